Context: an optimization exercise on an open-source flow, tuned for small area and a short achievable clock period. The choices shown serve that exercise and are no tape-out recipe.
Where RTL was checked, it was by simulation tests only, not by an equivalence proof against the original.
Runs are listed by start time; runs that overlapped did not see each other's results, and the first one shown may already differ from the original design.
The series may have gaps, and a smaller design here may also do less where the tests do not look.
The RTL of runs 2 and 17 was laid out without a check of its function.

<file path="flow/run.sh">
#!/bin/bash
# synth_recipe.tcl (not shown) runs the flow's synth.tcl, then flattens the netlist and writes it again
# the make line also repeats each setting of config.mk as NAME=value (left out here)
make -C /OpenROAD-flow-scripts/flow DESIGN_CONFIG=/design/flow/config.mk WORK_HOME=/design/flow/orfs CLKGATE_MAP_FILE= SYNTH_SCRIPT=/design/flow/synth_recipe.tcl finish
</file>
<file path="flow/config.mk">
export PLATFORM = sky130hd
export DESIGN_NAME = sub_module16
export DESIGN_NICKNAME = sub_module16
export VERILOG_FILES = /design/flow/design.v
export SDC_FILE = /design/flow/constraint.sdc
export NUM_CORES = 4
export LEC_CHECK = 0
export CAP_MARGIN = 20
export CORE_AREA = 10 10 290 390
export DIE_AREA = 0 0 300 400
export PLACE_DENSITY = 0.55
export SLEW_MARGIN = 20
</file>
<file path="flow/design.v">
module first_A(
  input clk, rst,
  input [7:0] data,
  output reg signed [10:0] A
);
  always @(posedge clk) begin
    if (rst)
      A <= {data, 3'b000};
  end
endmodule
module regfile_32x3_dual (
  input wire clk,
  input wire rst,
  input wire en,
  input signed  [4:0] addr,
  output reg [2:0] dout1,
  output reg [2:0] dout2
);
  reg [2:0] mem1 [0:31];
  reg [2:0] mem2 [0:31];
  always @(posedge clk) begin
    if (rst) begin
      mem1[0] <= 3'b000; mem1[1] <= 3'b010; mem1[2] <= 3'b001; mem1[3] <= 3'b010;
      mem1[4] <= 3'b000; mem1[5] <= 3'b001; mem1[6] <= 3'b001; mem1[7] <= 3'b000;
      mem1[8] <= 3'b000; mem1[9] <= 3'b010; mem1[10] <= 3'b001; mem1[11] <= 3'b010;
      mem1[12] <= 3'b000; mem1[13] <= 3'b001; mem1[14] <= 3'b001; mem1[15] <= 3'b000;
      mem1[16] <= 3'b101; mem1[17] <= 3'b100; mem1[18] <= 3'b101; mem1[19] <= 3'b101;
      mem1[20] <= 3'b100; mem1[21] <= 3'b110; mem1[22] <= 3'b101; mem1[23] <= 3'b110;
      mem1[24] <= 3'b101; mem1[25] <= 3'b100; mem1[26] <= 3'b101; mem1[27] <= 3'b101;
      mem1[28] <= 3'b100; mem1[29] <= 3'b110; mem1[30] <= 3'b101; mem1[31] <= 3'b110;
      mem2[0] <= 3'b100; mem2[1] <= 3'b111; mem2[2] <= 3'b110; mem2[3] <= 3'b011;
      mem2[4] <= 3'b101; mem2[5] <= 3'b011; mem2[6] <= 3'b010; mem2[7] <= 3'b111;
      mem2[8] <= 3'b100; mem2[9] <= 3'b111; mem2[10] <= 3'b110; mem2[11] <= 3'b011;
      mem2[12] <= 3'b101; mem2[13] <= 3'b011; mem2[14] <= 3'b010; mem2[15] <= 3'b111;
      mem2[16] <= 3'b101; mem2[17] <= 3'b011; mem2[18] <= 3'b110; mem2[19] <= 3'b111;
      mem2[20] <= 3'b001; mem2[21] <= 3'b111; mem2[22] <= 3'b010; mem2[23] <= 3'b011;
      mem2[24] <= 3'b101; mem2[25] <= 3'b011; mem2[26] <= 3'b110; mem2[27] <= 3'b111;
      mem2[28] <= 3'b001; mem2[29] <= 3'b111; mem2[30] <= 3'b010; mem2[31] <= 3'b011;
    end
  end
  always @(*) begin
    if (en) begin
    dout1 = mem1[addr[4:0]];  
    dout2 = mem2[addr[4:0]];
    end else begin
      dout1 = 3'b000;
      dout2 = 3'b000;
    end
  end
endmodule
module mux8_1 (
  input [10:0] A,
  input [2:0] dout1,
  output reg [10:0] out
);
  always @(*) begin
    case (dout1)
      3'd0: out = A;
      3'd1: out = A >> 1;
      3'd2: out = A >> 2;
      3'd3: out = A >> 3;
      3'd4: out = ~A + 1;
      3'd5: out = (~A + 1) >> 1;
      3'd6: out = (~A + 1) >> 2;
      3'd7: out = (~A + 1) >> 3;
      default: out = 11'b0;
    endcase
  end
endmodule
module mux4_1 (
  input [10:0] A,
  input [1:0] sel,  
  output reg [11:0] mux_out
);
  always @(*) begin
    case (sel)
      2'b00: mux_out = 12'b0;
      2'b01: mux_out = {1'b0, A};  
      2'b10: mux_out = {1'b0, (~A + 11'b00000000001)};  
      2'b11: mux_out = 12'b0;
      default: mux_out = 12'b0;
    endcase
  end
endmodule
module top_module(
  input clk, rst, en,
  input signed [7:0] data,
  input signed [4:0] addr,
  output signed [10:0] out1,
  output signed [10:0] out2,
  output signed [11:0] sum_out,
  output signed [12:0] final_sum
);
  wire signed [10:0] A_wire;
  wire [2:0] dout1, dout2;
  wire signed [11:0] temp_output3;
  first_A u1 (
    .clk(clk),
    .rst(rst),
    .data(data),
    .A(A_wire)
  );
  regfile_32x3_dual u2 (
    .clk(clk),
    .rst(rst),
    .en(en),
    .addr(addr),
    .dout1(dout1),
    .dout2(dout2)
  );
  mux8_1 u3 (
    .A(A_wire),
    .dout1(dout1),
    .out(out1)
  );
  mux8_1 u4 (
    .A(A_wire),
    .dout1(dout2), 
    .out(out2)
  );
  mux4_1 u5 (
    .A(A_wire),
    .sel(addr[4:3]),
    .mux_out(temp_output3)
  );
  assign sum_out = out1 + out2;
  assign final_sum = sum_out + temp_output3;
endmodule
module sub_module(
  input clk, rst, en,
  input signed [7:0] data1,data2,
  input signed [4:0] addr1,addr2,
  output signed [10:0] out1,out1_2,
  output signed [10:0] out2,out2_2,
  output signed [11:0] sum_out1,sum_out2,
  output signed [12:0] final_sum1,final_sum2,
  output signed [13:0] partial_sum14
);
  top_module t1 (
    .clk(clk),
    .rst(rst),
    .en(en),
    .data(data1),
    .addr(addr1),
    .out1(out1),
    .out2(out2),
    .sum_out(sum_out1),
    .final_sum(final_sum1)
  );
   top_module t2 (
    .clk(clk),
    .rst(rst),
    .en(en),
     .data(data2),
     .addr(addr2),
     .out1(out1_2),
     .out2(out2_2),
     .sum_out(sum_out2),
     .final_sum(final_sum2)
  );
  assign partial_sum14 = final_sum1 + final_sum2;
endmodule
module sub_module15(
  input clk,rst,en,
  input signed [7:0] data1,data2,data3,data4,
  input signed [4:0] addr1,addr2,addr3,addr4,
  output signed [10:0] out1,out1_2,out1_3,out1_4,
  output signed [10:0] out2,out2_2,out2_3,out2_4,
  output signed [11:0] sum_out1,sum_out2,sum_out3,sum_out4,
  output signed [12:0] final_sum1,final_sum2,final_sum3,final_sum4,
  output signed [13:0] partial_sum14,partial_sum14_1,
  output signed [14:0] partial_sum15
);
  sub_module s1 (
    .clk(clk),
    .rst(rst),
    .en(en),
    .data1(data1),
    .data2(data2),
    .addr1(addr1),
    .addr2(addr2),
    .out1(out1),
    .out1_2(out1_2),
    .out2(out2),
    .out2_2(out2_2),
    .sum_out1(sum_out1),
    .sum_out2(sum_out2),
    .final_sum1(final_sum1),
    .final_sum2(final_sum2),
    .partial_sum14(partial_sum14)
  );
    sub_module s2 (
    .clk(clk),
    .rst(rst),
    .en(en),
    .data1(data3),
    .data2(data4),
    .addr1(addr3),
    .addr2(addr4),
    .out1(out1_3),
    .out1_2(out1_4),
      .out2(out2_3),
      .out2_2(out2_4),
      .sum_out1(sum_out3),
      .sum_out2(sum_out4),
      .final_sum1(final_sum3),
      .final_sum2(final_sum4),
      .partial_sum14(partial_sum14_1)
  );
  assign partial_sum15 = partial_sum14 + partial_sum14_1;
endmodule
module sub_module16(
  input clk,rst,en,
  input signed [7:0] data1,data2,data3,data4,data5,data6,data7,data8,
  input signed [4:0] addr1,addr2,addr3,addr4,addr5,addr6,addr7,addr8,
  output signed [10:0] out1,out1_2,out1_3,out1_4,out1_5,out1_6,out1_7,out1_8,
  output signed [10:0] out2,out2_2,out2_3,out2_4,out2_5,out2_6,out2_7,out2_8,
  output signed [11:0] sum_out1,sum_out2,sum_out3,sum_out4,sum_out5,sum_out6,sum_out7,sum_out8,
  output signed [12:0] final_sum1,final_sum2,final_sum3,final_sum4,final_sum5,final_sum6,final_sum7,final_sum8,
  output signed [13:0] partial_sum14,partial_sum14_1,partial_sum14_2,partial_sum14_3,
  output signed [14:0] partial_sum15,partial_sum15_1,
  output signed [15:0] partial_sum16
);
   sub_module15 sm1 (
    .clk(clk),
    .rst(rst),
    .en(en),
    .data1(data1),
    .data2(data2),
    .data3(data3),
    .data4(data4),
    .addr1(addr1),
    .addr2(addr2),
    .addr3(addr3),
    .addr4(addr4),
    .out1(out1),
    .out1_2(out1_2),
    .out1_3(out1_3),
    .out1_4(out1_4),
    .out2(out2),
    .out2_2(out2_2),
    .out2_3(out2_3),
    .out2_4(out2_4),
    .sum_out1(sum_out1),
    .sum_out2(sum_out2),
    .sum_out3(sum_out3),
    .sum_out4(sum_out4), 
    .final_sum1(final_sum1),
    .final_sum2(final_sum2),
    .final_sum3(final_sum3),
    .final_sum4(final_sum4),
    .partial_sum14(partial_sum14),
    .partial_sum14_1(partial_sum14_1),
    .partial_sum15(partial_sum15)
   );
  sub_module15 sm2 (
    .clk(clk),
    .rst(rst),
    .en(en),
    .data1(data5),
    .data2(data6),
    .data3(data7),
    .data4(data8),
    .addr1(addr5),
    .addr2(addr6),
    .addr3(addr7),
    .addr4(addr8),
    .out1(out1_5),
    .out1_2(out1_6),
    .out1_3(out1_7),
    .out1_4(out1_8),
    .out2(out2_5),
    .out2_2(out2_6),
    .out2_3(out2_7),
    .out2_4(out2_8),
    .sum_out1(sum_out5),
    .sum_out2(sum_out6),
    .sum_out3(sum_out7),
    .sum_out4(sum_out8), 
    .final_sum1(final_sum5),
    .final_sum2(final_sum6),
    .final_sum3(final_sum7),
    .final_sum4(final_sum8),
    .partial_sum14(partial_sum14_2),
    .partial_sum14_1(partial_sum14_3),
    .partial_sum15(partial_sum15_1)
   );
  assign partial_sum16 = partial_sum15 + partial_sum15_1;
endmodule
</file>
<file path="flow/constraint.sdc">
create_clock -name core_clock -period 13.0 [get_ports {clk}]
set_input_delay 2.6000 -clock core_clock [delete_from_list [all_inputs] [get_ports {clk}]]
set_output_delay 2.6000 -clock core_clock [all_outputs]
set_load 0.01 [all_outputs]
</file>
==> results_dict.tcl, run 1 <==
set metrics [dict create \
    syn_avg_cell_area_um2 7.08 \
    synthArstFlopShare_pct 0 \
    vias_per_cell 4.92 \
    netlist_area_um2 21600 \
    core_area_um2 106000 \
    dp_hpwl_mm 107 \
    synth.area.top_cells "ha_1 (15%), xnor2_1 (11%), edfxtp_1 (8.9%)" \
    hold_class "primary input to flop" \
    slew_headroom_pct 32.4 \
    cp.arrival_ps 9990 \
    slew_viol_final 0 \
    grt_max_degree 45 \
    cts_inserted_buffers 9 \
    dr.pass1.iters 6 \
    dieArea_um2 120000 \
    preCtsSetupSlack_ps -648 \
    yosysTopAreaCellShare_pct 14.8 \
    grt_overflow_total 0 \
    fin_util_pct 33.0 \
    cp-start-kind "primary input" \
    drive_gt1_share_pct 22.1 \
    fin_ws_ps 413 \
    syn_inst 3052 \
    tritoncts "yes" \
    synth_area_leader_cell "ha_1" \
    yosys_warnings 6 \
    critPathTopFamily "compound AO/OA/AOI/OAI gates" \
    tightestPinTransition_ps 1010 \
    cpMaxStageDelayCell "clkdlybuf4s50_1" \
    grt_pass1_vias 27600 \
    synth-edff-count 64 \
    drt_iter0_drc 1947 \
    cp_num_buf_inv 4 \
    drtAntennaViolNets 0 \
    status "finished clean" \
    port_buffers 576 \
    die-width_um 300 \
    row_count 139 \
    place_inst 5563 \
    fmax_ghz 0.0794 \
    ctsHoldBuffers 0 \
    drt_wl_total_mm 124 \
    criticalPathCategory "primary input to output port" \
    clock-root-buffer "clkbuf_16" \
    grt_util_all_layers_pct 19.7 \
    nFillCells 11400 \
    path_clk_slew_ps 70 \
    fin_nets 4567 \
    area_growth_pct 61.4 \
    timing.final.crit_share_pct 96.8 \
    grt_first_pass_wirelength_mm 178 \
    yosys_most_used_dff "edfxtp_1" \
    gp_congestion 0.952 \
    ys_seq_area_share_pct 8.89 \
    period_minus_slack_ps 12590 \
    cpPeakStageDelay_ps 540 \
    clock-sinks 64 \
    h-tree-depth 3 \
    start_util_pct 20.4 \
    instances_no_fill 5598 \
    antenna_found_initial 4 \
    vias 27500 \
    seq_area_um2 1920 \
    synth-seq-cells 64 \
    crit_path_frequent_cell "ha_1" \
    cts_max_path_buffers 2 \
    hold_viol 0 \
    critPathRequiredTime_ps 10400 \
    setup_viol_count_final 0 \
    wl_per_cell_um 22.2 \
    io-pin-count 585 \
    remaining_drc_errors 0 \
    critPathCaptureType "output port" \
    crit_fanout 6 \
    maxCapViolCount 0 \
    die_h_um 400 \
    multiInputGateArea_um2 19000 \
    synthDistinctLibCells 90 \
]
[per-stage QoR]
stage	hold WS [ps]	setup TNS [ps]	area, um2
after floorplan	2700	0	21700
after global placement	3140	-2380	33700
after detailed placement	3140	-2580	33700
after CTS	2650	0	34300
after global routing	2680	-30.5	34900
final	2670	0	34900
[cell type report]
| type | instances | share of cell area [%] |
|---|---|---|
| multi-input cells | 2632 | 54.4 |
| repair buffers | 1311 | 32.5 |
| flip-flops and latches | 64 | 5.51 |
| well taps | 1410 | 5.06 |
| inverters | 163 | 1.75 |
| clock buffers | 9 | 0.646 |
| clock inverters | 7 | 0.0825 |
| diodes | 2 | 0.0144 |
[synth_stat cells, types with 34 or more instances]
cell type	number
a21o_1	51
a21oi_1	276
a22o_1	44
clkbuf_1	153
edfxtp_1	64
ha_1	256
inv_1	160
nand2_1	216
nand3_1	50
nor2_1	378
nor2b_1	64
nor3_1	85
o21ai_0	193
o21bai_1	47
o22ai_1	48
or3_1	34
xnor2_1	278
xor2_1	77
[cells in the final DEF (no fill, tap or decap), types with 34 or more instances in the layout]
master	synthesis	layout
or3_1	34	34
a21oi_1	276	247
nor3_1	85	84
edfxtp_1	64	64
o21bai_1	47	46
ha_1	256	252
buf_4	32	732
nor2b_1	64	62
a22o_1	44	44
xor2_1	77	65
nand3_1	50	50
o21ai_0	193	169
nand2_1	216	215
nor2_1	378	367
xnor2_2	2	38
o22ai_1	48	46
xnor2_1	278	242
inv_1	160	160
a21o_1	51	51
clkdlybuf4s50_1	0	559
[timing repair]
| action | CTS | global route |
|---|---|---|
| pin swaps | 10 | 23 |
| setup endpoints to repair | 6 | 8 |
| buffers inserted | 5 | 12 |
| resized for setup | 63 | 122 |
| gates cloned | 0 | 0 |
[metal layers]
layer	global-route usage, %	vias to the layer above	part of all wire [%]
met2	34.1	1012	48
met5	0	-	0.022
li1	-	13300	-
met4	11.0	4	5.9
met1	22.0	13000	40
met3	4.72	250	6.5
[sequential cells by signal, summed over array words and instances (netlist names)]
| register | count |
|---|---|
| sm1.s1.t1.u1.A | 8 |
| sm1.s1.t2.u1.A | 8 |
| sm1.s2.t1.u1.A | 8 |
| sm1.s2.t2.u1.A | 8 |
| sm2.s1.t1.u1.A | 8 |
| sm2.s1.t2.u1.A | 8 |
| sm2.s2.t1.u1.A | 8 |
| sm2.s2.t2.u1.A | 8 |
[cell families after synthesis]
kind of cell | Yosys count | synth area share (%)
simple gates | 962 | 20.8
mux | 23 | 1.08
xor+xnor | 357 | 14.5
fa+ha+maj | 281 | 17.0
flops | 64 | 8.89
other cells | 1 | 0.0173
compound gates | 993 | 30.6
buf+inv | 371 | 7.04
[path summary, 6_finish.rpt]
| check | startpoint | slack [ps] | cells after the start | endpoint |
|---|---|---|---|---|
| worst max-delay path | addr4[4] | 410 | 37 | partial_sum16[15] |
| worst min-delay path | rst | 2670 | 1 | sm1.s1.t1.u1.A[3] |
Power of run 1 is left out: the tool's default activity adds up to more than one toggle a clock period on the data nets, which glitch-free logic cannot reach.
--- run 2: outline of the changes from run 1 ---
flow/design.v: 289 -> 2321 lines; modules unchanged: 0
  sm_lane: new, 59 lines
  sub_module16: edited, 78 -> 2262 lines, shown in part
  removed: first_A, regfile_32x3_dual, mux8_1, mux4_1, top_module, sub_module, sub_module15
==> module sm_lane as of run 2 <==
module sm_lane (
  input         clk,
  input         rst,
  input         en,
  input  [7:0]  data,
  input  [4:0]  addr,
  output [10:0] out1,
  output [10:0] out2,
  output [10:0] t
);
  reg [7:0] d;
  always @(posedge clk)
    if (rst) d <= data;
  wire [7:0] n  = -d;
  wire       nz = |d;
  reg [2:0] s1, s2;
  always @(*) begin
    s1 = 3'd0;
    s2 = 3'd0;
    if (en) begin
      case ({addr[4], addr[2:0]})
        4'd0:  begin s1 = 3'd0; s2 = 3'd4; end
        4'd1:  begin s1 = 3'd2; s2 = 3'd7; end
        4'd2:  begin s1 = 3'd1; s2 = 3'd6; end
        4'd3:  begin s1 = 3'd2; s2 = 3'd3; end
        4'd4:  begin s1 = 3'd0; s2 = 3'd5; end
        4'd5:  begin s1 = 3'd1; s2 = 3'd3; end
        4'd6:  begin s1 = 3'd1; s2 = 3'd2; end
        4'd7:  begin s1 = 3'd0; s2 = 3'd7; end
        4'd8:  begin s1 = 3'd5; s2 = 3'd5; end
        4'd9:  begin s1 = 3'd4; s2 = 3'd3; end
        4'd10: begin s1 = 3'd5; s2 = 3'd6; end
        4'd11: begin s1 = 3'd5; s2 = 3'd7; end
        4'd12: begin s1 = 3'd4; s2 = 3'd1; end
        4'd13: begin s1 = 3'd6; s2 = 3'd7; end
        4'd14: begin s1 = 3'd5; s2 = 3'd2; end
        default: begin s1 = 3'd6; s2 = 3'd3; end
      endcase
    end
  end
  function [10:0] shf(input [2:0] s, input [7:0] dv, input [7:0] nv, input z);
    reg [7:0] v;
    reg       f;
    begin
      v = s[2] ? nv : dv;
      f = s[2] & z;
      case (s[1:0])
        2'd0: shf = {v, 3'b000};
        2'd1: shf = {f, v, 2'b00};
        2'd2: shf = {f, f, v, 1'b0};
        default: shf = {f, f, f, v};
      endcase
    end
  endfunction
  assign out1 = shf(s1, d, n, nz);
  assign out2 = shf(s2, d, n, nz);
  assign t = (addr[4:3] == 2'b01) ? {d, 3'b000} :
             (addr[4:3] == 2'b10) ? {n, 3'b000} : 11'd0;
endmodule
==> module sub_module16, changes in run 2, first 70 of 2317 lines <==
@@ -12,67 +12,2251 @@
 );
-   sub_module15 sm1 (
-    .clk(clk),
-    .rst(rst),
-    .en(en),
-    .data1(data1),
-    .data2(data2),
-    .data3(data3),
-    .data4(data4),
-    .addr1(addr1),
-    .addr2(addr2),
-    .addr3(addr3),
-    .addr4(addr4),
-    .out1(out1),
-    .out1_2(out1_2),
-    .out1_3(out1_3),
-    .out1_4(out1_4),
-    .out2(out2),
-    .out2_2(out2_2),
-    .out2_3(out2_3),
-    .out2_4(out2_4),
-    .sum_out1(sum_out1),
-    .sum_out2(sum_out2),
-    .sum_out3(sum_out3),
-    .sum_out4(sum_out4), 
-    .final_sum1(final_sum1),
-    .final_sum2(final_sum2),
-    .final_sum3(final_sum3),
-    .final_sum4(final_sum4),
-    .partial_sum14(partial_sum14),
-    .partial_sum14_1(partial_sum14_1),
-    .partial_sum15(partial_sum15)
-   );
-  sub_module15 sm2 (
-    .clk(clk),
-    .rst(rst),
-    .en(en),
-    .data1(data5),
-    .data2(data6),
-    .data3(data7),
-    .data4(data8),
-    .addr1(addr5),
-    .addr2(addr6),
-    .addr3(addr7),
-    .addr4(addr8),
-    .out1(out1_5),
-    .out1_2(out1_6),
-    .out1_3(out1_7),
-    .out1_4(out1_8),
-    .out2(out2_5),
-    .out2_2(out2_6),
-    .out2_3(out2_7),
-    .out2_4(out2_8),
-    .sum_out1(sum_out5),
-    .sum_out2(sum_out6),
-    .sum_out3(sum_out7),
-    .sum_out4(sum_out8), 
-    .final_sum1(final_sum5),
-    .final_sum2(final_sum6),
-    .final_sum3(final_sum7),
-    .final_sum4(final_sum8),
-    .partial_sum14(partial_sum14_2),
-    .partial_sum14_1(partial_sum14_3),
-    .partial_sum15(partial_sum15_1)
-   );
-  assign partial_sum16 = partial_sum15 + partial_sum15_1;
+  wire [10:0] t1;
+  sm_lane l1 (.clk(clk), .rst(rst), .en(en), .data(data1), .addr(addr1), .out1(out1), .out2(out2), .t(t1));
+  wire [10:0] t2;
--- a/flow/config.mk
+++ b/flow/config.mk
@@ -8,5 +8,6 @@
 export CAP_MARGIN = 20
-export CORE_AREA = 10 10 290 390
-export DIE_AREA = 0 0 300 400
-export PLACE_DENSITY = 0.55
+export CORE_MARGIN = 2
+export CORE_UTILIZATION = 50
+export GPL_TIMING_DRIVEN = 0
+export PLACE_DENSITY = 0.65
 export SLEW_MARGIN = 20
==> results_dict.tcl, run 2 <==
set metrics [dict create \
    drive_gt1_share_pct 23.7 \
    netlist_area_um2 26000 \
    synth-edff-count 64 \
    start_util_pct 50.6 \
    syn_avg_cell_area_um2 7.94 \
    port_buffers 574 \
    fin_ws_ps -124 \
    clock-sinks 64 \
    tritoncts "yes" \
    critPathCaptureType "output port" \
    syn_inst 3275 \
    dieArea_um2 53800 \
    ys_seq_area_share_pct 7.39 \
    criticalPathCategory "primary input to output port" \
    tightestPinTransition_ps 1140 \
    clock-root-buffer "clkbuf_16" \
    critPathTopFamily "adder cells" \
    synth.area.top_cells "ha_1 (14%), fa_1 (12%), buf_4 (8.7%)" \
    timing.final.crit_share_pct 101 \
    vias_per_cell 6.10 \
    mostFrequentLayoutCell "clkdlybuf4s50_1" \
    slew_headroom_pct 23.5 \
    hold_viol 0 \
    cts_inserted_buffers 9 \
    drt_iter0_drc 2658 \
    slew_viol_final 0 \
    die_h_um 232 \
    synthDistinctLibCells 85 \
    cp-start-kind "primary input" \
    synth_area_leader_cell "ha_1" \
    yosys_warnings 1 \
    instances_no_fill 4683 \
    rsz0062_at_grt "yes" \
    period_minus_slack_ps 13120 \
    status "finished with violations" \
    mostFrequentLayoutCells "clkdlybuf4s50_1 (548), buf_4 (450), inv_1 (263)" \
    synth-seq-cells 64 \
    grt_util_all_layers_pct 40.6 \
    gp_congestion 1.01 \
    fin_nets 4537 \
    ys_top_cells_by_count "buf_4 (302), ha_1 (281), inv_1 (275)" \
    cpPeakStageDelay_ps 580 \
    synthArstFlopShare_pct 0 \
    io-pin-count 585 \
    dp_hpwl_mm 90.0 \
    path_clk_slew_ps 80 \
    hold_class "primary input to flop" \
    drtAntennaViolNets 0 \
    yosys_most_used_dff "edfxtp_1" \
    maxCapViolCount 0 \
    cp_num_buf_inv 13 \
    so_faults "setup timing" \
    h-tree-depth 3 \
    cts_max_path_buffers 2 \
    core_area_um2 51400 \
    crit_path_frequent_cell "buf_4" \
    drt_wl_total_mm 114 \
    dr.pass1.iters 6 \
    cpMaxStageDelayCell "fa_1" \
    nFillCells 3993 \
    setup_viol_count_final 4 \
    antenna_found_initial 6 \
    fmax_ghz 0.0762 \
    yosysMostFrequentCell "buf_4" \
    grt_overflow_total 0 \
    crit_fanout 10 \
    place_inst 4531 \
    cp.arrival_ps 10520 \
    ctsHoldBuffers 0 \
    row_count 83 \
    die-width_um 232 \
    remaining_drc_errors 0 \
    vias 28600 \
    grt_first_pass_wirelength_mm 166 \
    area_growth_pct 40.2 \
    grt_max_degree 41 \
    critPathRequiredTime_ps 10400 \
    yosysTopAreaCellShare_pct 13.5 \
    wl_per_cell_um 24.3 \
    grt_pass1_vias 28100 \
]
## run 2: cell types whose count changed in the layout (fill, tap and decap cells not counted), moves of 59 or more
cell / before / now
fa_1: 23 / 133
inv_1: 160 / 263
xnor2_1: 242 / 138
a21oi_1: 247 / 132
clkbuf_1: 0 / 82
nor2_1: 367 / 221
o21ai_0: 169 / 110
buf_4: 732 / 450
## run 2: area by class of cell
| cell class | instances | area, um2 | share of cell area [%] |
|---|---|---|---|
| inverter | 276 | 1040 | 2.87 |
| antenna | 5 | 12.5 | 0.0343 |
| buffer | 447 | 3080 | 8.44 |
| sequential | 64 | 1920 | 5.27 |
| clock inverter | 7 | 77.6 | 0.213 |
| multi-input combinational | 2482 | 22500 | 61.7 |
| clock buffer | 9 | 225 | 0.618 |
| timing repair buffer | 713 | 6740 | 18.5 |
| tap | 680 | 851 | 2.33 |
## run 2: cell families (layout without fill, tap and decap cells)
family / after synthesis / in the layout / synth area share (%)
buffers and inverters: 729 / 1452 / 15.1
flip-flops: 64 / 64 / 7.39
other: 0 / 5 / 0
AND/OR/NAND/NOR: 841 / 841 / 15.6
AO/OA/AOI/OAI: 779 / 779 / 20.7
adder cells (fa/ha/maj): 437 / 437 / 25.5
XOR/XNOR: 295 / 295 / 9.94
multiplexers: 130 / 130 / 5.78
## run 2: path summary, 6_finish.rpt
kind / startpoint / depth (start not counted) / end / slack, ps
max: en / 35 / partial_sum16[15] / -120
min: rst / 1 / l4.d[5] / 2660
## run 2: layer usage
metal  global-route usage [%]  vias up  routed length (um)
met5                        0        -                  29
li1                         -    12700                   -
met2                     65.4     1776               51600
met4                     28.8        4                9420
met3                     7.58      439               10400
met1                     48.7    13700               42500
## run 2: repair_timing
| action | CTS | global route |
|---|---|---|
| cloned | 1 | 0 |
| hold endpoints to repair | 0 | 0 |
| endpoints found under the setup margin | 70 | 15 |
| resized for setup | 495 | 120 |
| pin swaps | 120 | 44 |
| buffers inserted | 107 | 29 |
## run 2: stage by stage
step / area, um2 / setup slack, ps / util (%) / TNS [ps] / hold slack [ps]
2_1_floorplan: 26000 / 0.000888 / - / 0 / 2700
3_3_place_gp: 32600 / -3930 / 63.4 / -110880 / 3160
3_5_place_dp: 32700 / -3980 / 63.5 / -96660 / 3080
4_1_cts: 35800 / 0.357 / 69.6 / 0 / 2660
5_1_grt: 36400 / -375 / 70.9 / -1890 / 2670
6_report: 36500 / -124 / 70.9 / -316 / 2660
Power of run 2 is left out for the same reason.
==> inputs of run 3 (changes only) <==
==> flow/design.v: back to that of run 1 <==
--- a/flow/config.mk
+++ b/flow/config.mk
@@ -8,6 +8,6 @@
 export CAP_MARGIN = 20
-export CORE_MARGIN = 2
-export CORE_UTILIZATION = 50
+export CORE_AREA = 10 10 290 390
+export DIE_AREA = 0 0 300 400
 export GPL_TIMING_DRIVEN = 0
-export PLACE_DENSITY = 0.65
+export PLACE_DENSITY = 0.55
 export SLEW_MARGIN = 20
==> results_dict.tcl, run 3 <==
set metrics [dict create \
    yosysTopAreaCellShare_pct 14.8 \
    rsz0062_at_grt "yes" \
    die-width_um 300 \
    path_clk_slew_ps 70 \
    cp.arrival_ps 10220 \
    cp_num_buf_inv 6 \
    fin_ws_ps 179 \
    yosysMostFrequentCell "nor2_1" \
    row_count 139 \
    dieArea_um2 120000 \
    gp_congestion 0.959 \
    drt_wl_total_mm 130 \
    slew_viol_final 0 \
    grt_max_degree 41 \
    tritoncts "yes" \
    area_growth_pct 50.1 \
    grt_first_pass_wirelength_mm 183 \
    cp-start-kind "primary input" \
    h-tree-depth 3 \
    crit_fanout 10 \
    netlist_area_um2 21600 \
    clock-root-buffer "clkbuf_16" \
    core_area_um2 106000 \
    grt_util_all_layers_pct 20.6 \
    ys_seq_area_share_pct 8.89 \
    critPathRequiredTime_ps 10400 \
    cts_max_path_buffers 2 \
    vias 26600 \
    synth_area_leader_cell "ha_1" \
    dr.pass1.iters 7 \
    drt_iter0_drc 2074 \
    tightestPinTransition_ps 1050 \
    mostFrequentLayoutCell "clkdlybuf4s50_1" \
    wl_per_cell_um 25.4 \
    remaining_drc_errors 0 \
    yosys_most_used_dff "edfxtp_1" \
    period_minus_slack_ps 12820 \
    cts_inserted_buffers 9 \
    status "finished clean" \
    die_h_um 400 \
    yosys_warnings 6 \
    setup_viol_count_final 0 \
    hold_class "primary input to flop" \
    dp_hpwl_mm 109 \
    grt_overflow_total 0 \
    cpPeakStageDelay_ps 700 \
    setup_tns_ps 0 \
    drive_gt1_share_pct 14.5 \
    syn_inst 3052 \
    synthDistinctLibCells 90 \
    timing.final.crit_share_pct 98.6 \
    synth-edff-count 64 \
    cpMaxStageDelayCell "o21ai_0" \
    antenna_found_initial 15 \
    hold_ws_ps 2580 \
    ctsHoldBuffers 0 \
    preCtsSetupSlack_ps -4560 \
    hold_viol 0 \
    critPathCaptureType "output port" \
    drtAntennaViolNets 0 \
    synthArstFlopShare_pct 0 \
    start_util_pct 20.4 \
    synth.area.top_cells "ha_1 (15%), xnor2_1 (11%), edfxtp_1 (8.9%)" \
    mostFrequentLayoutCells "clkdlybuf4s50_1 (543), nor2_1 (347), ha_1 (237)" \
    fmax_ghz 0.0780 \
    slew_headroom_pct 30.2 \
    maxCapViolCount 0 \
    vias_per_cell 5.18 \
    criticalPathCategory "primary input to output port" \
    io-pin-count 585 \
    clock-sinks 64 \
    port_buffers 562 \
    critPathTopFamily "compound AO/OA/AOI/OAI gates" \
    ys_top_cells_by_count "nor2_1 (378), xnor2_1 (278), a21oi_1 (276)" \
    fin_nets 4094 \
    grt_pass1_vias 26000 \
    synth-seq-cells 64 \
    syn_avg_cell_area_um2 7.08 \
]
[run 3: cell types whose count changed after synthesis, moves of 109 or more]
cell and change:
buf_4 -270, nor2_1 +135, fa_1 -133, a21oi_1 +122, inv_1 -115, xnor2_1 +109
[run 3: timing repair]
action	in CTS	in global routing
setup endpoints to repair	99	12
gates resized for setup	340	250
buffers inserted	49	28
pin swaps	29	39
[run 3: worst paths after layout]
check | from | to | cells past startpoint
setup / recovery | addr1[4] | partial_sum16[15] | 30
hold / removal | rst | sm1.s1.t2.u1.A[4] | 1
[run 3: area by class of cell]
type / instances / area [um2]
fillers: 11600 / 73300
multi-input cells: 2632 / 20300
repair buffers: 643 / 6300
flip-flops and latches: 64 / 1920
well taps: 1410 / 1760
plain buffers: 195 / 1290
inverters: 163 / 616
clock buffers: 9 / 225
clock inverters: 7 / 52.6
diodes: 4 / 10.0
[run 3: cells by family after synthesis]
kind of cell / synth area share (%)
compound gates: 30.6
xor+xnor: 14.5
fa+ha+maj: 17.0
buf+inv: 7.04
flops: 8.89
mux: 1.08
other cells: 0.0173
simple gates: 20.8
[run 3: metal layers]
layer | part of all wire (%) | GRT usage (%) | vias to the layer above
met1 | 39 | 23.2 | 12700
met3 | 7.6 | 5.38 | 283
li1 | - | - | 12400
met4 | 6.5 | 12.3 | 8
met5 | 0.037 | 0 | -
met2 | 47 | 34.7 | 1230
[run 3: stage by stage]
step                      utilization (%)  area (um2)  cells
after floorplan                         -       21700   3067
after global placement               27.5       29100   5039
after detailed placement             27.6       29200   5043
after CTS                            29.7       31400   5101
after global routing                 30.7       32400   5125
final                                30.7       32400   5127
Power of run 3 is left out for the same reason.
## Run 4: large edit since run 3, in outline
flow/design.v: 289 -> 2892 lines; modules unchanged: 0
  sm_lane: new, 60 lines
  sub_module16: edited, 78 -> 2832 lines, shown in part
  removed: first_A, regfile_32x3_dual, mux8_1, mux4_1, top_module, sub_module, sub_module15
==> module sm_lane as of run 4 <==
module sm_lane (
  input         clk,
  input         rst,
  input         en,
  input  [7:0]  data,
  input  [4:0]  addr,
  output [10:0] out1,
  output [10:0] out2,
  output [10:0] t
);
  reg [7:0] d;
  always @(posedge clk)
    if (rst) d <= data;
  wire [7:0] n  = -d;
  wire       nz = |d;
  wire [2:0] a = addr[2:0];
  wire       sn1 = en & addr[4];
  reg        sn2;
  reg  [1:0] k1, k2;
  always @(*) begin
    if (!en) begin
      sn2 = 1'b0; k1 = 2'd0; k2 = 2'd0;
    end else if (!addr[4]) begin
      case (a)
        3'd0: begin k1 = 2'd0; sn2 = 1'b1; k2 = 2'd0; end
        3'd1: begin k1 = 2'd2; sn2 = 1'b1; k2 = 2'd3; end
        3'd2: begin k1 = 2'd1; sn2 = 1'b1; k2 = 2'd2; end
        3'd3: begin k1 = 2'd2; sn2 = 1'b0; k2 = 2'd3; end
        3'd4: begin k1 = 2'd0; sn2 = 1'b1; k2 = 2'd1; end
        3'd5: begin k1 = 2'd1; sn2 = 1'b0; k2 = 2'd3; end
        3'd6: begin k1 = 2'd1; sn2 = 1'b0; k2 = 2'd2; end
        default: begin k1 = 2'd0; sn2 = 1'b1; k2 = 2'd3; end
      endcase
    end else begin
      case (a)
        3'd0: begin k1 = 2'd1; sn2 = 1'b1; k2 = 2'd1; end
        3'd1: begin k1 = 2'd0; sn2 = 1'b0; k2 = 2'd3; end
        3'd2: begin k1 = 2'd1; sn2 = 1'b1; k2 = 2'd2; end
        3'd3: begin k1 = 2'd1; sn2 = 1'b1; k2 = 2'd3; end
        3'd4: begin k1 = 2'd0; sn2 = 1'b0; k2 = 2'd1; end
        3'd5: begin k1 = 2'd2; sn2 = 1'b1; k2 = 2'd3; end
        3'd6: begin k1 = 2'd1; sn2 = 1'b0; k2 = 2'd2; end
        default: begin k1 = 2'd2; sn2 = 1'b0; k2 = 2'd3; end
      endcase
    end
  end
  wire [7:0] v1 = sn1 ? n : d;
  wire [7:0] v2 = sn2 ? n : d;
  wire       f1 = sn1 & nz;
  wire       f2 = sn2 & nz;
  assign out1 = ({11{k1 == 2'd0}} & {v1, 3'b000}) |
                ({11{k1 == 2'd1}} & {f1, v1, 2'b00}) |
                ({11{k1 == 2'd2}} & {f1, f1, v1, 1'b0});
  assign out2 = ({11{k2 == 2'd0}} & {v2, 3'b000}) |
                ({11{k2 == 2'd1}} & {f2, v2, 2'b00}) |
                ({11{k2 == 2'd2}} & {f2, f2, v2, 1'b0}) |
                ({11{k2 == 2'd3}} & {f2, f2, f2, v2});
  assign t = (addr[4:3] == 2'b01) ? {d, 3'b000} :
             (addr[4:3] == 2'b10) ? {n, 3'b000} : 11'd0;
endmodule
==> module sub_module16, changes in run 4, first 70 of 2887 lines <==
@@ -12,67 +12,2821 @@
 );
-   sub_module15 sm1 (
-    .clk(clk),
-    .rst(rst),
-    .en(en),
-    .data1(data1),
-    .data2(data2),
-    .data3(data3),
-    .data4(data4),
-    .addr1(addr1),
-    .addr2(addr2),
-    .addr3(addr3),
-    .addr4(addr4),
-    .out1(out1),
-    .out1_2(out1_2),
-    .out1_3(out1_3),
-    .out1_4(out1_4),
-    .out2(out2),
-    .out2_2(out2_2),
-    .out2_3(out2_3),
-    .out2_4(out2_4),
-    .sum_out1(sum_out1),
-    .sum_out2(sum_out2),
-    .sum_out3(sum_out3),
-    .sum_out4(sum_out4), 
-    .final_sum1(final_sum1),
-    .final_sum2(final_sum2),
-    .final_sum3(final_sum3),
-    .final_sum4(final_sum4),
-    .partial_sum14(partial_sum14),
-    .partial_sum14_1(partial_sum14_1),
-    .partial_sum15(partial_sum15)
-   );
-  sub_module15 sm2 (
-    .clk(clk),
-    .rst(rst),
-    .en(en),
-    .data1(data5),
-    .data2(data6),
-    .data3(data7),
-    .data4(data8),
-    .addr1(addr5),
-    .addr2(addr6),
-    .addr3(addr7),
-    .addr4(addr8),
-    .out1(out1_5),
-    .out1_2(out1_6),
-    .out1_3(out1_7),
-    .out1_4(out1_8),
-    .out2(out2_5),
-    .out2_2(out2_6),
-    .out2_3(out2_7),
-    .out2_4(out2_8),
-    .sum_out1(sum_out5),
-    .sum_out2(sum_out6),
-    .sum_out3(sum_out7),
-    .sum_out4(sum_out8), 
-    .final_sum1(final_sum5),
-    .final_sum2(final_sum6),
-    .final_sum3(final_sum7),
-    .final_sum4(final_sum8),
-    .partial_sum14(partial_sum14_2),
-    .partial_sum14_1(partial_sum14_3),
-    .partial_sum15(partial_sum15_1)
-   );
-  assign partial_sum16 = partial_sum15 + partial_sum15_1;
+  wire [10:0] t1;
+  sm_lane l1 (.clk(clk), .rst(rst), .en(en), .data(data1), .addr(addr1), .out1(out1), .out2(out2), .t(t1));
+  wire [10:0] t2;
--- a/flow/config.mk
+++ b/flow/config.mk
@@ -8,6 +8,7 @@
 export CAP_MARGIN = 20
-export CORE_AREA = 10 10 290 390
-export DIE_AREA = 0 0 300 400
+export CORE_MARGIN = 2
+export CORE_UTILIZATION = 50
 export GPL_TIMING_DRIVEN = 0
-export PLACE_DENSITY = 0.55
+export PLACE_DENSITY = 0.65
+export SETUP_SLACK_MARGIN = 2
 export SLEW_MARGIN = 20
==> results_dict.tcl, run 4 <==
set metrics [dict create \
    yosysMostFrequentCell "buf_4" \
    port_buffers 568 \
    ys_seq_area_share_pct 8.32 \
    remaining_drc_errors 0 \
    wl_per_cell_um 24.6 \
    mostFrequentLayoutCell "buf_4" \
    yosysTopAreaCellShare_pct 12.9 \
    dieArea_um2 47900 \
    tritoncts "yes" \
    die_h_um 219 \
    synth_top_family_by_area "compound AO/OA/AOI/OAI gates" \
    grt_first_pass_wirelength_mm 158 \
    synthAdderAreaFrac_pct 19.8 \
    clock-sinks 64 \
    synthMuxAreaShare_pct 0.829 \
    setup_viol_count_final 0 \
    path_clk_slew_ps 70 \
    synth-seq-cells 64 \
    critPathTopFamily "compound AO/OA/AOI/OAI gates" \
    netlist_area_um2 23100 \
    rsz0062_at_grt "yes" \
    core_area_um2 45500 \
    crit_fanout 7 \
    io-pin-count 585 \
    gp_congestion 1.00 \
    grt_util_all_layers_pct 42.8 \
    drt_iter0_drc 2832 \
    drive_gt1_share_pct 34.1 \
    cp_num_buf_inv 6 \
    critPathRequiredTime_ps 10400 \
    setup_tns_ps 0 \
    start_util_pct 50.8 \
    synthDistinctLibCells 87 \
    seq_area_um2 1920 \
    yosys_warnings 1 \
    cpPeakStageDelay_ps 500 \
    h-tree-depth 3 \
    grt_overflow_total 0 \
    yosys_most_used_dff "edfxtp_1" \
    fmax_ghz 0.0809 \
    nFillCells 2876 \
    tightestPinTransition_ps 1080 \
    synthArstFlopShare_pct 0 \
    area_growth_pct 58.0 \
    drtAntennaViolNets 0 \
    timing.final.crit_share_pct 95.1 \
    status "finished clean" \
    synthSimpleGateAreaFrac_pct 18.2 \
    multiInputGateArea_um2 21700 \
    dp_hpwl_mm 81.7 \
    row_count 78 \
    cts_inserted_buffers 9 \
    synth-xor-area-share_pct 12.6 \
    die-width_um 219 \
    syn_avg_cell_area_um2 7.69 \
    cp.arrival_ps 9760 \
    vias 28200 \
    cp-start-kind "primary input" \
    ys_top_cells_by_count "buf_4 (312), ha_1 (238), nor2_1 (216)" \
    critPathCaptureType "output port" \
    synth.area.top_cells "ha_1 (13%), buf_4 (10%), edfxtp_1 (8.3%)" \
    dr.pass1.iters 6 \
    ctsHoldBuffers 0 \
    slew_headroom_pct 27.1 \
    hold_class "primary input to flop" \
    mostFrequentLayoutCells "buf_4 (588), clkdlybuf4s50_1 (521), nand2_1 (191)" \
    period_minus_slack_ps 12360 \
    finalInstanceArea_um2 36500 \
    cpMaxStageDelayCell "fa_1" \
    synth-edff-count 64 \
    syn_inst 3001 \
    criticalPathCategory "primary input to output port" \
    grt_pass1_vias 27600 \
    clock-root-buffer "clkbuf_16" \
    slew_viol_final 0 \
    hold_viol 0 \
    cts_max_path_buffers 2 \
    synth_compound_gate_area_share_pct 25.2 \
    fin_nets 4301 \
    synth_area_leader_cell "ha_1" \
    grt_max_degree 43 \
    maxCapViolCount 0 \
    postPlaceCellArea_um2 29900 \
    vias_per_cell 6.29 \
    antenna_found_initial 5 \
    drt_wl_total_mm 111 \
]
==> run 4: cell types whose count changed after synthesis, moves of 55 or more <==
| cell | change |
|---|---|
| xnor2_1 | -80 |
| nor2_1 | -162 |
| a21oi_1 | -96 |
| o21ai_0 | -55 |
| clkbuf_1 | -64 |
| buf_4 | +280 |
| fa_1 | +56 |
==> run 4: cell type report <==
| class | instances | area share [%] |
|---|---|---|
| Antenna cell | 6 | 0.0412 |
| Buffer | 438 | 8.89 |
| Clock buffer | 9 | 0.617 |
| Clock inverter | 7 | 0.195 |
| Inverter | 159 | 1.65 |
| Multi-Input combinational cell | 2347 | 59.6 |
| Sequential cell | 64 | 5.27 |
| Tap cell | 600 | 2.06 |
| Timing Repair Buffer | 858 | 21.7 |
==> run 4: cells by family after synthesis <==
kind of cell,Yosys count
AOI/OAI and AO/OA,838
xor gates and xnor gates,329
adders and majority gates,319
buffers and inverters,597
DFF,64
muxes,18
other,1
and+or+nand+nor,835
==> run 4: through the flow <==
| stage | instances | setup WS [ps] | util, % | hold WS, ps |
|---|---|---|---|---|
| after floorplan | 3008 | 1370 | - | 2700 |
| after global placement | 4176 | -2080 | 65.6 | 3160 |
| after detailed placement | 4177 | -2240 | 65.7 | 3070 |
| after CTS | 4418 | 1050 | 76.9 | 2660 |
| after global routing | 4485 | 436 | 80.2 | 2670 |
| final | 4488 | 636 | 80.2 | 2660 |
==> run 4: worst paths after layout <==
path / from / to / depth (start not counted)
setup / recovery: addr8[0] / partial_sum16[14] / 36
hold / removal: rst / l4.d[2] / 1
==> run 4: what timing repair did <==
item                                    in CTS  in global routing
setup buffers                              225                 64
endpoints found under the setup margin     137                 36
resized for setup                          722                252
pin swaps                                  229                139
==> run 4: layer usage <==
layer / vias to the layer above / global-route usage, % / part of all wire [%]
li1: 12200 / - / -
met1: 13500 / 48.1 / 35
met2: 1928 / 71.5 / 46
met3: 634 / 9.22 / 9.9
met4: 2 / 31.7 / 9.0
met5: - / 0 / 0.012
Power of run 4 is left out for the same reason.
==> inputs of run 5 (changes only) <==
==> flow/flow/run.sh (new file) <==
#!/bin/bash
# The standard ORFS layout (standard.sh, unchanged synthesis) with two changes
# before global placement:
#  - the buffers that synthesis left in the netlist are removed, as the
#    standard flow does only when timing-driven placement is on;
#  - every port gets a sky130_fd_sc_hd__buf_1 as its buffer rather than the
#    larger cell buffer_ports picks by default (the resizer may still upsize it).
# make's whole output goes to standard.log; ORFS keeps each step's log under orfs/logs.
set -euo pipefail
work=$(pwd)
export PRE_GLOBAL_PLACE_TCL="$work/flow/pre_global_place.tcl"
export BUFFER_PORTS_ARGS="-buffer_cell sky130_fd_sc_hd__buf_1"
bash standard.sh > "$work/standard.log" 2>&1
==> flow/flow/pre_global_place.tcl (new file) <==
# Sourced by ORFS's global_place.tcl before it buffers the ports.
remove_buffers
==> flow/standard.sh (new file) <==
#!/bin/bash
# synth_recipe.tcl (not shown) runs the flow's synth.tcl, then flattens the netlist and writes it again
# the make line also repeats each setting of config.mk as NAME=value (left out here)
make -C /OpenROAD-flow-scripts/flow DESIGN_CONFIG=/design/flow/config.mk WORK_HOME=/design/flow/orfs CLKGATE_MAP_FILE= SYNTH_SCRIPT=/design/flow/synth_recipe.tcl "${@:-finish}"
--- a/flow/config.mk
+++ b/flow/config.mk
@@ -12,3 +12,3 @@
 export PLACE_DENSITY = 0.65
-export SETUP_SLACK_MARGIN = 2
+export SETUP_SLACK_MARGIN = 3
 export SLEW_MARGIN = 20
removed: flow/run.sh
==> results_dict.tcl, run 5 <==
set metrics [dict create \
    synth-edff-count 64 \
    period_minus_slack_ps 11870 \
    grt_overflow_total 0 \
    tritoncts "yes" \
    diodes 0 \
    yosysMostFrequentCell "buf_4" \
    h-tree-depth 3 \
    syn_inst 3001 \
    cts_inserted_buffers 9 \
    grt_first_pass_wirelength_mm 134 \
    seq_area_um2 1920 \
    setup_viol_count_final 0 \
    instances_no_fill 4089 \
    clock-sinks 64 \
    gp_congestion 0.984 \
    drt_wl_total_mm 94.6 \
    row_count 78 \
    fin_nets 3909 \
    yosysTopAreaCellShare_pct 12.9 \
    drt_iter0_drc 1809 \
    criticalPathCategory "primary input to output port" \
    vias_per_cell 6.19 \
    fmax_ghz 0.0842 \
    cpMaxStageDelayCell "fa_1" \
    slew_viol_final 0 \
    synthDistinctLibCells 87 \
    clock-root-buffer "clkbuf_16" \
    syn_avg_cell_area_um2 7.69 \
    vias 25300 \
    dieArea_um2 47900 \
    cp-start-kind "primary input" \
    critPathCaptureType "output port" \
    crit_fanout 7 \
    grt_util_all_layers_pct 36.0 \
    ys_top_cells_by_count "buf_4 (312), ha_1 (238), nor2_1 (216)" \
    die_h_um 219 \
    area_growth_pct 38.1 \
    hold_ws_ps 2370 \
    port_buffers 576 \
    status "finished clean" \
    netlist_area_um2 23100 \
    remaining_drc_errors 0 \
    drive_gt1_share_pct 31.9 \
    io-pin-count 585 \
    synthArstFlopShare_pct 0 \
    cpPeakStageDelay_ps 590 \
    synth.area.top_cells "ha_1 (13%), buf_4 (10%), edfxtp_1 (8.3%)" \
    slew_headroom_pct 36.6 \
    start_util_pct 50.8 \
    crit_path_frequent_cell "ha_4" \
    ys_seq_area_share_pct 8.32 \
    ctsHoldBuffers 0 \
    finalInstanceArea_um2 31900 \
    cts_max_path_buffers 2 \
    nFillCells 3609 \
    grt_max_degree 44 \
    timing.final.crit_share_pct 91.3 \
    wl_per_cell_um 23.1 \
    mostFrequentLayoutCell "buf_1" \
    critPathRequiredTime_ps 10400 \
    place_inst 3751 \
    mostFrequentLayoutCells "buf_1 (500), buf_4 (290), nand2_1 (187)" \
    postPlaceCellArea_um2 23900 \
    hold_class "primary input to flop" \
    multiInputGateArea_um2 22800 \
    core_area_um2 45500 \
    hold_viol 0 \
    cp.arrival_ps 9270 \
    die-width_um 219 \
    rsz0062_at_grt "yes" \
    synth_area_leader_cell "ha_1" \
    path_clk_slew_ps 60 \
    tightestPinTransition_ps 942 \
    yosys_most_used_dff "edfxtp_1" \
    dr.pass1.iters 6 \
    drtAntennaViolNets 0 \
    synth-seq-cells 64 \
    yosys_warnings 1 \
    maxCapViolCount 0 \
    grt_pass1_vias 23400 \
    antenna_found_initial 0 \
    dp_hpwl_mm 70.2 \
]
run 5: cell counts after synthesis:
Identical to the previous run, type by type.
run 5: layer usage:
metal	global-route usage (%)	part of all wire, %	up-vias
met5	0	0	-
met2	61.1	48	1249
met3	6.61	8.4	264
met4	17.0	5.5	0
li1	-	-	11400
met1	44.0	38	12400
run 5: stage by stage:
stage,TNS [ps],setup slack (ps),util [%]
floorplan,0,1370,-
global placement,-548320,-6200,52.2
detailed placement,-3490,-883,52.4
CTS,0,1320,62.8
global route,0,887,70.1
finish,0,1130,70.1
run 5: logic make-up (layout without fill, tap and decap cells):
| kind of cell | after synthesis | in the layout | synth area share (%) |
|---|---|---|---|
| xor+xnor | 329 | 329 | 12.6 |
| flops | 64 | 64 | 8.32 |
| simple gates | 835 | 835 | 18.2 |
| other cells | 1 | 8 | 0.0162 |
| compound gates | 838 | 838 | 25.2 |
| buf+inv | 597 | 1078 | 15.0 |
| mux | 18 | 18 | 0.829 |
| fa+ha+maj | 319 | 319 | 19.8 |
run 5: worst paths after layout:
kind | startpoint | to | slack [ps] | cells after the start
max | addr6[4] | partial_sum16[14] | 1130 | 34
min | data1[1] | l1.d[1] | 2370 | 1
run 5: final cells by class:
| cell class | instances | area share (%) |
|---|---|---|
| clock inverters | 2 | 0.0236 |
| inverters | 159 | 1.90 |
| clock buffers | 13 | 0.754 |
| flip-flops and latches | 64 | 6.03 |
| multi-input cells | 2347 | 71.4 |
| well taps | 600 | 2.36 |
| repair buffers | 904 | 17.5 |
run 5: worst max-delay path: cells and delay by family:
kind,cells,cell delay [ps]
buf+inv,5,700
compound gates,12,2240
xor+xnor,3,660
simple gates,9,1490
fa+ha+maj,5,1570
run 5: repair_timing:
item | CTS | global route
gates resized for setup | 549 | 473
cloned | 4 | 4
pin swaps | 168 | 215
setup endpoints to repair | 81 | 51
setup buffers | 185 | 130
Power of run 5 is left out for the same reason.
==> inputs of run 6 (changes only) <==
--- a/flow/config.mk
+++ b/flow/config.mk
@@ -12,3 +12,3 @@
 export PLACE_DENSITY = 0.65
-export SETUP_SLACK_MARGIN = 3
+export SETUP_SLACK_MARGIN = 1.5
 export SLEW_MARGIN = 20
==> results_dict.tcl, run 6 <==
set metrics [dict create \
    fin_nets 3754 \
    tritoncts "yes" \
    drtAntennaViolNets 0 \
    start_util_pct 50.8 \
    remaining_drc_errors 0 \
    grt_pass1_vias 23000 \
    ys_top_cells_by_count "buf_4 (312), ha_1 (238), nor2_1 (216)" \
    yosysTopAreaCellShare_pct 12.9 \
    slew_headroom_pct 26.6 \
    row_count 78 \
    synthArstFlopShare_pct 0 \
    die-width_um 219 \
    synth-edff-count 64 \
    netlist_area_um2 23100 \
    synth.area.top_cells "ha_1 (13%), buf_4 (10%), edfxtp_1 (8.3%)" \
    grt_max_degree 46 \
    synth-seq-cells 64 \
    grt_util_all_layers_pct 34.9 \
    yosysMostFrequentCell "buf_4" \
    maxCapViolCount 0 \
    syn_avg_cell_area_um2 7.69 \
    dr.pass1.iters 8 \
    period_minus_slack_ps 12010 \
    criticalPathCategory "primary input to output port" \
    crit_fanout 12 \
    path_clk_slew_ps 70 \
    cts_max_path_buffers 2 \
    drt_iter0_drc 1972 \
    yosys_most_used_dff "edfxtp_1" \
    core_area_um2 45500 \
    antenna_found_initial 0 \
    ctsHoldBuffers 0 \
    fmax_ghz 0.0833 \
    mostFrequentLayoutCells "buf_1 (536), nand2_1 (199), nor2_1 (195)" \
    gp_congestion 0.976 \
    area_growth_pct 21.3 \
    cpMaxStageDelayCell "fa_1" \
    dieArea_um2 47900 \
    preCtsSetupSlack_ps -707 \
    drive_gt1_share_pct 20.9 \
    cts_inserted_buffers 9 \
    fin_ws_ps 991 \
    grt_first_pass_wirelength_mm 130 \
    critPathCaptureType "output port" \
    vias 24100 \
    slew_viol_final 0 \
    synth_area_leader_cell "ha_1" \
    cp-start-kind "primary input" \
    critPathRequiredTime_ps 10400 \
    wl_per_cell_um 22.3 \
    rsz0062_at_grt "yes" \
    clock-sinks 64 \
    port_buffers 576 \
    hold_class "primary input to flop" \
    io-pin-count 585 \
    ys_seq_area_share_pct 8.32 \
    status "finished clean" \
    mostFrequentLayoutCell "buf_1" \
    cp.arrival_ps 9410 \
    timing.final.crit_share_pct 92.4 \
    synthDistinctLibCells 87 \
    yosys_warnings 1 \
    cpPeakStageDelay_ps 520 \
    clock-root-buffer "clkbuf_16" \
    dp_hpwl_mm 69.5 \
    die_h_um 219 \
    hold_viol 0 \
    vias_per_cell 6.11 \
    h-tree-depth 3 \
    setup_viol_count_final 0 \
    syn_inst 3001 \
    grt_overflow_total 0 \
    drt_wl_total_mm 87.8 \
    tightestPinTransition_ps 1090 \
]
run 6: layout make-up:
| class | count | area, um2 |
|---|---|---|
| diodes | 1 | 2.50 |
| clock buffers | 9 | 225 |
| clock inverters | 7 | 81.3 |
| fillers | 4036 | 17500 |
| inverters | 159 | 598 |
| multi-input cells | 2347 | 20600 |
| flip-flops and latches | 64 | 1920 |
| well taps | 600 | 751 |
| repair buffers | 749 | 3790 |
run 6: metrics by stage:
stage,cells,setup TNS (ps),area (um2),utilization (%),hold WS [ps]
after CTS,3921,0,27600,60.7,2350
after global placement,3746,-482560,23400,51.4,2770
after detailed placement,3751,-2120,23500,51.6,2770
after floorplan,3008,0,23300,-,2700
after global routing,3935,0,28000,61.6,2370
final,3936,0,28000,61.6,2370
run 6: critical path, delay by kind of cell:
| family | cells | cell delay, ps |
|---|---|---|
| fa+ha+maj | 5 | 1770 |
| buf+inv | 4 | 550 |
| compound gates | 11 | 2780 |
| simple gates | 6 | 850 |
| xor+xnor | 4 | 860 |
run 6: layer usage:
metal,part of all wire (%),vias up,GRT usage [%]
met5,0,-,0
met1,39,11600,41.7
met2,47,1135,59.3
met3,7.7,261,6.33
li1,-,11100,-
met4,6.4,0,19.0
run 6: cells by family (layout without fill, tap and decap cells):
kind of cell / after synthesis / in the layout / synth area share (%)
compound gates: 838 / 838 / 25.2
xor+xnor: 329 / 329 / 12.6
fa+ha+maj: 319 / 319 / 19.8
buf+inv: 597 / 924 / 15.0
flops: 64 / 64 / 8.32
mux: 18 / 18 / 0.829
other cells: 1 / 9 / 0.0162
simple gates: 835 / 835 / 18.2
run 6: worst paths after layout:
| check | startpoint | end | slack, ps | cells after the start |
|---|---|---|---|---|
| setup / recovery | addr6[0] | partial_sum16[14] | 990 | 30 |
| hold / removal | data2[4] | l2.d[4] | 2370 | 1 |
run 6: timing repair:
item	CTS	global route
endpoints found under the setup margin	33	12
gates resized for setup	526	49
cloned	1	0
setup buffers	153	14
pin swaps	180	44
Power of run 6 is left out for the same reason.
==> inputs of run 7 (changes only) <==
--- a/flow/config.mk
+++ b/flow/config.mk
@@ -12,3 +12,2 @@
 export PLACE_DENSITY = 0.65
-export SETUP_SLACK_MARGIN = 1.5
 export SLEW_MARGIN = 20
==> results_dict.tcl, run 7 <==
set metrics [dict create \
    status "finished clean" \
    grt_util_all_layers_pct 32.7 \
    cts_inserted_buffers 9 \
    synth-seq-cells 64 \
    dr.pass1.iters 8 \
    syn_avg_cell_area_um2 7.69 \
    cp.arrival_ps 10120 \
    cts_max_path_buffers 2 \
    port_buffers 576 \
    h-tree-depth 3 \
    instances_no_fill 3799 \
    yosys_most_used_dff "edfxtp_1" \
    syn_inst 3001 \
    hold_class "primary input to flop" \
    slew_headroom_pct 22.3 \
    drtAntennaViolNets 0 \
    ctsHoldBuffers 0 \
    drive_gt1_share_pct 8.17 \
    area_growth_pct 6.55 \
    cpPeakStageDelay_ps 630 \
    mostFrequentLayoutCells "buf_1 (550), ha_1 (233), nor2_1 (214)" \
    path_clk_slew_ps 70 \
    yosysTopAreaCellShare_pct 12.9 \
    start_util_pct 50.8 \
    io-pin-count 585 \
    netlist_area_um2 23100 \
    grt_max_degree 48 \
    mostFrequentLayoutCell "buf_1" \
    cp-start-kind "primary input" \
    antenna_found_initial 2 \
    setup_viol_count_final 0 \
    critPathCaptureType "output port" \
    tritoncts "yes" \
    grt_pass1_vias 21700 \
    core_area_um2 45500 \
    ys_seq_area_share_pct 8.32 \
    dp_hpwl_mm 68.8 \
    synthArstFlopShare_pct 0 \
    dieArea_um2 47900 \
    fin_util_pct 54.1 \
    fmax_ghz 0.0786 \
    slew_viol_final 0 \
    maxCapViolCount 0 \
    timing.final.crit_share_pct 97.9 \
    yosys_warnings 1 \
    crit_fanout 15 \
    remaining_drc_errors 0 \
    crit_path_frequent_cell "ha_1" \
    period_minus_slack_ps 12720 \
    postPlaceCellArea_um2 23300 \
    place_inst 3753 \
    synth_area_leader_cell "ha_1" \
    tightestPinTransition_ps 1150 \
    drt_iter0_drc 1882 \
    vias 23200 \
    clock-root-buffer "clkbuf_16" \
    die_h_um 219 \
    yosysMostFrequentCell "buf_4" \
    synth.area.top_cells "ha_1 (13%), buf_4 (10%), edfxtp_1 (8.3%)" \
    synthDistinctLibCells 87 \
    hold_viol 0 \
    wl_per_cell_um 21.7 \
    finalInstanceArea_um2 24600 \
    cpMaxStageDelayCell "xor2_1" \
    ys_top_cells_by_count "buf_4 (312), ha_1 (238), nor2_1 (216)" \
    drt_wl_total_mm 82.3 \
    critPathRequiredTime_ps 10400 \
    criticalPathCategory "primary input to output port" \
    fin_nets 3615 \
    clock-sinks 64 \
    die-width_um 219 \
    vias_per_cell 6.12 \
    gp_congestion 0.980 \
    row_count 78 \
    synth-edff-count 64 \
    grt_overflow_total 0 \
    grt_first_pass_wirelength_mm 122 \
]
==> run 7: cell counts after synthesis <==
Identical to the previous run, type by type.
==> run 7: layout make-up <==
type,count,area [um2]
multi-input cells,2347,18400
fillers,4506,20900
inverters,159,601
clock inverters,7,118
flip-flops and latches,64,1920
clock buffers,9,225
diodes,3,7.51
repair buffers,610,2530
well taps,600,751
==> run 7: cell families (layout without fill, tap and decap cells) <==
group | after synthesis | count (layout) | synth area share, %
xor gates and xnor gates | 329 | 329 | 12.6
muxes | 18 | 18 | 0.829
DFF | 64 | 64 | 8.32
AOI/OAI and AO/OA | 838 | 838 | 25.2
other | 1 | 11 | 0.0162
adders and majority gates | 319 | 319 | 19.8
buffers and inverters | 597 | 785 | 15.0
and+or+nand+nor | 835 | 835 | 18.2
==> run 7: metal layers <==
metal,GRT usage [%],share of wire (%),wire length [um]
met5,0,0,0
met2,54.3,46,38200
met3,5.20,7.2,5910
met4,18.6,6.2,5130
met1,40.1,40,33100
==> run 7: critical path: cells and delay by family <==
family,cells,cell delay [ps]
compound gates,11,2480
xor+xnor,5,1570
fa+ha+maj,5,1940
buf+inv,3,730
simple gates,6,760
==> run 7: timing repair <==
action | CTS | global route
buffers inserted | 2 | 25
setup endpoints to repair | 5 | 6
resized for setup | 54 | 114
gates cloned | 0 | 0
pin swaps | 1 | 25
==> run 7: through the flow <==
step	hold slack, ps	TNS, ps	setup WS [ps]
5_1_grt	2360	-68.2	-51.6
3_5_place_dp	2770	-2790	-953
2_1_floorplan	2700	0	840
4_1_cts	2350	0	11.9
6_report	2370	0	275
3_3_place_gp	2770	-508510	-6240
==> run 7: path summary, 6_finish.rpt <==
path / startpoint / endpoint / slack, ps / cells after the start
worst max-delay path: addr4[4] / partial_sum16[13] / 280 / 30
worst min-delay path: data7[1] / l7.d[1] / 2370 / 1
Power of run 7 is left out for the same reason.
==> run 8: too many edits to list; what changed since run 7 <==
flow/design.v: 2892 -> 2456 lines; modules unchanged: 1
  sub_module16: edited, 2832 -> 2396 lines, shown in part
==> module sub_module16 as of run 8, first 29 of 2396 lines <==
module sub_module16(
  input clk,rst,en,
  input signed [7:0] data1,data2,data3,data4,data5,data6,data7,data8,
  input signed [4:0] addr1,addr2,addr3,addr4,addr5,addr6,addr7,addr8,
  output signed [10:0] out1,out1_2,out1_3,out1_4,out1_5,out1_6,out1_7,out1_8,
  output signed [10:0] out2,out2_2,out2_3,out2_4,out2_5,out2_6,out2_7,out2_8,
  output signed [11:0] sum_out1,sum_out2,sum_out3,sum_out4,sum_out5,sum_out6,sum_out7,sum_out8,
  output signed [12:0] final_sum1,final_sum2,final_sum3,final_sum4,final_sum5,final_sum6,final_sum7,final_sum8,
  output signed [13:0] partial_sum14,partial_sum14_1,partial_sum14_2,partial_sum14_3,
  output signed [14:0] partial_sum15,partial_sum15_1,
  output signed [15:0] partial_sum16
);
  wire [10:0] t1;
  sm_lane l1 (.clk(clk), .rst(rst), .en(en), .data(data1), .addr(addr1), .out1(out1), .out2(out2), .t(t1));
  wire [10:0] t2;
  sm_lane l2 (.clk(clk), .rst(rst), .en(en), .data(data2), .addr(addr2), .out1(out1_2), .out2(out2_2), .t(t2));
  wire [10:0] t3;
  sm_lane l3 (.clk(clk), .rst(rst), .en(en), .data(data3), .addr(addr3), .out1(out1_3), .out2(out2_3), .t(t3));
  wire [10:0] t4;
  sm_lane l4 (.clk(clk), .rst(rst), .en(en), .data(data4), .addr(addr4), .out1(out1_4), .out2(out2_4), .t(t4));
  wire [10:0] t5;
  sm_lane l5 (.clk(clk), .rst(rst), .en(en), .data(data5), .addr(addr5), .out1(out1_5), .out2(out2_5), .t(t5));
  wire [10:0] t6;
  sm_lane l6 (.clk(clk), .rst(rst), .en(en), .data(data6), .addr(addr6), .out1(out1_6), .out2(out2_6), .t(t6));
  wire [10:0] t7;
  sm_lane l7 (.clk(clk), .rst(rst), .en(en), .data(data7), .addr(addr7), .out1(out1_7), .out2(out2_7), .t(t7));
  wire [10:0] t8;
  sm_lane l8 (.clk(clk), .rst(rst), .en(en), .data(data8), .addr(addr8), .out1(out1_8), .out2(out2_8), .t(t8));
  wire w1 = out1[1] ^ out2[1];
--- a/flow/config.mk
+++ b/flow/config.mk
@@ -9,5 +9,5 @@
 export CORE_MARGIN = 2
-export CORE_UTILIZATION = 50
+export CORE_UTILIZATION = 70
 export GPL_TIMING_DRIVEN = 0
-export PLACE_DENSITY = 0.65
+export PLACE_DENSITY = 0.82
 export SLEW_MARGIN = 20
==> results_dict.tcl, run 8 <==
set metrics [dict create \
    path_clk_slew_ps 70 \
    drive_gt1_share_pct 5.89 \
    io-pin-count 585 \
    cp.arrival_ps 10130 \
    fin_ws_ps 266 \
    clock-root-buffer "clkbuf_16" \
    status "finished clean" \
    yosys_warnings 1 \
    dieArea_um2 33000 \
    place_inst 3378 \
    dr.pass1.iters 6 \
    synth-edff-count 64 \
    row_count 65 \
    syn_inst 2819 \
    grt_max_degree 43 \
    area_growth_pct 4.03 \
    grt_overflow_total 0 \
    holdPathEnd "l5.d[5]" \
    die_h_um 182 \
    remaining_drc_errors 0 \
    crit_fanout 42 \
    antenna_found_initial 0 \
    tightestPinTransition_ps 828 \
    timing.final.crit_share_pct 98.0 \
    synth-seq-cells 64 \
    ys_top_cells_by_count "buf_4 (310), inv_1 (258), nor2_1 (247)" \
    drtAntennaViolNets 0 \
    hold_viol 0 \
    cts_inserted_buffers 9 \
    mostFrequentLayoutCells "buf_1 (562), inv_1 (258), nor2_1 (247)" \
    synth.area.top_cells "fa_1 (14%), buf_4 (11%), ha_1 (9.9%)" \
    hold_ws_ps 2380 \
    diodes 0 \
    hold_class "primary input to flop" \
    core_area_um2 31300 \
    cpPeakStageDelay_ps 480 \
    slew_viol_final 0 \
    cp-start-kind "primary input" \
    cts_max_path_buffers 2 \
    yosysTopAreaCellShare_pct 13.7 \
    port_buffers 576 \
    yosysMostFrequentCell "buf_4" \
    critPathRequiredTime_ps 10400 \
    hold_start "data5[5]" \
    preCtsSetupSlack_ps -370 \
    synthDistinctLibCells 77 \
    start_util_pct 70.5 \
    hold_depth 1 \
    clock-sinks 64 \
    gp_congestion 1.04 \
    syn_avg_cell_area_um2 7.83 \
    seq_area_um2 1920 \
    tritoncts "yes" \
    fmax_ghz 0.0785 \
    drt_wl_total_mm 76.4 \
    drt_iter0_drc 2186 \
    setup_viol_count_final 0 \
    synth_area_leader_cell "fa_1" \
    nFillCells 2500 \
    ys_seq_area_share_pct 8.71 \
    period_minus_slack_ps 12730 \
    grt_util_all_layers_pct 44.5 \
    h-tree-depth 3 \
    instances_no_fill 3405 \
    mostFrequentLayoutCell "buf_1" \
    grt_pass1_vias 20800 \
    fin_nets 3431 \
    vias_per_cell 6.50 \
    synthArstFlopShare_pct 0 \
    grt_first_pass_wirelength_mm 114 \
    crit_path_frequent_cell "ha_1" \
    multiInputGateArea_um2 16800 \
    maxCapViolCount 0 \
    slew_headroom_pct 44.6 \
    cpMaxStageDelayCell "fa_1" \
    vias 22100 \
    die-width_um 182 \
    wl_per_cell_um 22.4 \
    netlist_area_um2 22100 \
    dp_hpwl_mm 63.8 \
    critPathCaptureType "output port" \
    yosys_most_used_dff "edfxtp_1" \
    criticalPathCategory "primary input to output port" \
]
-- run 8: cell count changes after synthesis, moves of 32 or more --
| cell | previous run | this run |
|---|---|---|
| ha_1 | 238 | 175 |
| fa_1 | 79 | 151 |
| inv_1 | 158 | 258 |
| nand2_1 | 211 | 158 |
| o221ai_1 | 68 | 36 |
| o21ai_0 | 138 | 70 |
| xnor2_1 | 198 | 146 |
| o22ai_1 | 30 | 64 |
-- run 8: layout make-up --
class | instances | area share [%]
Inverter | 265 | 4.33
Multi-Input combinational cell | 2067 | 73.4
Clock buffer | 9 | 0.981
Tap cell | 402 | 2.19
Sequential cell | 64 | 8.37
Timing Repair Buffer | 591 | 10.3
Clock inverter | 7 | 0.480
-- run 8: metrics by stage --
step / util, % / cell area, um2 / setup TNS (ps)
after global routing: 73.3 / 23000 / -79.4
final: 73.3 / 23000 / 0
after global placement: 70.1 / 22000 / -134830
after CTS: 71.7 / 22500 / 0
after detailed placement: 70.4 / 22000 / -1180
after floorplan: - / 22100 / 0
-- run 8: layer usage --
layer  track usage, %  vias to the layer above  part of all wire, %
li1                 -                     9865                    -
met1             51.7                    10400                   35
met2             72.3                     1492                   45
met3             10.1                      390                   11
met4             32.8                        0                  9.0
met5                0                        -                    0
-- run 8: how the worst max path moves through the flow --
stage | start | end | slack [ps] | cells past startpoint
2_1_floorplan | en | partial_sum16[14] | 1120 | 30
3_3_place_gp | en | partial_sum16[14] | -3490 | 30
3_5_place_dp | en | partial_sum16[14] | -370 | 31
4_1_cts | addr8[4] | partial_sum16[15] | 20 | 32
5_1_grt | en | partial_sum16[14] | -70 | 32
6_report | en | partial_sum16[14] | 270 | 32
-- run 8: repair_timing --
action | in CTS | in global routing
gates resized for setup | 15 | 83
pin swaps | 0 | 1
hold buffers | 0 | 0
gates cloned | 0 | 0
endpoints found under the setup margin | 4 | 6
buffers inserted | 0 | 11
-- run 8: kinds of logic (layout without fill, tap and decap cells) --
group | count (synthesis) | count (layout) | share of synthesized area, %
AOI/OAI and AO/OA | 737 | 737 | 23.2
xor gates and xnor gates | 283 | 283 | 11.4
adders and majority gates | 326 | 326 | 23.6
buffers and inverters | 695 | 872 | 17.2
DFF | 64 | 64 | 8.71
muxes | 24 | 24 | 1.09
other | 1 | 8 | 0.0170
and+or+nand+nor | 689 | 689 | 14.8
-- run 8: critical path, delay by kind of cell --
kind	cells	cell delay (ps)
AOI/OAI and AO/OA	11	2500
adders and majority gates	5	1710
and+or+nand+nor	8	1670
buffers and inverters	5	960
xor gates and xnor gates	3	600
Power of run 8 is left out for the same reason.
--- run 9: outline of the changes from run 8 ---
flow/design.v: 2456 -> 2736 lines; modules unchanged: 1
  sub_module16: edited, 2396 -> 2676 lines, shown in part
==> module sub_module16 as of run 9, first 29 of 2676 lines <==
module sub_module16(
  input clk,rst,en,
  input signed [7:0] data1,data2,data3,data4,data5,data6,data7,data8,
  input signed [4:0] addr1,addr2,addr3,addr4,addr5,addr6,addr7,addr8,
  output signed [10:0] out1,out1_2,out1_3,out1_4,out1_5,out1_6,out1_7,out1_8,
  output signed [10:0] out2,out2_2,out2_3,out2_4,out2_5,out2_6,out2_7,out2_8,
  output signed [11:0] sum_out1,sum_out2,sum_out3,sum_out4,sum_out5,sum_out6,sum_out7,sum_out8,
  output signed [12:0] final_sum1,final_sum2,final_sum3,final_sum4,final_sum5,final_sum6,final_sum7,final_sum8,
  output signed [13:0] partial_sum14,partial_sum14_1,partial_sum14_2,partial_sum14_3,
  output signed [14:0] partial_sum15,partial_sum15_1,
  output signed [15:0] partial_sum16
);
  wire [10:0] t1;
  sm_lane l1 (.clk(clk), .rst(rst), .en(en), .data(data1), .addr(addr1), .out1(out1), .out2(out2), .t(t1));
  wire [10:0] t2;
  sm_lane l2 (.clk(clk), .rst(rst), .en(en), .data(data2), .addr(addr2), .out1(out1_2), .out2(out2_2), .t(t2));
  wire [10:0] t3;
  sm_lane l3 (.clk(clk), .rst(rst), .en(en), .data(data3), .addr(addr3), .out1(out1_3), .out2(out2_3), .t(t3));
  wire [10:0] t4;
  sm_lane l4 (.clk(clk), .rst(rst), .en(en), .data(data4), .addr(addr4), .out1(out1_4), .out2(out2_4), .t(t4));
  wire [10:0] t5;
  sm_lane l5 (.clk(clk), .rst(rst), .en(en), .data(data5), .addr(addr5), .out1(out1_5), .out2(out2_5), .t(t5));
  wire [10:0] t6;
  sm_lane l6 (.clk(clk), .rst(rst), .en(en), .data(data6), .addr(addr6), .out1(out1_6), .out2(out2_6), .t(t6));
  wire [10:0] t7;
  sm_lane l7 (.clk(clk), .rst(rst), .en(en), .data(data7), .addr(addr7), .out1(out1_7), .out2(out2_7), .t(t7));
  wire [10:0] t8;
  sm_lane l8 (.clk(clk), .rst(rst), .en(en), .data(data8), .addr(addr8), .out1(out1_8), .out2(out2_8), .t(t8));
  wire w1 = out1[1] ^ out2[1];
--- a/flow/config.mk
+++ b/flow/config.mk
@@ -9,5 +9,5 @@
 export CORE_MARGIN = 2
-export CORE_UTILIZATION = 70
+export CORE_UTILIZATION = 50
 export GPL_TIMING_DRIVEN = 0
-export PLACE_DENSITY = 0.82
+export PLACE_DENSITY = 0.62
 export SLEW_MARGIN = 20
==> results_dict.tcl, run 9 <==
set metrics [dict create \
    h-tree-depth 3 \
    drt_wl_total_mm 75.0 \
    grt_first_pass_wirelength_mm 110 \
    cpPeakStageDelay_ps 510 \
    vias 20900 \
    grt_util_all_layers_pct 32.6 \
    die_h_um 207 \
    clock-root-buffer "clkbuf_16" \
    hold_class "primary input to flop" \
    clock-sinks 64 \
    synth_area_leader_cell "ha_1" \
    postPlaceCellArea_um2 20800 \
    drtAntennaViolNets 0 \
    cp.arrival_ps 10040 \
    criticalPathCategory "primary input to output port" \
    rsz0062_at_grt "yes" \
    synthArstFlopShare_pct 0 \
    setup_viol_count_final 0 \
    timing.final.crit_share_pct 97.2 \
    ys_seq_area_share_pct 9.31 \
    start_util_pct 50.6 \
    cts_max_path_buffers 2 \
    cp-start-kind "primary input" \
    port_buffers 576 \
    io-pin-count 585 \
    status "finished clean" \
    critPathCaptureType "output port" \
    core_area_um2 40800 \
    nFillCells 3954 \
    synthDistinctLibCells 73 \
    syn_inst 2752 \
    syn_avg_cell_area_um2 7.50 \
    wl_per_cell_um 21.5 \
    slew_viol_final 0 \
    cpMaxStageDelayCell "fa_1" \
    period_minus_slack_ps 12640 \
    synth-edff-count 64 \
    mostFrequentLayoutCell "buf_1" \
    slew_headroom_pct 45.1 \
    hold_start "data6[4]" \
    fin_util_pct 55.9 \
    hold_viol 0 \
    tritoncts "yes" \
    path_clk_slew_ps 60 \
    fmax_ghz 0.0791 \
    die-width_um 207 \
    synth.area.top_cells "ha_1 (15%), buf_4 (11%), edfxtp_1 (9.3%)" \
    yosysMostFrequentCell "buf_4" \
    grt_pass1_vias 19300 \
    setup.worst_path.start "addr7[1]" \
    dr.pass1.iters 5 \
    synth-seq-cells 64 \
    cts_inserted_buffers 9 \
    yosysTopAreaCellShare_pct 15.0 \
    grt_max_degree 44 \
    drt_iter0_drc 1261 \
    grt_overflow_total 0 \
    ys_top_cells_by_count "buf_4 (310), ha_1 (247), xnor2_1 (212)" \
    drive_gt1_share_pct 11.8 \
    yosys_most_used_dff "edfxtp_1" \
    dp_hpwl_mm 63.3 \
    antenna_found_initial 2 \
    netlist_area_um2 20700 \
    yosys_warnings 1 \
    fin_nets 3335 \
    multiInputGateArea_um2 16700 \
    critPathRequiredTime_ps 10400 \
    finalInstanceArea_um2 22800 \
    seq_area_um2 1920 \
    mostFrequentLayoutCells "buf_1 (546), ha_1 (225), nor2_1 (191)" \
    remaining_drc_errors 0 \
    crit_path_frequent_cell "ha_1" \
    crit_fanout 10 \
    row_count 74 \
    gp_congestion 1.02 \
    maxCapViolCount 0 \
    vias_per_cell 5.98 \
    area_growth_pct 10.4 \
    dieArea_um2 42900 \
    hold_ws_ps 2380 \
    tightestPinTransition_ps 818 \
]
run 9: changes by cell type after synthesis, moves of 29 or more:
cell	change
fa_1	-128
ha_1	+72
inv_1	-112
nor2_1	-46
o21ai_0	+56
o21bai_1	+32
o221a_2	-29
o221ai_1	+35
xnor2_1	+66
run 9: cells by family after synthesis:
kind of cell	synth area share, %
buf+inv	16.6
simple gates	16.0
mux	1.23
xor+xnor	14.1
flops	9.31
compound gates	25.6
fa+ha+maj	17.2
other cells	0.0182
run 9: timing repair:
| action | CTS | global route |
|---|---|---|
| pin swaps | 13 | 67 |
| buffers inserted | 7 | 45 |
| resized for setup | 82 | 208 |
| endpoints found under the setup margin | 7 | 9 |
| hold buffers | 0 | 0 |
run 9: cell type report:
cell class	instances	area share, %
multi-input combinational	2098	73.0
inverter	153	2.52
clock inverter	4	0.302
clock buffer	12	1.04
timing repair buffer	632	11.7
antenna	1	0.0110
tap	532	2.92
sequential	64	8.43
run 9: metal layers:
layer | vias to the layer above | GRT usage (%) | wire length [um]
met5 | - | 0 | 0
met4 | 0 | 18.4 | 4920
met3 | 208 | 6.57 | 5030
met2 | 844 | 56.3 | 35900
met1 | 9981 | 37.6 | 29200
li1 | 9875 | - | -
run 9: metrics by stage:
| stage | cells | worst slack (ps) | TNS (ps) |
|---|---|---|---|
| after CTS | 3450 | 13.3 | 0 |
| after global placement | 3423 | -4710 | -204520 |
| after global routing | 3496 | -107 | -174 |
| after floorplan | 2759 | 675 | 0 |
| after detailed placement | 3427 | -1100 | -3980 |
| final | 3496 | 362 | 0 |
run 9: critical path, delay by kind of cell:
family | cells | cell delay (ps)
fa+ha+maj | 7 | 2330
compound gates | 13 | 2470
simple gates | 6 | 1110
buf+inv | 6 | 790
xor+xnor | 3 | 720
run 9: final timing paths:
path	cells after the start	slack, ps	endpoint
min	1	2380	l6.d[4]
max	35	360	partial_sum16[15]
Power of run 9 is left out for the same reason.
==> inputs of run 10 (changes only) <==
==> flow/design.v: back to that of run 8 <==
==> results_dict.tcl, run 10 <==
set metrics [dict create \
    fin_util_pct 53.0 \
    critPathCaptureType "output port" \
    synth-xor-area-share_pct 11.4 \
    vias 21000 \
    cpMaxStageDelayCell "fa_1" \
    setup.worst_path.start "addr1[1]" \
    fin_ws_ps 425 \
    cts_max_path_buffers 2 \
    hold_viol 0 \
    status "finished clean" \
    ys_seq_area_share_pct 8.71 \
    crit_path_frequent_cell "ha_1" \
    cp-start-kind "primary input" \
    grt_overflow_total 0 \
    slew_viol_final 0 \
    yosysMostFrequentCell "buf_4" \
    io-pin-count 585 \
    synth-seq-cells 64 \
    clock-sinks 64 \
    synth_area_leader_cell "fa_1" \
    preCtsSetupSlack_ps -254 \
    tritoncts "yes" \
    dr.pass1.iters 5 \
    nFillCells 4338 \
    maxCapViolCount 0 \
    tightestPinTransition_ps 841 \
    dp_hpwl_mm 67.0 \
    crit_fanout 9 \
    syn_avg_cell_area_um2 7.83 \
    grt_util_all_layers_pct 32.9 \
    grt_max_degree 40 \
    start_util_pct 50.9 \
    h-tree-depth 3 \
    synthMuxAreaShare_pct 1.09 \
    period_minus_slack_ps 12580 \
    path_clk_slew_ps 70 \
    antenna_found_initial 1 \
    drive_gt1_share_pct 5.47 \
    grt_pass1_vias 20400 \
    port_buffers 576 \
    cpPeakStageDelay_ps 510 \
    synth_compound_gate_area_share_pct 23.2 \
    timing.final.crit_share_pct 96.7 \
    hold_ws_ps 2380 \
    multiInputGateArea_um2 16700 \
    netlist_area_um2 22100 \
    drt_wl_total_mm 78.2 \
    synthAdderAreaFrac_pct 23.6 \
    core_area_um2 43400 \
    row_count 76 \
    slew_headroom_pct 43.5 \
    cts_inserted_buffers 9 \
    yosys_most_used_dff "edfxtp_1" \
    remaining_drc_errors 0 \
    gp_congestion 0.969 \
    mostFrequentLayoutCells "buf_1 (560), inv_1 (258), nor2_1 (247)" \
    criticalPathCategory "primary input to output port" \
    drt_iter0_drc 1402 \
    synthDistinctLibCells 77 \
    clock-root-buffer "clkbuf_16" \
    area_growth_pct 4.21 \
    diodes 0 \
    seq_area_um2 1920 \
    fmax_ghz 0.0795 \
    syn_inst 2819 \
    cp.arrival_ps 9980 \
    synthSimpleGateAreaFrac_pct 14.8 \
    ctsHoldBuffers 0 \
    synth-edff-count 64 \
    synth.area.top_cells "fa_1 (14%), buf_4 (11%), ha_1 (9.9%)" \
    hold_class "primary input to flop" \
    setup_viol_count_final 0 \
    wl_per_cell_um 21.8 \
    fin_nets 3427 \
    ys_top_cells_by_count "buf_4 (310), inv_1 (258), nor2_1 (247)" \
    mostFrequentLayoutCell "buf_1" \
    synth_top_family_by_area "adder cells" \
    hold_start "data6[4]" \
    vias_per_cell 5.87 \
    yosys_warnings 1 \
    die_h_um 214 \
    dieArea_um2 45800 \
    drtAntennaViolNets 0 \
    grt_first_pass_wirelength_mm 118 \
    yosysTopAreaCellShare_pct 13.7 \
    die-width_um 214 \
    synthArstFlopShare_pct 0 \
    critPathRequiredTime_ps 10400 \
]
[run 10: logic make-up (layout without fill, tap and decap cells)]
| logic type | after synthesis | after routing |
|---|---|---|
| AO/OA/AOI/OAI | 737 | 738 |
| XOR/XNOR | 283 | 283 |
| adder cells (fa/ha/maj) | 326 | 326 |
| buffers and inverters | 695 | 867 |
| flip-flops | 64 | 64 |
| multiplexers | 24 | 24 |
| other | 1 | 8 |
| AND/OR/NAND/NOR | 689 | 689 |
[run 10: what timing repair did]
item / in CTS / in global routing
gates resized for setup: 9 / 73
buffers inserted: 0 / 6
endpoints found under the setup margin: 4 / 5
cloned: 0 / 1
pin swaps: 0 / 3
[run 10: metal layers]
metal	global-route usage [%]	part of all wire [%]
met5	0	0.015
met4	17.7	5.8
met3	7.67	8.0
met2	53.7	46
met1	40.2	40
[run 10: metrics by stage]
step           cell area (um2)  TNS [ps]  cells
3_5_place_dp             22300      -559   3561
4_1_cts                  22600         0   3577
5_1_grt                  23000     -53.2   3584
2_1_floorplan            22100         0   2826
3_3_place_gp             22200   -228890   3557
6_report                 23000         0   3584
[run 10: worst paths after layout]
check                                to  slack [ps]  cells past startpoint
worst max-delay path  partial_sum16[14]         420                     33
worst min-delay path            l6.d[4]        2380                      1
[run 10: worst max-delay path, delay by kind of cell]
family / cells / cell delay [ps]
XOR/XNOR: 6 / 1460
adder cells (fa/ha/maj): 5 / 1800
AND/OR/NAND/NOR: 8 / 1330
AO/OA/AOI/OAI: 11 / 2120
buffers and inverters: 3 / 660
[run 10: cell type report]
type                       instances  share of cell area, %
multi-input combinational       2068                   72.7
tap                              585                   3.18
clock buffer                       9                  0.980
inverter                         265                   4.33
timing repair buffer             586                   10.1
sequential                        64                   8.36
clock inverter                     7                  0.375
Power of run 10 is left out for the same reason.
==> inputs of run 11 (changes only) <==
--- a/flow/config.mk
+++ b/flow/config.mk
@@ -7,2 +7,3 @@
 export LEC_CHECK = 0
+export ABC_AREA = 1
 export CAP_MARGIN = 20
==> results_dict.tcl, run 11 <==
set metrics [dict create \
    synth-seq-cells 64 \
    hold_depth 1 \
    cp_num_buf_inv 5 \
    syn_inst 3471 \
    cpPeakStageDelay_ps 500 \
    yosys_most_used_dff "edfxtp_1" \
    gp_congestion 1.03 \
    cts_max_path_buffers 2 \
    netlist_area_um2 22700 \
    synthArstFlopShare_pct 0 \
    critPathRequiredTime_ps 10400 \
    setup_tns_ps 0 \
    grt_util_all_layers_pct 32.1 \
    remaining_drc_errors 0 \
    instances_no_fill 4354 \
    tritoncts "yes" \
    io-pin-count 585 \
    setup_viol_count_final 0 \
    multiInputGateArea_um2 16000 \
    dieArea_um2 47100 \
    synth_compound_gate_area_share_pct 15.5 \
    synthDistinctLibCells 53 \
    area_growth_pct 4.66 \
    critPathCaptureType "output port" \
    slew_viol_final 0 \
    vias_per_cell 5.27 \
    slew_headroom_pct 53.4 \
    core_area_um2 45100 \
    grt_first_pass_wirelength_mm 117 \
    status "finished clean" \
    vias 22900 \
    hold_class "primary input to flop" \
    drtAntennaViolNets 0 \
    die-width_um 217 \
    crit_path_frequent_cell "nand2_1" \
    cts_inserted_buffers 9 \
    fmax_ghz 0.0801 \
    crit_fanout 19 \
    synth.area.top_cells "fa_1 (13%), nand2_1 (13%), inv_1 (10%)" \
    critPathTopFamily "simple AND/OR/NAND/NOR gates" \
    yosys_warnings 1 \
    clock-sinks 64 \
    port_buffers 576 \
    mostFrequentLayoutCells "nand2_1 (766), inv_1 (628), buf_1 (569)" \
    dr.pass1.iters 7 \
    timing.final.crit_share_pct 96.1 \
    cp.arrival_ps 9890 \
    synthAdderAreaFrac_pct 23.0 \
    grt_max_degree 31 \
    seq_area_um2 1920 \
    wl_per_cell_um 17.8 \
    grt_pass1_vias 20900 \
    die_h_um 217 \
    fin_nets 4181 \
    syn_avg_cell_area_um2 6.53 \
    dp_hpwl_mm 67.9 \
    grt_overflow_total 0 \
    synth-xor-area-share_pct 6.91 \
    cp-start-kind "primary input" \
    synth_top_family_by_area "simple AND/OR/NAND/NOR gates" \
    nFillCells 4784 \
    path_clk_slew_ps 70 \
    drt_wl_total_mm 77.7 \
    synthMuxAreaShare_pct 0 \
    crit_cells 37 \
    clock-root-buffer "clkbuf_16" \
    yosysMostFrequentCell "nand2_1" \
    start_util_pct 50.3 \
    synth-edff-count 64 \
    ys_seq_area_share_pct 8.47 \
    ctsHoldBuffers 0 \
    cpMaxStageDelayCell "fa_1" \
    antenna_found_initial 0 \
    ys_top_cells_by_count "nand2_1 (769), inv_1 (628), buf_4 (311)" \
    period_minus_slack_ps 12490 \
    holdPathEnd "l6.d[3]" \
    maxCapViolCount 0 \
    row_count 78 \
    criticalPathCategory "primary input to output port" \
    hold_start "data6[3]" \
    synth_area_leader_cell "fa_1" \
    synthSimpleGateAreaFrac_pct 24.6 \
    yosysTopAreaCellShare_pct 13.3 \
    h-tree-depth 3 \
    place_inst 4330 \
    mostFrequentLayoutCell "nand2_1" \
    hold_viol 0 \
    drive_gt1_share_pct 4.08 \
    tightestPinTransition_ps 692 \
    drt_iter0_drc 1969 \
]
run 11: how the worst max path moves through the flow:
stage / from / to / slack (ps)
5_1_grt: addr5[0] / partial_sum16[15] / -20
3_3_place_gp: en / partial_sum16[15] / -2050
2_1_floorplan: addr3[0] / partial_sum16[15] / 2040
4_1_cts: en / partial_sum16[15] / 150
3_5_place_dp: en / partial_sum16[15] / -110
6_report: en / partial_sum16[15] / 510
run 11: logic make-up after synthesis:
kind of cell             Yosys count
AND/OR/NAND/NOR                 1322
buffers and inverters            976
AO/OA/AOI/OAI                    603
adder cells (fa/ha/maj)          326
XOR/XNOR                         179
flip-flops                        64
other                              1
run 11: layout make-up:
| type | count | share of cell area [%] |
|---|---|---|
| well taps | 600 | 3.16 |
| clock buffers | 9 | 0.949 |
| clock inverters | 7 | 0.327 |
| multi-input cells | 2438 | 67.4 |
| diodes | 1 | 0.0105 |
| inverters | 649 | 10.3 |
| flip-flops and latches | 64 | 8.10 |
| repair buffers | 586 | 9.71 |
run 11: metrics by stage:
step	util [%]	setup slack, ps	hold WS, ps	area [um2]
2_1_floorplan	-	2040	2700	22700
3_3_place_gp	51.4	-2050	2770	23200
3_5_place_dp	51.6	-111	2770	23300
4_1_cts	52.3	153	2350	23600
5_1_grt	52.6	-17.7	2360	23700
6_report	52.6	511	2360	23700
run 11: what timing repair did:
item                       CTS  global route
setup endpoints to repair    2             6
gates resized for setup      2            41
pin swaps                    0             6
buffers inserted             0             7
run 11: per-layer routing:
layer  GRT usage [%]  up-vias  wire length (um)
li1                -    11400                 -
met1            40.7    10500             32100
met2            52.1      939             35300
met3            7.37      171              6590
met4            14.5        0              3670
met5               0        -                 0
Power of run 11 is left out for the same reason.
==> inputs of run 12 (changes only) <==
==> flow/design.v: back to that of run 9 <==
==> results_dict.tcl, run 12 <==
set metrics [dict create \
    yosysTopAreaCellShare_pct 15.3 \
    cp-start-kind "primary input" \
    grt_util_all_layers_pct 34.7 \
    hold_start "data5[7]" \
    fin_util_pct 55.1 \
    critPathTopFamily "compound AO/OA/AOI/OAI gates" \
    dr.pass1.iters 6 \
    status "finished clean" \
    drive_gt1_share_pct 6.34 \
    syn_inst 3444 \
    slew_headroom_pct 53.8 \
    yosys_warnings 1 \
    grt_max_degree 29 \
    port_buffers 576 \
    path_clk_slew_ps 60 \
    h-tree-depth 3 \
    synth_area_leader_cell "nand2_1" \
    cp.arrival_ps 10090 \
    synth.area.top_cells "nand2_1 (15%), ha_1 (14%), buf_4 (11%)" \
    maxCapViolCount 0 \
    critPathRequiredTime_ps 10400 \
    setup_viol_count_final 0 \
    die_h_um 211 \
    drt_iter0_drc 2049 \
    hold_depth 1 \
    hold_class "primary input to flop" \
    grt_first_pass_wirelength_mm 119 \
    area_growth_pct 8.17 \
    dp_hpwl_mm 70.9 \
    synth-edff-count 64 \
    critPathCaptureType "output port" \
    tightestPinTransition_ps 688 \
    drt_wl_total_mm 82.4 \
    vias_per_cell 5.60 \
    synth-seq-cells 64 \
    synthAdderAreaFrac_pct 16.5 \
    timing.final.crit_share_pct 97.6 \
    ys_top_cells_by_count "nand2_1 (874), inv_1 (438), buf_4 (312)" \
    syn_avg_cell_area_um2 6.24 \
    ys_seq_area_share_pct 8.94 \
    fin_nets 4141 \
    synthMuxAreaShare_pct 0.0466 \
    clock-root-buffer "clkbuf_16" \
    cpMaxStageDelayCell "fa_1" \
    synthArstFlopShare_pct 0 \
    criticalPathCategory "primary input to output port" \
    grt_pass1_vias 21300 \
    cpPeakStageDelay_ps 450 \
    cts_inserted_buffers 9 \
    netlist_area_um2 21500 \
    gp_congestion 1.00 \
    io-pin-count 585 \
    wl_per_cell_um 19.1 \
    clock-sinks 64 \
    synthDistinctLibCells 56 \
    core_area_um2 42200 \
    holdPathEnd "l5.d[7]" \
    grt_overflow_total 0 \
    synth_top_family_by_area "simple AND/OR/NAND/NOR gates" \
    cts_max_path_buffers 2 \
    drtAntennaViolNets 0 \
    antenna_found_initial 2 \
    synth_compound_gate_area_share_pct 17.0 \
    start_util_pct 50.9 \
    synth-xor-area-share_pct 8.96 \
    rsz0062_at_grt "yes" \
    tritoncts "yes" \
    synthSimpleGateAreaFrac_pct 29.1 \
    instances_no_fill 4313 \
    cp_num_buf_inv 7 \
    die-width_um 211 \
    mostFrequentLayoutCell "nand2_1" \
    crit_fanout 10 \
    yosysMostFrequentCell "nand2_1" \
    place_inst 4237 \
    dieArea_um2 44700 \
    yosys_most_used_dff "edfxtp_1" \
    remaining_drc_errors 0 \
    fmax_ghz 0.0788 \
    hold_viol 0 \
    period_minus_slack_ps 12690 \
    vias 24200 \
    row_count 75 \
    crit_path_frequent_cell "nand3_1" \
    slew_viol_final 0 \
    mostFrequentLayoutCells "nand2_1 (865), buf_1 (561), inv_1 (433)" \
]
==> run 12: cell count changes in the layout (fill, tap and decap cells not counted), sizes merged, moves of 25 or more <==
cell / delta
a21oi: +25
fa: -128
nand2: +107
nor2: -78
ha: +72
o21ai: -38
inv: -200
nand3: +112
buf: +39
xor2: +34
==> run 12: cell type report <==
cell class              count  area, um2
fillers                  4437      19000
multi-input cells        2600      15900
repair buffers            633       2670
flip-flops and latches     64       1920
inverters                 456       1730
well taps                 539        674
clock buffers               9        225
clock inverters             7       93.8
diodes                      5       12.5
==> run 12: worst max-delay path by stage <==
| stage | endpoint | cells past startpoint | slack, ps | startpoint |
|---|---|---|---|---|
| after global routing | partial_sum16[14] | 45 | -130 | addr5[0] |
| after floorplan | partial_sum16[14] | 42 | 1390 | en |
| after CTS | partial_sum16[14] | 40 | 2 | en |
| final | partial_sum16[14] | 44 | 310 | addr6[1] |
| after detailed placement | partial_sum16[14] | 39 | -610 | en |
| after global placement | partial_sum16[14] | 38 | -2440 | en |
==> run 12: logic make-up (layout without fill, tap and decap cells) <==
group	count (synthesis)	count (layout)
adders and majority gates	270	270
xor gates and xnor gates	220	220
and+or+nand+nor	1479	1480
DFF	64	64
muxes	1	1
AOI/OAI and AO/OA	621	621
buffers and inverters	788	1105
other	1	13
==> run 12: metrics by stage <==
step	hold slack [ps]	setup WS, ps	setup TNS (ps)	area (um2)
after floorplan	2700	1390	0	21500
after global placement	2770	-2440	-37760	21900
after detailed placement	2770	-613	-1810	22000
after global routing	2370	-129	-172	23200
after CTS	2360	2.46	0	22400
final	2380	306	0	23300
==> run 12: timing repair <==
| action | in CTS | in global routing |
|---|---|---|
| gates cloned | 0 | 1 |
| hold buffers | 0 | 0 |
| buffers inserted | 4 | 50 |
| endpoints found under the setup margin | 5 | 7 |
| pin swaps | 3 | 42 |
| gates resized for setup | 19 | 133 |
==> run 12: per-layer routing <==
| metal | GRT usage (%) | vias up | wire [um] |
|---|---|---|---|
| met5 | 0 | - | 0 |
| met4 | 16.4 | 0 | 4150 |
| met3 | 8.26 | 174 | 8220 |
| met2 | 54.7 | 1070 | 36200 |
| met1 | 44.7 | 11100 | 33800 |
| li1 | - | 11900 | - |
Power of run 12 is left out for the same reason.
==> inputs of run 13 (changes only) <==
--- a/flow/config.mk
+++ b/flow/config.mk
@@ -7,8 +7,8 @@
 export LEC_CHECK = 0
-export ABC_AREA = 1
 export CAP_MARGIN = 20
 export CORE_MARGIN = 2
-export CORE_UTILIZATION = 50
+export CORE_UTILIZATION = 40
+export CTS_BUF_LIST = sky130_fd_sc_hd__clkbuf_4 sky130_fd_sc_hd__clkbuf_8
 export GPL_TIMING_DRIVEN = 0
-export PLACE_DENSITY = 0.62
+export PLACE_DENSITY = 0.52
 export SLEW_MARGIN = 20
==> results_dict.tcl, run 13 <==
set metrics [dict create \
    synth_compound_gate_area_share_pct 25.6 \
    yosysMostFrequentCell "buf_4" \
    synthMuxAreaShare_pct 1.23 \
    fmax_ghz 0.0784 \
    met3WireLength_mm 4.71 \
    hold_class "primary input to flop" \
    tightestPinTransition_ps 816 \
    core_area_um2 51200 \
    port_buffers 576 \
    start_util_pct 40.3 \
    wl_per_cell_um 21.2 \
    grt_first_pass_wirelength_mm 112 \
    mostFrequentLayoutCell "buf_1" \
    clock-root-buffer "clkbuf_8" \
    cpPeakStageDelay_ps 380 \
    synthArstFlopShare_pct 0 \
    critPathCaptureType "output port" \
    antenna_found_initial 0 \
    io-pin-count 585 \
    crit_fanout 12 \
    wl_met1_mm 31.8 \
    drive_gt1_share_pct 12.3 \
    drt_wl_total_mm 77.5 \
    remaining_drc_errors 0 \
    slew_viol_final 0 \
    synth-edff-count 64 \
    yosys_warnings 1 \
    grt_overflow_total 0 \
    syn_inst 2752 \
    hold_depth 1 \
    die_h_um 231 \
    maxCapViolCount 0 \
    finalInstanceArea_um2 23000 \
    grt_max_degree 40 \
    cp-start-kind "primary input" \
    timing.final.crit_share_pct 98.1 \
    grt_util_all_layers_pct 27.1 \
    area_growth_pct 11.5 \
    synth.area.top_cells "ha_1 (15%), buf_4 (11%), edfxtp_1 (9.3%)" \
    dr.pass1.iters 8 \
    postPlaceCellArea_um2 20900 \
    period_minus_slack_ps 12760 \
    hold_viol 0 \
    cts_inserted_buffers 9 \
    met2WireLength_mm 37.7 \
    slew_headroom_pct 45.3 \
    top_layer "met4" \
    cp.arrival_ps 10160 \
    syn_avg_cell_area_um2 7.50 \
    fin_nets 3336 \
    vias_per_cell 5.62 \
    synth_area_leader_cell "ha_1" \
    row_count 83 \
    synth_top_family_by_area "compound AO/OA/AOI/OAI gates" \
    synthAdderAreaFrac_pct 17.2 \
    nFillCells 5339 \
    die-width_um 231 \
    synthDistinctLibCells 73 \
    h-tree-depth 3 \
    dieArea_um2 53500 \
    yosys_most_used_dff "edfxtp_1" \
    netlist_area_um2 20700 \
    hold_start "data1[3]" \
    multiInputGateArea_um2 16700 \
    dp_hpwl_mm 65.2 \
    holdPathEnd "l1.d[3]" \
    yosysTopAreaCellShare_pct 15.0 \
    gp_congestion 0.981 \
    mostFrequentLayoutCells "buf_1 (545), ha_1 (226), nor2_1 (189)" \
    cpMaxStageDelayCell "ha_2" \
    ctsHoldBuffers 0 \
    criticalPathCategory "primary input to output port" \
    clock-sinks 64 \
    tritoncts "yes" \
    fin_util_pct 45.0 \
    drt_iter0_drc 1205 \
    drtAntennaViolNets 0 \
    ys_top_cells_by_count "buf_4 (310), ha_1 (247), xnor2_1 (212)" \
    synth-xor-area-share_pct 14.1 \
    vias 20500 \
    grt_pass1_vias 19200 \
    status "finished clean" \
    seq_area_um2 1920 \
    synthSimpleGateAreaFrac_pct 16.0 \
    ys_seq_area_share_pct 9.31 \
    setup_viol_count_final 0 \
    critPathRequiredTime_ps 10400 \
    cts_max_path_buffers 2 \
    path_clk_slew_ps 100 \
    synth-seq-cells 64 \
]
## run 13: metrics by stage
stage | hold WS [ps] | cells | setup slack, ps | setup TNS (ps)
after floorplan | 2700 | 2759 | 675 | 0
after global placement | 2770 | 3571 | -5120 | -276160
after detailed placement | 2770 | 3575 | -1250 | -6750
after CTS | 2280 | 3601 | -29.8 | -29.8
after global routing | 2300 | 3644 | -102 | -159
final | 2330 | 3645 | 244 | 0
## run 13: final cells by class
type,count,area share [%]
Tap cell,680,3.70
Clock inverter,6,0.364
Sequential cell,64,8.35
Clock buffer,10,0.571
Multi-Input combinational cell,2099,72.5
Inverter,153,2.50
Antenna cell,1,0.0109
Timing Repair Buffer,632,12.0
## run 13: kinds of logic after synthesis
group | count (synthesis)
buf+inv | 597
fa+ha+maj | 270
flops | 64
mux | 25
other cells | 1
xor+xnor | 332
simple gates | 696
compound gates | 767
## run 13: layer usage
metal / global-route usage (%) / up-vias
met5: 0 / -
met4: 10.8 / 0
met3: 5.24 / 133
met2: 47.4 / 735
met1: 32.4 / 9749
li1: - / 9875
## run 13: critical path, delay by kind of cell
kind                       cells  cell delay [ps]
and+or+nand+nor                9             1160
buffers and inverters          3              450
xor gates and xnor gates       4              850
adders and majority gates      5             1700
AOI/OAI and AO/OA             17             3380
## run 13: worst max-delay path by stage
stage | from | to | slack [ps] | cells past startpoint
after floorplan | en | partial_sum16[14] | 670 | 36
after global placement | en | partial_sum16[14] | -5120 | 34
after detailed placement | en | partial_sum16[14] | -1250 | 35
after CTS | addr7[0] | partial_sum16[14] | -30 | 38
after global routing | addr5[1] | partial_sum16[14] | -100 | 39
final | addr5[1] | partial_sum16[14] | 240 | 38
## run 13: timing repair
item / in CTS / in global routing
resized for setup: 76 / 233
pin swaps: 8 / 55
cloned: 2 / 1
endpoints found under the setup margin: 12 / 7
setup buffers: 8 / 42
Power of run 13 is left out for the same reason.
==> inputs of run 14 (changes only) <==
--- a/flow/config.mk
+++ b/flow/config.mk
@@ -9,6 +9,6 @@
 export CORE_MARGIN = 2
-export CORE_UTILIZATION = 40
+export CORE_UTILIZATION = 50
 export CTS_BUF_LIST = sky130_fd_sc_hd__clkbuf_4 sky130_fd_sc_hd__clkbuf_8
 export GPL_TIMING_DRIVEN = 0
-export PLACE_DENSITY = 0.52
+export PLACE_DENSITY = 0.62
 export SLEW_MARGIN = 20
==> results_dict.tcl, run 14 <==
set metrics [dict create \
    cp-start-kind "primary input" \
    grt_max_degree 44 \
    netlist_area_um2 20700 \
    crit_path_frequent_cell "a21oi_2" \
    status "finished clean" \
    antenna_found_initial 2 \
    die-width_um 207 \
    met3WireLength_mm 5.18 \
    wl_per_cell_um 21.5 \
    synth-edff-count 64 \
    setup_viol_count_final 0 \
    dp_hpwl_mm 63.3 \
    tritoncts "yes" \
    synth-seq-cells 64 \
    port_buffers 576 \
    syn_inst 2752 \
    cp.arrival_ps 10030 \
    preCtsSetupSlack_ps -1100 \
    drive_gt1_share_pct 11.9 \
    grt_util_all_layers_pct 32.6 \
    gp_congestion 1.02 \
    drtAntennaViolNets 0 \
    ys_top_cells_by_count "buf_4 (310), ha_1 (247), xnor2_1 (212)" \
    grt_overflow_total 0 \
    synthArstFlopShare_pct 0 \
    syn_avg_cell_area_um2 7.50 \
    tightestPinTransition_ps 814 \
    dr.pass1.iters 5 \
    vias 20900 \
    dieArea_um2 42900 \
    clock-sinks 64 \
    timing.final.crit_share_pct 97.2 \
    synth_area_leader_cell "ha_1" \
    core_area_um2 40800 \
    hold_depth 1 \
    met2WireLength_mm 35.9 \
    fin_ws_ps 370 \
    crit_fanout 9 \
    period_minus_slack_ps 12630 \
    cts_max_path_buffers 2 \
    yosysMostFrequentCell "buf_4" \
    fin_nets 3337 \
    grt_first_pass_wirelength_mm 110 \
    slew_viol_final 0 \
    synthDistinctLibCells 73 \
    row_count 74 \
    cpMaxStageDelayCell "ha_2" \
    cpPeakStageDelay_ps 370 \
    yosys_most_used_dff "edfxtp_1" \
    slew_headroom_pct 45.4 \
    ctsHoldBuffers 0 \
    clock-root-buffer "clkbuf_8" \
    criticalPathCategory "primary input to output port" \
    critPathCaptureType "output port" \
    drt_iter0_drc 1314 \
    critPathRequiredTime_ps 10400 \
    remaining_drc_errors 0 \
    synth.area.top_cells "ha_1 (15%), buf_4 (11%), edfxtp_1 (9.3%)" \
    yosysTopAreaCellShare_pct 15.0 \
    mostFrequentLayoutCells "buf_1 (546), ha_1 (226), nor2_1 (191)" \
    hold_class "primary input to flop" \
    h-tree-depth 3 \
    grt_pass1_vias 19300 \
    die_h_um 207 \
    cts_inserted_buffers 9 \
    top_layer "met4" \
    area_growth_pct 10.0 \
    drt_wl_total_mm 75.2 \
    ys_seq_area_share_pct 9.31 \
    rsz0062_at_grt "yes" \
    path_clk_slew_ps 90 \
    mostFrequentLayoutCell "buf_1" \
    fin_util_pct 55.6 \
    vias_per_cell 5.97 \
    yosys_warnings 1 \
    start_util_pct 50.6 \
    fmax_ghz 0.0792 \
    maxCapViolCount 0 \
    wl_met1_mm 29.3 \
    hold_viol 0 \
    io-pin-count 585 \
]
run 14: cells by family after synthesis:
| family | Yosys count | share of synthesized area (%) |
|---|---|---|
| AND/OR/NAND/NOR | 696 | 16.0 |
| other | 1 | 0.0182 |
| multiplexers | 25 | 1.23 |
| buffers and inverters | 597 | 16.6 |
| XOR/XNOR | 332 | 14.1 |
| flip-flops | 64 | 9.31 |
| AO/OA/AOI/OAI | 767 | 25.6 |
| adder cells (fa/ha/maj) | 270 | 17.2 |
run 14: path summary, 6_finish.rpt:
path,startpoint,to,slack [ps]
hold / removal,data6[2],l6.d[2],2320
setup / recovery,addr1[1],partial_sum16[14],370
run 14: layout make-up:
type / count / area, um2
timing repair buffer: 634 / 2690
multi-input combinational: 2098 / 16600
clock buffer: 12 / 146
tap: 532 / 666
sequential: 64 / 1920
fill: 3958 / 18100
inverter: 153 / 576
clock inverter: 4 / 68.8
antenna: 1 / 2.50
run 14: critical path: cells and delay by family:
family / cells / cell delay [ps]
and+or+nand+nor: 9 / 1390
AOI/OAI and AO/OA: 18 / 2930
adders and majority gates: 5 / 1520
buffers and inverters: 3 / 470
xor gates and xnor gates: 6 / 1100
run 14: routing by layer:
metal	track usage [%]	vias up
li1	-	9878
met1	37.5	9975
met2	56.1	839
met3	6.87	203
met4	18.8	0
met5	0	-
run 14: stage by stage:
step	setup TNS [ps]	instances	cell area, um2	hold slack (ps)
2_1_floorplan	0	2759	20700	2700
3_3_place_gp	-204520	3423	20700	2770
3_5_place_dp	-3980	3427	20800	2770
4_1_cts	0	3450	21400	2280
5_1_grt	-182	3498	22700	2300
6_report	0	3498	22700	2320
run 14: what timing repair did:
action,in CTS,in global routing
gates resized for setup,82,208
pin swaps,13,69
setup endpoints to repair,7,9
setup buffers,7,47
endpoints found under the hold margin,0,0
Power of run 14 is left out for the same reason.
==> inputs of run 15 (changes only) <==
==> flow/design.v: back to that of run 8 <==
==> results_dict.tcl, run 15 <==
set metrics [dict create \
    synth_area_leader_cell "fa_1" \
    wl_per_cell_um 21.8 \
    drt_iter0_drc 1243 \
    cp.arrival_ps 10090 \
    die_h_um 214 \
    critPathRequiredTime_ps 10400 \
    ys_seq_area_share_pct 8.71 \
    drt_wl_total_mm 78.1 \
    synth.area.top_cells "fa_1 (14%), buf_4 (11%), ha_1 (9.9%)" \
    path_clk_slew_ps 100 \
    postPlaceCellArea_um2 22300 \
    ctsHoldBuffers 0 \
    multiInputGateArea_um2 16700 \
    synth_compound_gate_area_share_pct 23.2 \
    syn_avg_cell_area_um2 7.83 \
    synth-xor-area-share_pct 11.4 \
    hold_class "primary input to flop" \
    fin_nets 3427 \
    tritoncts "yes" \
    clock-sinks 64 \
    mostFrequentLayoutCells "buf_1 (560), inv_1 (258), nor2_1 (247)" \
    fmax_ghz 0.0788 \
    h-tree-depth 3 \
    top_usage_layer "met2" \
    synthMuxAreaShare_pct 1.09 \
    slew_headroom_pct 41.2 \
    row_count 76 \
    yosysTopAreaCellShare_pct 13.7 \
    cp-start-kind "primary input" \
    criticalPathCategory "primary input to output port" \
    synth-seq-cells 64 \
    crit_fanout 39 \
    grt_first_pass_wirelength_mm 118 \
    grt_util_all_layers_pct 32.9 \
    ys_top_cells_by_count "buf_4 (310), inv_1 (258), nor2_1 (247)" \
    cpPeakStageDelay_ps 520 \
    critPathCaptureType "output port" \
    slew_viol_final 0 \
    hold_depth 1 \
    diodes 0 \
    tightestPinTransition_ps 874 \
    maxCapViolCount 0 \
    syn_inst 2819 \
    synth-edff-count 64 \
    cts_max_path_buffers 2 \
    drtAntennaViolNets 0 \
    period_minus_slack_ps 12690 \
    remaining_drc_errors 0 \
    antenna_found_initial 1 \
    yosys_most_used_dff "edfxtp_1" \
    hold_viol 0 \
    io-pin-count 585 \
    mostFrequentLayoutCell "buf_1" \
    finalInstanceArea_um2 22900 \
    core_area_um2 43400 \
    synthArstFlopShare_pct 0 \
    synthSimpleGateAreaFrac_pct 14.8 \
    gp_congestion 0.969 \
    vias 21000 \
    gr-usage-met2_pct 53.7 \
    cts_inserted_buffers 9 \
    setup_viol_count_final 0 \
    yosysMostFrequentCell "buf_4" \
    dp_hpwl_mm 67.0 \
    cpMaxStageDelayCell "fa_1" \
    drive_gt1_share_pct 5.47 \
    port_buffers 576 \
    nFillCells 4348 \
    grt_use_met1_pct 40.3 \
    grt_pass1_vias 20400 \
    area_growth_pct 3.75 \
    vias_per_cell 5.86 \
    yosys_warnings 1 \
    synthAdderAreaFrac_pct 23.6 \
    start_util_pct 50.9 \
    netlist_area_um2 22100 \
    crit_path_frequent_cell "ha_1" \
    seq_area_um2 1920 \
    grt_overflow_total 0 \
    use_met3_pct 7.46 \
    clock-root-buffer "clkbuf_8" \
    dr.pass1.iters 8 \
    die-width_um 214 \
    dieArea_um2 45800 \
    grt_max_degree 40 \
    synthDistinctLibCells 77 \
    synth_top_family_by_area "adder cells" \
    timing.final.crit_share_pct 97.6 \
    status "finished clean" \
]
[run 15: cell count changes after synthesis, moves of 29 or more]
| cell | change |
|---|---|
| fa_1 | +128 |
| ha_1 | -72 |
| inv_1 | +112 |
| nor2_1 | +46 |
| o21ai_0 | -56 |
| o21bai_1 | -32 |
| o221a_2 | +29 |
| o221ai_1 | -35 |
| xnor2_1 | -66 |
[run 15: worst max-delay path: cells and delay by family]
kind,cells,cell delay [ps]
buf+inv,4,810
compound gates,13,2600
simple gates,6,1060
xor+xnor,5,1140
fa+ha+maj,5,1840
[run 15: kinds of logic after synthesis]
logic type	count (synthesis)
flops	64
buf+inv	695
fa+ha+maj	326
xor+xnor	283
simple gates	689
mux	24
compound gates	737
other cells	1
[run 15: timing repair]
action / 4_1_cts / 5_1_grt
cloned: 0 / 1
gates resized for setup: 8 / 75
setup endpoints to repair: 4 / 6
pin swaps: 0 / 3
setup buffers: 0 / 6
[run 15: metrics by stage]
step	cells	hold slack (ps)	setup WS [ps]	utilization, %	setup TNS [ps]
CTS	3577	2280	12.9	51.9	0
floorplan	2826	2700	1120	-	0
global placement	3557	2770	-4150	51.2	-228890
global route	3584	2290	-53.2	52.8	-53.2
finish	3584	2320	313	52.8	0
detailed placement	3561	2770	-254	51.4	-559
[run 15: area by class of cell]
cell class | instances | area share [%]
Multi-Input combinational cell | 2068 | 73.0
Timing Repair Buffer | 586 | 10.1
Sequential cell | 64 | 8.40
Inverter | 265 | 4.35
Tap cell | 585 | 3.20
Clock buffer | 9 | 0.541
Clock inverter | 7 | 0.377
[run 15: layer usage]
layer / wire [um] / share of wire, %
met1: 31300 / 40
met2: 36100 / 46
met3: 6180 / 7.9
met4: 4590 / 5.9
met5: 12 / 0.015
[run 15: worst paths after layout]
kind                  startpoint           endpoint
worst max-delay path          en  partial_sum16[14]
worst min-delay path    data6[4]            l6.d[4]
Power of run 15 is left out for the same reason.
==> inputs of run 16 (changes only) <==
==> flow/design.v: back to that of run 9 <==
--- a/flow/flow/run.sh
+++ b/flow/flow/run.sh
@@ -12,2 +12,3 @@
 export BUFFER_PORTS_ARGS="-buffer_cell sky130_fd_sc_hd__buf_1"
+export RECOVER_POWER=100
 bash standard.sh > "$work/standard.log" 2>&1
==> results_dict.tcl, run 16 <==
set metrics [dict create \
    fin_ws_ps 343 \
    grt_pass1_vias 19300 \
    start_util_pct 50.6 \
    cts_inserted_buffers 9 \
    tritoncts "yes" \
    crit_path_frequent_cell "a21oi_2" \
    criticalPathCategory "primary input to output port" \
    syn_avg_cell_area_um2 7.50 \
    so_faults "capacitance limit, slew limit" \
    wl_per_cell_um 21.5 \
    critPathCaptureType "output port" \
    core_area_um2 40800 \
    mostFrequentLayoutCell "buf_1" \
    vias_per_cell 5.98 \
    yosys_warnings 1 \
    cp-start-kind "primary input" \
    ys_seq_area_share_pct 9.31 \
    slew_headroom_pct -33.9 \
    crit_fanout 10 \
    drive_gt1_share_pct 11.8 \
    period_minus_slack_ps 12660 \
    rsz0062_at_grt "yes" \
    preCtsSetupSlack_ps -1100 \
    nFillCells 3969 \
    grt_max_degree 44 \
    area_growth_pct 9.84 \
    cp.arrival_ps 10060 \
    syn_inst 2752 \
    timing.final.crit_share_pct 97.4 \
    yosys_most_used_dff "edfxtp_1" \
    synth_area_leader_cell "ha_1" \
    synthDistinctLibCells 73 \
    dp_hpwl_mm 63.3 \
    gp_congestion 1.02 \
    cpMaxStageDelayCell "ha_1" \
    die-width_um 207 \
    row_count 74 \
    die_h_um 207 \
    critPathRequiredTime_ps 10400 \
    port_buffers 576 \
    ctsHoldBuffers 0 \
    synthArstFlopShare_pct 0 \
    fmax_ghz 0.0790 \
    fin_nets 3337 \
    synth.area.top_cells "ha_1 (15%), buf_4 (11%), edfxtp_1 (9.3%)" \
    dieArea_um2 42900 \
    setup_viol_count_final 0 \
    tightestPinTransition_ps 2010 \
    antenna_found_initial 2 \
    vias 20900 \
    grt_first_pass_wirelength_mm 110 \
    drt_iter0_drc 1332 \
    cpPeakStageDelay_ps 380 \
    cts_max_path_buffers 2 \
    slew_viol_final 56 \
    grt_util_all_layers_pct 32.6 \
    h-tree-depth 3 \
    clock-root-buffer "clkbuf_8" \
    io-pin-count 585 \
    maxCapViolCount 2 \
    hold_viol 0 \
    remaining_drc_errors 0 \
    clock-sinks 64 \
    dr.pass1.iters 6 \
    ys_top_cells_by_count "buf_4 (310), ha_1 (247), xnor2_1 (212)" \
    synth-seq-cells 64 \
    mostFrequentLayoutCells "buf_1 (546), ha_1 (226), nor2_1 (191)" \
    hold_class "primary input to flop" \
    setup_tns_ps 0 \
    grt_overflow_total 0 \
    yosysTopAreaCellShare_pct 15.0 \
    netlist_area_um2 20700 \
    yosysMostFrequentCell "buf_4" \
    drt_wl_total_mm 75.3 \
    drtAntennaViolNets 0 \
    path_clk_slew_ps 90 \
    synth-edff-count 64 \
    status "finished with violations" \
]
## run 16: changes by cell type after synthesis, moves of 29 or more
| cell | previous run | this run |
|---|---|---|
| o21bai_1 | 18 | 50 |
| o221ai_1 | 36 | 71 |
| nor2_1 | 247 | 201 |
| o21ai_0 | 70 | 126 |
| inv_1 | 258 | 146 |
| ha_1 | 175 | 247 |
| xnor2_1 | 146 | 212 |
| fa_1 | 151 | 23 |
| o221a_2 | 29 | 0 |
## run 16: worst paths after layout
check / from / endpoint / slack (ps) / cells past startpoint
worst max-delay path: addr7[1] / partial_sum16[14] / 340 / 39
worst min-delay path: data6[3] / l6.d[3] / 2320 / 1
## run 16: per-stage QoR
| stage | area, um2 | util [%] | cells | hold slack, ps |
|---|---|---|---|---|
| 2_1_floorplan | 20700 | - | 2759 | 2700 |
| 6_report | 22700 | 55.6 | 3499 | 2320 |
| 5_1_grt | 22700 | 55.6 | 3499 | 2300 |
| 3_5_place_dp | 20800 | 50.8 | 3427 | 2770 |
| 4_1_cts | 21400 | 52.4 | 3450 | 2280 |
| 3_3_place_gp | 20700 | 50.6 | 3423 | 2770 |
## run 16: kinds of logic after synthesis
logic type               count (synthesis)  synth area share (%)
AO/OA/AOI/OAI                          767                  25.6
AND/OR/NAND/NOR                        696                  16.0
buffers and inverters                  597                  16.6
XOR/XNOR                               332                  14.1
adder cells (fa/ha/maj)                270                  17.2
flip-flops                              64                  9.31
multiplexers                            25                  1.23
other                                    1                0.0182
## run 16: final cells by class
class / count / area, um2 / share of cell area [%]
multi-input combinational: 2098 / 16600 / 73.4
timing repair buffer: 634 / 2660 / 11.7
sequential: 64 / 1920 / 8.47
tap: 532 / 666 / 2.93
inverter: 153 / 576 / 2.54
clock buffer: 12 / 146 / 0.645
clock inverter: 4 / 68.8 / 0.303
antenna: 2 / 5.00 / 0.0221
## run 16: critical path: cells and delay by family
kind,cells,cell delay (ps)
and+or+nand+nor,5,750
xor gates and xnor gates,6,1390
buffers and inverters,6,790
AOI/OAI and AO/OA,17,2940
adders and majority gates,5,1570
## run 16: what timing repair did
| item | 4_1_cts | 5_1_grt |
|---|---|---|
| resized for setup | 82 | 208 |
| endpoints found under the setup margin | 7 | 9 |
| gates cloned | 0 | 0 |
| setup buffers | 7 | 47 |
| pin swaps | 13 | 69 |
## run 16: metal layers
| metal | global-route usage, % | up-vias | share of wire, % | routed length, um |
|---|---|---|---|---|
| met2 | 56.1 | 832 | 48 | 35800 |
| met5 | 0 | - | 0 | 0 |
| met3 | 6.87 | 209 | 6.7 | 5050 |
| met4 | 18.8 | 0 | 6.6 | 4970 |
| met1 | 37.5 | 9995 | 39 | 29500 |
| li1 | - | 9887 | - | - |
Power of run 16 is left out for the same reason.
==> inputs of run 17 (changes only) <==
--- a/flow/design.v
+++ b/flow/design.v
@@ -50,9 +50,12 @@
   wire       f2 = sn2 & nz;
-  assign out1 = ({11{k1 == 2'd0}} & {v1, 3'b000}) |
-                ({11{k1 == 2'd1}} & {f1, v1, 2'b00}) |
-                ({11{k1 == 2'd2}} & {f1, f1, v1, 1'b0});
-  assign out2 = ({11{k2 == 2'd0}} & {v2, 3'b000}) |
-                ({11{k2 == 2'd1}} & {f2, v2, 2'b00}) |
-                ({11{k2 == 2'd2}} & {f2, f2, v2, 1'b0}) |
-                ({11{k2 == 2'd3}} & {f2, f2, f2, v2});
+  assign out1 = (k1 == 2'd0) ? {v1, 3'b000} : (k1 == 2'd1) ? {f1, v1, 2'b00} : {f1, f1, v1, 1'b0};
+  reg [10:0] o2;
+  always @(*)
+    case (k2)
+      2'd0: o2 = {v2, 3'b000};
+      2'd1: o2 = {f2, v2, 2'b00};
+      2'd2: o2 = {f2, f2, v2, 1'b0};
+      default: o2 = {f2, f2, f2, v2};
+    endcase
+  assign out2 = o2;
   assign t = (addr[4:3] == 2'b01) ? {d, 3'b000} :
--- a/flow/flow/run.sh
+++ b/flow/flow/run.sh
@@ -12,3 +12,2 @@
 export BUFFER_PORTS_ARGS="-buffer_cell sky130_fd_sc_hd__buf_1"
-export RECOVER_POWER=100
 bash standard.sh > "$work/standard.log" 2>&1
==> results_dict.tcl, run 17 <==
set metrics [dict create \
    yosysMostFrequentCell "buf_4" \
    core_area_um2 41900 \
    cpMaxStageDelayCell "xnor2_1" \
    syn_inst 2866 \
    dr.pass1.iters 7 \
    start_util_pct 50.6 \
    yosys_warnings 1 \
    rsz0062_at_grt "yes" \
    mostFrequentLayoutCells "buf_1 (546), nor2_1 (238), ha_1 (238)" \
    slew_viol_final 0 \
    synth_compound_gate_area_share_pct 26.0 \
    synth_area_leader_cell "ha_1" \
    cts_max_path_buffers 2 \
    tightestPinTransition_ps 865 \
    hold_start "data6[2]" \
    finalInstanceArea_um2 22800 \
    path_clk_slew_ps 100 \
    hold_class "primary input to flop" \
    grt_overflow_total 0 \
    antenna_found_initial 7 \
    grt_max_degree 51 \
    clock-sinks 64 \
    hold_depth 1 \
    synth.area.top_cells "ha_1 (15%), buf_4 (11%), edfxtp_1 (9.1%)" \
    period_minus_slack_ps 12700 \
    maxCapViolCount 0 \
    remaining_drc_errors 0 \
    vias 21400 \
    fin_nets 3427 \
    synthDistinctLibCells 87 \
    netlist_area_um2 21200 \
    vias_per_cell 5.94 \
    cts_inserted_buffers 9 \
    timing.final.crit_share_pct 97.7 \
    ys_top_cells_by_count "buf_4 (310), ha_1 (247), nor2_1 (243)" \
    grt_pass1_vias 19200 \
    synth-xor-area-share_pct 13.9 \
    hold_viol 0 \
    synth_top_family_by_area "compound AO/OA/AOI/OAI gates" \
    slew_headroom_pct 41.9 \
    fmax_ghz 0.0787 \
    mostFrequentLayoutCell "buf_1" \
    clock-root-buffer "clkbuf_8" \
    yosysTopAreaCellShare_pct 14.6 \
    tritoncts "yes" \
    postPlaceCellArea_um2 21300 \
    syn_avg_cell_area_um2 7.38 \
    ctsHoldBuffers 0 \
    drtAntennaViolNets 0 \
    row_count 75 \
    cpPeakStageDelay_ps 710 \
    cp-start-kind "primary input" \
    drt_iter0_drc 1513 \
    critPathCaptureType "output port" \
    holdPathEnd "l6.d[2]" \
    yosys_most_used_dff "edfxtp_1" \
    wl_per_cell_um 21.8 \
    critPathRequiredTime_ps 10400 \
    grt_util_all_layers_pct 33.6 \
    setup_viol_count_final 0 \
    criticalPathCategory "primary input to output port" \
    synth-seq-cells 64 \
    area_growth_pct 7.58 \
    synthAdderAreaFrac_pct 16.8 \
    gp_congestion 1.02 \
    die-width_um 210 \
    cp.arrival_ps 10100 \
    drt_wl_total_mm 78.6 \
    synthArstFlopShare_pct 0 \
    port_buffers 576 \
    dieArea_um2 44000 \
    drive_gt1_share_pct 8.51 \
    h-tree-depth 3 \
    dp_hpwl_mm 66.6 \
    synth-edff-count 64 \
    ys_seq_area_share_pct 9.08 \
    synthMuxAreaShare_pct 1.63 \
    grt_first_pass_wirelength_mm 114 \
    crit_fanout 9 \
    synthSimpleGateAreaFrac_pct 16.2 \
    die_h_um 210 \
    io-pin-count 585 \
    status "finished clean" \
]
-- run 17: changes by cell type after synthesis, sizes merged, moves of 9 or more --
cell,delta
nor2,+42
o221ai,-35
a21oi,+33
o22a,-33
a31oi,+17
inv,+13
a21o,+12
nand3,-12
nand2,+11
a211oi,+10
a221oi,+10
o31ai,+10
nor3,+9
-- run 17: cells by family after synthesis --
logic type	after synthesis
XOR/XNOR	336
AO/OA/AOI/OAI	812
adder cells (fa/ha/maj)	270
multiplexers	34
other	1
buffers and inverters	610
flip-flops	64
AND/OR/NAND/NOR	739
-- run 17: worst max-delay path: cells and delay by family --
family,cells,cell delay [ps]
simple gates,4,820
buf+inv,6,730
xor+xnor,5,1520
fa+ha+maj,5,1850
compound gates,13,2460
mux,1,130
-- run 17: per-stage QoR --
| step | setup slack (ps) | setup TNS [ps] | utilization (%) | hold slack [ps] | cells |
|---|---|---|---|---|---|
| floorplan | 475 | 0 | - | 2700 | 2873 |
| global placement | -5240 | -344590 | 50.6 | 2770 | 3538 |
| detailed placement | -756 | -3120 | 50.8 | 2770 | 3543 |
| CTS | 10.1 | 0 | 52.2 | 2320 | 3571 |
| global route | -143 | -223 | 54.4 | 2340 | 3597 |
| finish | 298 | 0 | 54.4 | 2340 | 3599 |
-- run 17: worst max path at each step --
stage,cells past startpoint,startpoint,end,slack (ps)
floorplan,36,en,partial_sum16[13],480
global placement,35,en,partial_sum16[15],-5240
CTS,37,en,partial_sum16[13],10
detailed placement,34,en,partial_sum16[14],-760
finish,34,addr5[0],partial_sum16[13],300
global route,39,addr6[1],partial_sum16[15],-140
-- run 17: metal layers --
layer | up-vias | global-route usage, % | wire [um]
met5 | - | 0 | 27
met4 | 4 | 12.2 | 2910
met3 | 139 | 6.43 | 5890
met2 | 833 | 56.0 | 36600
met1 | 10200 | 43.2 | 33100
li1 | 10200 | - | -
-- run 17: area by class of cell --
cell class	count	area, um2
well taps	539	674
flip-flops and latches	64	1920
inverters	160	601
clock inverters	7	95.1
repair buffers	616	2670
diodes	5	12.5
fillers	4232	19100
multi-input cells	2199	16700
clock buffers	9	124
-- run 17: timing repair --
| action | CTS | global route |
|---|---|---|
| pin swaps | 4 | 27 |
| gates cloned | 1 | 3 |
| endpoints found under the setup margin | 8 | 7 |
| buffers inserted | 11 | 20 |
| hold endpoints to repair | 0 | 0 |
| gates resized for setup | 53 | 148 |
Power of run 17 is left out for the same reason.
==> inputs of run 18 (changes only) <==
--- a/flow/design.v
+++ b/flow/design.v
@@ -50,12 +50,6 @@
   wire       f2 = sn2 & nz;
-  assign out1 = (k1 == 2'd0) ? {v1, 3'b000} : (k1 == 2'd1) ? {f1, v1, 2'b00} : {f1, f1, v1, 1'b0};
-  reg [10:0] o2;
-  always @(*)
-    case (k2)
-      2'd0: o2 = {v2, 3'b000};
-      2'd1: o2 = {f2, v2, 2'b00};
-      2'd2: o2 = {f2, f2, v2, 1'b0};
-      default: o2 = {f2, f2, f2, v2};
-    endcase
-  assign out2 = o2;
+  wire [10:0] x1 = k1[0] ? {f1, v1, 2'b00} : {v1, 3'b000};
+  wire [10:0] x2 = k2[0] ? {f2, v2, 2'b00} : {v2, 3'b000};
+  assign out1 = k1[1] ? {f1, f1, x1[10:2]} : x1;
+  assign out2 = k2[1] ? {f2, f2, x2[10:2]} : x2;
   assign t = (addr[4:3] == 2'b01) ? {d, 3'b000} :
==> results_dict.tcl, run 18 <==
set metrics [dict create \
    instances_no_fill 3479 \
    vias 19900 \
    synth-seq-cells 64 \
    criticalPathCategory "primary input to output port" \
    fin_nets 3321 \
    postPlaceCellArea_um2 21000 \
    ys_top_cells_by_count "buf_4 (310), ha_1 (247), nor2_1 (209)" \
    maxCapViolCount 0 \
    grt_overflow_total 0 \
    vias_per_cell 5.72 \
    yosysMostFrequentCell "buf_4" \
    critPathRequiredTime_ps 10400 \
    syn_inst 2745 \
    clock-sinks 64 \
    slew_viol_final 0 \
    cp.arrival_ps 10000 \
    core_area_um2 41000 \
    row_count 74 \
    ctsHoldBuffers 0 \
    dr.pass1.iters 5 \
    synth.area.top_cells "ha_1 (15%), buf_4 (11%), edfxtp_1 (9.2%)" \
    yosys_most_used_dff "edfxtp_1" \
    cp-start-kind "primary input" \
    dieArea_um2 43300 \
    cts_inserted_buffers 9 \
    yosys_warnings 1 \
    io-pin-count 585 \
    grt_max_degree 45 \
    fmax_ghz 0.0794 \
    tritoncts "yes" \
    drive_gt1_share_pct 9.44 \
    rsz0062_at_grt "yes" \
    critPathCaptureType "output port" \
    cpMaxStageDelayCell "fa_1" \
    h-tree-depth 3 \
    remaining_drc_errors 0 \
    synth-edff-count 64 \
    area_growth_pct 6.67 \
    drt_wl_total_mm 70.9 \
    slew_headroom_pct 48.6 \
    synth_area_leader_cell "ha_1" \
    setup.worst_path.start "addr3[4]" \
    start_util_pct 50.8 \
    mostFrequentLayoutCells "buf_1 (544), ha_1 (237), nor2_1 (205)" \
    clock-root-buffer "clkbuf_8" \
    cts_max_path_buffers 2 \
    dp_hpwl_mm 60.4 \
    grt_first_pass_wirelength_mm 105 \
    port_buffers 576 \
    setup_viol_count_final 0 \
    die-width_um 208 \
    crit_path_frequent_cell "nor2_1" \
    finalInstanceArea_um2 22200 \
    setup_tns_ps 0 \
    hold_ws_ps 2330 \
    hold_start "data5[7]" \
    ys_seq_area_share_pct 9.22 \
    syn_avg_cell_area_um2 7.59 \
    hold_viol 0 \
    antenna_found_initial 1 \
    tightestPinTransition_ps 766 \
    gp_congestion 0.973 \
    grt_util_all_layers_pct 31.1 \
    grt_pass1_vias 18800 \
    crit_fanout 14 \
    synthDistinctLibCells 67 \
    cpPeakStageDelay_ps 460 \
    hold_class "primary input to flop" \
    place_inst 3429 \
    drtAntennaViolNets 0 \
    netlist_area_um2 20800 \
    yosysTopAreaCellShare_pct 14.8 \
    period_minus_slack_ps 12600 \
    nFillCells 4065 \
    wl_per_cell_um 20.4 \
    drt_iter0_drc 1006 \
    die_h_um 208 \
    timing.final.crit_share_pct 96.9 \
    status "finished clean" \
    synthArstFlopShare_pct 0 \
    path_clk_slew_ps 90 \
    mostFrequentLayoutCell "buf_1" \
]
## run 18: final timing paths
path                       endpoint  slack (ps)  cells past startpoint
hold / removal              l5.d[7]        2330                      1
setup / recovery  partial_sum16[15]         400                     38
## run 18: cell families (layout without fill, tap and decap cells)
family	Yosys count	count (layout)	share of synthesized area, %
DFF	64	64	9.22
and+or+nand+nor	690	690	15.5
other	1	9	0.0180
AOI/OAI and AO/OA	629	629	19.3
buffers and inverters	583	777	16.1
muxes	168	168	8.42
xor gates and xnor gates	340	340	14.4
adders and majority gates	270	270	17.0
## run 18: metal layers
metal / vias to the layer above / share of wire, % / wire length, um / GRT usage, %
li1: 9629 / - / - / -
met4: 0 / 5.3 / 3790 / 16.3
met1: 9353 / 40 / 28500 / 36.8
met5: - / 0 / 0 / 0
met3: 167 / 7.1 / 5050 / 5.75
met2: 748 / 47 / 33600 / 53.6
## run 18: repair_timing
item	in CTS	in global routing
endpoints found under the setup margin	7	7
gates cloned	0	1
resized for setup	43	150
setup buffers	3	32
pin swaps	0	34
## run 18: cell type report
cell class              count  area [um2]  area share, %
diodes                      1        2.50         0.0113
well taps                 532         666           2.99
multi-input cells        2105       16300           73.4
repair buffers            617        2620           11.8
clock inverters             3        12.5         0.0563
clock buffers              10         131          0.591
inverters                 147         552           2.48
flip-flops and latches     64        1920           8.64
## run 18: worst max-delay path, delay by kind of cell
family                   cells  cell delay, ps
AO/OA/AOI/OAI               13            2320
buffers and inverters        4             610
XOR/XNOR                     5            1130
AND/OR/NAND/NOR              9             990
adder cells (fa/ha/maj)      7            2360
## run 18: metrics by stage
stage / utilization (%) / setup slack [ps]
after floorplan: - / 968
after global placement: 50.9 / -4590
after detailed placement: 51.1 / -607
after CTS: 51.9 / 13.5
after global routing: 54.2 / -61.0
final: 54.2 / 398
Power of run 18 is left out for the same reason.
==> inputs of run 19 (changes only) <==
--- a/flow/config.mk
+++ b/flow/config.mk
@@ -13,2 +13,3 @@
 export PLACE_DENSITY = 0.62
+export SETUP_SLACK_MARGIN = -0.2
 export SLEW_MARGIN = 20
==> results_dict.tcl, run 19 <==
set metrics [dict create \
    status "finished clean" \
    criticalPathCategory "primary input to output port" \
    cpMaxStageDelayCell "fa_1" \
    synth_top_family_by_area "compound AO/OA/AOI/OAI gates" \
    hold_viol 0 \
    grt_pass1_vias 18700 \
    hold_depth 1 \
    path_clk_slew_ps 90 \
    synthAdderAreaFrac_pct 17.0 \
    port_buffers 576 \
    yosysMostFrequentCell "buf_4" \
    cpPeakStageDelay_ps 460 \
    h-tree-depth 3 \
    synth_area_leader_cell "ha_1" \
    io-pin-count 585 \
    crit_fanout 14 \
    die-width_um 208 \
    drive_gt1_share_pct 6.73 \
    dp_hpwl_mm 60.4 \
    core_area_um2 41000 \
    vias_per_cell 5.73 \
    synth-edff-count 64 \
    grt_util_all_layers_pct 31.1 \
    synth-xor-area-share_pct 14.4 \
    clock-root-buffer "clkbuf_8" \
    yosys_most_used_dff "edfxtp_1" \
    period_minus_slack_ps 12740 \
    yosys_warnings 1 \
    hold_ws_ps 2330 \
    drt_wl_total_mm 70.2 \
    ys_seq_area_share_pct 9.22 \
    synth-seq-cells 64 \
    clock-sinks 64 \
    synthArstFlopShare_pct 0 \
    drtAntennaViolNets 0 \
    tritoncts "yes" \
    finalInstanceArea_um2 21700 \
    grt_max_degree 45 \
    hold_start "data5[7]" \
    die_h_um 208 \
    syn_inst 2745 \
    mostFrequentLayoutCells "buf_1 (548), ha_1 (246), nor2_1 (207)" \
    netlist_area_um2 20800 \
    tightestPinTransition_ps 770 \
    synthSimpleGateAreaFrac_pct 15.5 \
    mostFrequentLayoutCell "buf_1" \
    fin_nets 3304 \
    start_util_pct 50.8 \
    slew_viol_final 0 \
    syn_avg_cell_area_um2 7.59 \
    cts_max_path_buffers 2 \
    cts_inserted_buffers 9 \
    row_count 74 \
    timing.final.crit_share_pct 98.0 \
    drt_iter0_drc 1089 \
    dr.pass1.iters 6 \
    slew_headroom_pct 48.3 \
    grt_first_pass_wirelength_mm 105 \
    vias 19800 \
    remaining_drc_errors 0 \
    crit_path_frequent_cell "nor2_1" \
    synth_compound_gate_area_share_pct 19.3 \
    dieArea_um2 43300 \
    setup_viol_count_final 0 \
    ys_top_cells_by_count "buf_4 (310), ha_1 (247), nor2_1 (209)" \
    cp-start-kind "primary input" \
    grt_overflow_total 0 \
    maxCapViolCount 0 \
    cp.arrival_ps 10140 \
    yosysTopAreaCellShare_pct 14.8 \
    fmax_ghz 0.0785 \
    wl_per_cell_um 20.3 \
    gp_congestion 0.973 \
    antenna_found_initial 1 \
    synthMuxAreaShare_pct 8.42 \
    synthDistinctLibCells 67 \
    critPathRequiredTime_ps 10400 \
    area_growth_pct 4.34 \
    critPathCaptureType "output port" \
    holdPathEnd "l5.d[7]" \
    postPlaceCellArea_um2 21000 \
    setup.worst_path.start "addr3[4]" \
    synth.area.top_cells "ha_1 (15%), buf_4 (11%), edfxtp_1 (9.2%)" \
    hold_class "primary input to flop" \
    nFillCells 4097 \
]
## run 19: layer usage
layer  up-vias  wire length (um)  GRT usage (%)
li1       9585                 -              -
met1      9302             28300           36.8
met2       790             33200           53.4
met3       160              4950           5.72
met4         0              3720           16.4
met5         -                 0              0
## run 19: cell families (layout without fill, tap and decap cells)
group,after synthesis,count (layout)
fa+ha+maj,270,270
flops,64,64
xor+xnor,340,340
other cells,1,9
buf+inv,583,760
simple gates,690,690
mux,168,168
compound gates,629,629
## run 19: through the flow
| stage | utilization [%] | instances | setup TNS, ps | worst slack, ps |
|---|---|---|---|---|
| after floorplan | - | 2752 | 0 | 968 |
| after global placement | 50.9 | 3424 | -252810 | -4590 |
| after detailed placement | 51.1 | 3429 | -2040 | -607 |
| after CTS | 51.6 | 3442 | -376 | -193 |
| after global routing | 53.0 | 3461 | -481 | -249 |
| final | 53.0 | 3462 | 0 | 264 |
## run 19: area by class of cell
class / count / area (um2) / share of cell area, %
repair buffers: 600 / 2450 / 11.3
multi-input cells: 2105 / 16000 / 73.6
inverters: 147 / 552 / 2.54
diodes: 1 / 2.50 / 0.0115
flip-flops and latches: 64 / 1920 / 8.84
clock buffers: 10 / 131 / 0.604
clock inverters: 3 / 12.5 / 0.0575
well taps: 532 / 666 / 3.06
## run 19: how the worst max path moves through the flow
stage and to:
2_1_floorplan partial_sum16[14], 3_5_place_dp partial_sum16[15], 6_report partial_sum16[15], 4_1_cts partial_sum16[14], 5_1_grt partial_sum16[14], 3_3_place_gp partial_sum16[14]
## run 19: timing repair
action	CTS	global route
endpoints found under the setup margin	4	7
gates resized for setup	17	104
cloned	0	0
hold buffers	0	0
pin swaps	0	10
buffers inserted	0	19
## run 19: critical path: cells and delay by family
family | cells | cell delay, ps
AOI/OAI and AO/OA | 13 | 2310
and+or+nand+nor | 9 | 1050
xor gates and xnor gates | 5 | 1140
adders and majority gates | 7 | 2390
buffers and inverters | 4 | 640
Power of run 19 is left out for the same reason.
==> inputs of run 20 (changes only) <==
--- a/flow/config.mk
+++ b/flow/config.mk
@@ -9,6 +9,6 @@
 export CORE_MARGIN = 2
-export CORE_UTILIZATION = 50
+export CORE_UTILIZATION = 45
 export CTS_BUF_LIST = sky130_fd_sc_hd__clkbuf_4 sky130_fd_sc_hd__clkbuf_8
 export GPL_TIMING_DRIVEN = 0
-export PLACE_DENSITY = 0.62
+export PLACE_DENSITY = 0.57
 export SETUP_SLACK_MARGIN = -0.2
==> results_dict.tcl, run 20 <==
set metrics [dict create \
    area_growth_pct 5.60 \
    vias_per_cell 5.59 \
    cp_num_buf_inv 3 \
    core_area_um2 45600 \
    netlist_area_um2 20800 \
    grt_overflow_total 0 \
    ys_seq_area_share_pct 9.22 \
    gp_congestion 0.970 \
    synthArstFlopShare_pct 0 \
    hold_depth 1 \
    die-width_um 219 \
    place_inst 3498 \
    remaining_drc_errors 0 \
    synth.area.top_cells "ha_1 (15%), buf_4 (11%), edfxtp_1 (9.2%)" \
    status "finished clean" \
    wl_met1_mm 29.5 \
    antenna_found_initial 2 \
    synth_area_leader_cell "ha_1" \
    holdPathEnd "l6.d[5]" \
    fin_nets 3306 \
    met3WireLength_mm 4.76 \
    wl_per_cell_um 20.3 \
    drtAntennaViolNets 0 \
    mostFrequentLayoutCells "buf_1 (547), ha_1 (240), nor2_1 (206)" \
    hold_viol 0 \
    hold_start "data6[5]" \
    yosys_warnings 1 \
    maxCapViolCount 0 \
    criticalPathCategory "primary input to output port" \
    rsz0062_at_grt "yes" \
    yosysMostFrequentCell "buf_4" \
    syn_inst 2745 \
    grt_max_degree 42 \
    critPathCaptureType "output port" \
    cp.arrival_ps 10150 \
    io-pin-count 585 \
    tritoncts "yes" \
    cp-start-kind "primary input" \
    synth-seq-cells 64 \
    synth-edff-count 64 \
    cpPeakStageDelay_ps 420 \
    drt_iter0_drc 1236 \
    clock-root-buffer "clkbuf_8" \
    yosysTopAreaCellShare_pct 14.8 \
    setup_viol_count_final 0 \
    start_util_pct 45.7 \
    critPathTopFamily "compound AO/OA/AOI/OAI gates" \
    timing.final.crit_share_pct 98.1 \
    tightestPinTransition_ps 852 \
    ctsHoldBuffers 0 \
    met2WireLength_mm 34.5 \
    mostFrequentLayoutCell "buf_1" \
    cpMaxStageDelayCell "o31a_1" \
    drive_gt1_share_pct 7.37 \
    grt_util_all_layers_pct 28.3 \
    port_buffers 576 \
    syn_avg_cell_area_um2 7.59 \
    dr.pass1.iters 5 \
    crit_fanout 14 \
    grt_first_pass_wirelength_mm 104 \
    ys_top_cells_by_count "buf_4 (310), ha_1 (247), nor2_1 (209)" \
    dp_hpwl_mm 61.5 \
    hold_ws_ps 2340 \
    cts_inserted_buffers 9 \
    fin_ws_ps 246 \
    clock-sinks 64 \
    preCtsSetupSlack_ps -772 \
    grt_pass1_vias 18600 \
    vias 19700 \
    crit_path_frequent_cell "ha_1" \
    die_h_um 219 \
    fmax_ghz 0.0784 \
    row_count 78 \
    critPathRequiredTime_ps 10400 \
    instances_no_fill 3534 \
    synthDistinctLibCells 67 \
    yosys_most_used_dff "edfxtp_1" \
    period_minus_slack_ps 12750 \
    path_clk_slew_ps 90 \
    drt_wl_total_mm 71.9 \
    slew_headroom_pct 42.8 \
    dieArea_um2 48100 \
    cts_max_path_buffers 2 \
    hold_class "primary input to flop" \
    slew_viol_final 0 \
    setup.worst_path.start "addr1[4]" \
    h-tree-depth 3 \
    top_layer "met4" \
]
[run 20: worst max path at each step]
stage	endpoint	slack (ps)	cells after the start
2_1_floorplan	partial_sum16[14]	970	37
3_3_place_gp	partial_sum16[14]	-5000	33
3_5_place_dp	partial_sum16[14]	-770	37
4_1_cts	partial_sum16[14]	-190	39
5_1_grt	partial_sum16[14]	-280	38
6_report	partial_sum16[15]	250	37
[run 20: stage by stage]
stage               util [%]  TNS [ps]  instance area [um2]
floorplan                  -         0                20900
global placement        46.0   -270360                21000
detailed placement      46.2     -3310                21100
CTS                     46.8      -390                21300
global route            48.3      -915                22000
finish                  48.3         0                22000
[run 20: logic make-up after synthesis]
kind of cell             Yosys count  share of synthesized area (%)
adder cells (fa/ha/maj)          270                           17.0
buffers and inverters            583                           16.1
multiplexers                     168                           8.42
other                              1                         0.0180
XOR/XNOR                         340                           14.4
flip-flops                        64                           9.22
AO/OA/AOI/OAI                    629                           19.3
AND/OR/NAND/NOR                  690                           15.5
[run 20: cell type report]
type                       count  area (um2)
clock inverter                 3        12.5
timing repair buffer         602        2500
sequential                    64        1920
antenna                        3        7.51
tap                          600         751
multi-input combinational   2105       16100
clock buffer                  10         131
fill                        4604       23600
inverter                     147         552
[run 20: metal layers]
metal / GRT usage (%) / vias to the layer above
met1: 33.9 / 9348
met2: 48.8 / 686
met3: 5.64 / 125
li1: - / 9583
met5: 0 / -
met4: 12.3 / 0
[run 20: timing repair]
action | in CTS | in global routing
setup endpoints to repair | 6 | 8
gates resized for setup | 29 | 118
cloned | 0 | 1
buffers inserted | 2 | 17
pin swaps | 0 | 15
endpoints found under the hold margin | 0 | 0
Power of run 20 is left out for the same reason.
==> inputs of run 21 (changes only) <==
--- a/flow/config.mk
+++ b/flow/config.mk
@@ -9,7 +9,7 @@
 export CORE_MARGIN = 2
-export CORE_UTILIZATION = 45
+export CORE_UTILIZATION = 50
 export CTS_BUF_LIST = sky130_fd_sc_hd__clkbuf_4 sky130_fd_sc_hd__clkbuf_8
 export GPL_TIMING_DRIVEN = 0
-export PLACE_DENSITY = 0.57
-export SETUP_SLACK_MARGIN = -0.2
+export PLACE_DENSITY = 0.62
+export SETUP_SLACK_MARGIN = -0.27
 export SLEW_MARGIN = 20
==> results_dict.tcl, run 21 <==
set metrics [dict create \
    status "finished clean" \
    critPathRequiredTime_ps 10400 \
    clock-sinks 64 \
    antenna_found_initial 1 \
    fin_nets 3303 \
    syn_inst 2745 \
    criticalPathCategory "primary input to output port" \
    drtAntennaViolNets 0 \
    start_util_pct 50.8 \
    synth-edff-count 64 \
    netlist_area_um2 20800 \
    mostFrequentLayoutCells "buf_1 (549), ha_1 (246), nor2_1 (207)" \
    remaining_drc_errors 0 \
    cp-start-kind "primary input" \
    grt_overflow_total 0 \
    cpPeakStageDelay_ps 430 \
    synth_area_leader_cell "ha_1" \
    vias_per_cell 5.71 \
    setup.worst_path.start "addr3[4]" \
    critPathCaptureType "output port" \
    tritoncts "yes" \
    yosysTopAreaCellShare_pct 14.8 \
    synth.area.top_cells "ha_1 (15%), buf_4 (11%), edfxtp_1 (9.2%)" \
    mostFrequentLayoutCell "buf_1" \
    h-tree-depth 3 \
    path_clk_slew_ps 80 \
    dieArea_um2 43300 \
    rsz0062_at_grt "yes" \
    yosysMostFrequentCell "buf_4" \
    grt_max_degree 45 \
    maxCapViolCount 0 \
    synthDistinctLibCells 67 \
    yosys_most_used_dff "edfxtp_1" \
    cts_max_path_buffers 2 \
    die-width_um 208 \
    hold_class "primary input to flop" \
    dp_hpwl_mm 60.4 \
    syn_avg_cell_area_um2 7.59 \
    die_h_um 208 \
    drt_iter0_drc 1048 \
    slew_viol_final 0 \
    hold_viol 0 \
    ys_top_cells_by_count "buf_4 (310), ha_1 (247), nor2_1 (209)" \
    period_minus_slack_ps 12800 \
    crit_path_frequent_cell "nor2_1" \
    drt_wl_total_mm 69.9 \
    place_inst 3429 \
    cp.arrival_ps 10200 \
    grt_util_all_layers_pct 31.0 \
    instances_no_fill 3461 \
    vias 19800 \
    core_area_um2 41000 \
    hold_depth 1 \
    postPlaceCellArea_um2 21000 \
    cts_inserted_buffers 9 \
    crit_fanout 14 \
    cpMaxStageDelayCell "fa_1" \
    endpoint "partial_sum16[15]" \
    clock-root-buffer "clkbuf_8" \
    port_buffers 576 \
    finalInstanceArea_um2 21700 \
    timing.final.crit_share_pct 98.5 \
    hold_start "data5[2]" \
    gp_congestion 0.973 \
    tightestPinTransition_ps 764 \
    grt_first_pass_wirelength_mm 105 \
    dr.pass1.iters 6 \
    synthArstFlopShare_pct 0 \
    fin_ws_ps 199 \
    row_count 74 \
    slew_headroom_pct 48.8 \
    preCtsSetupSlack_ps -607 \
    io-pin-count 585 \
    area_growth_pct 3.96 \
    fmax_ghz 0.0781 \
    ys_seq_area_share_pct 9.22 \
    grt_pass1_vias 18700 \
    setup_viol_count_final 0 \
    yosys_warnings 1 \
    synth-seq-cells 64 \
    drive_gt1_share_pct 6.25 \
    wl_per_cell_um 20.2 \
]
run 21: layer usage:
metal | track usage (%) | routed length, um | vias to the layer above
met3 | 5.74 | 5010 | 144
met4 | 16.5 | 3550 | 0
li1 | - | - | 9592
met2 | 53.2 | 33200 | 754
met1 | 36.8 | 28200 | 9278
met5 | 0 | 0 | -
run 21: what timing repair did:
action / 4_1_cts / 5_1_grt
resized for setup: 11 / 96
pin swaps: 0 / 9
hold buffers: 0 / 0
buffers inserted: 0 / 18
endpoints found under the setup margin: 4 / 7
endpoints found under the hold margin: 0 / 0
run 21: worst min path at each step:
stage,slack (ps),endpoint
final,2340,l5.d[2]
after global placement,2770,l5.d[3]
after global routing,2310,l5.d[2]
after detailed placement,2770,l2.d[0]
after floorplan,2700,l1.d[0]
after CTS,2290,l5.d[1]
run 21: kinds of logic (layout without fill, tap and decap cells):
family	Yosys count	after routing	synth area share, %
simple gates	690	690	15.5
compound gates	629	629	19.3
buf+inv	583	759	16.1
xor+xnor	340	340	14.4
fa+ha+maj	270	270	17.0
mux	168	168	8.42
flops	64	64	9.22
other cells	1	9	0.0180
run 21: layout make-up:
| type | count | area (um2) |
|---|---|---|
| clock inverter | 3 | 12.5 |
| multi-input combinational | 2105 | 15900 |
| fill | 4106 | 19300 |
| clock buffer | 10 | 131 |
| tap | 532 | 666 |
| inverter | 147 | 552 |
| sequential | 64 | 1920 |
| timing repair buffer | 599 | 2440 |
| antenna | 1 | 2.50 |
run 21: worst max-delay path, delay by kind of cell:
family,cells,cell delay [ps]
AO/OA/AOI/OAI,15,2660
XOR/XNOR,4,920
adder cells (fa/ha/maj),6,2010
buffers and inverters,4,700
AND/OR/NAND/NOR,11,1290
run 21: through the flow:
step	hold slack, ps	setup TNS [ps]	util (%)
floorplan	2700	0	-
global placement	2770	-252810	50.9
detailed placement	2770	-2040	51.1
CTS	2290	-490	51.6
global route	2310	-721	52.8
finish	2340	0	52.8
Power of run 21 is left out for the same reason.
==> inputs of run 22 (changes only) <==
--- a/flow/config.mk
+++ b/flow/config.mk
@@ -12,4 +12,4 @@
 export GPL_TIMING_DRIVEN = 0
-export PLACE_DENSITY = 0.62
-export SETUP_SLACK_MARGIN = -0.27
+export PLACE_DENSITY = 0.7
+export SETUP_SLACK_MARGIN = -0.2
 export SLEW_MARGIN = 20
==> results_dict.tcl, run 22 <==
set metrics [dict create \
    critPathRequiredTime_ps 10400 \
    ys_top_cells_by_count "buf_4 (310), ha_1 (247), nor2_1 (209)" \
    die-width_um 208 \
    port_buffers 576 \
    vias 20100 \
    ctsHoldBuffers 0 \
    cp_num_buf_inv 3 \
    dp_hpwl_mm 62.7 \
    synth-edff-count 64 \
    netlist_area_um2 20800 \
    cp-start-kind "primary input" \
    h-tree-depth 3 \
    criticalPathCategory "primary input to output port" \
    antenna_found_initial 0 \
    mostFrequentLayoutCells "buf_1 (546), ha_1 (239), nor2_1 (201)" \
    cts_max_path_buffers 2 \
    setup_viol_count_final 0 \
    synthDistinctLibCells 67 \
    grt_first_pass_wirelength_mm 109 \
    crit_fanout 14 \
    synth_top_family_by_area "compound AO/OA/AOI/OAI gates" \
    fin_nets 3307 \
    dr.pass1.iters 6 \
    mostFrequentLayoutCell "buf_1" \
    synth-xor-area-share_pct 14.4 \
    drive_gt1_share_pct 8.45 \
    tightestPinTransition_ps 1070 \
    wl_per_cell_um 21.1 \
    rsz0062_at_grt "yes" \
    grt_max_degree 42 \
    gp_congestion 1.03 \
    io-pin-count 585 \
    drt_wl_total_mm 73.2 \
    yosysMostFrequentCell "buf_4" \
    timing.final.crit_share_pct 98.5 \
    synth-seq-cells 64 \
    cpMaxStageDelayCell "fa_1" \
    core_area_um2 41000 \
    slew_headroom_pct 28.2 \
    syn_inst 2745 \
    ys_seq_area_share_pct 9.22 \
    hold_viol 0 \
    cts_inserted_buffers 9 \
    critPathCaptureType "output port" \
    dieArea_um2 43300 \
    area_growth_pct 6.11 \
    vias_per_cell 5.79 \
    synth_compound_gate_area_share_pct 19.3 \
    hold_class "primary input to flop" \
    yosysTopAreaCellShare_pct 14.8 \
    critPathTopFamily "compound AO/OA/AOI/OAI gates" \
    syn_avg_cell_area_um2 7.59 \
    synthArstFlopShare_pct 0 \
    remaining_drc_errors 0 \
    die_h_um 208 \
    synthAdderAreaFrac_pct 17.0 \
    path_clk_slew_ps 80 \
    fmax_ghz 0.0781 \
    synth_area_leader_cell "ha_1" \
    period_minus_slack_ps 12800 \
    fin_util_pct 53.9 \
    yosys_warnings 1 \
    grt_util_all_layers_pct 32.1 \
    maxCapViolCount 0 \
    clock-sinks 64 \
    synthMuxAreaShare_pct 8.42 \
    start_util_pct 50.8 \
    clock-root-buffer "clkbuf_8" \
    cp.arrival_ps 10200 \
    grt_overflow_total 0 \
    drt_iter0_drc 1524 \
    synth.area.top_cells "ha_1 (15%), buf_4 (11%), edfxtp_1 (9.2%)" \
    row_count 74 \
    tritoncts "yes" \
    grt_pass1_vias 19000 \
    yosys_most_used_dff "edfxtp_1" \
    drtAntennaViolNets 0 \
    synthSimpleGateAreaFrac_pct 15.5 \
    slew_viol_final 0 \
    cpPeakStageDelay_ps 480 \
    status "finished clean" \
]
[run 22: cell counts after synthesis]
No cell type changed its count.
[run 22: stage by stage]
step                hold WS (ps)  setup WS, ps  TNS, ps  std cells  area (um2)
floorplan                   2700           968        0       2752       20900
global placement            2770         -4880  -272100       3424       20900
detailed placement          2770          -674    -2820       3429       21000
CTS                         2290          -185     -360       3446       21400
global route                2310          -351     -606       3467       22100
finish                      2330           198        0       3469       22100
[run 22: timing repair]
action                                  4_1_cts  5_1_grt
resized for setup                            35      137
endpoints found under the setup margin        6        8
pin swaps                                     0       18
cloned                                        0        0
setup buffers                                 1       21
[run 22: per-layer routing]
metal	vias to the layer above	routed length, um	global-route usage [%]
met2	830	35100	55.9
met5	-	0	0
met1	9513	29300	38.4
li1	9573	-	-
met4	0	3410	13.8
met3	161	5400	6.08
[run 22: path summary, 6_finish.rpt]
check / startpoint / end / slack [ps] / depth (start not counted)
setup / recovery: addr2[4] / partial_sum16[15] / 200 / 37
hold / removal: data4[3] / l4.d[3] / 2330 / 1
[run 22: kinds of logic (layout without fill, tap and decap cells)]
| logic type | count (synthesis) | in the layout |
|---|---|---|
| fa+ha+maj | 270 | 270 |
| compound gates | 629 | 629 |
| mux | 168 | 168 |
| other cells | 1 | 10 |
| simple gates | 690 | 690 |
| buf+inv | 583 | 766 |
| xor+xnor | 340 | 340 |
| flops | 64 | 64 |
[run 22: final cells by class]
type | instances | area, um2
clock buffers | 9 | 124
well taps | 532 | 666
clock inverters | 7 | 110
inverters | 147 | 552
multi-input cells | 2105 | 16300
diodes | 2 | 5.00
repair buffers | 603 | 2480
fillers | 4050 | 18900
flip-flops and latches | 64 | 1920
Power of run 22 is left out for the same reason.

-- afterwards: timing with drivers on the ports --
In the flow no input, the clock included, has a driving cell. The finished layouts below were timed again as built, in two steps.
Step 1 assumes that a clkbuf_16 drives the clock port and a buf_2 every other input.
Step 2, shift: input delay + t, output delay - t, t = (earliest + latest rising clock arrival at the registers) / 2. This alone moves slack from input paths to output paths.
a / b / c = no drivers / after step 1 / after step 2; a / b = the first two.
| run | t (ns) | setup WS [ns] | cell pins on the clock port's net |
|---|---|---|---|
| run 1 | 0.485 | 0.413 / 0.385 / 0.385 | 1 |
| run 2 | 0.462 | -0.124 / -0.188 / -0.188 | 1 |
| run 3 | 0.475 | 0.179 / 0.066 / 0.066 | 1 |
| run 4 | 0.456 | 0.636 / 0.566 / 0.566 | 1 |
| run 5 | 0.454 | 1.129 / 1.016 / 1.016 | 1 |
| run 6 | 0.443 | 0.991 / 0.900 / 0.900 | 1 |
| run 7 | 0.446 | 0.275 / 0.253 / 0.253 | 1 |
| run 8 | 0.433 | 0.266 / 0.208 / 0.208 | 1 |
| run 9 | 0.439 | 0.362 / 0.328 / 0.329 | 1 |
| run 10 | 0.438 | 0.425 / 0.378 / 0.378 | 1 |
| run 11 | 0.453 | 0.511 / 0.455 / 0.455 | 1 |
| run 12 | 0.438 | 0.306 / 0.249 / 0.249 | 1 |
| run 13 | 0.478 | 0.244 / 0.181 / 0.181 | 1 |
| run 14 | 0.486 | 0.370 / 0.309 / 0.309 | 1 |
| run 15 | 0.486 | 0.313 / 0.285 / 0.285 | 1 |
| run 16 | 0.488 | 0.343 / 0.304 / 0.304 | 1 |
| run 17 | 0.455 | 0.298 / 0.265 / 0.265 | 1 |
| run 18 | 0.470 | 0.398 / 0.360 / 0.360 | 1 |
| run 19 | 0.475 | 0.264 / 0.221 / 0.221 | 1 |
| run 20 | 0.472 | 0.246 / 0.222 / 0.222 | 1 |
| run 21 | 0.472 | 0.199 / 0.156 / 0.156 | 1 |
| run 22 | 0.483 | 0.198 / 0.154 / 0.154 | 1 |
